From an optimization exercise on the open Yosys and OpenROAD flow, aimed at small area; shortcuts taken in it are not production practice.
At most, simulation tests tie the RTL to the original design; equivalence was not proved.
Runs are listed by start time; runs that overlapped did not see each other's results, and the first one shown may already differ from the original design.
Not every run is shown, and edits may drop behaviour that the tests do not exercise.
No functional check of the RTL was part of runs 1 to 8 and 10 to 14.
The clock port is modelled as an ideal driver; clocking choices that lean on that would not hold on a real chip.
Power is estimated from default activity; no workload was simulated.

$ cat flow/design.v
`default_nettype none
`timescale 1ns/1ps
module Fifo #(
    parameter LEN = 10,
    parameter SIZE = 32
) (
    input logic clk_i,
    input logic rst_i,
    input logic valid_i,
    input logic ready_i,
    input logic[SIZE-1:0] data_i,
    output logic[SIZE-1:0] data_o,
    output logic valid_o,
    output logic is_full_o
);
localparam PTR_BIT = 32;
logic [PTR_BIT-1:0] w_ptr, r_ptr;
logic [SIZE-1:0] fifo [LEN-1:0];
logic [LEN-1:0] data_stored;
assign is_full_o = & (data_stored);
always_ff @( posedge clk_i ) begin
    if (rst_i == 1'b0) begin
        w_ptr <= '0;
        r_ptr <= '0;
        data_stored <= '0;
        data_o <= '0;
        valid_o <= 1'b0;
    end else begin
        valid_o <= 1'b0;
        if (valid_i == 1'b1) begin  
            w_ptr <= (w_ptr < LEN-1) ? w_ptr + 'd1 : '0;
            fifo[w_ptr] <= data_i;
            data_stored[w_ptr] <= 1'b1;
        end else if (ready_i == 1'b1) begin  
            r_ptr <= (r_ptr < LEN-1) ? r_ptr + 'd1 : '0;
            data_o <= fifo[r_ptr];
            data_stored[r_ptr] <= 1'b0;
            valid_o <= 1'b1;
        end else begin
            r_ptr <= r_ptr;
            w_ptr <= w_ptr;
        end
    end
end
endmodule
$ cat flow/config.mk
export PLATFORM = sky130hd
export DESIGN_NAME = Fifo
export DESIGN_NICKNAME = Fifo
export VERILOG_FILES = /design/flow/design.v
export SDC_FILE = /design/flow/constraint.sdc
export NUM_CORES = 4
export LEC_CHECK = 0
export CAP_MARGIN = 20
export CORE_MARGIN = 2
export CORE_UTILIZATION = 40
export SLEW_MARGIN = 20
$ cat flow/run.sh
#!/bin/bash
# synth_recipe.tcl (not shown) runs the flow's synth.tcl, then flattens the netlist and writes it again
# the make line also repeats each setting of config.mk as NAME=value (left out here)
make -C /OpenROAD-flow-scripts/flow DESIGN_CONFIG=/design/flow/config.mk WORK_HOME=/design/flow/orfs CLKGATE_MAP_FILE= SYNTH_SCRIPT=/design/flow/synth_recipe.tcl finish
$ cat flow/constraint.sdc
create_clock -name core_clock -period 5.0 [get_ports {clk_i}]
set_input_delay 1.0000 -clock core_clock [delete_from_list [all_inputs] [get_ports {clk_i}]]
set_output_delay 1.0000 -clock core_clock [all_outputs]
set_load 0.01 [all_outputs]
==> results of run 1 <==
flip-flops by register name (all words and copies together) (netlist names):
register and cells:
data_stored 10, r_ptr 32, data_o 32, fifo 320
valid_o 1, w_ptr 32
kinds of logic (layout without fill, tap and decap cells):
| logic type | count (synthesis) | after routing |
|---|---|---|
| and+or+nand+nor | 439 | 439 |
| DFF | 427 | 427 |
| AOI/OAI and AO/OA | 233 | 233 |
| buffers and inverters | 116 | 181 |
| muxes | 103 | 103 |
| xor gates and xnor gates | 50 | 50 |
| adders and majority gates | 7 | 7 |
| other | 0 | 2 |
per-layer routing:
| layer | part of all wire | up-vias | GRT usage |
|---|---|---|---|
| li1 | - | 5390 | - |
| met1 | 0.47 | 5791 | 0.256 |
| met2 | 0.46 | 250 | 0.281 |
| met3 | 0.047 | 67 | 0.0310 |
| met4 | 0.019 | 4 | 0.0505 |
| met5 | 0.00064 | - | 0 |
metrics by stage:
stage	worst slack [ns]	hold WS, ns	std cells	cell area [um^2]	utilization
5_1_grt	0.694	0.494	2040	21300	0.467
3_3_place_gp	1.20	0.447	1958	19800	0.433
6_report	1.15	0.451	2042	21300	0.467
2_1_floorplan	1.68	0.430	1375	18500	-
4_1_cts	1.21	0.457	2039	21200	0.466
3_5_place_dp	1.19	0.448	1958	19800	0.433
cell type report:
type	count	area (um^2)
fill	3970	24300
tap	600	751
inverter	13	48.8
sequential	427	11800
clock inverter	20	273
antenna	2	5.00
clock buffer	61	1220
multi-input combinational	832	6370
timing repair buffer	87	841
power by group:
group / total, mW / internal [mW] / switching (mW)
Clock: 3.36 / 1.98 / 1.37
Sequential: 3.87 / 3.85 / 0.0196
Combinational: 0.536 / 0.239 / 0.297
Total: 7.76 / 6.07 / 1.69
layout by cell type, fill, tap and decap left out, types with 25 or more instances in the layout:
cell type and instances:
a211oi_1 67, a21oi_1 67, and2_1 39, clkbuf_16 44
clkdlybuf4s50_1 68, dfxtp_1 103, edfxtp_1 320, mux2i_1 38
mux4_2 64, nand2_1 50, nand3_1 33, nand4_1 25
nor2_1 120, nor2b_1 36, nor3_1 25, xor2_1 26
worst max-delay path, cell delays in order, from the launching register on:
cell      delay (ns)
dfxtp_1         0.43
nor4_2          0.61
nand4_1         0.65
nor4_2          0.65
a21boi_0        0.19
a211oi_1        0.21
o22ai_1         0.18
nor4_2          0.53
nand4_1         0.16
a21oi_1         0.17
worst min path at each step:
| stage | startpoint | endpoint | slack [ns] |
|---|---|---|---|
| detailed placement | data_stored[4] | data_stored[4] | 0.45 |
| CTS | data_stored[4] | data_stored[4] | 0.46 |
| global placement | data_stored[3] | data_stored[3] | 0.45 |
| floorplan | data_stored[2] | data_stored[2] | 0.43 |
| finish | data_stored[4] | data_stored[4] | 0.45 |
| global route | data_stored[4] | data_stored[4] | 0.49 |
==> flow_summary.json, run 1 <==
{
  "r2r_cells": 9,
  "whs_path_depth": 2,
  "top_level_ports": 70,
  "synth-edff-count": 320,
  "timing.rr.start": "w_ptr[8]",
  "cts.sinks": 427,
  "syn_nets": 1418,
  "yosysMostFrequentCell": "edfxtp_1",
  "leakage_nw": 6.87,
  "synth_adder_area_share": 0.00472,
  "crit_end": "data_stored[1]",
  "synthCells": 1375,
  "clk_pin_slew_ns": 0.06,
  "rsz0062_at_grt": "no",
  "drive_gt1_frac": 0.131,
  "end_kind": "flop",
  "synthMuxAreaShare": 0.0988,
  "wl_per_cell_um": 20.6,
  "detailed_place_hpwl_um": 24200,
  "synth_seq_cells": 427,
  "postCtsResizedCells": 0,
  "firstDrtPassIters": 5,
  "cts_hold_buf": 0,
  "cp.required_ns": 5.50,
  "cts_tree": "built",
  "numCtsBuffers": 44,
  "startpoint_type": "flop",
  "min_period_over_period": 0.770,
  "avgSynthCellArea_um2": 13.5,
  "die_width_um": 219,
  "synth_flop_cell": "edfxtp_1",
  "grt_pass1_wl_um": 66700,
  "row_count": 78,
  "power_mw": 7.76,
  "fp.dieH_um": 219,
  "vias": 11502,
  "slew_violations": 0,
  "outcome": "complete, no violations",
  "start_util": 0.407,
  "yosys-top-cells-area": "edfxtp_1, dfxtp_1, mux4_2, a211oi_1, nor2_1",
  "relSlewSlack": 0.265,
  "synth_warnings": 1,
  "ys_types": 76,
  "ir_worst_vdd_uv": 292,
  "synth_compound_area_frac": 0.0853,
  "postCtsSetupBuffers": 0,
  "gp_congestion": 0.834,
  "grt_pass1_vias": 11555,
  "worst_pin_slew_ns": 1.10,
  "cts_buffer_depth": 3,
  "setup_viol": 0,
  "r2r_slack_ns": 1.15,
  "yosysSeqAreaShare": 0.634,
  "route.detailed.drc": 0,
  "netlist_area_um2": 18500,
  "path_max_fanout": 15,
  "p_per_area_nw_per_um2": 365,
  "maxCapViolCount": 0,
  "grt_usage": 0.179,
  "path_class": "reg -> reg",
  "fin_skew_ns": 0.0312,
  "dieArea_um2": 48100,
  "vias_per_cell": 5.63,
  "synth_top_family_by_area": "simple AND/OR/NAND/NOR gates",
  "antenna_found_initial": 4,
  "overflow": 0,
  "worstPathArrival_ns": 4.35,
  "numPortBuffers": 69,
  "clock_latency_ns": 0.59,
  "hold_path.class": "reg -> reg",
  "postRouteAntennaNets": 0,
  "finalCriticalPeriod_ns": 3.85,
  "fin_tns_setup_ns": 0,
  "syn_to_final_growth_pct": 14.7,
  "startpoint": "w_ptr[8]",
  "synthTopCellsByCount": "edfxtp_1, nor2_1, dfxtp_1",
  "fp.coreArea_um2": 45600,
  "yosysTopAreaCell": "edfxtp_1",
  "finalNetCount": 1448,
  "cts-htree-levels": 2,
  "drtIter0Drc": 967,
  "yosysTopAreaCellShare": 0.518,
  "synth-xor-area-share": 0.0236,
  "async_reset_ff_frac": 0,
  "hold_violations": 0,
  "grt_max_degree": 80,
  "totalWireLength_um": 42100,
  "synth-simple-area-share": 0.130,
  "reg2reg_to": "data_stored[1]",
  "ctsRootBufferMaster": "clkbuf_16",
  "fmax_mhz": 260
}
==> run 2, diff against run 1 <==
==> flow/design.v (replaced) <==
`default_nettype none
`timescale 1ns/1ps
module Fifo #(
    parameter LEN = 10,
    parameter SIZE = 32
) (
    input logic clk_i,
    input logic rst_i,
    input logic valid_i,
    input logic ready_i,
    input logic[SIZE-1:0] data_i,
    output logic[SIZE-1:0] data_o,
    output logic valid_o,
    output logic is_full_o
);
localparam PTR_BIT = $clog2(LEN);
logic [PTR_BIT-1:0] w_ptr, r_ptr;
logic [SIZE-1:0] fifo [LEN-1:0];
logic [LEN-1:0] data_stored;
logic [LEN-1:0] w_dec, r_dec;
wire wr = valid_i;
wire rd = ~valid_i & ready_i;
assign is_full_o = &data_stored;
always_comb begin
    for (int i = 0; i < LEN; i++) begin
        w_dec[i] = (w_ptr == PTR_BIT'(i));
        r_dec[i] = (r_ptr == PTR_BIT'(i));
    end
end
always_ff @(posedge clk_i) begin
    if (rst_i == 1'b0) begin
        w_ptr <= '0;
        r_ptr <= '0;
        data_stored <= '0;
        valid_o <= 1'b0;
    end else begin
        valid_o <= rd;
        if (wr) begin
            w_ptr <= (w_ptr == PTR_BIT'(LEN-1)) ? '0 : w_ptr + 1'b1;
            data_stored <= data_stored | w_dec;
        end else if (rd) begin
            r_ptr <= (r_ptr == PTR_BIT'(LEN-1)) ? '0 : r_ptr + 1'b1;
            data_stored <= data_stored & ~r_dec;
        end
    end
end
always_ff @(posedge clk_i) begin
    for (int i = 0; i < LEN; i++)
        if (wr && w_dec[i]) fifo[i] <= data_i;
end
always_comb begin
    data_o = '0;
    for (int i = 0; i < LEN; i++)
        if (r_dec[(i + 1) % LEN]) data_o = data_o | fifo[i];
end
endmodule
==> flow_summary.json, run 2 <==
{
  "worst_pin_slew_ns": 0.769,
  "leakage_nw": 4.75,
  "clock_latency_ns": 0.51,
  "fp.coreArea_um2": 31400,
  "stdcell_area_um2": 15000,
  "fin_cells": 1205,
  "gp_congestion": 0.713,
  "overflow": 0,
  "min_period_over_period": 0.853,
  "setup_slack_ns": 0.733,
  "r2r_slack_ns": 2.90,
  "drtIter0Drc": 720,
  "hold_path.class": "reg -> reg",
  "top_level_ports": 70,
  "end_kind": "primary output",
  "switchingPower_mw": 1.20,
  "worstPathArrival_ns": 3.27,
  "finalCriticalPeriod_ns": 4.27,
  "outcome": "complete, no violations",
  "maxCapViolCount": 0,
  "synth_flop_cell": "edfxtp_1",
  "cts-htree-levels": 2,
  "slew_violations": 0,
  "fmax_mhz": 234,
  "cts_hold_buf": 0,
  "postCtsSetupBuffers": 0,
  "fp.dieH_um": 182,
  "ys_types": 32,
  "fin_tns_setup_ns": 0,
  "fin_skew_ns": 0.0146,
  "p_per_area_nw_per_um2": 391,
  "numCtsBuffers": 35,
  "rsz0062_at_grt": "no",
  "finalNetCount": 817,
  "area.sequential_um2": 9990,
  "postRouteAntennaNets": 0,
  "grt_max_degree": 65,
  "die_width_um": 182,
  "synthTopCellsByCount": "edfxtp_1, a22o_1, a22oi_1",
  "path_max_fanout": 22,
  "largest_reg_flops": 320,
  "cp.required_ns": 4.00,
  "multi_input_area_um2": 2520,
  "grt_usage": 0.181,
  "route.detailed.drc": 0,
  "dpl.cell_count": 1146,
  "hold_slack_ns": 0.521,
  "p_int_mw": 4.68,
  "grt_pass1_wl_um": 44400,
  "vias_per_cell": 5.82,
  "totalWireLength_um": 29900,
  "startpoint": "r_ptr[1]",
  "setup_viol": 0,
  "hold_violations": 0,
  "syn_nets": 736,
  "clk_pin_slew_ns": 0.06,
  "synth_seq_cells": 339,
  "cts.sinks": 339,
  "ir_worst_vdd_uv": 272,
  "reg.largest.list": "fifo x320, data_stored x10",
  "path_class": "reg -> out",
  "postCtsResizedCells": 0,
  "avgSynthCellArea_um2": 18.1,
  "crit_end": "data_o[6]",
  "yosys-top-cells-area": "edfxtp_1, a22o_1, a22oi_1, dfxtp_1, a222oi_1",
  "wl_per_cell_um": 24.8,
  "pwr-share-seq": 0.539,
  "detailed_place_hpwl_um": 15900,
  "cpPeakStageDelay_ns": 0.63,
  "cts_buffer_depth": 3,
  "power_mw": 5.87,
  "syn_to_final_growth_pct": 18.3,
  "synth_warnings": 2,
  "r2r_cells": 3,
  "fin_util": 0.478,
  "timing.rr.start": "w_ptr[0]",
  "vias": 7011,
  "placed_area_um2": 14000,
  "crit_chain": "nor2b_4, buf_4, a22o_1, a222oi_1, o211ai_1, clkdlybuf4s50_1",
  "p_clk_frac": 0.408,
  "startpoint_type": "flop",
  "p_comb_frac": 0.053,
  "relSlewSlack": 0.486,
  "antenna_found_initial": 1,
  "firstDrtPassIters": 5,
  "final_cell_mix": "edfxtp_1, a22o_1, clkdlybuf4s50_1",
  "netlist_area_um2": 12700,
  "layout_commonest_cell": "edfxtp_1",
  "nFillCells": 2640,
  "numPortBuffers": 69,
  "reg2reg_to": "fifo[9][10]",
  "dp_slack_ns": 1.30,
  "cts_tree": "built",
  "yosysMostFrequentCell": "edfxtp_1",
  "top_register": "fifo",
  "yosysSeqAreaShare": 0.788,
  "dieArea_um2": 33100,
  "async_reset_ff_frac": 0,
  "ctsRootBufferMaster": "clkbuf_16",
  "yosysTopAreaCell": "edfxtp_1",
  "synthCells": 700,
  "drive_gt1_frac": 0.134,
  "grt_pass1_vias": 7171,
  "synth-edff-count": 320,
  "start_util": 0.404,
  "slowest_stage": "nor2b_4",
  "netSwitchingFraction": 0.204,
  "row_count": 65,
  "yosysTopAreaCellShare": 0.758
}
run 2: cell families (layout without fill, tap and decap cells):
group | after synthesis | in the layout | share of synthesized area
flip-flops | 339 | 339 | 0.788
XOR/XNOR | 3 | 3 | 0.00207
AND/OR/NAND/NOR | 60 | 60 | 0.0252
AO/OA/AOI/OAI | 244 | 244 | 0.162
buffers and inverters | 54 | 155 | 0.0233
other | 0 | 2 | 0
run 2: worst min-delay path by stage:
stage                   from  endpoint  slack, ns  cells after the start
finish              w_ptr[0]  w_ptr[0]       0.52                      2
global route        w_ptr[0]  w_ptr[0]       0.54                      2
CTS                 w_ptr[0]  w_ptr[0]       0.52                      2
detailed placement  w_ptr[0]  w_ptr[0]       0.51                      2
global placement    w_ptr[0]  w_ptr[0]       0.49                      2
floorplan           w_ptr[0]  w_ptr[0]       0.48                      2
run 2: area by class of cell:
class	count	area share
multi-input cells	307	0.168
repair buffers	97	0.0625
well taps	402	0.0335
clock buffers	41	0.0599
inverters	1	0.000250
diodes	2	0.000333
flip-flops and latches	339	0.666
clock inverters	16	0.00967
run 2: worst max-delay path: cells and delay by family, from the launching register on:
kind	cells	cell delay, ns
simple gates	1	0.63
buf+inv	2	1.03
compound gates	3	0.46
flops	1	0.62
run 2: layer usage:
metal | vias to the layer above | global-route usage | wire (um)
li1 | 3141 | - | -
met1 | 3567 | 0.245 | 12700
met2 | 252 | 0.294 | 14500
met3 | 51 | 0.0321 | 2030
met4 | 0 | 0.0665 | 675
met5 | - | 0 | 0
run 2: power groups by stage:
stage / Combinational (mW) / Sequential [mW] / Clock [mW]
after floorplan: 0.152 / 3.22 / 0
after global placement: 0.309 / 3.22 / 0
after detailed placement: 0.311 / 3.23 / 0
after CTS: 0.313 / 3.16 / 2.45
after global routing: 0.335 / 3.17 / 2.55
final: 0.310 / 3.16 / 2.40
==> run 3, diff against run 2 <==
--- a/flow/design.v
+++ b/flow/design.v
@@ -16,6 +16,7 @@
 localparam PTR_BIT = $clog2(LEN);
-logic [PTR_BIT-1:0] w_ptr, r_ptr;
+logic [PTR_BIT-1:0] w_ptr;
+logic [LEN-1:0] r_oh;
 logic [SIZE-1:0] fifo [LEN-1:0];
 logic [LEN-1:0] data_stored;
-logic [LEN-1:0] w_dec, r_dec;
+logic [LEN-1:0] w_dec;
 wire wr = valid_i;
@@ -26,3 +27,2 @@
         w_dec[i] = (w_ptr == PTR_BIT'(i));
-        r_dec[i] = (r_ptr == PTR_BIT'(i));
     end
@@ -32,3 +32,3 @@
         w_ptr <= '0;
-        r_ptr <= '0;
+        r_oh <= LEN'(1);
         data_stored <= '0;
@@ -41,4 +41,4 @@
         end else if (rd) begin
-            r_ptr <= (r_ptr == PTR_BIT'(LEN-1)) ? '0 : r_ptr + 1'b1;
-            data_stored <= data_stored & ~r_dec;
+            r_oh <= {r_oh[LEN-2:0], r_oh[LEN-1]};
+            data_stored <= data_stored & ~r_oh;
         end
@@ -53,3 +53,3 @@
     for (int i = 0; i < LEN; i++)
-        if (r_dec[(i + 1) % LEN]) data_o = data_o | fifo[i];
+        if (r_oh[(i + 1) % LEN]) data_o = data_o | fifo[i];
 end
--- a/flow/config.mk
+++ b/flow/config.mk
@@ -10,2 +10,3 @@
 export CORE_UTILIZATION = 40
+export CTS_BUF_LIST = sky130_fd_sc_hd__clkbuf_4
 export SLEW_MARGIN = 20
==> flow_summary.json, run 3 <==
{
  "synthTopCellsByCount": "edfxtp_1, a22oi_1, nand4_1",
  "overflow": 0,
  "yosys-top-cells-area": "edfxtp_1, a22oi_1, dfxtp_1, a221oi_1, a22o_1",
  "syn_to_final_growth_pct": 17.7,
  "power_mw": 5.79,
  "min_period_over_period": 0.767,
  "clock_latency_ns": 0.69,
  "dp_slack_ns": 1.39,
  "layout_commonest_cell": "edfxtp_1",
  "firstDrtPassIters": 5,
  "finalNetCount": 837,
  "synth_warnings": 2,
  "cpPeakStageDelay_ns": 0.77,
  "synthCells": 678,
  "top_level_ports": 70,
  "path_buf_inv": 2,
  "r2r_slack_ns": 2.72,
  "synth_flop_cell": "edfxtp_1",
  "hold_path.class": "reg -> reg",
  "relSlewSlack": 0.297,
  "drive_gt1_frac": 0.180,
  "critical_path_cell_count": 5,
  "path_delay_family": "buffers and inverters",
  "cts_buffer_depth": 3,
  "stdcell_area_um2": 14500,
  "grt_pass1_wl_um": 42600,
  "slew_violations": 0,
  "antenna_found_initial": 1,
  "wl_per_cell_um": 22.4,
  "fin_tns_setup_ns": 0,
  "avgSynthCellArea_um2": 18.2,
  "largest_reg_flops": 320,
  "p_per_area_nw_per_um2": 398,
  "top_register": "fifo",
  "ctsRootBufferMaster": "clkbuf_4",
  "placed_area_um2": 13400,
  "postRouteAntennaNets": 0,
  "area.sequential_um2": 10100,
  "rsz0062_at_grt": "no",
  "ys_types": 33,
  "finalCriticalPeriod_ns": 3.83,
  "numPortBuffers": 69,
  "yosysTopAreaCellShare": 0.778,
  "route.detailed.drc": 0,
  "ir_worst_vdd_uv": 177,
  "totalWireLength_um": 28100,
  "timing.rr.start": "w_ptr[1]",
  "leakage_nw": 4.65,
  "syn_nets": 714,
  "startpoint_type": "flop",
  "yosysMostFrequentCell": "edfxtp_1",
  "path_class": "reg -> out",
  "grt_usage": 0.173,
  "drtIter0Drc": 599,
  "fmax_mhz": 261,
  "setup_slack_ns": 1.17,
  "path_max_fanout": 21,
  "gp_congestion": 0.833,
  "nFillCells": 2574,
  "crit_end": "data_o[30]",
  "cts.sinks": 345,
  "grt_max_degree": 35,
  "clk_pin_slew_ns": 0.06,
  "fp.dieH_um": 180,
  "setup_viol": 0,
  "yosysSeqAreaShare": 0.818,
  "outcome": "complete, no violations",
  "dieArea_um2": 32300,
  "postCtsSetupBuffers": 0,
  "fin_skew_ns": 0.0276,
  "grt_pass1_vias": 7337,
  "multi_input_area_um2": 2020,
  "async_reset_ff_frac": 0,
  "hold_slack_ns": 0.475,
  "startpoint": "r_oh[5]",
  "postCtsResizedCells": 0,
  "reg2reg_to": "fifo[8][19]",
  "numCtsBuffers": 88,
  "row_count": 64,
  "vias": 7059,
  "cp.required_ns": 4.00,
  "cts_hold_buf": 0,
  "cts-htree-levels": 3,
  "die_width_um": 180,
  "netlist_area_um2": 12400,
  "r2r_cells": 4,
  "crit_chain": "buf_4, a22o_1, a221oi_1, nand4_1, clkdlybuf4s50_1",
  "cts_tree": "built",
  "start_util": 0.405,
  "synth-edff-count": 320,
  "synth_seq_cells": 345,
  "fp.coreArea_um2": 30500,
  "worstPathArrival_ns": 2.83,
  "reg.largest.list": "fifo x320, data_stored x10, r_oh x10",
  "end_kind": "primary output",
  "maxCapViolCount": 0,
  "detailed_place_hpwl_um": 14800,
  "vias_per_cell": 5.62,
  "slowest_stage": "dfxtp_1",
  "hold_violations": 0,
  "final_cell_mix": "edfxtp_1, clkbuf_4, a22oi_1",
  "yosysTopAreaCell": "edfxtp_1",
  "worst_pin_slew_ns": 1.06
}
[run 3: worst min-delay path by stage]
stage / start / to / slack, ns / cells after the start
after floorplan: data_stored[9] / data_stored[9] / 0.44 / 2
after CTS: data_stored[1] / data_stored[1] / 0.48 / 2
final: data_stored[9] / data_stored[9] / 0.47 / 2
after global placement: data_stored[9] / data_stored[9] / 0.45 / 2
after global routing: data_stored[9] / data_stored[9] / 0.49 / 2
after detailed placement: data_stored[1] / data_stored[1] / 0.47 / 2
[run 3: power breakdown]
group	total (mW)	switching (mW)	internal, mW
Clock	2.37	1.06	1.31
Sequential	3.22	0.0217	3.20
Combinational	0.198	0.120	0.0783
Total	5.79	1.20	4.59
[run 3: kinds of logic (layout without fill, tap and decap cells)]
family | after synthesis | after routing | share of synthesized area
and+or+nand+nor | 93 | 93 | 0.0431
muxes | 1 | 1 | 0.000810
other | 0 | 1 | 0
xor gates and xnor gates | 1 | 1 | 0.000709
AOI/OAI and AO/OA | 185 | 185 | 0.116
buffers and inverters | 53 | 234 | 0.0207
DFF | 345 | 345 | 0.818
[run 3: worst reg2reg max path, stage by stage (launching register included)]
cell and delay [ns]:
dfxtp_1 0.45, nor2_1 0.43, nand2_1 0.17, nor2_4 0.51
buf_4 0.40
[run 3: through the flow]
step           cells  utilization
2_1_floorplan    678            -
3_3_place_gp    1107        0.440
3_5_place_dp    1107        0.440
4_1_cts         1255        0.477
5_1_grt         1256        0.477
6_report        1256        0.477
[run 3: per-layer routing]
layer  vias to the layer above  GRT usage  part of all wire
met5                         -          0                 0
met4                         0     0.0673             0.020
met3                        41     0.0413             0.072
met2                       310      0.274              0.47
met1                      3592      0.232              0.44
li1                       3116          -                 -
[run 3: cell type report]
class	count	share of cell area
Sequential cell	345	0.695
Multi-Input combinational cell	280	0.139
Clock buffer	120	0.0619
Timing Repair Buffer	82	0.0542
Tap cell	396	0.0341
Clock inverter	28	0.0146
Inverter	4	0.00103
Antenna cell	1	0.000172
==> run 4, diff against run 3 <==
--- a/flow/config.mk
+++ b/flow/config.mk
@@ -10,3 +10,3 @@
 export CORE_UTILIZATION = 40
-export CTS_BUF_LIST = sky130_fd_sc_hd__clkbuf_4
+export CTS_BUF_LIST = sky130_fd_sc_hd__clkbuf_8
 export SLEW_MARGIN = 20
==> flow_summary.json, run 4 <==
{
  "synth_flop_cell": "edfxtp_1",
  "syn_nets": 714,
  "power_mw": 5.78,
  "antenna_found_initial": 0,
  "ctsRootBufferMaster": "clkbuf_8",
  "maxCapViolCount": 0,
  "synth_seq_cells": 345,
  "clock_latency_ns": 0.57,
  "yosysTopAreaCellShare": 0.778,
  "cts.sinks": 345,
  "dieArea_um2": 32300,
  "cts-htree-levels": 2,
  "worstPathArrival_ns": 2.71,
  "synth_warnings": 2,
  "yosys-top-cells-area": "edfxtp_1, a22oi_1, dfxtp_1, a221oi_1, a22o_1",
  "fin_skew_ns": 0.0121,
  "route.detailed.drc": 0,
  "clk_pin_slew_ns": 0.06,
  "cp.required_ns": 4.00,
  "synthTopCellsByCount": "edfxtp_1, a22oi_1, nand4_1",
  "grt_max_degree": 35,
  "totalWireLength_um": 27600,
  "hold_path.class": "reg -> reg",
  "drtIter0Drc": 595,
  "min_period_over_period": 0.742,
  "fp.dieH_um": 180,
  "cts_hold_buf": 0,
  "crit_end": "data_o[30]",
  "yosysMostFrequentCell": "edfxtp_1",
  "die_width_um": 180,
  "final_cell_mix": "edfxtp_1, a22oi_1, clkdlybuf4s50_1",
  "finalCriticalPeriod_ns": 3.71,
  "critical_path_cell_count": 5,
  "top_register": "fifo",
  "startpoint": "r_oh[5]",
  "async_reset_ff_frac": 0,
  "hold_violations": 0,
  "yosysTopAreaCell": "edfxtp_1",
  "grt_usage": 0.168,
  "outcome": "complete, no violations",
  "postRouteAntennaNets": 0,
  "synthCells": 678,
  "r2r_cells": 4,
  "avgSynthCellArea_um2": 18.2,
  "ir_worst_vdd_uv": 189,
  "reg.largest.list": "fifo x320, data_stored x10, r_oh x10",
  "end_kind": "primary output",
  "drive_gt1_frac": 0.126,
  "cts_buffer_depth": 3,
  "yosysSeqAreaShare": 0.818,
  "relSlewSlack": 0.301,
  "row_count": 64,
  "vias": 6801,
  "layout_commonest_cell": "edfxtp_1",
  "top_level_ports": 70,
  "vias_per_cell": 5.65,
  "path_max_fanout": 21,
  "crit_chain": "buf_4, a22o_1, a221oi_1, nand4_1, clkdlybuf4s50_1",
  "hold_slack_ns": 0.475,
  "postCtsSetupBuffers": 0,
  "detailed_place_hpwl_um": 14800,
  "reg2reg_to": "fifo[8][19]",
  "largest_reg_flops": 320,
  "fin_util": 0.476,
  "startpoint_type": "flop",
  "path_class": "reg -> out",
  "ys_types": 33,
  "setup_slack_ns": 1.29,
  "fin_cells": 1204,
  "fp.coreArea_um2": 30500,
  "worst_pin_slew_ns": 1.05,
  "rsz0062_at_grt": "no",
  "synth-edff-count": 320,
  "slowest_stage": "dfxtp_1",
  "path_delay_family": "buffers and inverters",
  "cts_tree": "built",
  "grt_pass1_vias": 7085,
  "start_util": 0.405,
  "wl_per_cell_um": 22.9,
  "placed_area_um2": 13400,
  "num_antenna_cells": 0,
  "syn_to_final_growth_pct": 17.5,
  "leakage_nw": 4.60,
  "netlist_area_um2": 12400,
  "timing.rr.start": "w_ptr[1]",
  "r2r_slack_ns": 2.76,
  "gp_congestion": 0.833,
  "dp_slack_ns": 1.39,
  "numCtsBuffers": 54,
  "finalNetCount": 803,
  "p_per_area_nw_per_um2": 398,
  "fin_tns_setup_ns": 0,
  "setup_viol": 0,
  "fmax_mhz": 269,
  "path_buf_inv": 2,
  "stdcell_area_um2": 14500,
  "cpPeakStageDelay_ns": 0.75,
  "numPortBuffers": 69,
  "firstDrtPassIters": 5,
  "grt_pass1_wl_um": 41700,
  "postCtsResizedCells": 0,
  "dpl.cell_count": 1107,
  "overflow": 0,
  "slew_violations": 0
}
==> run 4: cell count changes in the layout (fill, tap and decap cells not counted) <==
cell        change
clkbuf_4      -120
clkbuf_8       +56
inv_1          +14
clkinv_1       -12
clkinv_2        +9
clkinvlp_4      +2
inv_2           -2
bufinv_16       +1
diode_2         -1
inv_8           +1
==> run 4: how the worst min path moves through the flow <==
stage                              start        endpoint  slack (ns)  cells after the start
final                     data_stored[9]  data_stored[9]        0.47                      2
after global routing      data_stored[9]  data_stored[9]        0.49                      2
after detailed placement  data_stored[1]  data_stored[1]        0.47                      2
after floorplan           data_stored[9]  data_stored[9]        0.44                      2
after global placement    data_stored[9]  data_stored[9]        0.45                      2
after CTS                 data_stored[1]  data_stored[1]        0.48                      2
==> run 4: where the power goes <==
group	switching (mW)	total, mW	internal [mW]
Combinational	0.120	0.199	0.0783
Sequential	0.0215	3.22	3.20
Clock	1.06	2.36	1.30
==> run 4: tightest hold or removal path: stages (launching register included) <==
cell     delay, ns
dfxtp_1       0.31
nand2_1       0.05
a21oi_1       0.06
==> run 4: kinds of logic (layout without fill, tap and decap cells) <==
logic type,after synthesis,in the layout,share of synthesized area
AOI/OAI and AO/OA,185,185,0.116
xor gates and xnor gates,1,1,0.000709
buffers and inverters,53,183,0.0207
DFF,345,345,0.818
muxes,1,1,0.000810
and+or+nand+nor,93,93,0.0431
==> run 4: layout make-up <==
| type | instances | area (um^2) |
|---|---|---|
| Inverter | 4 | 15.0 |
| Clock buffer | 56 | 771 |
| Fill cell | 2515 | 16000 |
| Timing Repair Buffer | 82 | 788 |
| Sequential cell | 345 | 10100 |
| Multi-Input combinational cell | 280 | 2020 |
| Clock inverter | 41 | 314 |
| Tap cell | 396 | 495 |
==> run 4: metal layers <==
| metal | vias to the layer above | GRT usage | wire, um |
|---|---|---|---|
| li1 | 3006 | - | - |
| met1 | 3466 | 0.233 | 12200 |
| met2 | 270 | 0.267 | 13100 |
| met3 | 59 | 0.0353 | 1730 |
| met4 | 0 | 0.0511 | 585 |
| met5 | - | 0 | 0 |
==> run 5, diff against run 4 <==
==> flow/flow/run.sh (new file) <==
#!/bin/bash
# Standard ORFS layout (standard.sh), with two knobs changed:
#  - port buffers use the smallest buffer cell (buf_1) instead of the default pick;
#  - clock tree synthesis without dummy loads, with larger sink clusters.
set -euo pipefail
cd "$(dirname "$0")/.."
bash standard.sh \
  "BUFFER_PORTS_ARGS=-buffer_cell sky130_fd_sc_hd__buf_1" \
  "CTS_ARGS=-sink_clustering_enable -repair_clock_nets -dont_use_dummy_load -buf_list sky130_fd_sc_hd__clkbuf_8" \
  finish > standard_flow.log 2>&1
==> flow/standard.sh (new file) <==
#!/bin/bash
# synth_recipe.tcl (not shown) runs the flow's synth.tcl, then flattens the netlist and writes it again
# the make line also repeats each setting of config.mk as NAME=value (left out here)
make -C /OpenROAD-flow-scripts/flow DESIGN_CONFIG=/design/flow/config.mk WORK_HOME=/design/flow/orfs CLKGATE_MAP_FILE= SYNTH_SCRIPT=/design/flow/synth_recipe.tcl "${@:-finish}"
--- a/flow/config.mk
+++ b/flow/config.mk
@@ -10,3 +10,2 @@
 export CORE_UTILIZATION = 40
-export CTS_BUF_LIST = sky130_fd_sc_hd__clkbuf_8
 export SLEW_MARGIN = 20
removed: flow/run.sh
==> flow_summary.json, run 5 <==
{
  "gp_congestion": 0.792,
  "dieArea_um2": 32300,
  "outcome": "complete, no violations",
  "grt_pass1_vias": 6821,
  "cts.sinks": 345,
  "grt_pass1_wl_um": 40600,
  "synth_warnings": 2,
  "synth-edff-count": 320,
  "finalCriticalPeriod_ns": 3.28,
  "dp_slack_ns": 1.66,
  "fin_skew_ns": 0.0463,
  "hold_path.class": "reg -> reg",
  "finalNetCount": 798,
  "synthMuxAreaShare": 0.000810,
  "route.detailed.drc": 0,
  "synth_top_family_by_area": "compound AO/OA/AOI/OAI gates",
  "rsz0062_at_grt": "no",
  "path_class": "reg -> out",
  "grt_usage": 0.163,
  "start_util": 0.405,
  "synth_adder_area_share": 0,
  "syn_nets": 714,
  "synth-xor-area-share": 0.000709,
  "reg.largest.list": "fifo x320, data_stored x10, r_oh x10",
  "synth_compound_area_frac": 0.116,
  "fp.dieH_um": 180,
  "antenna_found_initial": 1,
  "final_cell_mix": "edfxtp_1, a22oi_1, buf_1",
  "ys_types": 33,
  "numCtsBuffers": 53,
  "clock_latency_ns": 0.56,
  "overflow": 0,
  "maxCapViolCount": 0,
  "cts_buffer_depth": 3,
  "detailed_place_hpwl_um": 14400,
  "cp.required_ns": 4.00,
  "yosysTopAreaCell": "edfxtp_1",
  "synthCells": 678,
  "clk_pin_slew_ns": 0.05,
  "fmax_mhz": 305,
  "totalWireLength_um": 26600,
  "yosys-top-cells-area": "edfxtp_1, a22oi_1, dfxtp_1, a221oi_1, a22o_1",
  "worst_pin_slew_ns": 1.02,
  "postRouteAntennaNets": 0,
  "min_period_over_period": 0.656,
  "fp.coreArea_um2": 30500,
  "cts_hold_buf": 0,
  "yosysSeqAreaShare": 0.818,
  "dpl.cell_count": 1101,
  "worstPathArrival_ns": 2.28,
  "syn_to_final_growth_pct": 11.3,
  "wl_per_cell_um": 23.0,
  "end_kind": "primary output",
  "netlist_area_um2": 12400,
  "postCtsSetupBuffers": 0,
  "path_max_fanout": 21,
  "top_register": "fifo",
  "ctsRootBufferMaster": "clkbuf_8",
  "row_count": 64,
  "cts-htree-levels": 2,
  "avgSynthCellArea_um2": 18.2,
  "stdcell_area_um2": 13700,
  "synth-simple-area-share": 0.0431,
  "placed_area_um2": 13000,
  "fin_cells": 1157,
  "startpoint_type": "flop",
  "postCtsResizedCells": 0,
  "synth_seq_cells": 345,
  "fin_util": 0.451,
  "slew_violations": 0,
  "setup_viol": 0,
  "yosysTopAreaCellShare": 0.778,
  "p_per_area_nw_per_um2": 380,
  "leakage_nw": 4.17,
  "vias": 6618,
  "synthTopCellsByCount": "edfxtp_1, a22oi_1, nand4_1",
  "nFillCells": 2606,
  "largest_reg_flops": 320,
  "hold_violations": 0,
  "top_level_ports": 70,
  "vias_per_cell": 5.72,
  "die_width_um": 180,
  "yosysMostFrequentCell": "edfxtp_1",
  "fin_tns_setup_ns": 0,
  "cts_tree": "built",
  "setup_slack_ns": 1.72,
  "synth_flop_cell": "edfxtp_1",
  "drtIter0Drc": 414,
  "layout_commonest_cell": "edfxtp_1",
  "grt_max_degree": 36,
  "drive_gt1_frac": 0.105,
  "ir_worst_vdd_uv": 164,
  "relSlewSlack": 0.317,
  "numPortBuffers": 69,
  "async_reset_ff_frac": 0,
  "firstDrtPassIters": 4
}
==> run 5: cell counts after synthesis <==
Identical to the previous run, type by type.
==> run 5: critical path, stage by stage (launching register included) <==
cell,delay [ns]
dfxtp_1,0.78
buf_4,0.46
a22oi_1,0.17
nand4_1,0.16
buf_1,0.18
==> run 5: where the power goes <==
group,switching [mW],total [mW],internal [mW]
Combinational,0.112,0.154,0.0422
Sequential,0.0249,3.23,3.20
Clock,0.910,1.84,0.932
Total,1.05,5.22,4.18
==> run 5: final cells by class <==
class | instances | area (um^2) | area share
well taps | 396 | 495 | 0.0360
clock buffers | 53 | 729 | 0.0531
flip-flops and latches | 345 | 10100 | 0.736
repair buffers | 78 | 367 | 0.0267
inverters | 4 | 15.0 | 0.00109
multi-input cells | 280 | 2020 | 0.147
diodes | 1 | 2.50 | 0.000182
==> run 5: per-layer routing <==
metal / routed length [um] / track usage / vias up
met3: 1480 / 0.0322 / 52
met5: 0 / 0 / -
li1: - / - / 2960
met4: 593 / 0.0543 / 0
met2: 12400 / 0.259 / 202
met1: 12100 / 0.226 / 3404
==> run 5: kinds of logic (layout without fill, tap and decap cells) <==
family / after synthesis / count (layout)
other: 0 / 1
DFF: 345 / 345
and+or+nand+nor: 93 / 93
muxes: 1 / 1
buffers and inverters: 53 / 135
AOI/OAI and AO/OA: 185 / 185
xor gates and xnor gates: 1 / 1
==> run 5: stage by stage <==
| step | hold WS, ns | power, mW |
|---|---|---|
| 5_1_grt | 0.490 | 5.40 |
| 2_1_floorplan | 0.436 | 3.35 |
| 6_report | 0.480 | 5.22 |
| 4_1_cts | 0.474 | 5.27 |
| 3_5_place_dp | 0.467 | 3.44 |
| 3_3_place_gp | 0.462 | 3.43 |
==> run 5: path summary, 6_finish.rpt <==
path | endpoint | depth (start not counted) | start | slack, ns
worst max-delay path | data_o[28] | 4 | r_oh[7] | 1.72
worst max register to register | fifo[9][22] | 4 | w_ptr[1] | 2.59
worst min register to register | r_oh[1] | 2 | r_oh[1] | 0.48
worst min-delay path | r_oh[1] | 2 | r_oh[1] | 0.48
==> run 6, diff against run 5 <==
--- a/flow/design.v
+++ b/flow/design.v
@@ -50,7 +50,32 @@
 end
-always_comb begin
-    data_o = '0;
-    for (int i = 0; i < LEN; i++)
-        if (r_oh[(i + 1) % LEN]) data_o = data_o | fifo[i];
+logic [LEN-1:0] rsel;
+assign rsel = {r_oh[0], r_oh[LEN-1:1]};
+for (genvar b = 0; b < SIZE; b++) begin : g_rd
+    logic [LEN-1:0] col;
+    for (genvar i = 0; i < LEN; i++) begin : g_col
+        assign col[i] = fifo[i][b];
+    end
+    FifoReadBit #(.LEN(LEN)) u_rd (.sel_i(rsel), .d_i(col), .q_o(data_o[b]));
 end
 endmodule
+module FifoReadBit #(
+    parameter LEN = 10
+) (
+    input logic [LEN-1:0] sel_i,
+    input logic [LEN-1:0] d_i,
+    output logic q_o
+);
+logic [3:0] n;
+FifoAoi3 u_g0 (.s_i(sel_i[2:0]), .d_i(d_i[2:0]), .n_o(n[0]));
+FifoAoi3 u_g1 (.s_i(sel_i[5:3]), .d_i(d_i[5:3]), .n_o(n[1]));
+FifoAoi3 u_g2 (.s_i(sel_i[8:6]), .d_i(d_i[8:6]), .n_o(n[2]));
+assign n[3] = ~(sel_i[9] & d_i[9]);
+assign q_o = ~&n;
+endmodule
+module FifoAoi3 (
+    input logic [2:0] s_i,
+    input logic [2:0] d_i,
+    output logic n_o
+);
+assign n_o = ~|(s_i & d_i);
+endmodule
==> flow/flow/run.sh (replaced) <==
#!/bin/bash
# Standard ORFS layout (standard.sh), with two knobs changed:
#  - port buffers use the smallest buffer cell (buf_1) instead of the default pick;
#  - clock tree synthesis without dummy loads, with its own buffer list and sink clusters.
set -euo pipefail
cd "$(dirname "$0")/.."
bash standard.sh \
  "BUFFER_PORTS_ARGS=-buffer_cell sky130_fd_sc_hd__buf_1" \
  "CTS_ARGS=-sink_clustering_enable -repair_clock_nets -dont_use_dummy_load -buf_list sky130_fd_sc_hd__clkbuf_16 -sink_clustering_size 30 -sink_clustering_max_diameter 100" \
  finish > standard_flow.log 2>&1
--- a/flow/config.mk
+++ b/flow/config.mk
@@ -11 +11,2 @@
 export SLEW_MARGIN = 20
+export SYNTH_HIERARCHICAL = 1
==> flow_summary.json, run 6 <==
{
  "syn_to_final_growth_pct": 11.3,
  "worstPathArrival_ns": 2.46,
  "hold_path.class": "reg -> reg",
  "num_antenna_cells": 0,
  "cp.required_ns": 4.00,
  "r2r_slack_ns": 2.60,
  "ctsRootBufferMaster": "clkbuf_16",
  "totalWireLength_um": 25800,
  "firstDrtPassIters": 6,
  "fmax_mhz": 289,
  "min_period_over_period": 0.691,
  "reg.largest.list": "fifo x320, data_stored x10, r_oh x10",
  "netlist_area_um2": 12000,
  "relSlewSlack": 0.220,
  "grt_max_degree": 35,
  "synthCells": 609,
  "fin_skew_ns": 0.0179,
  "fin_util": 0.451,
  "hold_slack_ns": 0.473,
  "largest_reg_flops": 320,
  "yosysTopAreaCellShare": 0.802,
  "wl_per_cell_um": 23.6,
  "p_per_area_nw_per_um2": 354,
  "setup_viol": 0,
  "fp.dieH_um": 177,
  "yosysSeqAreaShare": 0.844,
  "die_width_um": 177,
  "detailed_place_hpwl_um": 14800,
  "cts_buffer_depth": 3,
  "gp_congestion": 0.791,
  "synth_warnings": 8,
  "cts-htree-levels": 1,
  "synth_seq_cells": 345,
  "slew_violations": 0,
  "synth_flop_cell": "edfxtp_1",
  "antenna_found_initial": 0,
  "synthTopCellsByCount": "edfxtp_1, a222oi_1, nand2_1",
  "start_util": 0.405,
  "worst_pin_slew_ns": 1.17,
  "ys_types": 27,
  "cts_hold_buf": 0,
  "finalCriticalPeriod_ns": 3.46,
  "grt_pass1_wl_um": 38100,
  "holdPathEnd": "data_stored[8]",
  "placed_area_um2": 12800,
  "numCtsBuffers": 15,
  "drive_gt1_frac": 0.0682,
  "hold_violations": 0,
  "path_max_fanout": 23,
  "fp.coreArea_um2": 29600,
  "grt_pass1_vias": 6358,
  "whs_path_depth": 2,
  "final_cell_mix": "edfxtp_1, a222oi_1, buf_1",
  "yosysMostFrequentCell": "edfxtp_1",
  "reg2reg_to": "fifo[8][30]",
  "avgSynthCellArea_um2": 19.7,
  "startpoint_type": "flop",
  "overflow": 0,
  "postCtsResizedCells": 0,
  "clk_pin_slew_ns": 0.11,
  "row_count": 63,
  "finalNetCount": 742,
  "vias_per_cell": 5.90,
  "cts.sinks": 345,
  "leakage_nw": 4.00,
  "outcome": "complete, no violations",
  "cts_tree": "built",
  "async_reset_ff_frac": 0,
  "maxCapViolCount": 0,
  "numPortBuffers": 69,
  "vias": 6451,
  "end_kind": "primary output",
  "drtIter0Drc": 978,
  "layout_commonest_cell": "edfxtp_1",
  "ir_worst_vdd_uv": 201,
  "clock_latency_ns": 0.49,
  "synth-edff-count": 320,
  "stdcell_area_um2": 13300,
  "rsz0062_at_grt": "no",
  "r2r_cells": 4,
  "route.detailed.drc": 0,
  "syn_nets": 645,
  "hp-start": "data_stored[8]",
  "timing.rr.start": "w_ptr[1]",
  "grt_usage": 0.161,
  "yosys-top-cells-area": "edfxtp_1, a222oi_1, dfxtp_1, nand4_1, nand2_1",
  "top_level_ports": 70,
  "dieArea_um2": 31400,
  "top_register": "fifo",
  "yosysTopAreaCell": "edfxtp_1",
  "path_class": "reg -> out",
  "fin_tns_setup_ns": 0,
  "power_mw": 4.72,
  "postRouteAntennaNets": 0,
  "postCtsSetupBuffers": 0
}
==> run 6: modules after synthesis, one instance, submodules excluded, a selection <==
module    cell area [um^2]  flops+latches  times used
Fifo                 10700            345           1
FifoAoi3              10.0              0          96
==> run 6: per-layer routing <==
metal,up-vias,part of all wire,GRT usage
met4,0,0.017,0.0413
met5,-,0,0
li1,2849,-,-
met1,3271,0.43,0.233
met3,36,0.086,0.0277
met2,295,0.47,0.255
==> run 6: power by group <==
group	total, mW	switching (mW)	leakage [nW]	internal (mW)
Sequential	3.23	0.0236	3.10	3.20
Clock	1.32	0.771	0.185	0.544
Combinational	0.175	0.127	0.710	0.0484
==> run 6: worst max-delay path by stage <==
stage             from          end  slack (ns)  cells after the start
2_1_floorplan  valid_i   fifo[0][0]        0.94                      2
3_3_place_gp   valid_i  fifo[2][10]        1.68                      3
3_5_place_dp   valid_i  fifo[7][19]        1.55                      3
4_1_cts        r_oh[2]    data_o[8]        1.56                      4
5_1_grt        r_oh[1]    data_o[8]        1.47                      4
6_report       r_oh[2]    data_o[8]        1.54                      4
==> run 6: stage by stage <==
stage,setup slack [ns],instances
final,1.54,1094
after global routing,1.47,1094
after CTS,1.56,1089
after detailed placement,1.55,1074
after global placement,1.68,1074
after floorplan,0.935,609
==> run 6: worst max-delay path, stage by stage (launching register included) <==
cell and delay (ns):
dfxtp_1 1.11, buf_4 0.39, a222oi_1 0.10, nand4_1 0.17, buf_1 0.18
==> run 6: area by class of cell <==
| cell class | instances | area [um^2] |
|---|---|---|
| clock buffers | 15 | 375 |
| fillers | 2501 | 16200 |
| inverters | 5 | 18.8 |
| multi-input cells | 249 | 1830 |
| flip-flops and latches | 345 | 10100 |
| well taps | 390 | 488 |
| repair buffers | 90 | 509 |
==> run 6: cell families after synthesis <==
kind of cell              count (synthesis)  share of synthesized area
xor gates and xnor gates                  2                    0.00146
DFF                                     345                      0.844
buffers and inverters                    15                    0.00794
and+or+nand+nor                         126                     0.0532
muxes                                     1                   0.000940
AOI/OAI and AO/OA                       120                     0.0926
==> run 7, diff against run 6 <==
--- a/flow/flow/run.sh
+++ b/flow/flow/run.sh
@@ -8,3 +8,3 @@
   "BUFFER_PORTS_ARGS=-buffer_cell sky130_fd_sc_hd__buf_1" \
-  "CTS_ARGS=-sink_clustering_enable -repair_clock_nets -dont_use_dummy_load -buf_list sky130_fd_sc_hd__clkbuf_16 -sink_clustering_size 30 -sink_clustering_max_diameter 100" \
+  "CTS_ARGS=-sink_clustering_enable -repair_clock_nets -dont_use_dummy_load -buf_list sky130_fd_sc_hd__clkbuf_8 -sink_clustering_size 20 -sink_clustering_max_diameter 80" \
   finish > standard_flow.log 2>&1
==> flow_summary.json, run 7 <==
{
  "fin_skew_ns": 0.0360,
  "placed_area_um2": 12800,
  "grt_max_degree": 35,
  "synthCells": 609,
  "nFillCells": 2495,
  "slew_violations": 0,
  "wl_per_cell_um": 23.5,
  "clk_pin_slew_ns": 0.12,
  "worst_pin_slew_ns": 1.23,
  "gp_congestion": 0.791,
  "vias": 6511,
  "switchingPower_mw": 0.924,
  "cts.sinks": 345,
  "yosysMostFrequentCell": "edfxtp_1",
  "reg.largest.list": "fifo x320, data_stored x10, r_oh x10",
  "yosysTopAreaCellShare": 0.802,
  "outcome": "complete, no violations",
  "fmax_mhz": 284,
  "cp.required_ns": 4.00,
  "drtIter0Drc": 928,
  "synthTopCellsByCount": "edfxtp_1, a222oi_1, nand2_1",
  "antenna_found_initial": 0,
  "synth-edff-count": 320,
  "p_per_area_nw_per_um2": 344,
  "p_clk_frac": 0.253,
  "leakage_nw": 3.96,
  "route.detailed.drc": 0,
  "top_level_ports": 70,
  "vias_per_cell": 5.92,
  "p_comb_frac": 0.038,
  "yosys-top-cells-area": "edfxtp_1, a222oi_1, dfxtp_1, nand4_1, nand2_1",
  "die_width_um": 177,
  "fin_tns_setup_ns": 0,
  "relSlewSlack": 0.180,
  "end_kind": "primary output",
  "largest_reg_flops": 320,
  "numCtsBuffers": 21,
  "start_util": 0.405,
  "ctsRootBufferMaster": "clkbuf_8",
  "detailed_place_hpwl_um": 14800,
  "top_register": "fifo",
  "hold_slack_ns": 0.474,
  "drive_gt1_frac": 0.0761,
  "cts-htree-levels": 1,
  "synth_warnings": 8,
  "finalCriticalPeriod_ns": 3.52,
  "syn_nets": 645,
  "netlist_area_um2": 12000,
  "postCtsResizedCells": 0,
  "ir_worst_vdd_uv": 156,
  "overflow": 0,
  "finalNetCount": 748,
  "path_class": "reg -> out",
  "syn_to_final_growth_pct": 10.6,
  "grt_pass1_vias": 6413,
  "async_reset_ff_frac": 0,
  "maxCapViolCount": 0,
  "totalWireLength_um": 25900,
  "cts_buffer_depth": 3,
  "firstDrtPassIters": 8,
  "numPortBuffers": 69,
  "yosysTopAreaCell": "edfxtp_1",
  "fp.coreArea_um2": 29600,
  "hold_violations": 0,
  "netSwitchingFraction": 0.203,
  "postCtsSetupBuffers": 0,
  "clock_latency_ns": 0.56,
  "layout_commonest_cell": "edfxtp_1",
  "synth_flop_cell": "edfxtp_1",
  "dieArea_um2": 31400,
  "postRouteAntennaNets": 0,
  "stdcell_area_um2": 13200,
  "worstPathArrival_ns": 2.52,
  "path_max_fanout": 23,
  "grt_usage": 0.162,
  "yosysSeqAreaShare": 0.844,
  "rsz0062_at_grt": "no",
  "p_int_mw": 3.63,
  "synth_seq_cells": 345,
  "cts_hold_buf": 0,
  "fp.dieH_um": 177,
  "ys_types": 27,
  "avgSynthCellArea_um2": 19.7,
  "min_period_over_period": 0.704,
  "row_count": 63,
  "pwr-share-seq": 0.708,
  "setup_viol": 0,
  "final_cell_mix": "edfxtp_1, a222oi_1, buf_1",
  "startpoint_type": "flop",
  "hold_path.class": "reg -> reg",
  "num_antenna_cells": 0,
  "cts_tree": "built",
  "grt_pass1_wl_um": 38400
}
-- run 7: cell counts after synthesis --
No cell type changed its count.
-- run 7: cells by family after synthesis --
family          after synthesis  share of synthesized area
buf+inv                      15                    0.00794
simple gates                126                     0.0532
compound gates              120                     0.0926
mux                           1                   0.000940
xor+xnor                      2                    0.00146
flops                       345                      0.844
-- run 7: power by group through the flow --
stage	clock (mW)	combinational (mW)	sequential, mW
finish	1.15	0.175	3.23
global route	1.28	0.193	3.23
CTS	1.19	0.176	3.23
detailed placement	0	0.176	3.29
global placement	0	0.169	3.29
floorplan	0	0.0807	3.29
-- run 7: final timing paths --
check,endpoint,slack (ns),start,cells past startpoint
min,data_stored[8],0.47,data_stored[8],2
max reg2reg,fifo[8][30],2.65,w_ptr[1],4
max,data_o[8],1.48,r_oh[2],4
min reg2reg,data_stored[8],0.47,data_stored[8],2
-- run 7: worst max-delay path, stage by stage, from the launching register on --
cell and delay, ns:
dfxtp_1 1.14, buf_4 0.40, a222oi_1 0.10, nand4_1 0.17
buf_1 0.18
-- run 7: routing by layer --
metal,wire (um),GRT usage
met3,2460,0.0264
met4,486,0.0424
met5,0,0
met2,12200,0.258
met1,10800,0.233
-- run 7: stage by stage --
stage               setup WS (ns)   util  total power, mW  instances
floorplan                   0.935      -             3.37        609
detailed placement           1.55  0.434             3.47       1074
finish                       1.48  0.448             4.56       1100
CTS                          1.49  0.444             4.59       1095
global route                 1.39  0.448             4.70       1100
global placement             1.68  0.434             3.46       1074
-- run 7: cell type report --
| type | count | area [um^2] | share of cell area |
|---|---|---|---|
| Sequential cell | 345 | 10100 | 0.763 |
| Multi-Input combinational cell | 249 | 1830 | 0.138 |
| Timing Repair Buffer | 90 | 509 | 0.0384 |
| Tap cell | 390 | 488 | 0.0368 |
| Clock buffer | 21 | 289 | 0.0218 |
| Inverter | 5 | 18.8 | 0.00142 |
-- run 7: modules after synthesis (local to each module, per instance), a selection --
| module | cells | flops+latches | area (um^2) |
|---|---|---|---|
| Fifo | 449 | 345 | 10700 |
| FifoAoi3 | 1 | 0 | 10.0 |
==> run 8, diff against run 7 <==
--- a/flow/design.v
+++ b/flow/design.v
@@ -15,8 +15,7 @@
 );
-localparam PTR_BIT = $clog2(LEN);
-logic [PTR_BIT-1:0] w_ptr;
-logic [LEN-1:0] r_oh;
+localparam JW = LEN / 2;
+logic [JW-1:0] w_ptr, r_ptr;
 logic [SIZE-1:0] fifo [LEN-1:0];
 logic [LEN-1:0] data_stored;
-logic [LEN-1:0] w_dec;
+logic [LEN-1:0] w_dec, r_dec;
 wire wr = valid_i;
@@ -25,4 +24,16 @@
 always_comb begin
-    for (int i = 0; i < LEN; i++) begin
-        w_dec[i] = (w_ptr == PTR_BIT'(i));
+    for (int k = 0; k < LEN; k++) begin
+        if (k == 0) begin
+            w_dec[k] = ~w_ptr[JW-1] & ~w_ptr[0];
+            r_dec[k] = ~r_ptr[JW-1] & ~r_ptr[0];
+        end else if (k < JW) begin
+            w_dec[k] = w_ptr[k-1] & ~w_ptr[k];
+            r_dec[k] = r_ptr[k-1] & ~r_ptr[k];
+        end else if (k == JW) begin
+            w_dec[k] = w_ptr[JW-1] & w_ptr[0];
+            r_dec[k] = r_ptr[JW-1] & r_ptr[0];
+        end else begin
+            w_dec[k] = ~w_ptr[k-JW-1] & w_ptr[k-JW];
+            r_dec[k] = ~r_ptr[k-JW-1] & r_ptr[k-JW];
+        end
     end
@@ -32,4 +43,3 @@
         w_ptr <= '0;
-        r_oh <= LEN'(1);
-        data_stored <= '0;
+        r_ptr <= '0;
         valid_o <= 1'b0;
@@ -37,10 +47,10 @@
         valid_o <= rd;
-        if (wr) begin
-            w_ptr <= (w_ptr == PTR_BIT'(LEN-1)) ? '0 : w_ptr + 1'b1;
-            data_stored <= data_stored | w_dec;
-        end else if (rd) begin
-            r_oh <= {r_oh[LEN-2:0], r_oh[LEN-1]};
-            data_stored <= data_stored & ~r_oh;
-        end
+        if (wr) w_ptr <= {w_ptr[JW-2:0], ~w_ptr[JW-1]};
+        if (rd) r_ptr <= {r_ptr[JW-2:0], ~r_ptr[JW-1]};
     end
+end
+always_ff @(posedge clk_i) begin
+    for (int i = 0; i < LEN; i++)
+        if (!rst_i || (wr && w_dec[i]) || (rd && r_dec[i]))
+            data_stored[i] <= rst_i && wr;
 end
@@ -51,3 +61,3 @@
 logic [LEN-1:0] rsel;
-assign rsel = {r_oh[0], r_oh[LEN-1:1]};
+assign rsel = {r_dec[0], r_dec[LEN-1:1]};
 for (genvar b = 0; b < SIZE; b++) begin : g_rd
--- a/flow/config.mk
+++ b/flow/config.mk
@@ -7,6 +7,6 @@
 export LEC_CHECK = 0
-export CAP_MARGIN = 20
+export CAP_MARGIN = 0
 export CORE_MARGIN = 2
-export CORE_UTILIZATION = 40
-export SLEW_MARGIN = 20
+export CORE_UTILIZATION = 65
+export SLEW_MARGIN = 0
 export SYNTH_HIERARCHICAL = 1
==> flow_summary.json, run 8 <==
{
  "outcome": "complete, no violations",
  "yosys-top-cells-area": "edfxtp_1, a222oi_1, dfxtp_1, nand4_1, nand2_1",
  "largest_reg_flops": 320,
  "async_reset_ff_frac": 0,
  "leakage_nw": 3.92,
  "top_register": "fifo",
  "overflow": 0,
  "drtIter0Drc": 1012,
  "synth_top_family_by_area": "compound AO/OA/AOI/OAI gates",
  "clk_pin_slew_ns": 0.12,
  "path_max_fanout": 23,
  "dpl.cell_count": 886,
  "maxCapViolCount": 0,
  "start_util": 0.662,
  "synth_seq_cells": 341,
  "synth_adder_area_share": 0,
  "fin_util": 0.718,
  "reg.largest.list": "fifo x320, data_stored x10",
  "syn_nets": 613,
  "synth-xor-area-share": 0,
  "synthTopCellsByCount": "edfxtp_1, a222oi_1, nand2_1",
  "die_width_um": 139,
  "fp.coreArea_um2": 17900,
  "yosysSeqAreaShare": 0.855,
  "fp.dieH_um": 139,
  "postCtsResizedCells": 0,
  "yosysMostFrequentCell": "edfxtp_1",
  "gp_congestion": 0.776,
  "finalNetCount": 716,
  "syn_to_final_growth_pct": 8.48,
  "synth_warnings": 8,
  "cts_hold_buf": 0,
  "postCtsSetupBuffers": 0,
  "row_count": 49,
  "slowest_stage": "nor2_2",
  "antenna_found_initial": 1,
  "vias_per_cell": 7.04,
  "fin_cells": 908,
  "setup_viol": 0,
  "cts-htree-levels": 1,
  "final_cell_mix": "edfxtp_1, a222oi_1, buf_1",
  "cts_tree": "built",
  "firstDrtPassIters": 7,
  "slew_violations": 0,
  "worst_pin_slew_ns": 1.24,
  "clock_latency_ns": 0.55,
  "netlist_area_um2": 11800,
  "critical_path_cell_count": 6,
  "synth_flop_cell": "edfxtp_1",
  "synthMuxAreaShare": 0.000845,
  "relSlewSlack": 0.172,
  "drive_gt1_frac": 0.0841,
  "fin_skew_ns": 0.0762,
  "grt_pass1_wl_um": 37100,
  "finalCriticalPeriod_ns": 3.68,
  "avgSynthCellArea_um2": 20.5,
  "dieArea_um2": 19300,
  "hold_violations": 0,
  "wl_per_cell_um": 27.3,
  "detailed_place_hpwl_um": 12800,
  "worstPathArrival_ns": 2.68,
  "postRouteAntennaNets": 0,
  "fin_tns_setup_ns": 0,
  "vias": 6395,
  "fmax_mhz": 272,
  "grt_pass1_vias": 6371,
  "hold_path.class": "reg -> reg",
  "p_per_area_nw_per_um2": 351,
  "cp.required_ns": 4.00,
  "crit_chain": "inv_1, nor2_2, buf_4, a222oi_1, nand4_1, buf_1",
  "synth-edff-count": 330,
  "min_period_over_period": 0.735,
  "numPortBuffers": 69,
  "ir_worst_vdd_uv": 325,
  "startpoint_type": "flop",
  "cts.sinks": 341,
  "top_level_ports": 70,
  "synth_compound_area_frac": 0.0923,
  "path_class": "reg -> out",
  "synthCells": 577,
  "totalWireLength_um": 24800,
  "cts_buffer_depth": 3,
  "layout_commonest_cell": "edfxtp_1",
  "grt_max_degree": 34,
  "path_buf_inv": 3,
  "route.detailed.drc": 0,
  "grt_usage": 0.254,
  "rsz0062_at_grt": "no",
  "cpPeakStageDelay_ns": 0.55,
  "end_kind": "primary output",
  "synth-simple-area-share": 0.0488,
  "ys_types": 25,
  "ctsRootBufferMaster": "clkbuf_8",
  "r2r_cells": 3,
  "yosysTopAreaCell": "edfxtp_1",
  "whs_path_depth": 2,
  "path_delay_family": "buffers and inverters",
  "numCtsBuffers": 21,
  "yosysTopAreaCellShare": 0.837
}
run 8: cell count changes after synthesis, sizes merged, moves of 4 or more:
cell and delta:
a211o +4, a21oi -4, a22oi -6, buf -6, dfxtp -14, edfxtp +10
nand3b -11, nor2 -5, nor2b +6
run 8: tightest hold or removal path, delay by kind of cell (launching register included):
family           cells  cell delay (ns)
flip-flops           1             0.37
AND/OR/NAND/NOR      1             0.08
AO/OA/AOI/OAI        1             0.06
run 8: path summary, 6_finish.rpt:
check | startpoint | to | slack, ns
max reg2reg | w_ptr[2] | data_stored[7] | 2.80
min reg2reg | w_ptr[4] | w_ptr[4] | 0.55
max | r_ptr[3] | data_o[18] | 1.32
min | w_ptr[4] | w_ptr[4] | 0.55
run 8: stage by stage:
stage | instance area (um^2) | hold WS (ns) | power [mW] | setup WS (ns)
after floorplan | 11800 | 0.479 | 3.34 | 0.976
after global placement | 12600 | 0.527 | 3.42 | 1.89
after detailed placement | 12600 | 0.536 | 3.44 | 1.80
after CTS | 12800 | 0.553 | 4.53 | 1.36
after global routing | 12900 | 0.590 | 4.64 | 1.29
final | 12900 | 0.551 | 4.51 | 1.32
run 8: layer usage:
metal  track usage  routed length (um)  vias up
li1              -                   -     2759
met1         0.375               10100     3270
met4        0.0654                 492        0
met3        0.0328                2130       38
met5             0                   0        -
met2         0.417               12000      328
run 8: area by class of cell:
cell class | instances | area [um^2]
multi-input cells | 229 | 1760
well taps | 229 | 287
flip-flops and latches | 341 | 10100
diodes | 1 | 2.50
clock buffers | 21 | 289
fillers | 1107 | 5050
repair buffers | 84 | 372
inverters | 3 | 11.3
run 8: cell families (layout without fill, tap and decap cells):
| family | Yosys count | in the layout |
|---|---|---|
| compound gates | 115 | 115 |
| buf+inv | 7 | 108 |
| flops | 341 | 341 |
| mux | 1 | 1 |
| other cells | 0 | 1 |
| simple gates | 113 | 113 |
run 8: where the power goes:
| group | leakage (nW) | switching (mW) | internal [mW] |
|---|---|---|---|
| combinational | 0.670 | 0.127 | 0.0445 |
| sequential | 3.10 | 0.0157 | 3.18 |
| clock | 0.151 | 0.756 | 0.381 |
run 8: modules after synthesis (local to each module, per instance), excerpt:
module / cells inside / cell area [um^2] / flops+latches / copies in the design
Fifo: 417 / 10600 / 341 / 1
FifoAoi3: 1 / 10.0 / 0 / 96
==> run 9, diff against run 8 <==
==> flow/design.v (replaced) <==
`default_nettype none
`timescale 1ns/1ps
module Fifo #(
    parameter LEN = 10,
    parameter SIZE = 32
) (
    input logic clk_i,
    input logic rst_i,
    input logic valid_i,
    input logic ready_i,
    input logic[SIZE-1:0] data_i,
    output logic[SIZE-1:0] data_o,
    output logic valid_o,
    output logic is_full_o
);
localparam JW = LEN / 2;
logic [JW-1:0] cnt;
logic [SIZE-1:0] fifo [LEN-1:0];
logic [LEN-1:0] occ;
logic [LEN-1:0] cnt_dec;
wire wr = valid_i;
wire rd = ~valid_i & ready_i;
assign is_full_o = &occ;
always_comb begin
    for (int k = 0; k < LEN; k++) begin
        if (k == 0)
            cnt_dec[k] = ~cnt[JW-1] & ~cnt[0];
        else if (k < JW)
            cnt_dec[k] = cnt[k-1] & ~cnt[k];
        else if (k == JW)
            cnt_dec[k] = cnt[JW-1] & cnt[0];
        else
            cnt_dec[k] = ~cnt[k-JW-1] & cnt[k-JW];
    end
end
always_ff @(posedge clk_i) begin
    if (rst_i == 1'b0) begin
        cnt <= '0;
        valid_o <= 1'b0;
    end else begin
        valid_o <= rd;
        if (wr)
            cnt <= {cnt[JW-2:0], ~cnt[JW-1]};
        else if (rd)
            cnt <= {~cnt[0], cnt[JW-1:1]};
    end
end
always_ff @(posedge clk_i) begin
    for (int p = 0; p < LEN; p++)
        if (!rst_i || wr || (rd && cnt_dec[(p + 1) % LEN]))
            occ[p] <= rst_i && wr && (p == 0 ? 1'b1 : occ[(p + LEN - 1) % LEN]);
end
always_ff @(posedge clk_i) begin
    if (wr) begin
        fifo[0] <= data_i;
        for (int p = 1; p < LEN; p++)
            fifo[p] <= fifo[p-1];
    end
end
for (genvar b = 0; b < SIZE; b++) begin : g_rd
    logic [LEN-1:0] col;
    for (genvar i = 0; i < LEN; i++) begin : g_col
        assign col[i] = fifo[i][b];
    end
    FifoReadBit #(.LEN(LEN)) u_rd (.sel_i(cnt_dec), .d_i(col), .q_o(data_o[b]));
end
endmodule
module FifoReadBit #(
    parameter LEN = 10
) (
    input logic [LEN-1:0] sel_i,
    input logic [LEN-1:0] d_i,
    output logic q_o
);
logic [3:0] n;
FifoAoi3 u_g0 (.s_i(sel_i[2:0]), .d_i(d_i[2:0]), .n_o(n[0]));
FifoAoi3 u_g1 (.s_i(sel_i[5:3]), .d_i(d_i[5:3]), .n_o(n[1]));
FifoAoi3 u_g2 (.s_i(sel_i[8:6]), .d_i(d_i[8:6]), .n_o(n[2]));
assign n[3] = ~(sel_i[9] & d_i[9]);
assign q_o = ~&n;
endmodule
module FifoAoi3 (
    input logic [2:0] s_i,
    input logic [2:0] d_i,
    output logic n_o
);
assign n_o = ~|(s_i & d_i);
endmodule
==> flow_summary.json, run 9 <==
{
  "die_width_um": 138,
  "timing.rr.start": "cnt[3]",
  "finalNetCount": 686,
  "ctsRootBufferMaster": "clkbuf_8",
  "nFillCells": 1118,
  "maxCapViolCount": 0,
  "clock_latency_ns": 0.54,
  "fin_cells": 877,
  "vias": 6210,
  "fp.dieH_um": 138,
  "gp_congestion": 0.778,
  "end_kind": "primary output",
  "slowest_stage": "nor2b_4",
  "synth_warnings": 8,
  "cpPeakStageDelay_ns": 1.01,
  "route.detailed.drc": 0,
  "hold_slack_ns": 0.443,
  "startpoint": "cnt[3]",
  "firstDrtPassIters": 10,
  "num_antenna_cells": 0,
  "yosysTopAreaCell": "edfxtp_1",
  "outcome": "complete, no violations",
  "grt_pass1_wl_um": 34900,
  "setup_viol": 0,
  "clk_pin_slew_ns": 0.12,
  "p_per_area_nw_per_um2": 385,
  "ir_worst_vdd_uv": 312,
  "final_cell_mix": "edfxtp_1, a222oi_1, buf_1",
  "row_count": 49,
  "postCtsResizedCells": 0,
  "worstPathArrival_ns": 2.80,
  "postRouteAntennaNets": 0,
  "hold_violations": 0,
  "postCtsSetupBuffers": 0,
  "drtIter0Drc": 1143,
  "syn_nets": 596,
  "synth-edff-count": 330,
  "startpoint_type": "flop",
  "antenna_found_initial": 0,
  "layout_commonest_cell": "edfxtp_1",
  "syn_to_final_growth_pct": 7.89,
  "path_buf_inv": 1,
  "yosysTopAreaCellShare": 0.845,
  "dieArea_um2": 19100,
  "async_reset_ff_frac": 0,
  "grt_max_degree": 106,
  "fin_skew_ns": 0.0207,
  "multi_input_area_um2": 1730,
  "vias_per_cell": 7.08,
  "fp.coreArea_um2": 17800,
  "avgSynthCellArea_um2": 20.9,
  "power_mw": 4.87,
  "largest_reg_flops": 320,
  "fin_util": 0.709,
  "hold_path.class": "reg -> reg",
  "fin_tns_setup_ns": 0,
  "synth_flop_cell": "edfxtp_1",
  "fmax_mhz": 263,
  "path_delay_family": "simple AND/OR/NAND/NOR gates",
  "worst_pin_slew_ns": 1.17,
  "finalCriticalPeriod_ns": 3.80,
  "dpl.cell_count": 857,
  "netlist_area_um2": 11700,
  "top_level_ports": 70,
  "relSlewSlack": 0.221,
  "drive_gt1_frac": 0.0602,
  "cts.sinks": 336,
  "cp.required_ns": 4.00,
  "synthTopCellsByCount": "edfxtp_1, a222oi_1, nand2_1",
  "totalWireLength_um": 22700,
  "cts_hold_buf": 0,
  "start_util": 0.657,
  "area.sequential_um2": 10000,
  "rsz0062_at_grt": "no",
  "yosysMostFrequentCell": "edfxtp_1",
  "yosys-top-cells-area": "edfxtp_1, a222oi_1, nand4_1, nand2_1, dfxtp_1",
  "synthCells": 560,
  "overflow": 0,
  "cts_buffer_depth": 3,
  "numPortBuffers": 69,
  "path_max_fanout": 33,
  "grt_pass1_vias": 6115,
  "top_register": "fifo",
  "path_class": "reg -> out",
  "leakage_nw": 4.07,
  "wl_per_cell_um": 25.8,
  "slew_violations": 0,
  "reg.largest.list": "fifo x320, occ x10, cnt x5",
  "cts_tree": "built",
  "crit_chain": "nor2b_4, a222oi_1, nand4_1, buf_1",
  "cts-htree-levels": 1,
  "detailed_place_hpwl_um": 11800,
  "synth_seq_cells": 336,
  "min_period_over_period": 0.760,
  "yosysSeqAreaShare": 0.855,
  "hp-start": "fifo[1][14]",
  "grt_usage": 0.232,
  "numCtsBuffers": 20,
  "ys_types": 25
}
run 9: cell count changes after synthesis, moves of 4 or more:
cell / previous run / this run
nor2_1: 13 / 2
nand2_1: 47 / 37
a21oi_1: 9 / 0
and3_1: 1 / 10
a211o_1: 5 / 0
dfxtp_1: 11 / 6
o21ai_1: 0 / 5
a21o_1: 0 / 4
o211a_1: 0 / 4
run 9: layer usage:
metal / vias up / part of all wire / global-route usage / routed length [um]
met5: - / 0 / 0 / 0
met4: 0 / 0.016 / 0.0542 / 358
met3: 29 / 0.11 / 0.0391 / 2420
met2: 347 / 0.49 / 0.366 / 11000
met1: 3155 / 0.39 / 0.351 / 8870
li1: 2679 / - / - / -
run 9: cell type report:
class,instances,area share
tap,229,0.0227
timing repair buffer,74,0.0257
sequential,336,0.793
multi-input combinational,217,0.137
clock buffer,20,0.0218
inverter,1,0.000297
run 9: worst reg2reg max path: stages (launching register included):
cell and delay, ns:
dfxtp_1 0.58, nor2b_4 1.02, a21o_1 0.24
run 9: worst paths after layout:
| kind | to | cells after the start | slack (ns) |
|---|---|---|---|
| min reg2reg | fifo[2][14] | 0 | 0.44 |
| min | fifo[2][14] | 0 | 0.44 |
| max reg2reg | occ[7] | 2 | 2.90 |
| max | data_o[22] | 4 | 1.20 |
run 9: modules after synthesis, one instance, submodules excluded, a selection:
module	cells inside	times used	flops+latches	area, um^2
Fifo	400	1	336	10400
FifoAoi3	1	96	0	10.0
run 9: logic make-up after synthesis:
| group | synth area share |
|---|---|
| AOI/OAI and AO/OA | 0.0908 |
| buffers and inverters | 0.00299 |
| DFF | 0.855 |
| muxes | 0.00416 |
| and+or+nand+nor | 0.0466 |
run 9: report_power, final:
part | leakage, nW | internal, mW | switching, mW | total [mW]
sequential | 3.29 | 3.29 | 0.0929 | 3.38
combinational | 0.631 | 0.124 | 0.247 | 0.372
clock | 0.144 | 0.364 | 0.753 | 1.12
total | 4.07 | 3.78 | 1.09 | 4.87
run 9: metrics by stage:
step	setup WS, ns	area, um^2
2_1_floorplan	1.98	11700
3_3_place_gp	1.87	12400
3_5_place_dp	1.83	12400
4_1_cts	1.23	12600
5_1_grt	1.11	12600
6_report	1.20	12600
==> run 10, diff against run 9 <==
--- a/flow/design.v
+++ b/flow/design.v
@@ -49,4 +49,4 @@
     for (int p = 0; p < LEN; p++)
-        if (!rst_i || wr || (rd && cnt_dec[(p + 1) % LEN]))
-            occ[p] <= rst_i && wr && (p == 0 ? 1'b1 : occ[(p + LEN - 1) % LEN]);
+        occ[p] <= rst_i && (wr ? (p == 0 ? 1'b1 : occ[(p + LEN - 1) % LEN])
+                               : (occ[p] && !(ready_i && cnt_dec[(p + 1) % LEN])));
 end
--- a/flow/flow/run.sh
+++ b/flow/flow/run.sh
@@ -8,3 +8,3 @@
   "BUFFER_PORTS_ARGS=-buffer_cell sky130_fd_sc_hd__buf_1" \
-  "CTS_ARGS=-sink_clustering_enable -repair_clock_nets -dont_use_dummy_load -buf_list sky130_fd_sc_hd__clkbuf_8 -sink_clustering_size 20 -sink_clustering_max_diameter 80" \
+  "CTS_ARGS=-sink_clustering_enable -repair_clock_nets -dont_use_dummy_load -buf_list sky130_fd_sc_hd__clkbuf_8 -sink_clustering_size 20 -sink_clustering_max_diameter 60" \
   finish > standard_flow.log 2>&1
--- a/flow/config.mk
+++ b/flow/config.mk
@@ -9,3 +9,3 @@
 export CORE_MARGIN = 2
-export CORE_UTILIZATION = 65
+export CORE_UTILIZATION = 70
 export SLEW_MARGIN = 0
==> flow_summary.json, run 10 <==
{
  "async_reset_ff_frac": 0,
  "finalCriticalPeriod_ns": 3.74,
  "startpoint_type": "flop",
  "postCtsResizedCells": 0,
  "totalWireLength_um": 22200,
  "drive_gt1_frac": 0.0696,
  "die_width_um": 133,
  "worstPathArrival_ns": 2.74,
  "route.detailed.drc": 0,
  "slowest_stage": "nor2b_4",
  "avgSynthCellArea_um2": 21.0,
  "crit_chain": "nor2b_4, a222oi_1, nand4_1, buf_1",
  "synthTopCellsByCount": "edfxtp_1, a222oi_1, nand2_1",
  "largest_reg_flops": 320,
  "cts_buffer_depth": 3,
  "cts.sinks": 336,
  "gp_congestion": 0.757,
  "synth-edff-count": 320,
  "wl_per_cell_um": 25.6,
  "synth_warnings": 8,
  "postRouteAntennaNets": 0,
  "top_level_ports": 70,
  "slew_violations": 0,
  "yosys-top-cells-area": "edfxtp_1, a222oi_1, dfxtp_1, nand4_1, nand2_1",
  "synth_seq_cells": 336,
  "leakage_nw": 3.99,
  "grt_pass1_wl_um": 33800,
  "path_max_fanout": 32,
  "firstDrtPassIters": 6,
  "dpl.cell_count": 847,
  "overflow": 0,
  "grt_max_degree": 125,
  "switchingPower_mw": 1.08,
  "grt_pass1_vias": 5966,
  "worst_pin_slew_ns": 1.14,
  "ys_types": 31,
  "cp.required_ns": 4.00,
  "ctsRootBufferMaster": "clkbuf_8",
  "synth_flop_cell": "edfxtp_1",
  "yosysTopAreaCellShare": 0.820,
  "start_util": 0.712,
  "pwr-share-seq": 0.695,
  "ir_worst_vdd_uv": 266,
  "fin_tns_setup_ns": 0,
  "numCtsBuffers": 20,
  "setup_viol": 0,
  "drtIter0Drc": 1147,
  "cts_hold_buf": 0,
  "outcome": "complete, no violations",
  "top_register": "fifo",
  "fmax_mhz": 268,
  "netlist_area_um2": 11700,
  "yosysTopAreaCell": "edfxtp_1",
  "netSwitchingFraction": 0.224,
  "min_period_over_period": 0.747,
  "row_count": 47,
  "path_buf_inv": 1,
  "yosysSeqAreaShare": 0.847,
  "yosysMostFrequentCell": "edfxtp_1",
  "p_clk_frac": 0.230,
  "path_class": "reg -> out",
  "synthCells": 559,
  "clk_pin_slew_ns": 0.12,
  "fin_skew_ns": 0.0367,
  "vias": 6241,
  "syn_to_final_growth_pct": 7.45,
  "relSlewSlack": 0.238,
  "num_antenna_cells": 0,
  "p_int_mw": 3.76,
  "syn_nets": 595,
  "p_comb_frac": 0.075,
  "numPortBuffers": 69,
  "cts_tree": "built",
  "detailed_place_hpwl_um": 11600,
  "cts-htree-levels": 1,
  "finalNetCount": 685,
  "cpPeakStageDelay_ns": 0.94,
  "p_per_area_nw_per_um2": 384,
  "fp.coreArea_um2": 16500,
  "dieArea_um2": 17800,
  "vias_per_cell": 7.20,
  "layout_commonest_cell": "edfxtp_1",
  "end_kind": "primary output",
  "nFillCells": 911,
  "fp.dieH_um": 133,
  "antenna_found_initial": 0,
  "hold_path.class": "reg -> reg",
  "maxCapViolCount": 0,
  "final_cell_mix": "edfxtp_1, a222oi_1, buf_1",
  "rsz0062_at_grt": "no",
  "fin_cells": 867,
  "clock_latency_ns": 0.56,
  "reg.largest.list": "fifo x320, occ x10, cnt x5",
  "grt_usage": 0.246,
  "hold_violations": 0,
  "path_delay_family": "simple AND/OR/NAND/NOR gates",
  "postCtsSetupBuffers": 0
}
-- run 10: cell count changes after synthesis, sizes merged, moves of 3 or more --
cell / previous run / this run
dfxtp: 6 / 16
edfxtp: 330 / 320
and3: 10 / 1
o311a: 0 / 7
a311oi: 0 / 5
a21o: 4 / 0
o211a: 4 / 0
o21ai: 5 / 1
clkbuf: 4 / 1
mux2: 4 / 7
-- run 10: per-module statistics from Yosys (local to each module, per instance), a selection --
| module | times used | cell area (um^2) | cells | flip-flops and latches |
|---|---|---|---|---|
| Fifo | 1 | 10400 | 399 | 336 |
| FifoAoi3 | 96 | 10.0 | 1 | 0 |
-- run 10: through the flow --
stage / hold slack, ns / util / area (um^2) / power, mW / setup slack (ns)
after global routing: 0.469 / 0.765 / 12600 / 5.00 / 1.14
final: 0.456 / 0.765 / 12600 / 4.84 / 1.26
after CTS: 0.456 / 0.765 / 12600 / 4.86 / 1.25
after global placement: 0.430 / 0.748 / 12300 / 3.77 / 1.86
after detailed placement: 0.432 / 0.748 / 12300 / 3.78 / 1.86
after floorplan: 0.425 / - / 11700 / 3.58 / 2.03
-- run 10: final timing paths --
path                                   from  cells past startpoint          end  slack [ns]
worst min register to register  fifo[4][15]                      0  fifo[5][15]        0.46
worst max register to register       cnt[0]                      2       occ[0]        3.23
worst min-delay path            fifo[4][15]                      0  fifo[5][15]        0.46
worst max-delay path                 cnt[2]                      4   data_o[31]        1.26
-- run 10: power groups by stage --
stage	sequential [mW]	combinational, mW	clock (mW)
6_report	3.36	0.361	1.11
5_1_grt	3.38	0.387	1.23
4_1_cts	3.36	0.360	1.14
3_5_place_dp	3.42	0.360	0
3_3_place_gp	3.41	0.355	0
2_1_floorplan	3.39	0.191	0
-- run 10: final cells by class --
class,count,area [um^2],area share
sequential,336,9930,0.789
multi-input combinational,216,1790,0.142
timing repair buffer,73,318,0.0252
clock buffer,20,275,0.0219
tap,220,275,0.0219
inverter,2,7.51,0.000596
-- run 10: cells by family (layout without fill, tap and decap cells) --
family,Yosys count,after routing,synth area share
AO/OA/AOI/OAI,111,111,0.0946
buffers and inverters,7,95,0.00491
flip-flops,336,336,0.847
multiplexers,9,9,0.00908
AND/OR/NAND/NOR,96,96,0.0441
-- run 10: routing by layer --
layer | track usage | vias to the layer above | routed length (um)
met5 | 0 | - | 0
met4 | 0.0662 | 0 | 435
met3 | 0.0445 | 40 | 2320
met2 | 0.379 | 418 | 10600
met1 | 0.378 | 3094 | 8780
li1 | - | 2689 | -
==> run 11, diff against run 10 <==
==> flow/flow/run.sh (replaced) <==
#!/bin/bash
# Standard ORFS layout (standard.sh), with three knobs changed:
#  - port buffers use the smallest buffer cell (buf_1) instead of the default pick;
#  - clock tree synthesis without dummy loads, with its own buffer list and sink clusters;
#  - after clock tree synthesis, cells with slack to spare are sized down (post_cts.tcl).
set -euo pipefail
cd "$(dirname "$0")/.."
bash standard.sh \
  "BUFFER_PORTS_ARGS=-buffer_cell sky130_fd_sc_hd__buf_1" \
  "CTS_ARGS=-sink_clustering_enable -repair_clock_nets -dont_use_dummy_load -buf_list sky130_fd_sc_hd__clkbuf_8 -sink_clustering_size 20 -sink_clustering_max_diameter 60" \
  "POST_CTS_TCL=$PWD/flow/post_cts.tcl" \
  finish > standard_flow.log 2>&1
==> flow/flow/post_cts.tcl (new file) <==
# After clock tree synthesis and its timing repair: size down cells on paths
# with timing slack to spare, then legalise the placement again.
estimate_parasitics -placement
repair_timing -setup -recover_power 100
detailed_placement
check_placement -verbose
==> flow_summary.json, run 11 <==
{
  "outcome": "complete, no violations",
  "worstPathArrival_ns": 2.74,
  "async_reset_ff_frac": 0,
  "slew_violations": 0,
  "ys_types": 31,
  "r2r_cells": 2,
  "p_per_area_nw_per_um2": 383,
  "yosys-top-cells-area": "edfxtp_1, a222oi_1, dfxtp_1, nand4_1, nand2_1",
  "worst_pin_slew_ns": 1.17,
  "startpoint_type": "flop",
  "end_kind": "primary output",
  "final_cell_mix": "edfxtp_1, a222oi_1, buf_1",
  "top_level_ports": 70,
  "firstDrtPassIters": 6,
  "netlist_area_um2": 11700,
  "wl_per_cell_um": 25.4,
  "die_width_um": 133,
  "met1_length_um": 8750,
  "top_layer": "met4",
  "path_max_fanout": 32,
  "dieArea_um2": 17800,
  "grt_pass1_vias": 5966,
  "antenna_found_initial": 0,
  "leakage_nw": 4.00,
  "vias_per_cell": 7.18,
  "fin_skew_ns": 0.0288,
  "min_period_over_period": 0.747,
  "cts.sinks": 336,
  "drtIter0Drc": 1176,
  "r2r_slack_ns": 3.22,
  "fmax_mhz": 268,
  "synth-edff-count": 320,
  "drive_gt1_frac": 0.0663,
  "vias": 6243,
  "detailed_place_hpwl_um": 11600,
  "ir_worst_vdd_uv": 274,
  "synthCells": 559,
  "cts_tree": "built",
  "finalCriticalPeriod_ns": 3.74,
  "yosysTopAreaCell": "edfxtp_1",
  "clock_latency_ns": 0.55,
  "totalWireLength_um": 22100,
  "reg.largest.list": "fifo x320, occ x10, cnt x5",
  "top_register": "fifo",
  "yosysTopAreaCellShare": 0.820,
  "grt_pass1_wl_um": 33800,
  "reg2reg_to": "occ[0]",
  "fp.coreArea_um2": 16500,
  "crit_end": "data_o[1]",
  "hold_violations": 0,
  "start_util": 0.712,
  "clk_pin_slew_ns": 0.12,
  "numPortBuffers": 69,
  "overflow": 0,
  "yosysSeqAreaShare": 0.847,
  "synth_seq_cells": 336,
  "synth_flop_cell": "edfxtp_1",
  "num_antenna_cells": 0,
  "syn_to_final_growth_pct": 7.62,
  "hold_path.class": "reg -> reg",
  "fp.dieH_um": 133,
  "grt_max_degree": 125,
  "maxCapViolCount": 0,
  "row_count": 47,
  "avgSynthCellArea_um2": 21.0,
  "finalNetCount": 687,
  "timing.rr.start": "cnt[0]",
  "hold_slack_ns": 0.460,
  "startpoint": "cnt[2]",
  "largest_reg_flops": 320,
  "gp_congestion": 0.757,
  "route.detailed.drc": 0,
  "path_class": "reg -> out",
  "synth_warnings": 8,
  "route.met2.wl_um": 10700,
  "relSlewSlack": 0.218,
  "rsz0062_at_grt": "no",
  "yosysMostFrequentCell": "edfxtp_1",
  "grt_usage": 0.246,
  "dr_wl_met3_um": 2350,
  "cp.required_ns": 4.00,
  "postRouteAntennaNets": 0,
  "layout_commonest_cell": "edfxtp_1",
  "synthTopCellsByCount": "edfxtp_1, a222oi_1, nand2_1",
  "setup_viol": 0,
  "fin_tns_setup_ns": 0,
  "syn_nets": 595
}
-- run 11: cell counts after synthesis --
No cell type changed its count.
-- run 11: worst min path at each step --
stage,from,endpoint,slack [ns],cells after the start
after floorplan,fifo[0][0],fifo[1][0],0.43,0
after global placement,fifo[6][3],fifo[7][3],0.43,0
after detailed placement,fifo[7][15],fifo[8][15],0.43,0
after global routing,fifo[1][6],fifo[2][6],0.47,0
final,fifo[7][2],fifo[8][2],0.46,0
-- run 11: layout make-up --
class | count | area (um^2)
tap | 220 | 275
inverter | 2 | 7.51
sequential | 336 | 9930
multi-input combinational | 216 | 1770
timing repair buffer | 75 | 352
fill | 912 | 3850
clock buffer | 20 | 275
-- run 11: power breakdown --
group	switching [mW]	leakage (nW)	internal, mW
logic	0.240	0.594	0.123
registers	0.0916	3.26	3.27
clock network	0.746	0.144	0.364
total	1.08	4.00	3.76
-- run 11: routing by layer --
metal	track usage	vias up
met5	0	-
met4	0.0656	0
met3	0.0441	27
met2	0.380	412
met1	0.377	3115
li1	-	2689
-- run 11: worst max-delay path, cell delays in order, from the launching register on --
cell,delay (ns)
dfxtp_1,0.60
nor2b_4,0.94
a222oi_1,0.34
nand4_1,0.16
buf_1,0.16
-- run 11: per-stage QoR --
step	cell area [um^2]	cells	setup WS, ns	util	power (mW)
after global placement	12300	847	1.86	0.748	3.77
final	12600	869	1.26	0.766	4.84
after floorplan	11700	559	2.03	-	3.58
after detailed placement	12300	847	1.86	0.748	3.78
after global routing	12600	869	1.14	0.766	5.00
-- run 11: modules after synthesis (local to each module, per instance), excerpt --
module	cells	times used
FifoAoi3	1	96
Fifo	399	1
-- run 11: cell families after synthesis --
group	synth area share
DFF	0.847
AOI/OAI and AO/OA	0.0946
and+or+nand+nor	0.0441
muxes	0.00908
buffers and inverters	0.00491
==> run 12, diff against run 11 <==
==> flow/flow/run.sh (replaced) <==
#!/bin/bash
# Standard ORFS layout (standard.sh), with two knobs changed:
#  - port buffers use the smallest buffer cell (buf_1) instead of the default pick;
#  - clock tree synthesis without dummy loads, with its own buffer list and sink clusters.
set -euo pipefail
cd "$(dirname "$0")/.."
bash standard.sh \
  "BUFFER_PORTS_ARGS=-buffer_cell sky130_fd_sc_hd__buf_1" \
  "CTS_ARGS=-sink_clustering_enable -repair_clock_nets -dont_use_dummy_load -buf_list sky130_fd_sc_hd__clkbuf_16 -sink_clustering_size 40 -sink_clustering_max_diameter 50" \
  finish > standard_flow.log 2>&1
removed: flow/flow/post_cts.tcl
==> flow_summary.json, run 12 <==
{
  "cts_buffer_depth": 3,
  "die_width_um": 133,
  "grt_max_degree": 125,
  "worstPathArrival_ns": 2.66,
  "synth-xor-area-share": 0,
  "path_max_fanout": 32,
  "yosysMostFrequentCell": "edfxtp_1",
  "reg.largest.list": "fifo x320, occ x10, cnt x5",
  "yosys-top-cells-area": "edfxtp_1, a222oi_1, dfxtp_1, nand4_1, nand2_1",
  "startpoint_type": "flop",
  "p_per_area_nw_per_um2": 426,
  "cts_hold_buf": 0,
  "finalNetCount": 692,
  "fp.dieH_um": 133,
  "netlist_area_um2": 11700,
  "crit_chain": "nor2b_4, a222oi_1, nand4_1, buf_1",
  "ys_types": 31,
  "r2r_cells": 2,
  "synth_seq_cells": 336,
  "grt_usage": 0.256,
  "firstDrtPassIters": 9,
  "numPortBuffers": 69,
  "maxCapViolCount": 0,
  "hold_slack_ns": 0.414,
  "synth_warnings": 8,
  "clk_pin_slew_ns": 0.08,
  "placed_area_um2": 12300,
  "ir_worst_vdd_uv": 320,
  "synthMuxAreaShare": 0.00908,
  "min_period_over_period": 0.732,
  "numCtsBuffers": 27,
  "fmax_mhz": 273,
  "r2r_slack_ns": 3.21,
  "slowest_stage": "nor2b_4",
  "antenna_found_initial": 0,
  "fp.coreArea_um2": 16500,
  "totalWireLength_um": 23000,
  "path_class": "reg -> out",
  "setup_viol": 0,
  "grt_util_met2": 0.405,
  "async_reset_ff_frac": 0,
  "outcome": "complete, no violations",
  "top_register": "fifo",
  "synthCells": 559,
  "postCtsSetupBuffers": 0,
  "synth-simple-area-share": 0.0441,
  "drtIter0Drc": 1251,
  "overflow": 0,
  "reg2reg_to": "occ[0]",
  "dp_slack_ns": 1.86,
  "yosysTopAreaCellShare": 0.820,
  "syn_to_final_growth_pct": 10.9,
  "clock_latency_ns": 0.55,
  "postCtsResizedCells": 0,
  "ctsRootBufferMaster": "clkbuf_16",
  "synth_flop_cell": "edfxtp_1",
  "synth-edff-count": 320,
  "yosysTopAreaCell": "edfxtp_1",
  "leakage_nw": 4.18,
  "hold_path.class": "reg -> reg",
  "timing.rr.start": "cnt[0]",
  "relSlewSlack": 0.223,
  "route.detailed.drc": 0,
  "grt_use_met3": 0.0438,
  "cts_tree": "built",
  "grt_pass1_vias": 6173,
  "vias": 6332,
  "synthTopCellsByCount": "edfxtp_1, a222oi_1, nand2_1",
  "row_count": 47,
  "synth_top_family_by_area": "compound AO/OA/AOI/OAI gates",
  "critical_path_cell_count": 4,
  "hp-start": "fifo[5][19]",
  "hold_violations": 0,
  "layout_commonest_cell": "edfxtp_1",
  "detailed_place_hpwl_um": 11600,
  "vias_per_cell": 7.24,
  "gp_congestion": 0.757,
  "num_antenna_cells": 0,
  "yosysSeqAreaShare": 0.847,
  "postRouteAntennaNets": 0,
  "use_met1": 0.381,
  "top_level_ports": 70,
  "end_kind": "primary output",
  "drive_gt1_frac": 0.0795,
  "dieArea_um2": 17800,
  "setup_slack_ns": 1.34,
  "fin_skew_ns": 0.0374,
  "fin_tns_setup_ns": 0,
  "cts-htree-levels": 1,
  "worst_pin_slew_ns": 1.16,
  "whs_path_depth": 0,
  "holdPathEnd": "fifo[6][19]",
  "path_buf_inv": 1,
  "largest_reg_flops": 320,
  "wl_per_cell_um": 26.3,
  "synth_compound_area_frac": 0.0946,
  "final_cell_mix": "edfxtp_1, a222oi_1, buf_1",
  "path_delay_family": "simple AND/OR/NAND/NOR gates",
  "avgSynthCellArea_um2": 21.0,
  "slew_violations": 0,
  "cts.sinks": 336,
  "syn_nets": 595,
  "synth_adder_area_share": 0,
  "stdcell_area_um2": 13000,
  "grt_busiest_layer": "met2",
  "cp.required_ns": 4.00,
  "finalCriticalPeriod_ns": 3.66,
  "rsz0062_at_grt": "no",
  "grt_pass1_wl_um": 35000,
  "start_util": 0.712,
  "cpPeakStageDelay_ns": 0.92
}
## run 12: cell counts after synthesis
Identical to the previous run, type by type.
## run 12: power breakdown
group	switching, mW	leakage, nW	internal (mW)	total (mW)
Clock	0.850	0.333	0.947	1.80
Sequential	0.0944	3.26	3.28	3.37
Combinational	0.245	0.585	0.121	0.366
Total	1.19	4.18	4.34	5.53
## run 12: worst register-to-register path, stage by stage (launching register included)
cell and delay (ns):
dfxtp_1 0.58, and2b_2 0.88, a31oi_1 0.17
## run 12: logic make-up (layout without fill, tap and decap cells)
logic type,after synthesis,count (layout)
simple gates,96,96
compound gates,111,111
flops,336,336
mux,9,9
buf+inv,7,102
## run 12: how the worst max path moves through the flow
| stage | startpoint | slack [ns] | to |
|---|---|---|---|
| after global routing | cnt[2] | 1.22 | data_o[31] |
| after floorplan | cnt[2] | 2.03 | data_o[0] |
| after detailed placement | cnt[3] | 1.86 | data_o[22] |
| final | cnt[2] | 1.34 | data_o[18] |
| after CTS | cnt[3] | 1.32 | data_o[16] |
| after global placement | cnt[3] | 1.86 | data_o[22] |
## run 12: Yosys stat by module (local to each module, per instance), excerpt
module | copies in the design | cells inside | area, um^2 | flip-flops and latches
Fifo | 1 | 399 | 10400 | 336
FifoAoi3 | 96 | 1 | 10.0 | 0
## run 12: layer usage
| metal | up-vias | routed length (um) |
|---|---|---|
| met4 | 0 | 498 |
| met3 | 37 | 2180 |
| met5 | - | 0 |
| met1 | 3191 | 9170 |
| met2 | 396 | 11200 |
| li1 | 2708 | - |
## run 12: per-stage QoR
stage	power [mW]	utilization	cells
after global routing	5.70	0.789	874
after floorplan	3.58	-	559
after global placement	3.77	0.748	847
final	5.53	0.789	874
after CTS	5.56	0.789	874
after detailed placement	3.78	0.748	847
## run 12: layout make-up
class | instances | area (um^2)
well taps | 220 | 275
multi-input cells | 216 | 1790
clock buffers | 27 | 676
inverters | 2 | 7.51
flip-flops and latches | 336 | 9930
fillers | 858 | 3470
repair buffers | 73 | 318
==> run 13, diff against run 12 <==
--- a/flow/flow/run.sh
+++ b/flow/flow/run.sh
@@ -8,3 +8,3 @@
   "BUFFER_PORTS_ARGS=-buffer_cell sky130_fd_sc_hd__buf_1" \
-  "CTS_ARGS=-sink_clustering_enable -repair_clock_nets -dont_use_dummy_load -buf_list sky130_fd_sc_hd__clkbuf_16 -sink_clustering_size 40 -sink_clustering_max_diameter 50" \
+  "CTS_ARGS=-sink_clustering_enable -repair_clock_nets -dont_use_dummy_load -buf_list sky130_fd_sc_hd__clkbuf_8 -sink_clustering_size 20 -sink_clustering_max_diameter 60" \
   finish > standard_flow.log 2>&1
--- a/flow/config.mk
+++ b/flow/config.mk
@@ -9,3 +9,4 @@
 export CORE_MARGIN = 2
-export CORE_UTILIZATION = 70
+export CORE_UTILIZATION = 76
+export PLACE_DENSITY = 0.84
 export SLEW_MARGIN = 0
==> flow_summary.json, run 13 <==
{
  "grt_usage": 0.276,
  "min_period_over_period": 0.749,
  "top_layer": "met4",
  "fp.coreArea_um2": 15100,
  "nFillCells": 682,
  "p_per_area_nw_per_um2": 384,
  "startpoint_type": "flop",
  "antenna_found_initial": 0,
  "cts-htree-levels": 1,
  "avgSynthCellArea_um2": 21.0,
  "yosysMostFrequentCell": "edfxtp_1",
  "reg.largest.list": "fifo x320, occ x10, cnt x5",
  "yosysTopAreaCell": "edfxtp_1",
  "cts.sinks": 336,
  "synthCells": 559,
  "leakage_nw": 4.01,
  "timing.rr.start": "cnt[4]",
  "p_comb_frac": 0.076,
  "drtIter0Drc": 1506,
  "numCtsBuffers": 20,
  "vias": 6334,
  "ctsRootBufferMaster": "clkbuf_8",
  "fin_skew_ns": 0.0254,
  "postCtsResizedCells": 0,
  "p_clk_frac": 0.227,
  "numPortBuffers": 69,
  "end_kind": "primary output",
  "overflow": 0,
  "cp.required_ns": 4.00,
  "postRouteAntennaNets": 0,
  "detailed_place_hpwl_um": 12300,
  "postCtsSetupBuffers": 0,
  "vias_per_cell": 7.57,
  "dieArea_um2": 16400,
  "fmax_mhz": 267,
  "ys_types": 31,
  "slew_violations": 0,
  "yosys-top-cells-area": "edfxtp_1, a222oi_1, dfxtp_1, nand4_1, nand2_1",
  "gp_congestion": 0.780,
  "dr_wl_met3_um": 2450,
  "crit_end": "data_o[20]",
  "ir_worst_vdd_uv": 274,
  "path_class": "reg -> out",
  "synth_warnings": 8,
  "clk_pin_slew_ns": 0.12,
  "yosysTopAreaCellShare": 0.820,
  "syn_to_final_growth_pct": 7.32,
  "grt_pass1_vias": 6297,
  "worstPathArrival_ns": 2.75,
  "cts_hold_buf": 0,
  "grt_pass1_wl_um": 34300,
  "route.met2.wl_um": 10800,
  "finalCriticalPeriod_ns": 3.75,
  "hold_violations": 0,
  "relSlewSlack": 0.259,
  "finalNetCount": 687,
  "num_antenna_cells": 0,
  "reg2reg_to": "occ[9]",
  "firstDrtPassIters": 9,
  "fin_tns_setup_ns": 0,
  "rsz0062_at_grt": "no",
  "r2r_slack_ns": 3.29,
  "clock_latency_ns": 0.53,
  "layout_commonest_cell": "edfxtp_1",
  "met1_length_um": 8710,
  "yosysSeqAreaShare": 0.847,
  "switchingPower_mw": 1.07,
  "route.detailed.drc": 0,
  "synth-edff-count": 320,
  "outcome": "complete, no violations",
  "cts_tree": "built",
  "area.sequential_um2": 9930,
  "syn_nets": 595,
  "start_util": 0.774,
  "worst_pin_slew_ns": 1.11,
  "top_level_ports": 70,
  "final_cell_mix": "edfxtp_1, a222oi_1, buf_1",
  "p_int_mw": 3.76,
  "die_width_um": 128,
  "maxCapViolCount": 0,
  "startpoint": "cnt[2]",
  "netlist_area_um2": 11700,
  "setup_viol": 0,
  "r2r_cells": 2,
  "row_count": 45,
  "synthTopCellsByCount": "edfxtp_1, a222oi_1, nand2_1",
  "totalWireLength_um": 22400,
  "synth_seq_cells": 336,
  "netSwitchingFraction": 0.222,
  "path_max_fanout": 32,
  "hold_path.class": "reg -> reg",
  "wl_per_cell_um": 26.8,
  "drive_gt1_frac": 0.0693,
  "synth_flop_cell": "edfxtp_1",
  "top_register": "fifo",
  "cts_buffer_depth": 3,
  "async_reset_ff_frac": 0,
  "fp.dieH_um": 128,
  "multi_input_area_um2": 1780,
  "pwr-share-seq": 0.697,
  "grt_max_degree": 138,
  "hold_slack_ns": 0.453,
  "largest_reg_flops": 320
}
[run 13: cell counts after synthesis]
Identical to the previous run, type by type.
[run 13: area by class of cell]
cell class	count	area share
timing repair buffer	75	0.0275
inverter	2	0.000597
sequential	336	0.789
multi-input combinational	216	0.142
clock buffer	20	0.0219
tap	188	0.0187
[run 13: worst max-delay path, stage by stage (launching register included)]
cell and delay, ns:
dfxtp_1 0.59, nor2b_4 0.95, a222oi_1 0.32, nand4_1 0.18, buf_1 0.18
[run 13: kinds of logic after synthesis]
kind of cell    after synthesis  share of synthesized area
mux                           9                    0.00908
simple gates                 96                     0.0441
compound gates              111                     0.0946
buf+inv                       7                    0.00491
flops                       336                      0.847
[run 13: power groups by stage]
stage               Combinational [mW]  Sequential, mW  Clock (mW)
floorplan                        0.191            3.39           0
global placement                 0.350            3.41           0
detailed placement               0.363            3.43           0
CTS                              0.364            3.37        1.11
global route                     0.391            3.38        1.19
finish                           0.367            3.37        1.10
[run 13: metal layers]
layer / up-vias / GRT usage
met5: - / 0
met4: 0 / 0.0950
met3: 36 / 0.0392
met2: 482 / 0.423
met1: 3128 / 0.426
li1: 2688 / -
[run 13: how the worst min path moves through the flow]
stage	from	to	slack (ns)	depth (start not counted)
6_report	fifo[4][4]	fifo[5][4]	0.45	0
5_1_grt	fifo[8][2]	fifo[9][2]	0.45	0
4_1_cts	fifo[8][2]	fifo[9][2]	0.45	0
3_5_place_dp	fifo[4][4]	fifo[5][4]	0.43	0
3_3_place_gp	fifo[3][15]	fifo[4][15]	0.43	0
2_1_floorplan	fifo[0][0]	fifo[1][0]	0.43	0
[run 13: metrics by stage]
stage / instances / utilization / worst slack (ns) / total power, mW / instance area [um^2]
2_1_floorplan: 559 / - / 2.03 / 3.58 / 11700
6_report: 837 / 0.830 / 1.25 / 4.83 / 12600
5_1_grt: 837 / 0.830 / 1.15 / 4.97 / 12600
4_1_cts: 837 / 0.830 / 1.29 / 4.84 / 12600
3_5_place_dp: 817 / 0.812 / 1.87 / 3.79 / 12300
3_3_place_gp: 817 / 0.812 / 1.88 / 3.76 / 12300
[run 13: modules after synthesis (local to each module, per instance), a selection]
| module | cell area (um^2) | times used | cells inside | flip-flops and latches |
|---|---|---|---|---|
| FifoAoi3 | 10.0 | 96 | 1 | 0 |
| Fifo | 10400 | 1 | 399 | 336 |
==> run 14, diff against run 13 <==
--- a/flow/flow/run.sh
+++ b/flow/flow/run.sh
@@ -8,3 +8,3 @@
   "BUFFER_PORTS_ARGS=-buffer_cell sky130_fd_sc_hd__buf_1" \
-  "CTS_ARGS=-sink_clustering_enable -repair_clock_nets -dont_use_dummy_load -buf_list sky130_fd_sc_hd__clkbuf_8 -sink_clustering_size 20 -sink_clustering_max_diameter 60" \
+  "CTS_ARGS=-sink_clustering_enable -repair_clock_nets -dont_use_dummy_load -buf_list {sky130_fd_sc_hd__clkbuf_8 sky130_fd_sc_hd__clkbuf_16} -sink_clustering_size 30 -sink_clustering_max_diameter 80" \
   finish > standard_flow.log 2>&1
--- a/flow/config.mk
+++ b/flow/config.mk
@@ -9,4 +9,3 @@
 export CORE_MARGIN = 2
-export CORE_UTILIZATION = 76
-export PLACE_DENSITY = 0.84
+export CORE_UTILIZATION = 70
 export SLEW_MARGIN = 0
==> flow_summary.json, run 14 <==
{
  "outcome": "complete, no violations",
  "row_count": 47,
  "grt_usage": 0.245,
  "hold_violations": 0,
  "drtIter0Drc": 1163,
  "top_register": "fifo",
  "cp.required_ns": 4.00,
  "firstDrtPassIters": 7,
  "synth_seq_cells": 336,
  "slew_violations": 0,
  "ys_types": 31,
  "postRouteAntennaNets": 0,
  "grt_max_degree": 125,
  "drive_gt1_frac": 0.0623,
  "yosys-top-cells-area": "edfxtp_1, a222oi_1, dfxtp_1, nand4_1, nand2_1",
  "slowest_stage": "nor2b_4",
  "fin_tns_setup_ns": 0,
  "synth_flop_cell": "edfxtp_1",
  "detailed_place_hpwl_um": 11600,
  "async_reset_ff_frac": 0,
  "synthCells": 559,
  "path_buf_inv": 1,
  "overflow": 0,
  "hold_slack_ns": 0.440,
  "setup_viol": 0,
  "cts-htree-levels": 1,
  "clk_pin_slew_ns": 0.10,
  "rsz0062_at_grt": "no",
  "cts.sinks": 336,
  "placed_area_um2": 12300,
  "dieArea_um2": 17800,
  "grt_pass1_vias": 5961,
  "netlist_area_um2": 11700,
  "ir_worst_vdd_uv": 339,
  "reg.largest.list": "fifo x320, occ x10, cnt x5",
  "postCtsSetupBuffers": 0,
  "fp.coreArea_um2": 16500,
  "path_delay_family": "simple AND/OR/NAND/NOR gates",
  "r2r_slack_ns": 3.23,
  "vias": 6250,
  "yosysTopAreaCellShare": 0.820,
  "cts_tree": "built",
  "ctsRootBufferMaster": "clkbuf_16",
  "relSlewSlack": 0.247,
  "fmax_mhz": 273,
  "numPortBuffers": 69,
  "gp_congestion": 0.757,
  "postCtsResizedCells": 0,
  "worstPathArrival_ns": 2.66,
  "leakage_nw": 4.03,
  "synth-edff-count": 320,
  "end_kind": "primary output",
  "top_level_ports": 70,
  "maxCapViolCount": 0,
  "vias_per_cell": 7.25,
  "stdcell_area_um2": 12700,
  "totalWireLength_um": 22200,
  "syn_to_final_growth_pct": 8.31,
  "hold_path.class": "reg -> reg",
  "numCtsBuffers": 15,
  "synthTopCellsByCount": "edfxtp_1, a222oi_1, nand2_1",
  "fp.dieH_um": 133,
  "path_class": "reg -> out",
  "final_cell_mix": "edfxtp_1, a222oi_1, buf_1",
  "syn_nets": 595,
  "startpoint_type": "flop",
  "nFillCells": 899,
  "cpPeakStageDelay_ns": 0.92,
  "wl_per_cell_um": 25.7,
  "min_period_over_period": 0.732,
  "largest_reg_flops": 320,
  "fin_skew_ns": 0.0241,
  "clock_latency_ns": 0.50,
  "cts_buffer_depth": 3,
  "yosysSeqAreaShare": 0.847,
  "die_width_um": 133,
  "path_max_fanout": 32,
  "yosysMostFrequentCell": "edfxtp_1",
  "num_antenna_cells": 0,
  "worst_pin_slew_ns": 1.13,
  "cts_hold_buf": 0,
  "layout_commonest_cell": "edfxtp_1",
  "synth_warnings": 8,
  "avgSynthCellArea_um2": 21.0,
  "yosysTopAreaCell": "edfxtp_1",
  "finalCriticalPeriod_ns": 3.66,
  "grt_pass1_wl_um": 33800,
  "antenna_found_initial": 0,
  "finalNetCount": 680,
  "start_util": 0.712,
  "route.detailed.drc": 0,
  "crit_chain": "nor2b_4, a222oi_1, nand4_1, buf_1",
  "p_per_area_nw_per_um2": 396
}
-- run 14: changes by cell type in the layout (fill, tap and decap cells not counted), sizes merged --
cell | before | now
clkbuf | 21 | 16
buf | 74 | 72
-- run 14: through the flow --
stage          setup slack, ns  utilization  power [mW]  instances
5_1_grt                   1.24        0.771        5.18        862
4_1_cts                   1.34        0.771        5.05        862
3_3_place_gp              1.86        0.748        3.77        847
6_report                  1.34        0.771        5.02        862
3_5_place_dp              1.86        0.748        3.78        847
2_1_floorplan             2.03            -        3.58        559
-- run 14: final cells by class --
type	instances	area, um^2	area share
sequential	336	9930	0.782
multi-input combinational	216	1790	0.141
clock buffer	15	375	0.0296
timing repair buffer	73	318	0.0250
tap	220	275	0.0217
inverter	2	7.51	0.000591
-- run 14: power by group --
group | internal (mW) | switching, mW
Clock | 0.543 | 0.752
Sequential | 3.27 | 0.0923
Combinational | 0.121 | 0.241
-- run 14: worst register-to-register path, cell delays in order, from the launching register on --
cell and delay, ns:
dfxtp_1 0.59, and2b_2 0.86, a31oi_1 0.17
-- run 14: worst paths after layout --
check                  start    endpoint  cells past startpoint
setup / recovery      cnt[3]  data_o[16]                      4
hold / removal    fifo[2][7]  fifo[3][7]                      0
setup reg to reg      cnt[0]      occ[0]                      2
hold reg to reg   fifo[2][7]  fifo[3][7]                      0
-- run 14: kinds of logic (layout without fill, tap and decap cells) --
kind of cell           Yosys count  count (layout)  synth area share
AO/OA/AOI/OAI                  111             111            0.0946
buffers and inverters            7              90           0.00491
flip-flops                     336             336             0.847
multiplexers                     9               9           0.00908
AND/OR/NAND/NOR                 96              96            0.0441
-- run 14: per-module statistics from Yosys, one instance, submodules excluded, excerpt --
module	area, um^2	copies in the design
Fifo	10400	1
FifoAoi3	10.0	96
-- run 14: routing by layer --
metal | routed length, um | up-vias | track usage
met5 | 0 | - | 0
met4 | 536 | 0 | 0.0626
met3 | 2030 | 42 | 0.0403
met2 | 10500 | 385 | 0.387
met1 | 9090 | 3143 | 0.372
li1 | - | 2680 | -
==> run 15, diff against run 14 <==
--- a/flow/design.v
+++ b/flow/design.v
@@ -36,18 +36,17 @@
 always_ff @(posedge clk_i) begin
-    if (rst_i == 1'b0) begin
-        cnt <= '0;
-        valid_o <= 1'b0;
-    end else begin
-        valid_o <= rd;
-        if (wr)
-            cnt <= {cnt[JW-2:0], ~cnt[JW-1]};
-        else if (rd)
-            cnt <= {~cnt[0], cnt[JW-1:1]};
-    end
+    valid_o <= rst_i && rd;
+    if (!rst_i || valid_i || ready_i)
+        cnt <= !rst_i ? '0 : wr ? {cnt[JW-2:0], ~cnt[JW-1]} : {~cnt[0], cnt[JW-1:1]};
 end
-always_ff @(posedge clk_i) begin
-    for (int p = 0; p < LEN; p++)
-        occ[p] <= rst_i && (wr ? (p == 0 ? 1'b1 : occ[(p + LEN - 1) % LEN])
-                               : (occ[p] && !(ready_i && cnt_dec[(p + 1) % LEN])));
+wire wr_go = rst_i & valid_i;      
+wire hold_go = rst_i & ~valid_i;   
+logic [LEN-1:0] occ_d;
+for (genvar p = 0; p < LEN; p++) begin : g_occ
+    FifoFlagNext #(.FIRST(p == 0)) u_next (
+        .occ_i(occ[p]), .prev_i(occ[(p + LEN - 1) % LEN]),
+        .ready_i(ready_i), .dec_i(cnt_dec[(p + 1) % LEN]),
+        .wr_i(wr_go), .hold_i(hold_go), .occ_o(occ_d[p])
+    );
 end
+always_ff @(posedge clk_i) occ <= occ_d;
 always_ff @(posedge clk_i) begin
@@ -88 +87,14 @@
 endmodule
+module FifoFlagNext #(
+    parameter bit FIRST = 0
+) (
+    input logic occ_i,
+    input logic prev_i,
+    input logic ready_i,
+    input logic dec_i,
+    input logic wr_i,
+    input logic hold_i,
+    output logic occ_o
+);
+assign occ_o = ((FIRST | prev_i) & wr_i) | (occ_i & hold_i & ~(ready_i & dec_i));
+endmodule
--- a/flow/flow/run.sh
+++ b/flow/flow/run.sh
@@ -8,3 +8,3 @@
   "BUFFER_PORTS_ARGS=-buffer_cell sky130_fd_sc_hd__buf_1" \
-  "CTS_ARGS=-sink_clustering_enable -repair_clock_nets -dont_use_dummy_load -buf_list {sky130_fd_sc_hd__clkbuf_8 sky130_fd_sc_hd__clkbuf_16} -sink_clustering_size 30 -sink_clustering_max_diameter 80" \
+  "CTS_ARGS=-sink_clustering_enable -repair_clock_nets -dont_use_dummy_load -buf_list sky130_fd_sc_hd__clkbuf_8 -sink_clustering_size 20 -sink_clustering_max_diameter 60" \
   finish > standard_flow.log 2>&1
==> flow_summary.json, run 15 <==
{
  "grt_max_degree": 110,
  "synthCells": 547,
  "numPortBuffers": 69,
  "synth_seq_cells": 336,
  "route.detailed.drc": 0,
  "cp.required_ns": 4.00,
  "synthMuxAreaShare": 0.00259,
  "firstDrtPassIters": 6,
  "relSlewSlack": 0.203,
  "path_buf_inv": 1,
  "p_int_mw": 3.80,
  "cts-htree-levels": 1,
  "die_width_um": 133,
  "reg2reg_to": "occ[1]",
  "crit_chain": "nor2_4, a222oi_1, nand4_1, buf_1",
  "synth_compound_area_frac": 0.0929,
  "rsz0062_at_grt": "no",
  "grt_pass1_wl_um": 33900,
  "overflow": 0,
  "finalNetCount": 677,
  "synth_flop_cell": "edfxtp_1",
  "fp.coreArea_um2": 16400,
  "postCtsSetupBuffers": 0,
  "syn_to_final_growth_pct": 8.14,
  "outcome": "complete, no violations",
  "synth-edff-count": 325,
  "clock_latency_ns": 0.54,
  "postRouteAntennaNets": 0,
  "worst_pin_slew_ns": 1.19,
  "p_per_area_nw_per_um2": 393,
  "vias_per_cell": 7.16,
  "holdPathEnd": "fifo[1][29]",
  "yosysTopAreaCellShare": 0.841,
  "clk_pin_slew_ns": 0.11,
  "path_max_fanout": 33,
  "netlist_area_um2": 11600,
  "synth_adder_area_share": 0,
  "cts.sinks": 336,
  "final_cell_mix": "edfxtp_1, a222oi_1, buf_1",
  "cts_tree": "built",
  "fin_skew_ns": 0.0359,
  "leakage_nw": 3.95,
  "dieArea_um2": 17600,
  "synth-xor-area-share": 0,
  "timing.rr.start": "cnt[1]",
  "fin_tns_setup_ns": 0,
  "finalCriticalPeriod_ns": 3.73,
  "postCtsResizedCells": 0,
  "top_level_ports": 70,
  "largest_reg_flops": 320,
  "avgSynthCellArea_um2": 21.2,
  "yosysSeqAreaShare": 0.860,
  "grt_util_met2": 0.381,
  "synthTopCellsByCount": "edfxtp_1, a222oi_1, nand2_1",
  "fmax_mhz": 268,
  "nFillCells": 910,
  "vias": 6152,
  "ys_types": 18,
  "netSwitchingFraction": 0.230,
  "end_kind": "primary output",
  "worstPathArrival_ns": 2.73,
  "drive_gt1_frac": 0.0579,
  "drtIter0Drc": 1190,
  "maxCapViolCount": 0,
  "hp-start": "fifo[0][29]",
  "ctsRootBufferMaster": "clkbuf_8",
  "min_period_over_period": 0.747,
  "slew_violations": 0,
  "synth-simple-area-share": 0.0438,
  "use_met1": 0.392,
  "power_mw": 4.94,
  "numCtsBuffers": 21,
  "async_reset_ff_frac": 0,
  "cts_hold_buf": 0,
  "hold_violations": 0,
  "row_count": 47,
  "totalWireLength_um": 22300,
  "whs_path_depth": 0,
  "p_clk_frac": 0.229,
  "gp_congestion": 0.750,
  "slowest_stage": "nor2_4",
  "yosysTopAreaCell": "edfxtp_1",
  "grt_usage": 0.250,
  "hold_path.class": "reg -> reg",
  "p_comb_frac": 0.088,
  "cpPeakStageDelay_ns": 0.96,
  "synth_top_family_by_area": "compound AO/OA/AOI/OAI gates",
  "yosys-top-cells-area": "edfxtp_1, a222oi_1, dfxtp_1, nand4_1, nand2_1",
  "antenna_found_initial": 0,
  "r2r_cells": 3,
  "r2r_slack_ns": 2.90,
  "syn_nets": 583,
  "critical_path_cell_count": 4,
  "yosysMostFrequentCell": "edfxtp_1",
  "ir_worst_vdd_uv": 282,
  "cts_buffer_depth": 3,
  "num_antenna_cells": 0,
  "top_register": "fifo",
  "layout_commonest_cell": "edfxtp_1",
  "hold_slack_ns": 0.428,
  "setup_viol": 0,
  "pwr-share-seq": 0.683,
  "wl_per_cell_um": 25.9,
  "reg.largest.list": "fifo x320, occ x10, cnt x5",
  "fp.dieH_um": 133,
  "start_util": 0.707,
  "path_delay_family": "simple AND/OR/NAND/NOR gates",
  "startpoint_type": "flop",
  "synth_warnings": 8,
  "grt_use_met3": 0.0452,
  "path_class": "reg -> out",
  "grt_pass1_vias": 6035,
  "switchingPower_mw": 1.13,
  "detailed_place_hpwl_um": 11600,
  "grt_busiest_layer": "met1"
}
## run 15: cell types whose count changed in the layout (fill, tap and decap cells not counted), sizes merged, moves of 2 or more
cell	change
dfxtp	-5
edfxtp	+5
a311oi	-5
nor2b	+3
a32o	+9
and2b	-2
inv	-2
o311a	-7
mux2	-7
clkbuf	+6
nand2	+7
a21boi	+2
## run 15: worst max path at each step
stage	end	slack, ns	from
after floorplan	data_o[0]	1.99	cnt[0]
after global placement	data_o[21]	1.88	cnt[1]
after detailed placement	data_o[21]	1.88	cnt[1]
after CTS	data_o[21]	1.28	cnt[0]
after global routing	data_o[12]	1.13	cnt[1]
final	data_o[21]	1.27	cnt[0]
## run 15: area by class of cell
type	count	area [um^2]	share of cell area
Timing Repair Buffer	72	323	0.0257
Tap cell	220	275	0.0219
Sequential cell	336	9980	0.795
Clock buffer	21	289	0.0230
Multi-Input combinational cell	210	1690	0.134
## run 15: Yosys stat by module (local to each module, per instance), excerpt
module    area, um^2  copies in the design  flip-flops and latches
FifoAoi3        10.0                    96                       0
Fifo           10200                     1                     336
## run 15: per-layer routing
metal  vias up  routed length [um]
li1       2648                   -
met1      3146                9280
met2       337               10700
met3        21                2060
met4         0                 263
met5         -                   0
## run 15: metrics by stage
step           setup WS [ns]  std cells  utilization  cell area [um^2]
2_1_floorplan           1.99        547            -             11600
3_3_place_gp            1.88        838        0.747             12300
3_5_place_dp            1.88        838        0.747             12300
4_1_cts                 1.28        859        0.765             12600
5_1_grt                 1.13        859        0.765             12600
6_report                1.27        859        0.765             12600
## run 15: logic make-up (layout without fill, tap and decap cells)
group                  Yosys count  in the layout
buffers and inverters            1             93
DFF                            336            336
AOI/OAI and AO/OA              108            108
muxes                            3              3
and+or+nand+nor                 99             99
## run 15: power groups by stage
| stage | clock (mW) | combinational, mW | sequential (mW) |
|---|---|---|---|
| 3_3_place_gp | 0 | 0.425 | 3.42 |
| 3_5_place_dp | 0 | 0.431 | 3.43 |
| 2_1_floorplan | 0 | 0.226 | 3.39 |
| 4_1_cts | 1.15 | 0.433 | 3.37 |
| 6_report | 1.13 | 0.434 | 3.37 |
| 5_1_grt | 1.25 | 0.465 | 3.39 |
==> run 16, diff against run 15 <==
--- a/flow/config.mk
+++ b/flow/config.mk
@@ -10,2 +10,3 @@
 export CORE_UTILIZATION = 70
+export GPL_TIMING_DRIVEN = 0
 export SLEW_MARGIN = 0
==> flow_summary.json, run 16 <==
{
  "rsz0062_at_grt": "no",
  "postCtsSetupBuffers": 0,
  "cpPeakStageDelay_ns": 0.84,
  "yosysMostFrequentCell": "edfxtp_1",
  "switchingPower_mw": 1.13,
  "yosysTopAreaCell": "edfxtp_1",
  "hold_path.class": "reg -> reg",
  "fmax_mhz": 285,
  "fin_util": 0.783,
  "fin_tns_setup_ns": 0,
  "path_class": "reg -> out",
  "synthTopCellsByCount": "edfxtp_1, a222oi_1, nand2_1",
  "cts.sinks": 336,
  "path_delay_family": "simple AND/OR/NAND/NOR gates",
  "yosysTopAreaCellShare": 0.841,
  "numPortBuffers": 69,
  "maxCapViolCount": 0,
  "placed_area_um2": 12600,
  "grt_pass1_wl_um": 35100,
  "power_mw": 4.97,
  "fp.coreArea_um2": 16400,
  "detailed_place_hpwl_um": 13000,
  "netlist_area_um2": 11600,
  "ir_worst_vdd_uv": 294,
  "finalCriticalPeriod_ns": 3.51,
  "p_clk_frac": 0.226,
  "synth-edff-count": 325,
  "p_int_mw": 3.84,
  "slowest_stage": "and2_2",
  "outcome": "complete, no violations",
  "postRouteAntennaNets": 0,
  "async_reset_ff_frac": 0,
  "ctsRootBufferMaster": "clkbuf_8",
  "synth_flop_cell": "edfxtp_1",
  "vias": 6163,
  "hold_violations": 0,
  "cp.required_ns": 4.00,
  "vias_per_cell": 7.05,
  "avgSynthCellArea_um2": 21.2,
  "postCtsResizedCells": 0,
  "numCtsBuffers": 21,
  "finalNetCount": 692,
  "cts-htree-levels": 1,
  "route.detailed.drc": 0,
  "crit_chain": "and2_2, a222oi_1, nand4_1, buf_1",
  "clk_pin_slew_ns": 0.11,
  "fin_skew_ns": 0.0423,
  "leakage_nw": 4.08,
  "worstPathArrival_ns": 2.51,
  "path_max_fanout": 33,
  "die_width_um": 133,
  "synth_seq_cells": 336,
  "layout_commonest_cell": "edfxtp_1",
  "synthCells": 547,
  "end_kind": "primary output",
  "grt_pass1_vias": 6233,
  "p_comb_frac": 0.097,
  "overflow": 0,
  "drive_gt1_frac": 0.0795,
  "ys_types": 18,
  "pwr-share-seq": 0.678,
  "top_register": "fifo",
  "setup_viol": 0,
  "top_level_ports": 70,
  "largest_reg_flops": 320,
  "startpoint_type": "flop",
  "final_cell_mix": "edfxtp_1, a222oi_1, buf_1",
  "cts_buffer_depth": 3,
  "start_util": 0.707,
  "num_antenna_cells": 0,
  "netSwitchingFraction": 0.228,
  "syn_to_final_growth_pct": 10.7,
  "grt_max_degree": 48,
  "reg.largest.list": "fifo x320, occ x10, cnt x5",
  "syn_nets": 583,
  "totalWireLength_um": 22600,
  "worst_pin_slew_ns": 0.944,
  "stdcell_area_um2": 12800,
  "grt_usage": 0.259,
  "min_period_over_period": 0.701,
  "wl_per_cell_um": 25.9,
  "p_per_area_nw_per_um2": 387,
  "path_buf_inv": 1,
  "firstDrtPassIters": 7,
  "synth_warnings": 8,
  "clock_latency_ns": 0.53,
  "cts_tree": "built",
  "slew_violations": 0,
  "fp.dieH_um": 133,
  "cts_hold_buf": 0,
  "yosysSeqAreaShare": 0.860,
  "dieArea_um2": 17600,
  "relSlewSlack": 0.371,
  "antenna_found_initial": 0,
  "yosys-top-cells-area": "edfxtp_1, a222oi_1, dfxtp_1, nand4_1, nand2_1",
  "row_count": 47,
  "gp_congestion": 0.742,
  "drtIter0Drc": 900
}
==> run 16: cell counts after synthesis <==
No cell type changed its count.
==> run 16: path summary, 6_finish.rpt <==
kind	to	slack, ns	cells past startpoint	start
max	data_o[7]	1.49	4	cnt[0]
min	fifo[9][26]	0.42	0	fifo[8][26]
max reg2reg	occ[4]	3.12	3	cnt[0]
min reg2reg	fifo[9][26]	0.42	0	fifo[8][26]
==> run 16: per-module statistics from Yosys, one instance, submodules excluded, excerpt <==
module    flops+latches  times used  cells
Fifo                336           1    367
FifoAoi3              0          96      1
==> run 16: cell families (layout without fill, tap and decap cells) <==
kind of cell           count (synthesis)  after routing  synth area share
DFF                                  336            336             0.860
AOI/OAI and AO/OA                    108            108            0.0929
and+or+nand+nor                       99             99            0.0438
muxes                                  3              3           0.00259
buffers and inverters                  1            108          0.000970
==> run 16: metrics by stage <==
step	hold slack, ns	setup slack, ns	cells
finish	0.417	1.49	874
global route	0.429	1.32	874
CTS	0.416	1.47	874
detailed placement	0.433	2.07	853
global placement	0.430	-8.03	836
floorplan	0.425	1.99	547
==> run 16: area by class of cell <==
type / count / area (um^2)
repair buffers: 86 / 608
multi-input cells: 210 / 1690
plain buffers: 1 / 11.3
flip-flops and latches: 336 / 9980
clock buffers: 21 / 289
well taps: 220 / 275
fillers: 845 / 3560
==> run 16: power groups by stage <==
stage	clock (mW)	sequential [mW]	combinational [mW]
3_3_place_gp	0	3.47	0.420
2_1_floorplan	0	3.39	0.226
6_report	1.12	3.37	0.480
4_1_cts	1.16	3.37	0.482
3_5_place_dp	0	3.43	0.480
5_1_grt	1.25	3.39	0.517
==> run 16: routing by layer <==
metal	track usage	up-vias	share of wire
met2	0.425	369	0.50
li1	-	2675	-
met4	0.0711	0	0.013
met3	0.0383	25	0.095
met1	0.377	3094	0.39
met5	0	-	0
==> run 17, diff against run 16 <==
--- a/flow/config.mk
+++ b/flow/config.mk
@@ -10,3 +10,3 @@
 export CORE_UTILIZATION = 70
-export GPL_TIMING_DRIVEN = 0
+export PLACE_DENSITY = 0.9
 export SLEW_MARGIN = 0
==> flow_summary.json, run 17 <==
{
  "fp.coreArea_um2": 16400,
  "largest_reg_flops": 320,
  "cts_tree": "built",
  "worst_pin_slew_ns": 1.14,
  "numPortBuffers": 69,
  "fin_tns_setup_ns": 0,
  "postCtsResizedCells": 0,
  "num_antenna_cells": 0,
  "startpoint_type": "flop",
  "path_buf_inv": 1,
  "route.detailed.drc": 0,
  "reg.largest.list": "fifo x320, occ x10, cnt x5",
  "synth_warnings": 8,
  "synthTopCellsByCount": "edfxtp_1, a222oi_1, nand2_1",
  "row_count": 47,
  "finalCriticalPeriod_ns": 3.80,
  "p_per_area_nw_per_um2": 394,
  "syn_to_final_growth_pct": 8.02,
  "cts-htree-levels": 1,
  "r2r_cells": 3,
  "netlist_area_um2": 11600,
  "top_register": "fifo",
  "ys_types": 18,
  "hp-start": "fifo[5][9]",
  "grt_max_degree": 111,
  "setup_viol": 0,
  "crit_chain": "nor2b_4, a222oi_1, nand4_1, buf_1",
  "gp_congestion": 0.783,
  "final_cell_mix": "edfxtp_1, a222oi_1, buf_1",
  "ctsRootBufferMaster": "clkbuf_8",
  "setup_slack_ns": 1.20,
  "vias": 6408,
  "holdPathEnd": "fifo[6][9]",
  "wl_per_cell_um": 27.2,
  "path_delay_family": "simple AND/OR/NAND/NOR gates",
  "cts_hold_buf": 0,
  "dieArea_um2": 17600,
  "end_kind": "primary output",
  "slew_violations": 0,
  "numCtsBuffers": 20,
  "overflow": 0,
  "path_class": "reg -> out",
  "yosysMostFrequentCell": "edfxtp_1",
  "fp.dieH_um": 133,
  "synth-edff-count": 325,
  "cts.sinks": 336,
  "yosys-top-cells-area": "edfxtp_1, a222oi_1, dfxtp_1, nand4_1, nand2_1",
  "postRouteAntennaNets": 0,
  "maxCapViolCount": 0,
  "whs_path_depth": 0,
  "antenna_found_initial": 0,
  "ir_worst_vdd_uv": 280,
  "min_period_over_period": 0.759,
  "yosysSeqAreaShare": 0.860,
  "fin_cells": 858,
  "path_max_fanout": 33,
  "relSlewSlack": 0.242,
  "yosysTopAreaCellShare": 0.841,
  "hold_violations": 0,
  "top_level_ports": 70,
  "fin_skew_ns": 0.0121,
  "grt_pass1_vias": 6307,
  "synth_flop_cell": "edfxtp_1",
  "drtIter0Drc": 1334,
  "detailed_place_hpwl_um": 12800,
  "layout_commonest_cell": "edfxtp_1",
  "async_reset_ff_frac": 0,
  "vias_per_cell": 7.47,
  "synthCells": 547,
  "grt_usage": 0.260,
  "dpl.cell_count": 838,
  "cp.required_ns": 4.00,
  "outcome": "complete, no violations",
  "clock_latency_ns": 0.54,
  "firstDrtPassIters": 7,
  "syn_nets": 583,
  "slowest_stage": "nor2b_4",
  "leakage_nw": 3.94,
  "rsz0062_at_grt": "no",
  "fmax_mhz": 263,
  "clk_pin_slew_ns": 0.11,
  "cts_buffer_depth": 3,
  "totalWireLength_um": 23300,
  "dp_slack_ns": 1.93,
  "postCtsSetupBuffers": 0,
  "start_util": 0.707,
  "reg2reg_to": "occ[2]",
  "grt_pass1_wl_um": 35100,
  "hold_path.class": "reg -> reg",
  "drive_gt1_frac": 0.0564,
  "yosysTopAreaCell": "edfxtp_1",
  "synth_seq_cells": 336,
  "die_width_um": 133,
  "finalNetCount": 676,
  "timing.rr.start": "cnt[2]",
  "cpPeakStageDelay_ns": 0.95,
  "r2r_slack_ns": 2.88,
  "avgSynthCellArea_um2": 21.2,
  "worstPathArrival_ns": 2.80
}
-- run 17: modules after synthesis (local to each module, per instance), a selection --
module | copies in the design | cells | area (um^2) | flops+latches
FifoAoi3 | 96 | 1 | 10.0 | 0
Fifo | 1 | 367 | 10200 | 336
-- run 17: power by group --
| group | internal [mW] | switching (mW) |
|---|---|---|
| Combinational | 0.144 | 0.296 |
| Sequential | 3.28 | 0.102 |
| Clock | 0.364 | 0.754 |
| Total | 3.79 | 1.15 |
-- run 17: worst max-delay path by stage --
stage | start | end | slack (ns) | cells past startpoint
finish | cnt[2] | data_o[12] | 1.20 | 4
CTS | cnt[1] | data_o[27] | 1.26 | 4
global route | cnt[1] | data_o[31] | 1.15 | 4
floorplan | cnt[0] | data_o[0] | 1.99 | 3
global placement | cnt[1] | data_o[31] | 1.96 | 4
detailed placement | cnt[1] | data_o[29] | 1.93 | 4
-- run 17: layer usage --
layer / vias to the layer above / track usage / part of all wire
li1: 2648 / - / -
met1: 3143 / 0.378 / 0.37
met2: 553 / 0.398 / 0.48
met3: 64 / 0.0479 / 0.13
met4: 0 / 0.116 / 0.028
met5: - / 0 / 0
-- run 17: worst reg2reg max path, delay by kind of cell, from the launching register on --
family	cells	cell delay, ns
AND/OR/NAND/NOR	2	1.12
AO/OA/AOI/OAI	1	0.31
flip-flops	1	0.60
-- run 17: layout make-up --
class,count,area [um^2]
Sequential cell,336,9980
Fill cell,813,3870
Multi-Input combinational cell,210,1690
Timing Repair Buffer,72,323
Clock buffer,20,275
Tap cell,220,275
-- run 17: cell families after synthesis --
| group | count (synthesis) | share of synthesized area |
|---|---|---|
| flops | 336 | 0.860 |
| mux | 3 | 0.00259 |
| compound gates | 108 | 0.0929 |
| simple gates | 99 | 0.0438 |
| buf+inv | 1 | 0.000970 |
-- run 17: per-stage QoR --
step | total power [mW] | util | hold WS, ns | instance area (um^2)
finish | 4.94 | 0.764 | 0.452 | 12500
global placement | 3.84 | 0.747 | 0.430 | 12300
global route | 5.07 | 0.764 | 0.458 | 12500
detailed placement | 3.87 | 0.747 | 0.434 | 12300
floorplan | 3.62 | - | 0.425 | 11600
CTS | 4.94 | 0.764 | 0.450 | 12500
==> run 18, diff against run 17 <==
--- a/flow/design.v
+++ b/flow/design.v
@@ -16,3 +16,5 @@
 localparam JW = LEN / 2;
-logic [JW-1:0] cnt;
+localparam logic [JW-1:0] CNT_POL = JW'({(JW + 1) / 2{2'b10}});
+logic [JW-1:0] cnt, cnt_q;
+assign cnt = cnt_q ^ CNT_POL;
 logic [SIZE-1:0] fifo [LEN-1:0];
@@ -38,3 +40,3 @@
     if (!rst_i || valid_i || ready_i)
-        cnt <= !rst_i ? '0 : wr ? {cnt[JW-2:0], ~cnt[JW-1]} : {~cnt[0], cnt[JW-1:1]};
+        cnt_q <= CNT_POL ^ (!rst_i ? '0 : wr ? {cnt[JW-2:0], ~cnt[JW-1]} : {~cnt[0], cnt[JW-1:1]});
 end
==> flow_summary.json, run 18 <==
{
  "outcome": "complete, no violations",
  "ctsRootBufferMaster": "clkbuf_8",
  "yosysTopAreaCell": "edfxtp_1",
  "yosysSeqAreaShare": 0.861,
  "route.detailed.drc": 0,
  "clock_latency_ns": 0.54,
  "grt_max_degree": 84,
  "relSlewSlack": 0.274,
  "synthTopCellsByCount": "edfxtp_1, a222oi_1, nand2_1",
  "wl_per_cell_um": 26.8,
  "setup_viol": 0,
  "async_reset_ff_frac": 0,
  "cts_hold_buf": 0,
  "slew_violations": 0,
  "power_mw": 4.88,
  "numCtsBuffers": 20,
  "grt_pass1_wl_um": 34900,
  "cts-htree-levels": 1,
  "hold_violations": 0,
  "rsz0062_at_grt": "no",
  "cp.required_ns": 4.00,
  "layout_commonest_cell": "edfxtp_1",
  "synth-xor-area-share": 0,
  "antenna_found_initial": 0,
  "path_max_fanout": 33,
  "p_per_area_nw_per_um2": 390,
  "slowest_stage": "nor2_4",
  "path_buf_inv": 1,
  "yosysTopAreaCellShare": 0.842,
  "startpoint_type": "flop",
  "finalCriticalPeriod_ns": 3.64,
  "synth_top_family_by_area": "compound AO/OA/AOI/OAI gates",
  "netlist_area_um2": 11600,
  "setup_slack_ns": 1.36,
  "synth_flop_cell": "edfxtp_1",
  "postCtsSetupBuffers": 0,
  "hold_path.class": "reg -> reg",
  "clk_pin_slew_ns": 0.12,
  "fmax_mhz": 274,
  "synth-edff-count": 325,
  "row_count": 47,
  "syn_nets": 581,
  "drtIter0Drc": 1390,
  "firstDrtPassIters": 7,
  "top_register": "fifo",
  "grt_usage": 0.259,
  "die_width_um": 133,
  "vias_per_cell": 7.43,
  "drive_gt1_frac": 0.0611,
  "totalWireLength_um": 23000,
  "cts.sinks": 336,
  "grt_pass1_vias": 6309,
  "leakage_nw": 3.95,
  "num_antenna_cells": 0,
  "numPortBuffers": 69,
  "stdcell_area_um2": 12500,
  "end_kind": "primary output",
  "start_util": 0.707,
  "gp_congestion": 0.808,
  "synth_compound_area_frac": 0.0914,
  "syn_to_final_growth_pct": 7.94,
  "fin_tns_setup_ns": 0,
  "avgSynthCellArea_um2": 21.3,
  "vias": 6376,
  "top_level_ports": 70,
  "postCtsResizedCells": 0,
  "synthCells": 545,
  "worstPathArrival_ns": 2.64,
  "synthMuxAreaShare": 0.00518,
  "path_delay_family": "simple AND/OR/NAND/NOR gates",
  "synth_adder_area_share": 0,
  "worst_pin_slew_ns": 1.09,
  "yosysMostFrequentCell": "edfxtp_1",
  "cpPeakStageDelay_ns": 0.84,
  "whs_path_depth": 0,
  "dieArea_um2": 17600,
  "r2r_cells": 3,
  "placed_area_um2": 12200,
  "synth_warnings": 8,
  "maxCapViolCount": 0,
  "yosys-top-cells-area": "edfxtp_1, a222oi_1, dfxtp_1, nand4_1, nand2_1",
  "synth-simple-area-share": 0.0417,
  "ys_types": 15,
  "overflow": 0,
  "synth_seq_cells": 336,
  "path_class": "reg -> out",
  "critical_path_cell_count": 4,
  "min_period_over_period": 0.729,
  "fin_skew_ns": 0.0331,
  "postRouteAntennaNets": 0,
  "dp_slack_ns": 1.96,
  "ir_worst_vdd_uv": 268,
  "largest_reg_flops": 320,
  "fp.coreArea_um2": 16400,
  "nFillCells": 837,
  "final_cell_mix": "edfxtp_1, a222oi_1, buf_1",
  "detailed_place_hpwl_um": 12900,
  "cts_buffer_depth": 3,
  "cts_tree": "built",
  "crit_chain": "nor2_4, a222oi_1, nand4_1, buf_1",
  "fp.dieH_um": 133,
  "reg.largest.list": "fifo x320, occ x10, cnt_q x5",
  "finalNetCount": 676
}
## run 18: changes by cell type after synthesis
cell	before	now
a21boi_2	1	0
mux2_4	0	2
nor2b_1	11	0
nand2_1	44	45
nor2_1	1	5
and2_1	3	10
or2_1	1	0
nand2b_1	3	1
a21boi_1	1	0
## run 18: layout make-up
class / count / area [um^2] / area share
Timing Repair Buffer: 74 / 338 / 0.0270
Multi-Input combinational cell: 208 / 1650 / 0.132
Clock buffer: 20 / 275 / 0.0220
Tap cell: 220 / 275 / 0.0220
Sequential cell: 336 / 9980 / 0.797
## run 18: logic make-up (layout without fill, tap and decap cells)
group | after synthesis | in the layout
mux | 5 | 5
compound gates | 106 | 106
flops | 336 | 336
buf+inv | 1 | 94
simple gates | 97 | 97
## run 18: metal layers
metal,vias up,track usage,share of wire
met5,-,0,0
met4,0,0.106,0.024
met3,51,0.0425,0.11
met2,513,0.402,0.49
met1,3167,0.379,0.38
li1,2645,-,-
## run 18: path summary, 6_finish.rpt
kind | slack, ns | to | from
setup reg to reg | 3.00 | occ[3] | cnt_q[3]
hold reg to reg | 0.44 | fifo[3][1] | fifo[2][1]
hold / removal | 0.44 | fifo[3][1] | fifo[2][1]
setup / recovery | 1.36 | data_o[29] | cnt_q[0]
## run 18: per-module statistics from Yosys, one instance, submodules excluded, excerpt
module	cell area, um^2	copies in the design	cells	flip-flops and latches
Fifo	10200	1	365	336
FifoAoi3	10.0	96	1	0
## run 18: per-stage QoR
stage / hold WS (ns) / instances / util
final: 0.441 / 858 / 0.763
after global routing: 0.466 / 858 / 0.763
after CTS: 0.453 / 858 / 0.763
after detailed placement: 0.433 / 838 / 0.746
after global placement: 0.429 / 838 / 0.746
after floorplan: 0.425 / 545 / -
## run 18: worst reg2reg max path: cells and delay by family (launching register included)
family,cells,cell delay [ns]
AND/OR/NAND/NOR,2,1.02
flip-flops,1,0.55
AO/OA/AOI/OAI,1,0.33
## run 18: where the power goes
part	internal, mW	switching [mW]	leakage, nW
clock	0.364	0.741	0.144
combinational	0.128	0.266	0.530
sequential	3.28	0.0979	3.27
==> run 19, diff against run 18 <==
--- a/flow/config.mk
+++ b/flow/config.mk
@@ -10,3 +10,2 @@
 export CORE_UTILIZATION = 70
-export PLACE_DENSITY = 0.9
 export SLEW_MARGIN = 0
==> flow_summary.json, run 19 <==
{
  "outcome": "complete, no violations",
  "setup_slack_ns": 1.30,
  "ctsRootBufferMaster": "clkbuf_8",
  "cpPeakStageDelay_ns": 0.92,
  "startpoint": "cnt_q[0]",
  "totalWireLength_um": 22300,
  "antenna_found_initial": 0,
  "fmax_mhz": 270,
  "min_period_over_period": 0.741,
  "dieArea_um2": 17600,
  "synthCells": 545,
  "finalCriticalPeriod_ns": 3.70,
  "fin_util": 0.761,
  "hold_path.class": "reg -> reg",
  "wl_per_cell_um": 26.0,
  "hp-start": "fifo[2][5]",
  "synth_seq_cells": 336,
  "ys_types": 15,
  "final_cell_mix": "edfxtp_1, a222oi_1, buf_1",
  "start_util": 0.707,
  "route.met2.wl_um": 11000,
  "layout_commonest_cell": "edfxtp_1",
  "synthTopCellsByCount": "edfxtp_1, a222oi_1, nand2_1",
  "dr_wl_met3_um": 2300,
  "cts-htree-levels": 1,
  "worst_pin_slew_ns": 1.14,
  "cts_buffer_depth": 3,
  "synth_warnings": 8,
  "r2r_cells": 3,
  "yosysTopAreaCell": "edfxtp_1",
  "timing.rr.start": "cnt_q[2]",
  "holdPathEnd": "fifo[3][5]",
  "overflow": 0,
  "end_kind": "primary output",
  "drive_gt1_frac": 0.0611,
  "num_antenna_cells": 0,
  "path_buf_inv": 1,
  "hold_violations": 0,
  "synth_flop_cell": "edfxtp_1",
  "worstPathArrival_ns": 2.70,
  "cp.required_ns": 4.00,
  "leakage_nw": 3.94,
  "yosysTopAreaCellShare": 0.842,
  "syn_to_final_growth_pct": 7.73,
  "relSlewSlack": 0.241,
  "avgSynthCellArea_um2": 21.3,
  "fp.dieH_um": 133,
  "r2r_slack_ns": 2.99,
  "reg.largest.list": "fifo x320, occ x10, cnt_q x5",
  "grt_usage": 0.253,
  "p_per_area_nw_per_um2": 389,
  "detailed_place_hpwl_um": 11800,
  "cts.sinks": 336,
  "top_layer": "met4",
  "crit_chain": "nor2_4, a222oi_1, nand4_1, buf_1",
  "fp.coreArea_um2": 16400,
  "reg2reg_to": "occ[7]",
  "cts_hold_buf": 0,
  "postCtsResizedCells": 0,
  "grt_pass1_wl_um": 34300,
  "syn_nets": 581,
  "firstDrtPassIters": 8,
  "slew_violations": 0,
  "postRouteAntennaNets": 0,
  "finalNetCount": 676,
  "vias_per_cell": 7.20,
  "top_level_ports": 70,
  "vias": 6174,
  "postCtsSetupBuffers": 0,
  "clock_latency_ns": 0.55,
  "grt_max_degree": 169,
  "largest_reg_flops": 320,
  "ir_worst_vdd_uv": 239,
  "die_width_um": 133,
  "netlist_area_um2": 11600,
  "clk_pin_slew_ns": 0.11,
  "top_register": "fifo",
  "slowest_stage": "nor2_4",
  "nFillCells": 917,
  "yosysMostFrequentCell": "edfxtp_1",
  "dp_slack_ns": 1.94,
  "met1_length_um": 8690,
  "startpoint_type": "flop",
  "whs_path_depth": 0,
  "gp_congestion": 0.734,
  "yosysSeqAreaShare": 0.861,
  "grt_pass1_vias": 6091,
  "path_max_fanout": 33,
  "numPortBuffers": 69,
  "setup_viol": 0,
  "synth-edff-count": 325,
  "path_delay_family": "simple AND/OR/NAND/NOR gates",
  "row_count": 47,
  "fin_tns_setup_ns": 0,
  "numCtsBuffers": 20,
  "route.detailed.drc": 0,
  "path_class": "reg -> out",
  "async_reset_ff_frac": 0,
  "rsz0062_at_grt": "no",
  "yosys-top-cells-area": "edfxtp_1, a222oi_1, dfxtp_1, nand4_1, nand2_1",
  "fin_skew_ns": 0.0295,
  "cts_tree": "built",
  "drtIter0Drc": 1113,
  "maxCapViolCount": 0
}
[run 19: changes by cell type in the layout (fill, tap and decap cells not counted)]
cell    previous run  this run
buf_12             3         1
buf_4              2         4
[run 19: layout make-up]
cell class / instances / area [um^2] / area share
well taps: 220 / 275 / 0.0220
clock buffers: 20 / 275 / 0.0220
repair buffers: 74 / 313 / 0.0250
flip-flops and latches: 336 / 9980 / 0.799
multi-input cells: 208 / 1650 / 0.132
[run 19: logic make-up after synthesis]
group                  synth area share
flip-flops                        0.861
AND/OR/NAND/NOR                  0.0417
buffers and inverters          0.000971
AO/OA/AOI/OAI                    0.0914
multiplexers                    0.00518
[run 19: how the worst max path moves through the flow]
stage,endpoint,slack (ns),depth (start not counted)
2_1_floorplan,data_o[0],2.06,3
3_3_place_gp,data_o[0],1.96,4
3_5_place_dp,data_o[5],1.94,4
4_1_cts,data_o[5],1.34,4
5_1_grt,data_o[26],1.24,4
6_report,data_o[12],1.30,4
[run 19: power breakdown]
group / internal, mW / switching (mW)
clock: 0.364 / 0.740
combinational: 0.125 / 0.261
sequential: 3.28 / 0.0894
[run 19: routing by layer]
metal	up-vias	global-route usage
li1	2648	-
met1	3116	0.387
met2	391	0.406
met3	19	0.0372
met4	0	0.0508
met5	-	0
[run 19: Yosys stat by module, one instance, submodules excluded, a selection]
module / times used / cells / cell area (um^2) / flops+latches
FifoAoi3: 96 / 1 / 10.0 / 0
Fifo: 1 / 365 / 10200 / 336
[run 19: stage by stage]
stage	cell area [um^2]	hold slack (ns)	power [mW]	std cells
after floorplan	11600	0.425	3.59	545
after global placement	12200	0.430	3.80	838
after detailed placement	12200	0.432	3.81	838
after CTS	12500	0.439	4.88	858
after global routing	12500	0.460	5.02	858
final	12500	0.446	4.86	858
[run 19: worst register-to-register path: stages (launching register included)]
cell and delay [ns]:
edfxtp_1 0.54, nor2_4 0.92, nand2_1 0.12, a32o_1 0.32

==> port drivers added, routing unchanged <==
The flow's constraints put no driver on any port. The routed layouts listed below were extracted and timed again, unchanged, in two steps.
Step 1 sets driving cells, clkbuf_16 on the clock port and buf_2 on the other inputs (assumed; they add their load-dependent delay and slew).
Step 2, shift: input delay + t, output delay - t, t = (earliest + latest rising clock arrival at the registers) / 2. This alone moves slack from input paths to output paths.
a / b / c = no drivers / after step 1 / after step 2; a / b = the first two.
run	t (ns)	setup WS [ns]	hold WS [ns]	latest minus earliest clock arrival (ns)	pins driven straight from the clock port
run 1	0.632	1.148 / 1.148 / 1.148	0.451 / 0.451 / 0.451	0.035 / 0.034	1
run 2	0.546	0.733 / 0.684 / 1.231	0.521 / 0.521 / 0.521	0.015 / 0.015	1
run 3	0.707	1.165 / 1.124 / 1.361	0.475 / 0.475 / 0.475	0.039 / 0.039	1
run 4	0.609	1.289 / 1.250 / 1.363	0.475 / 0.475 / 0.475	0.019 / 0.019	1
run 5	0.582	1.721 / 1.675 / 1.743	0.480 / 0.480 / 0.480	0.047 / 0.046	1
run 6	0.534	1.544 / 1.495 / 1.600	0.473 / 0.473 / 0.473	0.029 / 0.029	1
run 7	0.581	1.479 / 1.437 / 1.620	0.474 / 0.474 / 0.474	0.036 / 0.036	1
run 8	0.547	1.325 / 1.288 / 1.835	0.551 / 0.551 / 0.551	0.076 / 0.076	1
run 9	0.575	1.199 / 1.158 / 1.732	0.443 / 0.443 / 0.443	0.026 / 0.027	1
run 10	0.574	1.264 / 1.228 / 1.801	0.456 / 0.456 / 0.456	0.038 / 0.039	1
run 11	0.572	1.264 / 1.226 / 1.421	0.460 / 0.460 / 0.460	0.030 / 0.031	1
run 12	0.568	1.338 / 1.295 / 1.863	0.414 / 0.414 / 0.414	0.049 / 0.049	1
run 13	0.556	1.254 / 1.212 / 1.768	0.453 / 0.453 / 0.453	0.029 / 0.029	1
run 14	0.524	1.342 / 1.301 / 1.825	0.440 / 0.440 / 0.440	0.032 / 0.032	1
run 15	0.565	1.266 / 1.228 / 1.792	0.428 / 0.428 / 0.428	0.039 / 0.039	1
run 16	0.553	1.493 / 1.454 / 2.007	0.417 / 0.417 / 0.417	0.044 / 0.043	1
run 17	0.571	1.204 / 1.167 / 1.738	0.452 / 0.452 / 0.452	0.020 / 0.020	1
run 18	0.560	1.357 / 1.319 / 1.879	0.441 / 0.441 / 0.441	0.039 / 0.038	1
run 19	0.572	1.297 / 1.258 / 1.829	0.446 / 0.446 / 0.446	0.034 / 0.033	1
After both steps every run listed still meets setup and hold.
